What follows belongs to an exercise in optimizing a design on an open flow for small area; a production flow would make more cautious choices.
At most, simulation tests tie the RTL to the original design; equivalence was not proved.
Order is by start time. A run may have started before the one above it ended, and the first run may already hold edits.
Not every run is shown, and edits may drop behaviour that the tests do not exercise.
For runs 2, 5 and 18, only the layout was checked, not whether the RTL still works.

### constraint.sdc
create_clock -name core_clock -period 12.0 [get_ports {i_clk}]
set_input_delay 2.4000 -clock core_clock [delete_from_list [all_inputs] [get_ports {i_clk}]]
set_output_delay 2.4000 -clock core_clock [all_outputs]
set_load 0.01 [all_outputs]
### design.v
module Top(
	input i_clk,
	input i_rst,
	input i_start,
	input [31:0] i_init,
	output [3:0] o_random_out,
	output o_idle
);
	parameter IDLE = 2'b00;
	parameter RUN_1 = 2'b01;
	parameter RUN_2 = 2'b10;
	parameter RUN_3 = 2'b11;
	logic [1:0]state, next_state;
	logic [29:0]count, next_count;
	logic [3:0] num;
	logic [3:0] show_num, n_show_num;
	logic [31:0] random, n_random;
	assign o_random_out = show_num;
	assign o_idle = (state == IDLE);
	always_comb begin
		case(state)
			IDLE: begin
				if(i_start == 0) next_state = IDLE;
				else next_state = RUN_1; 
				next_count = 30'b0;
				n_show_num = show_num;
			end
			RUN_1: begin
				if(count == 30'd10000)begin
					next_state = RUN_2;
					next_count = count + 1'b1;
				end
				else if(i_start == 1)begin
					next_state = RUN_1;
					next_count = 0;
				end
				else begin
					next_state = RUN_1;
					next_count = count + 1'b1;
				end
				if(count == 30'd500) n_show_num = num;
				else if(count == 30'd1000) n_show_num = num;
				else if(count == 30'd1500) n_show_num = num;
				else if(count == 30'd2000) n_show_num = num;
				else if(count == 30'd2500) n_show_num = num;
				else if(count == 30'd3000) n_show_num = num;
				else if(count == 30'd3500) n_show_num = num;
				else if(count == 30'd4000) n_show_num = num;
				else if(count == 30'd4500) n_show_num = num;
				else if(count == 30'd5000) n_show_num = num;
				else if(count == 30'd5500) n_show_num = num;
				else if(count == 30'd6000) n_show_num = num;
				else if(count == 30'd6500) n_show_num = num;
				else if(count == 30'd7000) n_show_num = num;
				else if(count == 30'd7500) n_show_num = num;
				else if(count == 30'd8000) n_show_num = num;
				else if(count == 30'd8500) n_show_num = num;
				else if(count == 30'd9000) n_show_num = num;
				else if(count == 30'd9500) n_show_num = num;
				else if(count == 30'd10000) n_show_num = num;
				else n_show_num = show_num;
			end
			RUN_2: begin
				if(count == 30'd20000)begin
					next_state = RUN_3;
					next_count = count + 1'b1;
				end
				else if(i_start == 1)begin
					next_state = RUN_1;
					next_count = 0;
				end
				else begin 
					next_state = RUN_2;
					next_count = count + 1'b1;
				end
				if(count == 30'd11000) n_show_num = num;
				else if(count == 30'd12000) n_show_num = num;
				else if(count == 30'd13000) n_show_num = num;
				else if(count == 30'd14000) n_show_num = num;
				else if(count == 30'd15000) n_show_num = num;
				else if(count == 30'd16000) n_show_num = num;
				else if(count == 30'd17000) n_show_num = num;
				else if(count == 30'd18000) n_show_num = num;
				else if(count == 30'd19000) n_show_num = num;
				else if(count == 30'd20000) n_show_num = num;
				else n_show_num = show_num;
			end
			RUN_3: begin
				if(count == 30'd30000)begin
					next_state = IDLE;
					next_count = count + 1'b1;
				end
				else if(i_start == 1)begin
					next_state = RUN_1;
					next_count = 0;
				end
				else begin 
					next_state = RUN_3;
					next_count = count + 1'b1;		
				end
				if(count == 30'd22500) n_show_num = num;	
				else if(count == 30'd25000) n_show_num = num;
				else if(count == 30'd27500) n_show_num = num;
				else if(count == 30'd30000) n_show_num = num;
				else n_show_num = show_num;	
			end
		endcase
	end
	assign n_random = random*16807 % 2147483647;
	assign num = random[27:24];
	always_ff@(posedge i_clk) begin
		if(~i_rst)begin
			state <= IDLE;
			count <= 30'd0;
			show_num <= 4'd0;
			random <= i_init;
		end
		else begin
			state <= next_state;
			count <= next_count;
			show_num <= n_show_num;
			random <= n_random;
		end
	end
endmodule
### run.sh
#!/bin/bash
# synth_recipe.tcl (not shown) runs the flow's synth.tcl, then flattens the netlist and writes it again
# the make line also repeats each setting of config.mk as NAME=value (left out here)
make -C /OpenROAD-flow-scripts/flow DESIGN_CONFIG=/design/flow/config.mk WORK_HOME=/design/flow/orfs CLKGATE_MAP_FILE= SYNTH_SCRIPT=/design/flow/synth_recipe.tcl finish
### config.mk
export PLATFORM = sky130hd
export DESIGN_NAME = Top
export DESIGN_NICKNAME = Top
export VERILOG_FILES = /design/flow/design.v
export SDC_FILE = /design/flow/constraint.sdc
export NUM_CORES = 4
export LEC_CHECK = 0
export CAP_MARGIN = 20
export CORE_MARGIN = 2
export CORE_UTILIZATION = 40
export SLEW_MARGIN = 20
==> impl_metrics.csv, run 1 <==
group,metric,value,unit
sta,fmax,104.6,MHz
placed_design,dpl.hpwl,23920,µm
synthesis,synth_area,11000,µm²
routing,wire_per_inst,17.48,µm
min_path,hp-class,"register to register",
floorplan,ios,40,
sta,period_minus_slack,9.558,ns
cts,cts_root_buf,"clkbuf_16",
floorplan,core,26950,µm²
global_routing,grt_pass1_vias,9035,
cts,clkLatencyLatePin,0.34,ns
sta,worstMarginPinSlew,1.031,ns
synthesis,ys_top_cells_by_area,"fa_1, ha_1, dfxtp_1, inv_1, xnor2_1",
synthesis,ys_ff_latch,68,
cts,cts_resized,0,
placed_design,io_buffers,39,
sta,skew,0.008926,ns
global_routing,grt_pass1_wl,48110,µm
synthesis,syn_area_per_cell,8.331,µm²
critical_path,reg2reg_setup_slack,2.44,ns
sta,rsz0062_at_grt,"false",
synthesis,synth_cell_types,92,
final_layout,synthToLayoutAreaGrowth,8.362,%
global_routing,grt_max_degree,36,
min_path,holdPathEnd,"count[0]",
critical_path,crit_top_cell,"inv_1",
routing,ant_nets,0,
routing,drtPass1Iterations,5,
critical_path,endpoint_kind,"register",
sta,setup_slack,2.442,ns
global_routing,grt_util_all_layers,21.19,%
global_routing,antenna_found_initial,0,
sta,finalSetupViolations,0,
placed_design,place_area,11620,µm²
floorplan,std_cell_rows,60,
sta,post-route-period-util,79.65,%
critical_path,reg2reg_from,"random[14]",
critical_path,crit_fanout,24,
sta,slew_violations,0,
sta,hold_viol_final,0,
synthesis,ys_seq_area_share,12.38,%
cts,post_cts.repair.setup_buffers,0,
final_layout,design_area,11920,µm²
global_routing,gr-total-overflow,0,
placed_design,preCtsSetupSlack,2.630,ns
critical_path,critical_path.max_stage_delay,0.82,ns
critical_path,worst_r2r_path_depth,31,
cts,clk_pin_slew,0.07,ns
routing,via_count,9173,
cts,clk_path_buf_depth,2,
synthesis,synth_top_area_share,20.57,%
final_layout,fin_util,44.22,%
synthesis,synth_ff_type,"dfxtp_1",
synthesis,yosysTopAreaCell,"fa_1",
critical_path,reg2reg_to,"random[10]",
final_layout,insertedDiodeCount,0,
floorplan,initial_utilization,40.80,%
final_layout,drive_above_1_share,3.910,%
cts,cts_inserted_buffers,9,
sta,slew_headroom,30.80,%
routing,drc,0,
final_layout,fin_nets,1613,
floorplan,dieArea,28830,µm²
critical_path,cp.arrival,9.79,ns
critical_path,start_kind,"register",
cts,cts_hold_buf,0,
routing,drtIter0Drc,584,
critical_path,worstSetupPathType,"register to register",
floorplan,fp.dieW,169.8,µm
synthesis,synth_edf_count,0,
synthesis,ys_async_sr_fraction,0,%
critical_path,worstPathRequired,12.23,ns
synthesis,ys_warn_count,1,
status,status,"finished clean",
routing,wl,29200,µm
cts,cts.sinks,68,
routing,viasPerCell,5.490,
min_path,hold_start,"count[0]",
floorplan,fp.dieH,169.8,µm
synthesis,synth_cells,1320,
critical_path,crit_path_top_delay_cell,"xnor2_1",
flow_run,drv_cap,0,
min_path,hold_path_depth,1,
placed_design,gp_congestion,0.9238,
cts,cts_tree,"done",
cts,htreeDepth,3,
sta,tns,0,ns
-- synthesized netlist by cell type, types with 13 or more instances --
| master | instances |
|---|---|
| nor2b_1 | 14 |
| nor4_1 | 16 |
| nor3_1 | 38 |
| nor2_1 | 102 |
| nand3_1 | 40 |
| o21ai_0 | 26 |
| dfxtp_1 | 68 |
| ha_1 | 140 |
| nand4_1 | 19 |
| xor2_1 | 31 |
| o21a_1 | 13 |
| nand2_1 | 87 |
| a21oi_1 | 47 |
| xnor2_1 | 49 |
| fa_1 | 113 |
| inv_1 | 241 |
| and3_1 | 16 |
| clkbuf_1 | 32 |
-- cells in the final DEF (no fill, tap or decap), types with 39 or more instances in the layout --
| cell type | count |
|---|---|
| xnor2_1 | 49 |
| fa_1 | 113 |
| nor2_1 | 102 |
| clkdlybuf4s50_1 | 39 |
| nand3_1 | 40 |
| nand2_1 | 87 |
| ha_1 | 140 |
| dfxtp_1 | 68 |
| inv_1 | 241 |
| a21oi_1 | 47 |
-- area by class of cell --
type | count | area [µm²]
Fill cell | 2685 | 15030
Multi-Input combinational cell | 961 | 8499
Sequential cell | 68 | 1361
Inverter | 242 | 908.4
Tap cell | 341 | 426.7
Timing Repair Buffer | 43 | 420.4
Clock buffer | 9 | 225.2
Clock inverter | 7 | 75.07
-- kinds of logic after synthesis --
group | after synthesis | synth area share (%)
flops | 68 | 12.38
simple gates | 415 | 20.49
buf+inv | 291 | 10.37
xor+xnor | 80 | 6.372
fa+ha+maj | 253 | 36.50
mux | 9 | 0.8761
compound gates | 204 | 13.02
-- per-stage QoR --
stage               hold WS [ns]  cells
detailed placement        0.4528   1655
global route              0.4933   1671
global placement          0.4447   1655
floorplan                 0.4297   1320
finish                    0.4647   1671
CTS                       0.4696   1671
-- routing by layer --
layer / GRT usage [%] / share of wire, % / vias up
met3: 1.702 / 3.7 / 29
met4: 4.719 / 1.4 / 0
met1: 29.98 / 48 / 4472
met5: 0 / 0 / -
li1: - / - / 4457
met2: 35.37 / 47 / 215
-- worst max-delay path, delay by kind of cell, from the launching register on --
| family | cells | cell delay, ns |
|---|---|---|
| fa+ha+maj | 8 | 3.55 |
| simple gates | 8 | 2.05 |
| compound gates | 8 | 1.99 |
| xor+xnor | 1 | 0.82 |
| flops | 1 | 0.55 |
| buf+inv | 6 | 0.45 |
-- state kept, by name (all words and copies together) (netlist names) --
name and count:
random 32, count 30, state 2, show_num 4
-- how the worst max path moves through the flow --
stage / startpoint / endpoint / slack (ns) / cells past startpoint
after floorplan: random[16] / random[19] / 4.12 / 32
after global placement: random[14] / random[10] / 2.61 / 31
after detailed placement: random[14] / random[10] / 2.63 / 31
after CTS: random[14] / random[10] / 2.54 / 31
after global routing: random[14] / random[10] / 1.81 / 31
final: random[14] / random[10] / 2.44 / 31
Power of run 1 is left out: the tool's default activity adds up to more than one toggle a clock period on the data nets, which glitch-free logic cannot reach.
==> run 2, diff against run 1 <==
==> design.v (replaced) <==
module Top(
	input i_clk,
	input i_rst,
	input i_start,
	input [31:0] i_init,
	output [3:0] o_random_out,
	output o_idle
);
  logic [31:0] P;
  logic        raw;
  logic        idle;
  logic [8:0]  r;
  logic [5:0]  q;
  logic [3:0]  show;
  assign o_random_out = show;
  assign o_idle = idle;
  wire [30:0] b = P[30:0];
  wire        a = P[31];
  wire [31:0] nb = {1'b1, ~b};
  wire        ones = &b[30:1];
  wire        corner = ones & (b[0] | a);
  wire        e1  = a & ~raw;
  wire        ne1 = ~e1;
  wire        t31 = raw & a;
  wire        ovr = corner & ~raw;
  wire [31:0] kprod = (a & b[0]) ? 32'd16807 : 32'd0;
  wire [31:0] pnext;
  assign pnext = ovr ? kprod : prod;
  wire [31:0] prod;
  wire ys1 = ~(nb[0] ^ e1);
  wire yc2 = nb[0] | e1;
  wire ys3 = nb[1] ^ e1 ^ yc2;
  wire yc4 = (nb[1] & e1) | (yc2 & (nb[1] ^ e1));
  wire ys5 = nb[2] ^ e1 ^ yc4;
  wire yc6 = (nb[2] & e1) | (yc4 & (nb[2] ^ e1));
  wire ys7 = b[0] ^ nb[3] ^ yc6;
  wire yc8 = (b[0] & nb[3]) | (yc6 & (b[0] ^ nb[3]));
  wire ys9 = b[1] ^ nb[4] ^ yc8;
  wire yc10 = (b[1] & nb[4]) | (yc8 & (b[1] ^ nb[4]));
  wire ys11 = b[2] ^ nb[5] ^ yc10;
  wire yc12 = (b[2] & nb[5]) | (yc10 & (b[2] ^ nb[5]));
  wire ys13 = b[3] ^ nb[6] ^ yc12;
  wire yc14 = (b[3] & nb[6]) | (yc12 & (b[3] ^ nb[6]));
  wire ys15 = b[4] ^ nb[7] ^ yc14;
  wire yc16 = (b[4] & nb[7]) | (yc14 & (b[4] ^ nb[7]));
  wire ys17 = b[5] ^ nb[8] ^ yc16;
  wire yc18 = (b[5] & nb[8]) | (yc16 & (b[5] ^ nb[8]));
  wire ys19 = b[6] ^ nb[9] ^ yc18;
  wire yc20 = (b[6] & nb[9]) | (yc18 & (b[6] ^ nb[9]));
  wire ys21 = b[7] ^ nb[10] ^ yc20;
  wire yc22 = (b[7] & nb[10]) | (yc20 & (b[7] ^ nb[10]));
  wire ys23 = b[8] ^ nb[11] ^ yc22;
  wire yc24 = (b[8] & nb[11]) | (yc22 & (b[8] ^ nb[11]));
  wire ys25 = b[9] ^ nb[12] ^ yc24;
  wire yc26 = (b[9] & nb[12]) | (yc24 & (b[9] ^ nb[12]));
  wire ys27 = b[10] ^ nb[13] ^ yc26;
  wire yc28 = (b[10] & nb[13]) | (yc26 & (b[10] ^ nb[13]));
  wire ys29 = b[11] ^ nb[14] ^ yc28;
  wire yc30 = (b[11] & nb[14]) | (yc28 & (b[11] ^ nb[14]));
  wire ys31 = b[12] ^ nb[15] ^ yc30;
  wire yc32 = (b[12] & nb[15]) | (yc30 & (b[12] ^ nb[15]));
  wire ys33 = b[13] ^ nb[16] ^ yc32;
  wire yc34 = (b[13] & nb[16]) | (yc32 & (b[13] ^ nb[16]));
  wire ys35 = b[14] ^ nb[17] ^ yc34;
  wire yc36 = (b[14] & nb[17]) | (yc34 & (b[14] ^ nb[17]));
  wire ys37 = b[15] ^ nb[18] ^ yc36;
  wire yc38 = (b[15] & nb[18]) | (yc36 & (b[15] ^ nb[18]));
  wire ys39 = b[16] ^ nb[19] ^ yc38;
  wire yc40 = (b[16] & nb[19]) | (yc38 & (b[16] ^ nb[19]));
  wire ys41 = b[17] ^ nb[20] ^ yc40;
  wire yc42 = (b[17] & nb[20]) | (yc40 & (b[17] ^ nb[20]));
  wire ys43 = b[18] ^ nb[21] ^ yc42;
  wire yc44 = (b[18] & nb[21]) | (yc42 & (b[18] ^ nb[21]));
  wire ys45 = b[19] ^ nb[22] ^ yc44;
  wire yc46 = (b[19] & nb[22]) | (yc44 & (b[19] ^ nb[22]));
  wire ys47 = b[20] ^ nb[23] ^ yc46;
  wire yc48 = (b[20] & nb[23]) | (yc46 & (b[20] ^ nb[23]));
  wire ys49 = b[21] ^ nb[24] ^ yc48;
  wire yc50 = (b[21] & nb[24]) | (yc48 & (b[21] ^ nb[24]));
  wire ys51 = b[22] ^ nb[25] ^ yc50;
  wire yc52 = (b[22] & nb[25]) | (yc50 & (b[22] ^ nb[25]));
  wire ys53 = b[23] ^ nb[26] ^ yc52;
  wire yc54 = (b[23] & nb[26]) | (yc52 & (b[23] ^ nb[26]));
  wire ys55 = b[24] ^ nb[27] ^ yc54;
  wire yc56 = (b[24] & nb[27]) | (yc54 & (b[24] ^ nb[27]));
  wire ys57 = b[25] ^ nb[28] ^ yc56;
  wire yc58 = (b[25] & nb[28]) | (yc56 & (b[25] ^ nb[28]));
  wire ys59 = b[26] ^ nb[29] ^ yc58;
  wire yc60 = (b[26] & nb[29]) | (yc58 & (b[26] ^ nb[29]));
  wire ys61 = b[27] ^ nb[30] ^ yc60;
  wire yc62 = (b[27] & nb[30]) | (yc60 & (b[27] ^ nb[30]));
  wire ys63 = ~(b[28] ^ yc62);
  wire yc64 = b[28] | yc62;
  wire y0_ = ys1;
  wire y1_ = ys3;
  wire y2_ = ys5;
  wire y3_ = ys7;
  wire y4_ = ys9;
  wire y5_ = ys11;
  wire y6_ = ys13;
  wire y7_ = ys15;
  wire y8_ = ys17;
  wire y9_ = ys19;
  wire y10_ = ys21;
  wire y11_ = ys23;
  wire y12_ = ys25;
  wire y13_ = ys27;
  wire y14_ = ys29;
  wire y15_ = ys31;
  wire y16_ = ys33;
  wire y17_ = ys35;
  wire y18_ = ys37;
  wire y19_ = ys39;
  wire y20_ = ys41;
  wire y21_ = ys43;
  wire y22_ = ys45;
  wire y23_ = ys47;
  wire y24_ = ys49;
  wire y25_ = ys51;
  wire y26_ = ys53;
  wire y27_ = ys55;
  wire y28_ = ys57;
  wire y29_ = ys59;
  wire y30_ = ys61;
  wire y31_ = ys63;
  wire ps65 = nb[0] ^ ne1 ^ y5_;
  wire pc66 = (nb[0] & ne1) | (y5_ & (nb[0] ^ ne1));
  wire ps67 = nb[1] ^ y0_ ^ y6_;
  wire pc68 = (nb[1] & y0_) | (y6_ & (nb[1] ^ y0_));
  wire ps69 = pc66 ^ ps67;
  wire pc70 = pc66 & ps67;
  wire ps71 = nb[2] ^ y1_ ^ y7_;
  wire pc72 = (nb[2] & y1_) | (y7_ & (nb[2] ^ y1_));
  wire ps73 = pc68 ^ pc70 ^ ps71;
  wire pc74 = (pc68 & pc70) | (ps71 & (pc68 ^ pc70));
  wire ps75 = nb[3] ^ y2_ ^ y8_;
  wire pc76 = (nb[3] & y2_) | (y8_ & (nb[3] ^ y2_));
  wire ps77 = pc72 ^ pc74 ^ ps75;
  wire pc78 = (pc72 & pc74) | (ps75 & (pc72 ^ pc74));
  wire ps79 = nb[4] ^ y3_ ^ y9_;
  wire pc80 = (nb[4] & y3_) | (y9_ & (nb[4] ^ y3_));
  wire ps81 = pc76 ^ pc78 ^ ps79;
  wire pc82 = (pc76 & pc78) | (ps79 & (pc76 ^ pc78));
  wire ps83 = nb[5] ^ y4_ ^ y10_;
  wire pc84 = (nb[5] & y4_) | (y10_ & (nb[5] ^ y4_));
  wire ps85 = pc80 ^ pc82 ^ ps83;
  wire pc86 = (pc80 & pc82) | (ps83 & (pc80 ^ pc82));
  wire ps87 = nb[6] ^ y5_ ^ y11_;
  wire pc88 = (nb[6] & y5_) | (y11_ & (nb[6] ^ y5_));
  wire ps89 = pc84 ^ pc86 ^ ps87;
  wire pc90 = (pc84 & pc86) | (ps87 & (pc84 ^ pc86));
  wire ps91 = nb[7] ^ y6_ ^ y12_;
  wire pc92 = (nb[7] & y6_) | (y12_ & (nb[7] ^ y6_));
  wire ps93 = pc88 ^ pc90 ^ ps91;
  wire pc94 = (pc88 & pc90) | (ps91 & (pc88 ^ pc90));
  wire ps95 = nb[8] ^ y7_ ^ y13_;
  wire pc96 = (nb[8] & y7_) | (y13_ & (nb[8] ^ y7_));
  wire ps97 = pc92 ^ pc94 ^ ps95;
  wire pc98 = (pc92 & pc94) | (ps95 & (pc92 ^ pc94));
  wire ps99 = b[0] ^ nb[9] ^ e1;
  wire pc100 = (b[0] & nb[9]) | (e1 & (b[0] ^ nb[9]));
  wire ps101 = ps99 ^ y8_ ^ y14_;
  wire pc102 = (ps99 & y8_) | (y14_ & (ps99 ^ y8_));
  wire ps103 = pc96 ^ pc98 ^ ps101;
  wire pc104 = (pc96 & pc98) | (ps101 & (pc96 ^ pc98));
  wire ps105 = b[1] ^ nb[10] ^ pc100;
  wire pc106 = (b[1] & nb[10]) | (pc100 & (b[1] ^ nb[10]));
  wire ps107 = ps105 ^ y9_ ^ y15_;
  wire pc108 = (ps105 & y9_) | (y15_ & (ps105 ^ y9_));
  wire ps109 = pc102 ^ pc104 ^ ps107;
  wire pc110 = (pc102 & pc104) | (ps107 & (pc102 ^ pc104));
  wire ps111 = b[2] ^ nb[11] ^ pc106;
  wire pc112 = (b[2] & nb[11]) | (pc106 & (b[2] ^ nb[11]));
  wire ps113 = ps111 ^ y10_ ^ y16_;
  wire pc114 = (ps111 & y10_) | (y16_ & (ps111 ^ y10_));
  wire ps115 = pc108 ^ pc110 ^ ps113;
  wire pc116 = (pc108 & pc110) | (ps113 & (pc108 ^ pc110));
  wire ps117 = b[3] ^ nb[12] ^ pc112;
  wire pc118 = (b[3] & nb[12]) | (pc112 & (b[3] ^ nb[12]));
  wire ps119 = ps117 ^ y11_ ^ y17_;
  wire pc120 = (ps117 & y11_) | (y17_ & (ps117 ^ y11_));
  wire ps121 = pc114 ^ pc116 ^ ps119;
  wire pc122 = (pc114 & pc116) | (ps119 & (pc114 ^ pc116));
  wire ps123 = b[4] ^ nb[13] ^ pc118;
  wire pc124 = (b[4] & nb[13]) | (pc118 & (b[4] ^ nb[13]));
  wire ps125 = ps123 ^ y12_ ^ y18_;
  wire pc126 = (ps123 & y12_) | (y18_ & (ps123 ^ y12_));
  wire ps127 = pc120 ^ pc122 ^ ps125;
  wire pc128 = (pc120 & pc122) | (ps125 & (pc120 ^ pc122));
  wire ps129 = b[5] ^ nb[14] ^ pc124;
  wire pc130 = (b[5] & nb[14]) | (pc124 & (b[5] ^ nb[14]));
  wire ps131 = ps129 ^ y13_ ^ y19_;
  wire pc132 = (ps129 & y13_) | (y19_ & (ps129 ^ y13_));
  wire ps133 = pc126 ^ pc128 ^ ps131;
  wire pc134 = (pc126 & pc128) | (ps131 & (pc126 ^ pc128));
  wire ps135 = b[6] ^ nb[15] ^ pc130;
  wire pc136 = (b[6] & nb[15]) | (pc130 & (b[6] ^ nb[15]));
  wire ps137 = ps135 ^ y14_ ^ y20_;
  wire pc138 = (ps135 & y14_) | (y20_ & (ps135 ^ y14_));
  wire ps139 = pc132 ^ pc134 ^ ps137;
  wire pc140 = (pc132 & pc134) | (ps137 & (pc132 ^ pc134));
  wire ps141 = b[7] ^ nb[16] ^ pc136;
  wire pc142 = (b[7] & nb[16]) | (pc136 & (b[7] ^ nb[16]));
  wire ps143 = ps141 ^ y15_ ^ y21_;
  wire pc144 = (ps141 & y15_) | (y21_ & (ps141 ^ y15_));
  wire ps145 = pc138 ^ pc140 ^ ps143;
  wire pc146 = (pc138 & pc140) | (ps143 & (pc138 ^ pc140));
  wire ps147 = b[8] ^ nb[17] ^ pc142;
  wire pc148 = (b[8] & nb[17]) | (pc142 & (b[8] ^ nb[17]));
  wire ps149 = ps147 ^ y16_ ^ y22_;
  wire pc150 = (ps147 & y16_) | (y22_ & (ps147 ^ y16_));
  wire ps151 = pc144 ^ pc146 ^ ps149;
  wire pc152 = (pc144 & pc146) | (ps149 & (pc144 ^ pc146));
  wire ps153 = b[9] ^ nb[18] ^ pc148;
  wire pc154 = (b[9] & nb[18]) | (pc148 & (b[9] ^ nb[18]));
  wire ps155 = ps153 ^ y17_ ^ y23_;
  wire pc156 = (ps153 & y17_) | (y23_ & (ps153 ^ y17_));
  wire ps157 = pc150 ^ pc152 ^ ps155;
  wire pc158 = (pc150 & pc152) | (ps155 & (pc150 ^ pc152));
  wire ps159 = b[10] ^ nb[19] ^ pc154;
  wire pc160 = (b[10] & nb[19]) | (pc154 & (b[10] ^ nb[19]));
  wire ps161 = ps159 ^ y18_ ^ y24_;
  wire pc162 = (ps159 & y18_) | (y24_ & (ps159 ^ y18_));
  wire ps163 = pc156 ^ pc158 ^ ps161;
  wire pc164 = (pc156 & pc158) | (ps161 & (pc156 ^ pc158));
  wire ps165 = b[11] ^ nb[20] ^ pc160;
  wire pc166 = (b[11] & nb[20]) | (pc160 & (b[11] ^ nb[20]));
  wire ps167 = ps165 ^ y19_ ^ y25_;
  wire pc168 = (ps165 & y19_) | (y25_ & (ps165 ^ y19_));
  wire ps169 = pc162 ^ pc164 ^ ps167;
  wire pc170 = (pc162 & pc164) | (ps167 & (pc162 ^ pc164));
  wire ps171 = b[12] ^ nb[21] ^ pc166;
  wire pc172 = (b[12] & nb[21]) | (pc166 & (b[12] ^ nb[21]));
  wire ps173 = ps171 ^ y20_ ^ y26_;
  wire pc174 = (ps171 & y20_) | (y26_ & (ps171 ^ y20_));
  wire ps175 = pc168 ^ pc170 ^ ps173;
  wire pc176 = (pc168 & pc170) | (ps173 & (pc168 ^ pc170));
  wire ps177 = b[13] ^ nb[22] ^ pc172;
  wire pc178 = (b[13] & nb[22]) | (pc172 & (b[13] ^ nb[22]));
  wire ps179 = ps177 ^ y21_ ^ y27_;
  wire pc180 = (ps177 & y21_) | (y27_ & (ps177 ^ y21_));
  wire ps181 = pc174 ^ pc176 ^ ps179;
  wire pc182 = (pc174 & pc176) | (ps179 & (pc174 ^ pc176));
  wire ps183 = b[14] ^ nb[23] ^ pc178;
  wire pc184 = (b[14] & nb[23]) | (pc178 & (b[14] ^ nb[23]));
  wire ps185 = ps183 ^ y22_ ^ y28_;
  wire pc186 = (ps183 & y22_) | (y28_ & (ps183 ^ y22_));
  wire ps187 = pc180 ^ pc182 ^ ps185;
  wire pc188 = (pc180 & pc182) | (ps185 & (pc180 ^ pc182));
  wire ps189 = b[15] ^ nb[24] ^ pc184;
  wire pc190 = (b[15] & nb[24]) | (pc184 & (b[15] ^ nb[24]));
  wire ps191 = ps189 ^ y23_ ^ y29_;
  wire pc192 = (ps189 & y23_) | (y29_ & (ps189 ^ y23_));
  wire ps193 = pc186 ^ pc188 ^ ps191;
  wire pc194 = (pc186 & pc188) | (ps191 & (pc186 ^ pc188));
  wire ps195 = b[16] ^ nb[25] ^ pc190;
  wire pc196 = (b[16] & nb[25]) | (pc190 & (b[16] ^ nb[25]));
  wire ps197 = ps195 ^ y24_ ^ y30_;
  wire pc198 = (ps195 & y24_) | (y30_ & (ps195 ^ y24_));
  wire ps199 = pc192 ^ pc194 ^ ps197;
  wire pc200 = (pc192 & pc194) | (ps197 & (pc192 ^ pc194));
  wire ps201 = b[17] ^ nb[26] ^ t31;
  wire ps203 = ps201 ^ pc196 ^ y25_;
  wire ps205 = ps203 ^ y31_ ^ pc198;
  wire ps207 = pc200 ^ ps205;
  assign prod = {ps207, ps199, ps193, ps187, ps181, ps175, ps169, ps163, ps157, ps151, ps145, ps139, ps133, ps127, ps121, ps115, ps109, ps103, ps97, ps93, ps89, ps85, ps81, ps77, ps73, ps69, ps65, y4_, y3_, y2_, y1_, y0_};
  wire        cy24 = a & (&b[23:0]);
  wire [3:0]  num = corner ? 4'd0 : (b[27:24] + {3'd0, cy24});
  wire r0 = (r == 9'd0);
  wire rlast = (r == 9'd499);
  logic hq;
  always_comb begin
    hq = 1'b0;
    if (q >= 6'd1 && q <= 6'd20) hq = 1'b1;
    if (q >= 6'd22 && q <= 6'd40 && !q[0]) hq = 1'b1;
    if (q == 6'd45 || q == 6'd50 || q == 6'd55 || q == 6'd60) hq = 1'b1;
  end
  wire endpt = r0 & (q == 6'd20 || q == 6'd40 || q == 6'd60);
  wire fin   = r0 & (q == 6'd60);
  wire sample = ~idle & r0 & hq;
  wire clr = idle | (i_start & ~endpt);
  always_ff @(posedge i_clk) begin
    if (~i_rst) begin
      P <= i_init;
      raw <= 1'b1;
      idle <= 1'b1;
      show <= 4'd0;
    end else begin
      P <= pnext;
      raw <= 1'b0;
      idle <= idle ? ~i_start : fin;
      if (sample) show <= num;
    end
  end
  always_ff @(posedge i_clk) begin
    if (clr) begin
      r <= 9'd0;
      q <= 6'd0;
    end else if (rlast) begin
      r <= 9'd0;
      q <= q + 6'd1;
    end else begin
      r <= r + 9'd1;
    end
  end
endmodule
==> run 2 against run 1 <==
The layout now fails its checks (setup timing). Non-clock buffer count rose by 30. Clock skew decreased by 0.0029 ns. Critical path depth rose by 13. Worst setup slack got worse by 3.6 ns. Critical path type unchanged. Critical endpoint is now P[31]. Largest cell class unchanged. Highest routed layer unchanged.
==> impl_metrics.csv, run 2 <==
group,metric,value,unit
cts,clkLatencyLatePin,0.29,ns
sta,tns,-2.199,ns
sta,worstMarginPinSlew,0.8221,ns
final_layout,stdcell_count,610,
synthesis,synth_most_common_cell,"fa_1",
sta,fmax,75.80,MHz
synthesis,yosysTopAreaCell,"fa_1",
cts,cts.sinks,53,
status,check.faults,"setup timing",
routing,via_count,3065,
cts,cts_tree,"done",
cts,cts_inserted_buffers,5,
routing,wl,10360,µm
sta,period_minus_slack,13.19,ns
routing,route.met3.wl,427,µm
synthesis,ys_warn_count,1,
final_layout,final_cell_mix,"inv_1, fa_1, dfxtp_1, fa_2, clkdlybuf4s50_1",
routing,wl_met1,4865,µm
critical_path,crit_path_top_delay_cell,"fa_1",
sta,setup_slack,-1.193,ns
routing,dr_wl_met2,4985,µm
sta,slew_headroom,44.74,%
critical_path,worstSetupPathType,"register to register",
routing,ant_nets,0,
critical_path,critical_path.max_stage_delay,0.58,ns
floorplan,initial_utilization,41.41,%
sta,rsz0062_at_grt,"true",
sta,post-route-period-util,109.9,%
critical_path,endpoint_kind,"register",
routing,highest_layer,"met4",
global_routing,grt_util_all_layers,19.10,%
final_layout,fin_nets,613,
cts,post_cts.repair.setup_buffers,0,
min_path,hp-class,"register to register",
placed_design,dpl.cell_count,601,
floorplan,ios,40,
global_routing,gr-total-overflow,0,
synthesis,synth_edf_count,0,
critical_path,worstPathRequired,12.21,ns
global_routing,grt_pass1_wl,17430,µm
routing,drc,0,
global_routing,grt_pass1_vias,3396,
routing,drtPass1Iterations,4,
critical_path,cp.arrival,13.40,ns
floorplan,std_cell_rows,38,
final_layout,fin_util,50.95,%
synthesis,ys_async_sr_fraction,0,%
critical_path,reg2reg_setup_slack,-1.19,ns
critical_path,crit_fanout,3,
sta,finalSetupViolations,3,
critical_path,start_kind,"register",
synthesis,synth_cells,401,
floorplan,dieArea,12190,µm²
sta,skew,0.005982,ns
floorplan,fp.dieW,110.4,µm
final_layout,largest-register,"P",
routing,drtIter0Drc,163,
placed_design,preCtsSetupSlack,-1.215,ns
placed_design,io_buffers,39,
routing,viasPerCell,5.025,
cts,cts_root_buf,"clkbuf_16",
final_layout,final_common_cell,"inv_1",
placed_design,dpl.hpwl,8589,µm
synthesis,synth_top_area_share,42.88,%
synthesis,ys_seq_area_share,23.43,%
sta,hold_viol_final,0,
synthesis,synth_cell_types,37,
placed_design,gp_congestion,0.9286,
final_layout,largest_reg_flops,32,
critical_path,crit_top_cell,"fa_2",
synthesis,ys_top_cells_by_area,"fa_1, dfxtp_1, inv_1, a22o_1, ha_1",
cts,clk_pin_slew,0.08,ns
final_layout,synthToLayoutAreaGrowth,23.04,%
floorplan,core,10940,µm²
final_layout,drive_above_1_share,20.21,%
global_routing,antenna_found_initial,0,
synthesis,ys_top_cells_by_count,"fa_1, inv_1, dfxtp_1",
final_layout,insertedDiodeCount,0,
final_layout,top_regs,"P x32, r x9, q x6",
sta,slew_violations,0,
global_routing,grt_max_degree,36,
flow_run,drv_cap,0,
routing,wire_per_inst,16.99,µm
synthesis,ys_ff_latch,53,
synthesis,syn_area_per_cell,11.29,µm²
floorplan,fp.dieH,110.4,µm
synthesis,synth_ff_type,"dfxtp_1",
status,status,"complete, but fails checks",
cts,htreeDepth,2,
synthesis,synth_area,4528,µm²
cts,clk_path_buf_depth,2,
cts,cts_hold_buf,0,
==> run 2: changes by cell type in the layout (fill, tap and decap cells not counted), moves of 39 or more <==
cell	change
a21oi_1	-45
fa_1	-55
fa_2	+39
ha_1	-129
inv_1	-168
nand2_1	-78
nor2_1	-80
==> run 2: routing by layer <==
layer / global-route usage [%] / up-vias
met5: 0 / -
met4: 3.036 / 0
met3: 2.939 / 8
met2: 31.73 / 58
met1: 27.12 / 1580
li1: - / 1419
==> run 2: final cells by class <==
type / count / area [µm²]
Fill cell: 997 / 5364
Multi-Input combinational cell: 256 / 3228
Sequential cell: 53 / 1064
Timing Repair Buffer: 73 / 653.1
Inverter: 80 / 300.3
Tap cell: 140 / 175.2
Clock buffer: 5 / 125.1
Clock inverter: 3 / 26.28
==> run 2: cells by family (layout without fill, tap and decap cells) <==
| logic type | count (synthesis) | after routing | synth area share, % |
|---|---|---|---|
| buffers and inverters | 92 | 161 | 8.041 |
| muxes | 5 | 5 | 1.105 |
| xor gates and xnor gates | 23 | 23 | 4.449 |
| AOI/OAI and AO/OA | 43 | 43 | 8.014 |
| adders and majority gates | 109 | 109 | 46.20 |
| DFF | 53 | 53 | 23.43 |
| and+or+nand+nor | 76 | 76 | 8.759 |
==> run 2: critical path: cells and delay by family (launching register included) <==
family | cells | cell delay, ns
flops | 1 | 0.33
simple gates | 1 | 0.13
compound gates | 1 | 0.19
fa+ha+maj | 33 | 11.64
buf+inv | 5 | 0.22
xor+xnor | 4 | 0.59
==> run 2: stage by stage <==
stage          hold WS, ns  instance area, µm²
5_1_grt             0.4875                5572
3_5_place_dp        0.4539                5395
2_1_floorplan       0.4415                4646
6_report            0.4604                5572
4_1_cts             0.4651                5547
3_3_place_gp        0.4458                5395
==> run 2: worst paths after layout <==
check / endpoint / from / cells past startpoint
setup / recovery: P[31] / raw / 44
hold / removal: show[3] / show[3] / 2
setup reg to reg: P[31] / raw / 44
hold reg to reg: show[3] / show[3] / 2
==> run 2: timing repair <==
| action | 4_1_cts | 5_1_grt |
|---|---|---|
| pin swaps | 3 | 6 |
| resized for setup | 2 | 1 |
| setup endpoints to repair | 4 | 4 |
| gates cloned | 0 | 0 |
Power of run 2 is left out for the same reason.
==> run 3, diff against run 2 <==
==> design.v (replaced) <==
module Top(
	input i_clk,
	input i_rst,
	input i_start,
	input [31:0] i_init,
	output [3:0] o_random_out,
	output o_idle
);
  localparam M = 23;
  logic [31:0] s;
  logic        c;
  logic        raw;
  logic        idle;
  logic [8:0]  r;
  logic [5:0]  q;
  logic [3:0]  show;
  assign o_random_out = show;
  assign o_idle = idle;
  wire [31:0] ns = ~s;
  wire        nc = ~c;
  wire        hi_ones = &s[30:M];
  wire        a = s[31] ^ (c & hi_ones);
  wire        ones = (&s[M-1:1]) & (&s[30:M+1]) & (s[M] ^ c);
  wire        corner = ones & (s[0] | a);
  wire        e1  = a & ~raw;
  wire        ne1 = ~e1;
  wire        t31 = raw ? s[31] : (c & hi_ones);
  wire [31:0] prod;
  wire        prod_c;
  wire ys1 = ~(ns[0] ^ e1);
  wire yc2 = ns[0] | e1;
  wire ys3 = ns[1] ^ e1 ^ yc2;
  wire yc4 = (ns[1] & e1) | (yc2 & (ns[1] ^ e1));
  wire ys5 = ns[2] ^ e1 ^ yc4;
  wire yc6 = (ns[2] & e1) | (yc4 & (ns[2] ^ e1));
  wire ys7 = s[0] ^ ns[3] ^ yc6;
  wire yc8 = (s[0] & ns[3]) | (yc6 & (s[0] ^ ns[3]));
  wire ys9 = s[1] ^ ns[4] ^ yc8;
  wire yc10 = (s[1] & ns[4]) | (yc8 & (s[1] ^ ns[4]));
  wire ys11 = s[2] ^ ns[5] ^ yc10;
  wire yc12 = (s[2] & ns[5]) | (yc10 & (s[2] ^ ns[5]));
  wire ys13 = s[3] ^ ns[6] ^ yc12;
  wire yc14 = (s[3] & ns[6]) | (yc12 & (s[3] ^ ns[6]));
  wire ys15 = s[4] ^ ns[7] ^ yc14;
  wire yc16 = (s[4] & ns[7]) | (yc14 & (s[4] ^ ns[7]));
  wire ys17 = s[5] ^ ns[8] ^ yc16;
  wire yc18 = (s[5] & ns[8]) | (yc16 & (s[5] ^ ns[8]));
  wire ys19 = s[6] ^ ns[9] ^ yc18;
  wire yc20 = (s[6] & ns[9]) | (yc18 & (s[6] ^ ns[9]));
  wire ys21 = s[7] ^ ns[10] ^ yc20;
  wire yc22 = (s[7] & ns[10]) | (yc20 & (s[7] ^ ns[10]));
  wire ys23 = s[8] ^ ns[11] ^ yc22;
  wire yc24 = (s[8] & ns[11]) | (yc22 & (s[8] ^ ns[11]));
  wire ys25 = s[9] ^ ns[12] ^ yc24;
  wire yc26 = (s[9] & ns[12]) | (yc24 & (s[9] ^ ns[12]));
  wire ys27 = s[10] ^ ns[13] ^ yc26;
  wire yc28 = (s[10] & ns[13]) | (yc26 & (s[10] ^ ns[13]));
  wire ys29 = s[11] ^ ns[14] ^ yc28;
  wire yc30 = (s[11] & ns[14]) | (yc28 & (s[11] ^ ns[14]));
  wire ys31 = s[12] ^ ns[15] ^ yc30;
  wire yc32 = (s[12] & ns[15]) | (yc30 & (s[12] ^ ns[15]));
  wire ys33 = s[13] ^ ns[16];
  wire yc34 = s[13] & ns[16];
  wire ys35 = s[14] ^ ns[17] ^ yc34;
  wire yc36 = (s[14] & ns[17]) | (yc34 & (s[14] ^ ns[17]));
  wire ys37 = s[15] ^ ns[18] ^ yc36;
  wire yc38 = (s[15] & ns[18]) | (yc36 & (s[15] ^ ns[18]));
  wire ys39 = s[16] ^ ns[19] ^ yc38;
  wire yc40 = (s[16] & ns[19]) | (yc38 & (s[16] ^ ns[19]));
  wire ys41 = s[17] ^ ns[20] ^ yc40;
  wire yc42 = (s[17] & ns[20]) | (yc40 & (s[17] ^ ns[20]));
  wire ys43 = s[18] ^ ns[21] ^ yc42;
  wire yc44 = (s[18] & ns[21]) | (yc42 & (s[18] ^ ns[21]));
  wire ys45 = s[19] ^ ns[22] ^ yc44;
  wire yc46 = (s[19] & ns[22]) | (yc44 & (s[19] ^ ns[22]));
  wire ys47 = s[20] ^ ns[23] ^ yc46;
  wire yc48 = (s[20] & ns[23]) | (yc46 & (s[20] ^ ns[23]));
  wire ys49 = s[21] ^ ns[24] ^ yc48;
  wire yc50 = (s[21] & ns[24]) | (yc48 & (s[21] ^ ns[24]));
  wire ys51 = s[22] ^ ns[25] ^ yc50;
  wire yc52 = (s[22] & ns[25]) | (yc50 & (s[22] ^ ns[25]));
  wire ys53 = s[23] ^ ns[26] ^ yc52;
  wire yc54 = (s[23] & ns[26]) | (yc52 & (s[23] ^ ns[26]));
  wire ys55 = s[24] ^ ns[27] ^ yc54;
  wire yc56 = (s[24] & ns[27]) | (yc54 & (s[24] ^ ns[27]));
  wire ys57 = s[25] ^ ns[28] ^ yc56;
  wire yc58 = (s[25] & ns[28]) | (yc56 & (s[25] ^ ns[28]));
  wire ys59 = s[26] ^ ns[29] ^ yc58;
  wire yc60 = (s[26] & ns[29]) | (yc58 & (s[26] ^ ns[29]));
  wire ys61 = s[27] ^ ns[30] ^ yc60;
  wire yc62 = (s[27] & ns[30]) | (yc60 & (s[27] ^ ns[30]));
  wire ys63 = ~(s[28] ^ yc62);
  wire y0_ = ys1;
  wire y1_ = ys3;
  wire y2_ = ys5;
  wire y3_ = ys7;
  wire y4_ = ys9;
  wire y5_ = ys11;
  wire y6_ = ys13;
  wire y7_ = ys15;
  wire y8_ = ys17;
  wire y9_ = ys19;
  wire y10_ = ys21;
  wire y11_ = ys23;
  wire y12_ = ys25;
  wire y13_ = ys27;
  wire y14_ = ys29;
  wire y15_ = ys31;
  wire y16_ = ys33;
  wire y17_ = ys35;
  wire y18_ = ys37;
  wire y19_ = ys39;
  wire y20_ = ys41;
  wire y21_ = ys43;
  wire y22_ = ys45;
  wire y23_ = ys47;
  wire y24_ = ys49;
  wire y25_ = ys51;
  wire y26_ = ys53;
  wire y27_ = ys55;
  wire y28_ = ys57;
  wire y29_ = ys59;
  wire y30_ = ys61;
  wire y31_ = ys63;
  wire yk16_ = yc32;
  wire ps65 = ns[0] ^ ne1 ^ y5_;
  wire pc66 = (ns[0] & ne1) | (y5_ & (ns[0] ^ ne1));
  wire ps67 = ns[1] ^ y0_ ^ y6_;
  wire pc68 = (ns[1] & y0_) | (y6_ & (ns[1] ^ y0_));
  wire ps69 = ns[2] ^ y1_ ^ y7_;
  wire pc70 = (ns[2] & y1_) | (y7_ & (ns[2] ^ y1_));
  wire ps71 = ns[3] ^ y2_ ^ y8_;
  wire pc72 = (ns[3] & y2_) | (y8_ & (ns[3] ^ y2_));
  wire ps73 = ns[4] ^ y3_ ^ y9_;
  wire pc74 = (ns[4] & y3_) | (y9_ & (ns[4] ^ y3_));
  wire ps75 = ns[5] ^ y4_ ^ y10_;
  wire pc76 = (ns[5] & y4_) | (y10_ & (ns[5] ^ y4_));
  wire ps77 = ns[6] ^ y5_ ^ y11_;
  wire pc78 = (ns[6] & y5_) | (y11_ & (ns[6] ^ y5_));
  wire ps79 = ns[7] ^ y6_ ^ y12_;
  wire pc80 = (ns[7] & y6_) | (y12_ & (ns[7] ^ y6_));
  wire ps81 = ns[8] ^ y7_ ^ y13_;
  wire pc82 = (ns[8] & y7_) | (y13_ & (ns[8] ^ y7_));
  wire ps83 = s[0] ^ ns[9] ^ e1;
  wire pc84 = (s[0] & ns[9]) | (e1 & (s[0] ^ ns[9]));
  wire ps85 = ps83 ^ y8_ ^ y14_;
  wire pc86 = (ps83 & y8_) | (y14_ & (ps83 ^ y8_));
  wire ps87 = s[1] ^ ns[10] ^ pc84;
  wire pc88 = (s[1] & ns[10]) | (pc84 & (s[1] ^ ns[10]));
  wire ps89 = ps87 ^ y9_ ^ y15_;
  wire pc90 = (ps87 & y9_) | (y15_ & (ps87 ^ y9_));
  wire ps91 = s[2] ^ ns[11] ^ y16_;
  wire pc92 = (s[2] & ns[11]) | (y16_ & (s[2] ^ ns[11]));
  wire ps93 = ps91 ^ pc88 ^ y10_;
  wire pc94 = (ps91 & pc88) | (y10_ & (ps91 ^ pc88));
  wire ps95 = ps93 ^ yk16_ ^ pc90;
  wire pc96 = (ps93 & yk16_) | (pc90 & (ps93 ^ yk16_));
  wire ps97 = s[3] ^ ns[12] ^ pc92;
  wire pc98 = (s[3] & ns[12]) | (pc92 & (s[3] ^ ns[12]));
  wire ps99 = y17_ ^ ps97 ^ y11_;
  wire pc100 = (y17_ & ps97) | (y11_ & (y17_ ^ ps97));
  wire ps101 = pc94 ^ ps99 ^ pc96;
  wire pc102 = (pc94 & ps99) | (pc96 & (pc94 ^ ps99));
  wire ps103 = s[4] ^ ns[13] ^ pc98;
  wire pc104 = (s[4] & ns[13]) | (pc98 & (s[4] ^ ns[13]));
  wire ps105 = y18_ ^ ps103 ^ y12_;
  wire pc106 = (y18_ & ps103) | (y12_ & (y18_ ^ ps103));
  wire ps107 = pc100 ^ ps105 ^ pc102;
  wire pc108 = (pc100 & ps105) | (pc102 & (pc100 ^ ps105));
  wire ps109 = s[5] ^ ns[14] ^ pc104;
  wire pc110 = (s[5] & ns[14]) | (pc104 & (s[5] ^ ns[14]));
  wire ps111 = y19_ ^ ps109 ^ y13_;
  wire pc112 = (y19_ & ps109) | (y13_ & (y19_ ^ ps109));
  wire ps113 = pc106 ^ ps111 ^ pc108;
  wire pc114 = (pc106 & ps111) | (pc108 & (pc106 ^ ps111));
  wire ps115 = s[6] ^ ns[15] ^ pc110;
  wire pc116 = (s[6] & ns[15]) | (pc110 & (s[6] ^ ns[15]));
  wire ps117 = y20_ ^ ps115 ^ y14_;
  wire pc118 = (y20_ & ps115) | (y14_ & (y20_ ^ ps115));
  wire ps119 = pc112 ^ ps117 ^ pc114;
  wire pc120 = (pc112 & ps117) | (pc114 & (pc112 ^ ps117));
  wire ps121 = s[7] ^ ns[16] ^ pc116;
  wire pc122 = (s[7] & ns[16]) | (pc116 & (s[7] ^ ns[16]));
  wire ps123 = y21_ ^ ps121 ^ y15_;
  wire pc124 = (y21_ & ps121) | (y15_ & (y21_ ^ ps121));
  wire ps125 = pc118 ^ ps123 ^ pc120;
  wire pc126 = (pc118 & ps123) | (pc120 & (pc118 ^ ps123));
  wire ps127 = s[8] ^ ns[17] ^ y16_;
  wire pc128 = (s[8] & ns[17]) | (y16_ & (s[8] ^ ns[17]));
  wire ps129 = ps127 ^ pc122 ^ y22_;
  wire pc130 = (ps127 & pc122) | (y22_ & (ps127 ^ pc122));
  wire ps131 = ps129 ^ yk16_ ^ pc124;
  wire pc132 = (ps129 & yk16_) | (pc124 & (ps129 ^ yk16_));
  wire ps133 = s[9] ^ c ^ ns[18];
  wire pc134 = (s[9] & c) | (ns[18] & (s[9] ^ c));
  wire ps135 = ps133 ^ pc128 ^ y17_;
  wire pc136 = (ps133 & pc128) | (y17_ & (ps133 ^ pc128));
  wire ps137 = ps135 ^ y23_ ^ pc130;
  wire pc138 = (ps135 & y23_) | (pc130 & (ps135 ^ y23_));
  wire ps139 = s[10] ^ c ^ ns[19];
  wire pc140 = (s[10] & c) | (ns[19] & (s[10] ^ c));
  wire ps141 = pc134 ^ ps139 ^ y18_;
  wire pc142 = (pc134 & ps139) | (y18_ & (pc134 ^ ps139));
  wire ps143 = pc136 ^ ps141 ^ y24_;
  wire pc144 = (pc136 & ps141) | (y24_ & (pc136 ^ ps141));
  wire ps145 = s[11] ^ c ^ ns[20];
  wire pc146 = (s[11] & c) | (ns[20] & (s[11] ^ c));
  wire ps147 = pc140 ^ ps145 ^ y19_;
  wire pc148 = (pc140 & ps145) | (y19_ & (pc140 ^ ps145));
  wire ps149 = pc142 ^ ps147 ^ y25_;
  wire pc150 = (pc142 & ps147) | (y25_ & (pc142 ^ ps147));
  wire ps151 = s[12] ^ ns[21] ^ pc146;
  wire pc152 = (s[12] & ns[21]) | (pc146 & (s[12] ^ ns[21]));
  wire ps153 = ps151 ^ y20_ ^ pc148;
  wire pc154 = (ps151 & y20_) | (pc148 & (ps151 ^ y20_));
  wire ps155 = ps153 ^ y26_ ^ pc150;
  wire pc156 = (ps153 & y26_) | (pc150 & (ps153 ^ y26_));
  wire ps157 = s[13] ^ ns[22] ^ pc152;
  wire pc158 = (s[13] & ns[22]) | (pc152 & (s[13] ^ ns[22]));
  wire ps159 = ps157 ^ y21_ ^ pc154;
  wire pc160 = (ps157 & y21_) | (pc154 & (ps157 ^ y21_));
  wire ps161 = ps159 ^ y27_ ^ pc156;
  wire pc162 = (ps159 & y27_) | (pc156 & (ps159 ^ y27_));
  wire ps163 = s[14] ^ c ^ ns[23];
  wire pc164 = (s[14] & c) | (ns[23] & (s[14] ^ c));
  wire ps165 = ps163 ^ pc158 ^ y22_;
  wire pc166 = (ps163 & pc158) | (y22_ & (ps163 ^ pc158));
  wire ps167 = pc160 ^ ps165 ^ y28_;
  wire pc168 = (pc160 & ps165) | (y28_ & (pc160 ^ ps165));
  wire ps169 = s[15] ^ ns[24] ^ pc164;
  wire pc170 = (s[15] & ns[24]) | (pc164 & (s[15] ^ ns[24]));
  wire ps171 = ps169 ^ y23_ ^ pc166;
  wire pc172 = (ps169 & y23_) | (pc166 & (ps169 ^ y23_));
  wire ps173 = ps171 ^ y29_ ^ pc168;
  wire pc174 = (ps171 & y29_) | (pc168 & (ps171 ^ y29_));
  wire ps175 = s[16] ^ c ^ ns[25];
  wire pc176 = (s[16] & c) | (ns[25] & (s[16] ^ c));
  wire ps177 = ps175 ^ pc170 ^ y24_;
  wire pc178 = (ps175 & pc170) | (y24_ & (ps175 ^ pc170));
  wire ps179 = pc172 ^ ps177 ^ y30_;
  wire pc180 = (pc172 & ps177) | (y30_ & (pc172 ^ ps177));
  wire ps181 = s[17] ^ c ^ ns[26];
  wire ps183 = pc176 ^ ps181 ^ t31;
  wire ps185 = ps183 ^ y25_ ^ pc178;
  wire ps187 = ps185 ^ y31_ ^ pc180;
  wire ps189 = pc66 ^ ps67;
  wire pc190 = pc66 & ps67;
  wire ps191 = pc68 ^ pc190 ^ ps69;
  wire pc192 = (pc68 & pc190) | (ps69 & (pc68 ^ pc190));
  wire ps193 = pc70 ^ ps71 ^ pc192;
  wire pc194 = (pc70 & ps71) | (pc192 & (pc70 ^ ps71));
  wire ps195 = pc72 ^ ps73 ^ pc194;
  wire pc196 = (pc72 & ps73) | (pc194 & (pc72 ^ ps73));
  wire ps197 = pc74 ^ ps75 ^ pc196;
  wire pc198 = (pc74 & ps75) | (pc196 & (pc74 ^ ps75));
  wire ps199 = pc76 ^ ps77 ^ pc198;
  wire pc200 = (pc76 & ps77) | (pc198 & (pc76 ^ ps77));
  wire ps201 = pc78 ^ ps79 ^ pc200;
  wire pc202 = (pc78 & ps79) | (pc200 & (pc78 ^ ps79));
  wire ps203 = pc80 ^ ps81 ^ pc202;
  wire pc204 = (pc80 & ps81) | (pc202 & (pc80 ^ ps81));
  wire ps205 = pc82 ^ ps85 ^ pc204;
  wire pc206 = (pc82 & ps85) | (pc204 & (pc82 ^ ps85));
  wire ps207 = pc86 ^ ps89 ^ pc206;
  wire pc208 = (pc86 & ps89) | (pc206 & (pc86 ^ ps89));
  wire ps209 = ps95 ^ pc208;
  wire pc210 = ps95 & pc208;
  wire ps211 = pc210 ^ ps101;
  wire pc212 = pc210 & ps101;
  wire ps213 = pc212 ^ ps107;
  wire pc214 = pc212 & ps107;
  wire ps215 = pc214 ^ ps113;
  wire pc216 = pc214 & ps113;
  wire ps217 = pc216 ^ ps119;
  wire pc218 = pc216 & ps119;
  wire ps219 = pc218 ^ ps125;
  wire pc220 = pc218 & ps125;
  wire ps221 = ps131 ^ pc126 ^ pc220;
  wire pc222 = (ps131 & pc126) | (pc220 & (ps131 ^ pc126));
  wire ps223 = ps137 ^ pc132;
  wire pc224 = ps137 & pc132;
  wire ps225 = pc138 ^ ps143 ^ pc224;
  wire pc226 = (pc138 & ps143) | (pc224 & (pc138 ^ ps143));
  wire ps227 = pc144 ^ ps149 ^ pc226;
  wire pc228 = (pc144 & ps149) | (pc226 & (pc144 ^ ps149));
  wire ps229 = ps155 ^ pc228;
  wire pc230 = ps155 & pc228;
  wire ps231 = ps161 ^ pc230;
  wire pc232 = ps161 & pc230;
  wire ps233 = pc162 ^ ps167 ^ pc232;
  wire pc234 = (pc162 & ps167) | (pc232 & (pc162 ^ ps167));
  wire ps235 = ps173 ^ pc234;
  wire pc236 = ps173 & pc234;
  wire ps237 = pc174 ^ ps179 ^ pc236;
  wire pc238 = (pc174 & ps179) | (pc236 & (pc174 ^ ps179));
  wire ps239 = ps187 ^ pc238;
  assign prod = {ps239, ps237, ps235, ps233, ps231, ps229, ps227, ps225, ps223, ps221, ps219, ps217, ps215, ps213, ps211, ps209, ps207, ps205, ps203, ps201, ps199, ps197, ps195, ps193, ps191, ps189, ps65, y4_, y3_, y2_, y1_, y0_};
  assign prod_c = pc222;
  wire        ovr = corner & ~raw;
  wire [31:0] s_next = ovr ? ((a & s[0]) ? 32'd16807 : 32'd0) : prod;
  wire        c_next = prod_c & ~ovr;
  localparam [23:0] HM = {24{1'b1}} << M;
  localparam [23:0] MK = ~(24'd1 << M);
  wire        inc24 = c & (&(s[23:0] | ~HM));
  wire        low_ones = (&(s[23:0] | ~MK)) & (s[M] ^ c);
  wire        cy24 = inc24 | (a & low_ones);
  wire [3:0]  num = corner ? 4'd0 : (s[27:24] + {3'd0, cy24});
  wire r0 = (r == 9'd0);
  wire rlast = (r == 9'd499);
  logic hq;
  always_comb begin
    hq = 1'b0;
    if (q >= 6'd1 && q <= 6'd20) hq = 1'b1;
    if (q >= 6'd22 && q <= 6'd40 && !q[0]) hq = 1'b1;
    if (q == 6'd45 || q == 6'd50 || q == 6'd55 || q == 6'd60) hq = 1'b1;
  end
  wire endpt = r0 & (q == 6'd20 || q == 6'd40 || q == 6'd60);
  wire fin   = r0 & (q == 6'd60);
  wire sample = ~idle & r0 & hq;
  wire clr = idle | (i_start & ~endpt);
  always_ff @(posedge i_clk) begin
    if (~i_rst) begin
      s <= i_init;
      c <= 1'b0;
      raw <= 1'b1;
      idle <= 1'b1;
      show <= 4'd0;
    end else begin
      s <= s_next;
      c <= c_next;
      raw <= 1'b0;
      idle <= idle ? ~i_start : fin;
      if (sample) show <= num;
    end
  end
  always_ff @(posedge i_clk) begin
    if (clr) begin
      r <= 9'd0;
      q <= 6'd0;
    end else if (rlast) begin
      r <= 9'd0;
      q <= q + 6'd1;
    end else begin
      r <= r + 9'd1;
    end
  end
endmodule
==> flow/run.sh (new file) <==
#!/bin/bash
# Layout flow: the standard synthesis, then a netlist pass that removes
# inverters around full adders (flow/fixinv.py, function unchanged, registers
# untouched), then the standard ORFS flow with minimum-size port buffers.
set -euo pipefail
R=orfs/results/${FLOW_PLATFORM}/Top/base
bash standard.sh synth > synth_make.log 2>&1
python3 flow/fixinv.py "$R/1_2_yosys.v" "$R/1_2_yosys.fixinv.v" > fixinv.log 2>&1
cp "$R/1_2_yosys.v" "$R/1_2_yosys.orig.v"
cp "$R/1_2_yosys.fixinv.v" "$R/1_2_yosys.v"
rm -f "$R/1_synth.odb" "$R/1_synth.sdc"
export BUFFER_PORTS_ARGS="-buffer_cell sky130_fd_sc_hd__buf_1"
bash standard.sh finish > layout_make.log 2>&1
==> flow/fixinv.py (new file) <==
#!/usr/bin/env python3
"""Removes inverters around full adders in a Yosys netlist.

A full adder is self-dual: FA(~a, ~b, ~c) = (~sum, ~cout). Yosys's extract_fa
often builds adders whose inputs and outputs pass through inverters. This
script treats every inverter as a literal (net, phase), chooses for every
full adder whether to flip it (feed it complemented inputs, which
complements both outputs), and then re-inserts one inverter per net whose
complement is still needed. The netlist's function is unchanged; registers
and all other cells are kept as they are.

usage: fixinv.py in.v out.v
"""
import re, sys, random

OUTPINS = {"X", "Y", "Q", "Q_N", "SUM", "COUT", "HI", "LO"}
src = open(sys.argv[1]).read()
inst_re = re.compile(r"^(\s*)(sky130_fd_sc_hd__\w+)\s+(\S+)\s*\((.*?)\);\n", re.S | re.M)
pin_re = re.compile(r"\.(\w+)\(\s*(.*?)\s*\)(?=\s*[,)]|\s*$)", re.S)

insts = []
for m in inst_re.finditer(src):
    body = m.group(4)
    pins = [(p, n.strip()) for p, n in re.findall(r"\.(\w+)\(([^()]*)\)", body)]
    insts.append({"span": m.span(), "type": m.group(2), "name": m.group(3), "pins": pins})

def is_inv(t): return re.match(r"sky130_fd_sc_hd__(inv|clkinv)_\d+$", t) is not None
def is_fa(t): return re.match(r"sky130_fd_sc_hd__fa_\d+$", t) is not None

# literal of a net: follow inverter chains to a non-inverter driver
inv_of = {}            # inverter output net -> input net
for it in insts:
    if is_inv(it["type"]):
        d = dict(it["pins"]); inv_of[d["Y"]] = d["A"]
def lit(n):
    ph = 0
    seen = 0
    while n in inv_of:
        n = inv_of[n]; ph ^= 1; seen += 1
        if seen > 1000: raise SystemExit("inverter loop")
    return (n, ph)

fas = [it for it in insts if is_fa(it["type"])]
others = [it for it in insts if not is_inv(it["type"])]
fa_out = {}            # base net -> fa index (nets driven by FA outputs)
for i, it in enumerate(fas):
    for p, n in it["pins"]:
        if p in OUTPINS: fa_out[n] = i

# consumers: list of (inst, pin, literal); FA inputs depend on flip
# ports: output port nets must be driven with their literal
port_outs = []
hdr = src[:src.index(");") + 2]
m = re.search(r"module\s+\w+\s*\((.*?)\);", src, re.S)
outs_decl = re.findall(r"^\s*output\s+(\[\d+:\d+\])?\s*(\w+);", src, re.M)
out_nets = set()
for rng, name in outs_decl:
    if rng:
        a, b = map(int, rng[1:-1].split(":"))
        for k in range(min(a, b), max(a, b) + 1): out_nets.add(f"{name}[{k}]")
    else:
        out_nets.add(name)
# a net that is an output port and driven by an inverter: keep it as is
cons = []   # (kind, idx, pin, literal)
for i, it in enumerate(insts):
    if is_inv(it["type"]):
        d = dict(it["pins"])
        if d["Y"] in out_nets:
            cons.append(("port", i, "Y", lit(d["Y"])))
        continue
    for p, n in it["pins"]:
        if p in OUTPINS: continue
        cons.append(("fa" if is_fa(it["type"]) else "cell", i, p, lit(n)))

fa_index = {id(it): k for k, it in enumerate(fas)}
def phys_phase(base, flip):
    k = fa_out.get(base)
    return flip[k] if k is not None else 0

def needed(flip):
    need = set()
    for kind, i, p, (base, ph) in cons:
        req = ph
        if kind == "fa":
            req ^= flip[fa_index[id(insts[i])]]
        if req != phys_phase(base, flip):
            need.add(base)
    return need

flip = [0] * len(fas)
best = len(needed(flip))
start = best
random.seed(1)
improved = True
while improved:
    improved = False
    for k in range(len(fas)):
        flip[k] ^= 1
        c = len(needed(flip))
        if c < best:
            best = c; improved = True
        else:
            flip[k] ^= 1
# a few rounds of pair moves
for _ in range(3):
    improved = False
    for k in range(len(fas)):
        for l in range(k + 1, len(fas)):
            flip[k] ^= 1; flip[l] ^= 1
            c = len(needed(flip))
            if c < best:
                best = c; improved = True
            else:
                flip[k] ^= 1; flip[l] ^= 1
    if not improved: break

need = needed(flip)
def esc(n): return n + " " if n.startswith("\\") else n
invnet = {}
newwires = []
newinsts = []
for k, base in enumerate(sorted(need)):
    nn = f"fixinv_n{k}"
    invnet[base] = nn
    newwires.append(f"  wire {nn};\n")
    newinsts.append(f"  sky130_fd_sc_hd__inv_1 fixinv_i{k} (\n    .A({esc(base)}),\n    .Y({nn})\n  );\n")

def net_for(base, req, flip):
    if req == phys_phase(base, flip): return base
    return invnet[base]

# rewrite instances
out = []
pos = 0
ci = 0
cons_by = {}
for kind, i, p, l in cons:
    cons_by[(i, p)] = (kind, l)
for i, it in enumerate(insts):
    a, b = it["span"]
    out.append(src[pos:a]); pos = b
    if is_inv(it["type"]):
        d = dict(it["pins"])
        if d["Y"] in out_nets:
            base, ph = lit(d["Y"])
            n = net_for(base, ph, flip)
            # drive the port with a buffer-free inverter pair is avoided: use inverter of the literal's complement
            if n == base:
                # need: port = literal(base, ph) and base carries ph physically -> port must equal base
                out.append(f"  sky130_fd_sc_hd__buf_1 {it['name']} (\n    .A({esc(base)}),\n    .X({esc(d['Y'])})\n  );\n")
            else:
                out.append(f"  sky130_fd_sc_hd__inv_1 {it['name']} (\n    .A({esc(base)}),\n    .Y({esc(d['Y'])})\n  );\n")
        continue
    pins = []
    fl = flip[fa_index[id(it)]] if is_fa(it["type"]) else 0
    for p, n in it["pins"]:
        if p in OUTPINS:
            pins.append((p, n)); continue
        kind, (base, ph) = cons_by[(i, p)]
        pins.append((p, net_for(base, ph ^ fl, flip)))
    body = ",\n".join(f"    .{p}({esc(n)})" for p, n in pins)
    out.append(f"  {it['type']} {it['name']} (\n{body}\n  );\n")
out.append(src[pos:])
res = "".join(out)
# declare new wires after the last wire declaration, new cells before endmodule
idx = res.rfind("endmodule")
res = res[:idx] + "".join(newinsts) + res[idx:]
m = list(re.finditer(r"^\s*wire .*;\n", res, re.M))[-1]
res = res[:m.end()] + "".join(newwires) + res[m.end():]
open(sys.argv[2], "w").write(res)
ninv0 = sum(1 for it in insts if is_inv(it["type"]))
sys.stderr.write(f"fixinv: {len(fas)} full adders, {sum(flip)} flipped; inverters {ninv0} -> {len(need)}\n")
==> standard.sh (new file) <==
#!/bin/bash
# synth_recipe.tcl (not shown) runs the flow's synth.tcl, then flattens the netlist and writes it again
# the make line also repeats each setting of config.mk as NAME=value (left out here)
make -C /OpenROAD-flow-scripts/flow DESIGN_CONFIG=/design/flow/config.mk WORK_HOME=/design/flow/orfs CLKGATE_MAP_FILE= SYNTH_SCRIPT=/design/flow/synth_recipe.tcl "${@:-finish}"
--- a/config.mk
+++ b/config.mk
@@ -9,3 +9,5 @@
 export CORE_MARGIN = 2
 export CORE_UTILIZATION = 40
+export CTS_BUF_LIST = sky130_fd_sc_hd__clkbuf_8
+export GPL_TIMING_DRIVEN = 0
 export SLEW_MARGIN = 20
removed: run.sh
==> run 3 against run 2 <==
Now clean on timing, DRC and antenna. Die area is 6.3% higher. Hold slack better by 0.012 ns. Flip-flop and latch count is 1 higher. Fmax is 14% higher. Core utilization is 6.1 points lower. Synthesized cell count is 0.50% higher. Global-route usage is 0.14 points lower. Worst setup slack better by 1.6 ns. Critical path type unchanged.
==> impl_metrics.csv, run 3 <==
group,metric,value,unit
final_layout,stdcell_count,603,
floorplan,ios,40,
final_layout,synthToLayoutAreaGrowth,10.69,%
routing,via_count,3119,
sta,slew_violations,0,
placed_design,dpl.hpwl,9168,µm
final_layout,fill_cells,1133,
routing,drtPass1Iterations,4,
cts,cts_hold_buf,0,
final_layout,final_common_cell,"fa_1",
synthesis,synth_area,4823,µm²
global_routing,gr-total-overflow,0,
min_path,hp-class,"register to register",
critical_path,worstSetupPathType,"register to register",
critical_path,worstPathRequired,12.23,ns
final_layout,top_regs,"s x32, r x9, q x6",
synthesis,ys_warn_count,1,
cts,cts.sinks,54,
critical_path,crit_fanout,6,
floorplan,fp.dieH,113.8,µm
global_routing,grt_max_degree,16,
routing,drc,0,
global_routing,antenna_found_initial,0,
critical_path,endpoint_kind,"register",
final_layout,final_cell_mix,"fa_1, inv_1, dfxtp_1, buf_1, ha_1",
sta,slew_headroom,50.05,%
floorplan,std_cell_rows,40,
sta,skew,0.01189,ns
cts,clkLatencyLatePin,0.33,ns
final_layout,largest-register,"s",
placed_design,io_buffers,38,
final_layout,largest_reg_flops,32,
sta,worstMarginPinSlew,0.7431,ns
cts,clk_pin_slew,0.10,ns
floorplan,fp.dieW,113.8,µm
final_layout,fin_nets,615,
flow_run,drv_cap,0,
final_layout,insertedDiodeCount,0,
cts,cts_inserted_buffers,5,
critical_path,crit_start,"s[26]",
critical_path,reg2reg_from,"s[26]",
cts,cts_root_buf,"clkbuf_8",
sta,finalSetupViolations,0,
critical_path,reg2reg_setup_slack,0.42,ns
placed_design,dpl.cell_count,588,
cts,clk_path_buf_depth,2,
synthesis,synth_cells,403,
status,status,"finished clean",
final_layout,drive_above_1_share,8.991,%
sta,fmax,86.32,MHz
critical_path,worst_r2r_path_depth,37,
final_layout,ff_latch_area,1092,µm²
critical_path,critical_path.max_stage_delay,0.48,ns
critical_path,cp.arrival,11.81,ns
critical_path,reg2reg_to,"s[31]",
critical_path,cp-endpoint,"s[31]",
routing,drtIter0Drc,162,
final_layout,multiInputGateArea,3522,µm²
global_routing,grt_pass1_wl,18340,µm
sta,period_minus_slack,11.58,ns
cts,cts_tree,"done",
routing,wl,11050,µm
floorplan,dieArea,12950,µm²
global_routing,grt_util_all_layers,18.96,%
sta,rsz0062_at_grt,"false",
global_routing,grt_pass1_vias,3468,
routing,wire_per_inst,18.32,µm
critical_path,start_kind,"register",
placed_design,gp_congestion,0.8780,
synthesis,syn_area_per_cell,11.97,µm²
critical_path,crit_path_top_delay_cell,"fa_2",
sta,post-route-period-util,96.54,%
floorplan,initial_utilization,40.49,%
critical_path,crit_top_cell,"fa_1",
routing,ant_nets,0,
routing,viasPerCell,5.172,
sta,hold_viol_final,0,
floorplan,core,11910,µm²
cts,htreeDepth,2,
-- run 3: what timing repair did --
action	4_1_cts	5_1_grt
endpoints found under the setup margin	2	1
pin swaps	0	5
resized for setup	6	9
buffers inserted	0	7
gates cloned	0	0
-- run 3: cell type report --
class                      instances  share of cell area, %
clock buffer                       6                  1.547
clock inverter                     2                 0.1640
tap                              147                  3.445
multi-input combinational        286                  65.97
inverter                          49                  3.445
timing repair buffer              45                  3.656
sequential                        54                  20.46
buffer                            14                  1.312
-- run 3: critical path: cells and delay by family, from the launching register on --
| kind | cells | cell delay (ns) |
|---|---|---|
| XOR/XNOR | 4 | 0.73 |
| AO/OA/AOI/OAI | 4 | 0.88 |
| flip-flops | 1 | 0.37 |
| buffers and inverters | 2 | 0.20 |
| adder cells (fa/ha/maj) | 26 | 9.19 |
| AND/OR/NAND/NOR | 1 | 0.10 |
-- run 3: worst min path at each step --
stage              end  depth (start not counted)     from  slack [ns]
6_report       show[0]                          2  show[0]        0.47
5_1_grt        show[0]                          2  show[0]        0.51
4_1_cts        show[0]                          2  show[0]        0.49
3_5_place_dp   show[0]                          2  show[0]        0.47
3_3_place_gp      r[0]                          1     r[0]        0.46
2_1_floorplan     r[0]                          1     r[0]        0.44
-- run 3: metal layers --
layer	part of all wire (%)	track usage (%)
met1	44	25.35
met2	49	31.06
met3	4.5	4.091
met4	2.0	6.016
met5	0	0
-- run 3: through the flow --
stage | utilization, % | area [µm²] | setup TNS [ns] | setup WS (ns) | hold slack [ns]
after floorplan | - | 4823 | 0 | 0.3117 | 0.4412
after global placement | 43.24 | 5150 | -0.4988 | -0.4988 | 0.4590
after detailed placement | 43.24 | 5150 | -0.6903 | -0.6519 | 0.4730
after CTS | 44.15 | 5259 | 0 | 0.006339 | 0.4876
after global routing | 44.82 | 5339 | 0 | 0.003576 | 0.5122
final | 44.82 | 5339 | 0 | 0.4153 | 0.4729
Power of run 3 is left out for the same reason.
==> run 4, diff against run 3 <==
==> flow/run.sh (replaced) <==
#!/bin/bash
# Layout flow: the standard synthesis, then a netlist pass (flow/fixinv.py)
# that sets cells to their smallest drive strength and removes inverters
# around full adders (function unchanged, registers untouched), then the
# standard ORFS flow with minimum-size port buffers and power recovery
# (downsizing of non-critical cells) after global routing.
set -euo pipefail
R=orfs/results/${FLOW_PLATFORM}/Top/base
LIB=${FLOW_HOME}/platforms/${FLOW_PLATFORM}/lib/sky130_fd_sc_hd__tt_025C_1v80.lib
bash standard.sh synth > synth_make.log 2>&1
python3 flow/fixinv.py "$R/1_2_yosys.v" "$R/1_2_yosys.fixinv.v" --downsize "$LIB" > fixinv.log 2>&1
cp "$R/1_2_yosys.v" "$R/1_2_yosys.orig.v"
cp "$R/1_2_yosys.fixinv.v" "$R/1_2_yosys.v"
rm -f "$R/1_synth.odb" "$R/1_synth.sdc"
export BUFFER_PORTS_ARGS="-buffer_cell sky130_fd_sc_hd__buf_1"
export RECOVER_POWER=100
bash standard.sh finish > layout_make.log 2>&1
--- a/flow/fixinv.py
+++ b/flow/fixinv.py
@@ -10,5 +10,9 @@
 and all other cells are kept as they are.
 
-usage: fixinv.py in.v out.v
+With --downsize LIB, every cell is first set to the smallest drive strength
+of its family in the liberty file (the layout's repair steps size cells up
+where timing or slew needs it).
+
+usage: fixinv.py in.v out.v [--downsize LIB]
 """
 import re, sys, random
@@ -16,4 +20,23 @@
 OUTPINS = {"X", "Y", "Q", "Q_N", "SUM", "COUT", "HI", "LO"}
 src = open(sys.argv[1]).read()
+if "--downsize" in sys.argv:
+    lib = open(sys.argv[sys.argv.index("--downsize") + 1]).read()
+    area = {m.group(1): float(m.group(2)) for m in re.finditer(
+        r'cell\s*\(\s*"?(sky130_fd_sc_hd__\w+)"?\s*\)\s*\{.*?area\s*:\s*([\d.]+)', lib, re.S)}
+    fam = {}
+    for c, a in area.items():
+        mm = re.match(r"(.*)_(\d+)$", c)
+        if mm: fam.setdefault(mm.group(1), []).append((a, 0 if mm.group(2) == "1" else 1, c))
+    def small(c):
+        mm = re.match(r"(.*)_(\d+)$", c)
+        if not mm or mm.group(1) not in fam: return c
+        return min(fam[mm.group(1)])[2]
+    nd = [0]
+    def rep(m):
+        c = small(m.group(1))
+        if c != m.group(1): nd[0] += 1
+        return m.group(0).replace(m.group(1), c, 1)
+    src = re.sub(r"^\s*(sky130_fd_sc_hd__\w+)\s", rep, src, flags=re.M)
+    sys.stderr.write(f"fixinv: downsized {nd[0]} cells\n")
 inst_re = re.compile(r"^(\s*)(sky130_fd_sc_hd__\w+)\s+(\S+)\s*\((.*?)\);\n", re.S | re.M)
 pin_re = re.compile(r"\.(\w+)\(\s*(.*?)\s*\)(?=\s*[,)]|\s*$)", re.S)
==> run 4 against run 3 <==
Critical endpoint unchanged. Largest cell class unchanged. Synthesized area decreased by 1.7%. Synthesized cell count unchanged. Clock skew shrank 0.0025 ns. Clock-buffer cell count decreased by 1. Hold slack worse by 0.011 ns. Worst setup slack improved by 0.032 ns. First-iteration DRC count down 12%. Flip-flop and latch count stayed put.
==> impl_metrics.csv, run 4 <==
group,metric,value,unit
global_routing,grt_pass1_wl,18210,µm
sta,hold_viol_final,0,
critical_path,worst_r2r_path_depth,36,
sta,slew_headroom,16.60,%
final_layout,largest_reg_flops,32,
final_layout,fin_nets,616,
synthesis,synth_area,4741,µm²
cts,clk_pin_slew,0.10,ns
cts,cts_root_buf,"clkbuf_8",
final_layout,final_cell_mix,"fa_1, inv_1, dfxtp_1, buf_1, ha_1",
final_layout,largest-register,"s",
critical_path,reg2reg_from,"s[26]",
sta,fmax,86.56,MHz
routing,drc,0,
sta,period_minus_slack,11.55,ns
placed_design,io_buffers,38,
sta,rsz0062_at_grt,"false",
critical_path,critical_path.max_stage_delay,0.47,ns
min_path,hold_path_depth,2,
critical_path,reg2reg_setup_slack,0.45,ns
floorplan,std_cell_rows,39,
floorplan,fp.dieH,112.9,µm
final_layout,final_common_cell,"fa_1",
floorplan,dieArea,12740,µm²
floorplan,fp.dieW,112.9,µm
synthesis,synth_cells,403,
routing,wire_per_inst,18.35,µm
sta,worstMarginPinSlew,1.240,ns
flow_run,drv_cap,0,
global_routing,gr-total-overflow,0,
critical_path,crit_path_top_delay_cell,"fa_2",
routing,via_count,3102,
critical_path,crit_top_cell,"fa_1",
final_layout,fin_util,45.95,%
cts,cts_inserted_buffers,5,
cts,cts_hold_buf,0,
status,status,"finished clean",
routing,viasPerCell,5.170,
critical_path,cp.arrival,11.79,ns
final_layout,synthToLayoutAreaGrowth,11.61,%
placed_design,dpl.hpwl,9095,µm
min_path,hold_start,"show[3]",
global_routing,grt_pass1_vias,3502,
synthesis,ys_warn_count,1,
critical_path,crit_fanout,7,
floorplan,core,11520,µm²
cts,cts.sinks,54,
cts,clkLatencyLatePin,0.34,ns
critical_path,reg2reg_to,"s[31]",
routing,wl,11010,µm
critical_path,endpoint_kind,"register",
global_routing,grt_util_all_layers,18.92,%
synthesis,syn_area_per_cell,11.76,µm²
cts,cts_tree,"done",
final_layout,top_regs,"s x32, r x9, q x6",
final_layout,drive_above_1_share,6.565,%
cts,clk_path_buf_depth,2,
critical_path,start_kind,"register",
floorplan,initial_utilization,41.17,%
routing,drtPass1Iterations,15,
min_path,hp-class,"register to register",
sta,skew,0.009367,ns
routing,drtIter0Drc,142,
critical_path,worstSetupPathType,"register to register",
sta,post-route-period-util,96.28,%
floorplan,ios,40,
critical_path,worstPathRequired,12.24,ns
placed_design,gp_congestion,0.9014,
global_routing,antenna_found_initial,0,
final_layout,insertedDiodeCount,0,
sta,slew_violations,0,
global_routing,grt_max_degree,17,
min_path,holdPathEnd,"show[3]",
sta,finalSetupViolations,0,
cts,htreeDepth,2,
routing,ant_nets,0,
[run 4: cell count changes in the layout (fill, tap and decap cells not counted), sizes merged]
cell / before / now
clkbuf: 12 / 14
bufinv: 0 / 1
clkinv: 1 / 2
inv: 50 / 49
buf: 53 / 51
[run 4: per-layer routing]
metal / global-route usage [%] / vias up / wire, µm
met5: 0 / - / 0
met4: 4.309 / 0 / 137
met3: 5.356 / 10 / 641
met2: 30.24 / 79 / 5129
met1: 25.92 / 1564 / 5102
li1: - / 1449 / -
[run 4: how the worst max path moves through the flow]
stage | from | end | cells after the start
detailed placement | c | s[31] | 36
global route | s[26] | s[31] | 36
floorplan | c | s[31] | 36
global placement | c | s[31] | 36
CTS | c | s[31] | 36
finish | s[26] | s[31] | 36
[run 4: critical path, delay by kind of cell, from the launching register on]
family,cells,cell delay [ns]
fa+ha+maj,26,9.13
flops,1,0.41
xor+xnor,4,0.80
compound gates,4,0.92
buf+inv,1,0.05
simple gates,1,0.12
[run 4: what timing repair did]
| action | in CTS | in global routing |
|---|---|---|
| resized for setup | 3 | 16 |
| pin swaps | 0 | 2 |
| setup buffers | 0 | 9 |
| setup endpoints to repair | 2 | 1 |
[run 4: area by class of cell]
class	instances	area [µm²]
Buffer	13	48.80
Clock buffer	5	68.82
Clock inverter	3	40.04
Fill cell	1081	6225
Inverter	49	183.9
Multi-Input combinational cell	286	3456
Sequential cell	54	1105
Tap cell	143	178.9
Timing Repair Buffer	47	210.2
[run 4: metrics by stage]
stage,std cells,area (µm²),setup TNS [ns],hold WS [ns],setup slack (ns)
detailed placement,584,5062,-0.5124,0.4523,-0.4936
finish,600,5291,0,0.4620,0.4470
CTS,591,5180,0,0.4671,0.03103
global route,600,5291,0,0.4961,0.01081
global placement,584,5062,-0.3626,0.4508,-0.3626
floorplan,403,4741,0,0.4412,0.4283
Power of run 4 is left out for the same reason.
==> run 5, diff against run 4 <==
==> design.v (replaced) <==
module Top(
	input i_clk,
	input i_rst,
	input i_start,
	input [31:0] i_init,
	output [3:0] o_random_out,
	output o_idle
);
  localparam M = 23;
  logic [31:0] s;
  logic        c;
  logic        raw;
  logic        idle;
  logic [8:0]  r;
  logic [5:0]  q;
  logic [3:0]  show;
  assign o_random_out = show;
  assign o_idle = idle;
  wire [31:0] ns = ~s;
  wire        nc = ~c;
  wire        hi_ones = &s[30:M];
  wire        a = s[31] ^ (c & hi_ones);
  wire        ones = (&s[M-1:1]) & (&s[30:M+1]) & (s[M] ^ c);
  wire        corner = ones & (s[0] | a);
  wire        e1  = a & ~raw;
  wire        ne1 = ~e1;
  wire        t31 = raw ? s[31] : (c & hi_ones);
  wire [31:0] prod;
  wire        prod_c;
  wire ys1 = ~(ns[0] ^ e1);
  wire yc2 = ns[0] | e1;
  wire ys3 = ns[1] ^ e1 ^ yc2;
  wire yc4 = (ns[1] & e1) | (yc2 & (ns[1] ^ e1));
  wire ys5 = ns[2] ^ e1 ^ yc4;
  wire yc6 = (ns[2] & e1) | (yc4 & (ns[2] ^ e1));
  wire ys7 = s[0] ^ ns[3] ^ yc6;
  wire yc8 = (s[0] & ns[3]) | (yc6 & (s[0] ^ ns[3]));
  wire ys9 = s[1] ^ ns[4] ^ yc8;
  wire yc10 = (s[1] & ns[4]) | (yc8 & (s[1] ^ ns[4]));
  wire ys11 = s[2] ^ ns[5] ^ yc10;
  wire yc12 = (s[2] & ns[5]) | (yc10 & (s[2] ^ ns[5]));
  wire ys13 = s[3] ^ ns[6];
  wire yc14 = s[3] & ns[6];
  wire ys15 = s[4] ^ ns[7] ^ yc14;
  wire yc16 = (s[4] & ns[7]) | (yc14 & (s[4] ^ ns[7]));
  wire ys17 = s[5] ^ ns[8] ^ yc16;
  wire yc18 = (s[5] & ns[8]) | (yc16 & (s[5] ^ ns[8]));
  wire ys19 = s[6] ^ ns[9] ^ yc18;
  wire yc20 = (s[6] & ns[9]) | (yc18 & (s[6] ^ ns[9]));
  wire ys21 = s[7] ^ ns[10] ^ yc20;
  wire yc22 = (s[7] & ns[10]) | (yc20 & (s[7] ^ ns[10]));
  wire ys23 = s[8] ^ ns[11] ^ yc22;
  wire yc24 = (s[8] & ns[11]) | (yc22 & (s[8] ^ ns[11]));
  wire ys25 = s[9] ^ ns[12] ^ yc24;
  wire yc26 = (s[9] & ns[12]) | (yc24 & (s[9] ^ ns[12]));
  wire ys27 = s[10] ^ ns[13];
  wire yc28 = s[10] & ns[13];
  wire ys29 = s[11] ^ ns[14] ^ yc28;
  wire yc30 = (s[11] & ns[14]) | (yc28 & (s[11] ^ ns[14]));
  wire ys31 = s[12] ^ ns[15] ^ yc30;
  wire yc32 = (s[12] & ns[15]) | (yc30 & (s[12] ^ ns[15]));
  wire ys33 = s[13] ^ ns[16] ^ yc32;
  wire yc34 = (s[13] & ns[16]) | (yc32 & (s[13] ^ ns[16]));
  wire ys35 = s[14] ^ ns[17] ^ yc34;
  wire yc36 = (s[14] & ns[17]) | (yc34 & (s[14] ^ ns[17]));
  wire ys37 = s[15] ^ ns[18] ^ yc36;
  wire yc38 = (s[15] & ns[18]) | (yc36 & (s[15] ^ ns[18]));
  wire ys39 = s[16] ^ ns[19] ^ yc38;
  wire yc40 = (s[16] & ns[19]) | (yc38 & (s[16] ^ ns[19]));
  wire ys41 = s[17] ^ ns[20] ^ yc40;
  wire yc42 = (s[17] & ns[20]) | (yc40 & (s[17] ^ ns[20]));
  wire ys43 = s[18] ^ ns[21] ^ yc42;
  wire yc44 = (s[18] & ns[21]) | (yc42 & (s[18] ^ ns[21]));
  wire ys45 = s[19] ^ ns[22] ^ yc44;
  wire yc46 = (s[19] & ns[22]) | (yc44 & (s[19] ^ ns[22]));
  wire ys47 = s[20] ^ ns[23] ^ yc46;
  wire yc48 = (s[20] & ns[23]) | (yc46 & (s[20] ^ ns[23]));
  wire ys49 = s[21] ^ ns[24] ^ yc48;
  wire yc50 = (s[21] & ns[24]) | (yc48 & (s[21] ^ ns[24]));
  wire ys51 = s[22] ^ ns[25] ^ yc50;
  wire yc52 = (s[22] & ns[25]) | (yc50 & (s[22] ^ ns[25]));
  wire ys53 = s[23] ^ ns[26] ^ yc52;
  wire yc54 = (s[23] & ns[26]) | (yc52 & (s[23] ^ ns[26]));
  wire ys55 = s[24] ^ ns[27] ^ yc54;
  wire yc56 = (s[24] & ns[27]) | (yc54 & (s[24] ^ ns[27]));
  wire ys57 = s[25] ^ ns[28] ^ yc56;
  wire yc58 = (s[25] & ns[28]) | (yc56 & (s[25] ^ ns[28]));
  wire ys59 = s[26] ^ ns[29] ^ yc58;
  wire yc60 = (s[26] & ns[29]) | (yc58 & (s[26] ^ ns[29]));
  wire ys61 = s[27] ^ ns[30] ^ yc60;
  wire yc62 = (s[27] & ns[30]) | (yc60 & (s[27] ^ ns[30]));
  wire ys63 = ~(s[28] ^ yc62);
  wire y0_ = ys1;
  wire y1_ = ys3;
  wire y2_ = ys5;
  wire y3_ = ys7;
  wire y4_ = ys9;
  wire y5_ = ys11;
  wire y6_ = ys13;
  wire y7_ = ys15;
  wire y8_ = ys17;
  wire y9_ = ys19;
  wire y10_ = ys21;
  wire y11_ = ys23;
  wire y12_ = ys25;
  wire y13_ = ys27;
  wire y14_ = ys29;
  wire y15_ = ys31;
  wire y16_ = ys33;
  wire y17_ = ys35;
  wire y18_ = ys37;
  wire y19_ = ys39;
  wire y20_ = ys41;
  wire y21_ = ys43;
  wire y22_ = ys45;
  wire y23_ = ys47;
  wire y24_ = ys49;
  wire y25_ = ys51;
  wire y26_ = ys53;
  wire y27_ = ys55;
  wire y28_ = ys57;
  wire y29_ = ys59;
  wire y30_ = ys61;
  wire y31_ = ys63;
  wire yk6_ = yc12;
  wire yk13_ = yc26;
  wire ps65 = ns[0] ^ ne1 ^ y5_;
  wire pc66 = (ns[0] & ne1) | (y5_ & (ns[0] ^ ne1));
  wire ps67 = ns[1] ^ y6_ ^ y0_;
  wire pc68 = (ns[1] & y6_) | (y0_ & (ns[1] ^ y6_));
  wire ps69 = ps67 ^ yk6_ ^ pc66;
  wire pc70 = (ps67 & yk6_) | (pc66 & (ps67 ^ yk6_));
  wire ps71 = ns[2] ^ y7_ ^ pc68;
  wire pc72 = (ns[2] & y7_) | (pc68 & (ns[2] ^ y7_));
  wire ps73 = y1_ ^ ps71 ^ pc70;
  wire pc74 = (y1_ & ps71) | (pc70 & (y1_ ^ ps71));
  wire ps75 = ns[3] ^ y8_ ^ pc72;
  wire pc76 = (ns[3] & y8_) | (pc72 & (ns[3] ^ y8_));
  wire ps77 = y2_ ^ ps75 ^ pc74;
  wire pc78 = (y2_ & ps75) | (pc74 & (y2_ ^ ps75));
  wire ps79 = ns[4] ^ y9_ ^ pc76;
  wire pc80 = (ns[4] & y9_) | (pc76 & (ns[4] ^ y9_));
  wire ps81 = y3_ ^ ps79 ^ pc78;
  wire pc82 = (y3_ & ps79) | (pc78 & (y3_ ^ ps79));
  wire ps83 = ns[5] ^ y10_ ^ pc80;
  wire pc84 = (ns[5] & y10_) | (pc80 & (ns[5] ^ y10_));
  wire ps85 = y4_ ^ ps83 ^ pc82;
  wire pc86 = (y4_ & ps83) | (pc82 & (y4_ ^ ps83));
  wire ps87 = ns[6] ^ y11_ ^ pc84;
  wire pc88 = (ns[6] & y11_) | (pc84 & (ns[6] ^ y11_));
  wire ps89 = y5_ ^ ps87 ^ pc86;
  wire pc90 = (y5_ & ps87) | (pc86 & (y5_ ^ ps87));
  wire ps91 = ns[7] ^ y6_ ^ y12_;
  wire pc92 = (ns[7] & y6_) | (y12_ & (ns[7] ^ y6_));
  wire ps93 = ps91 ^ yk6_ ^ pc88;
  wire pc94 = (ps91 & yk6_) | (pc88 & (ps91 ^ yk6_));
  wire ps95 = ns[8] ^ y13_ ^ y7_;
  wire pc96 = (ns[8] & y13_) | (y7_ & (ns[8] ^ y13_));
  wire ps97 = ps95 ^ yk13_ ^ pc92;
  wire pc98 = (ps95 & yk13_) | (pc92 & (ps95 ^ yk13_));
  wire ps99 = s[0] ^ ns[9] ^ y14_;
  wire pc100 = (s[0] & ns[9]) | (y14_ & (s[0] ^ ns[9]));
  wire ps101 = y8_ ^ pc96 ^ ps99;
  wire pc102 = (y8_ & pc96) | (ps99 & (y8_ ^ pc96));
  wire ps103 = e1 ^ ps101 ^ pc98;
  wire pc104 = (e1 & ps101) | (pc98 & (e1 ^ ps101));
  wire ps105 = s[1] ^ ns[10] ^ y15_;
  wire pc106 = (s[1] & ns[10]) | (y15_ & (s[1] ^ ns[10]));
  wire ps107 = pc100 ^ y9_ ^ pc102;
  wire pc108 = (pc100 & y9_) | (pc102 & (pc100 ^ y9_));
  wire ps109 = ps105 ^ ps107 ^ pc104;
  wire pc110 = (ps105 & ps107) | (pc104 & (ps105 ^ ps107));
  wire ps111 = s[2] ^ ns[11] ^ y16_;
  wire pc112 = (s[2] & ns[11]) | (y16_ & (s[2] ^ ns[11]));
  wire ps113 = pc106 ^ y10_ ^ pc108;
  wire pc114 = (pc106 & y10_) | (pc108 & (pc106 ^ y10_));
  wire ps115 = ps111 ^ ps113 ^ pc110;
  wire pc116 = (ps111 & ps113) | (pc110 & (ps111 ^ ps113));
  wire ps117 = s[3] ^ ns[12] ^ y17_;
  wire pc118 = (s[3] & ns[12]) | (y17_ & (s[3] ^ ns[12]));
  wire ps119 = pc112 ^ y11_ ^ pc114;
  wire pc120 = (pc112 & y11_) | (pc114 & (pc112 ^ y11_));
  wire ps121 = ps117 ^ ps119 ^ pc116;
  wire pc122 = (ps117 & ps119) | (pc116 & (ps117 ^ ps119));
  wire ps123 = s[4] ^ ns[13] ^ y18_;
  wire pc124 = (s[4] & ns[13]) | (y18_ & (s[4] ^ ns[13]));
  wire ps125 = pc118 ^ y12_ ^ pc120;
  wire pc126 = (pc118 & y12_) | (pc120 & (pc118 ^ y12_));
  wire ps127 = ps123 ^ ps125 ^ pc122;
  wire pc128 = (ps123 & ps125) | (pc122 & (ps123 ^ ps125));
  wire ps129 = s[5] ^ ns[14] ^ y13_;
  wire pc130 = (s[5] & ns[14]) | (y13_ & (s[5] ^ ns[14]));
  wire ps131 = ps129 ^ yk13_ ^ y19_;
  wire pc132 = (ps129 & yk13_) | (y19_ & (ps129 ^ yk13_));
  wire ps133 = pc124 ^ pc126 ^ ps131;
  wire pc134 = (pc124 & pc126) | (ps131 & (pc124 ^ pc126));
  wire ps135 = s[6] ^ ns[15] ^ y14_;
  wire pc136 = (s[6] & ns[15]) | (y14_ & (s[6] ^ ns[15]));
  wire ps137 = pc130 ^ ps135 ^ y20_;
  wire pc138 = (pc130 & ps135) | (y20_ & (pc130 ^ ps135));
  wire ps139 = pc132 ^ pc134 ^ ps137;
  wire pc140 = (pc132 & pc134) | (ps137 & (pc132 ^ pc134));
  wire ps141 = s[7] ^ ns[16] ^ y15_;
  wire pc142 = (s[7] & ns[16]) | (y15_ & (s[7] ^ ns[16]));
  wire ps143 = pc136 ^ ps141 ^ y21_;
  wire pc144 = (pc136 & ps141) | (y21_ & (pc136 ^ ps141));
  wire ps145 = pc138 ^ pc140 ^ ps143;
  wire pc146 = (pc138 & pc140) | (ps143 & (pc138 ^ pc140));
  wire ps147 = s[8] ^ ns[17] ^ y16_;
  wire pc148 = (s[8] & ns[17]) | (y16_ & (s[8] ^ ns[17]));
  wire ps149 = pc142 ^ ps147 ^ y22_;
  wire pc150 = (pc142 & ps147) | (y22_ & (pc142 ^ ps147));
  wire ps151 = pc144 ^ pc146 ^ ps149;
  wire pc152 = (pc144 & pc146) | (ps149 & (pc144 ^ pc146));
  wire ps153 = s[9] ^ c ^ ns[18];
  wire pc154 = (s[9] & c) | (ns[18] & (s[9] ^ c));
  wire ps155 = ps153 ^ y17_ ^ pc148;
  wire pc156 = (ps153 & y17_) | (pc148 & (ps153 ^ y17_));
  wire ps157 = ps155 ^ y23_ ^ pc150;
  wire pc158 = (ps155 & y23_) | (pc150 & (ps155 ^ y23_));
  wire ps159 = s[10] ^ c ^ ns[19];
  wire pc160 = (s[10] & c) | (ns[19] & (s[10] ^ c));
  wire ps161 = pc154 ^ ps159 ^ y18_;
  wire pc162 = (pc154 & ps159) | (y18_ & (pc154 ^ ps159));
  wire ps163 = pc156 ^ ps161 ^ y24_;
  wire pc164 = (pc156 & ps161) | (y24_ & (pc156 ^ ps161));
  wire ps165 = s[11] ^ c ^ ns[20];
  wire pc166 = (s[11] & c) | (ns[20] & (s[11] ^ c));
  wire ps167 = pc160 ^ ps165 ^ y19_;
  wire pc168 = (pc160 & ps165) | (y19_ & (pc160 ^ ps165));
  wire ps169 = pc162 ^ ps167 ^ y25_;
  wire pc170 = (pc162 & ps167) | (y25_ & (pc162 ^ ps167));
  wire ps171 = s[12] ^ ns[21] ^ pc166;
  wire pc172 = (s[12] & ns[21]) | (pc166 & (s[12] ^ ns[21]));
  wire ps173 = ps171 ^ y20_ ^ pc168;
  wire pc174 = (ps171 & y20_) | (pc168 & (ps171 ^ y20_));
  wire ps175 = ps173 ^ y26_ ^ pc170;
  wire pc176 = (ps173 & y26_) | (pc170 & (ps173 ^ y26_));
  wire ps177 = s[13] ^ ns[22] ^ pc172;
  wire pc178 = (s[13] & ns[22]) | (pc172 & (s[13] ^ ns[22]));
  wire ps179 = ps177 ^ y21_ ^ pc174;
  wire pc180 = (ps177 & y21_) | (pc174 & (ps177 ^ y21_));
  wire ps181 = ps179 ^ y27_ ^ pc176;
  wire pc182 = (ps179 & y27_) | (pc176 & (ps179 ^ y27_));
  wire ps183 = s[14] ^ c ^ ns[23];
  wire pc184 = (s[14] & c) | (ns[23] & (s[14] ^ c));
  wire ps185 = ps183 ^ pc178 ^ y22_;
  wire pc186 = (ps183 & pc178) | (y22_ & (ps183 ^ pc178));
  wire ps187 = pc180 ^ ps185 ^ y28_;
  wire pc188 = (pc180 & ps185) | (y28_ & (pc180 ^ ps185));
  wire ps189 = s[15] ^ ns[24] ^ pc184;
  wire pc190 = (s[15] & ns[24]) | (pc184 & (s[15] ^ ns[24]));
  wire ps191 = ps189 ^ y23_ ^ pc186;
  wire pc192 = (ps189 & y23_) | (pc186 & (ps189 ^ y23_));
  wire ps193 = ps191 ^ y29_ ^ pc188;
  wire pc194 = (ps191 & y29_) | (pc188 & (ps191 ^ y29_));
  wire ps195 = s[16] ^ c ^ ns[25];
  wire pc196 = (s[16] & c) | (ns[25] & (s[16] ^ c));
  wire ps197 = ps195 ^ pc190 ^ y24_;
  wire pc198 = (ps195 & pc190) | (y24_ & (ps195 ^ pc190));
  wire ps199 = pc192 ^ ps197 ^ y30_;
  wire pc200 = (pc192 & ps197) | (y30_ & (pc192 ^ ps197));
  wire ps201 = s[17] ^ c ^ ns[26];
  wire ps203 = pc196 ^ ps201 ^ t31;
  wire ps205 = ps203 ^ y25_ ^ pc198;
  wire ps207 = ps205 ^ y31_ ^ pc200;
  wire ps209 = ps93 ^ pc90;
  wire pc210 = ps93 & pc90;
  wire ps211 = ps97 ^ pc94 ^ pc210;
  wire pc212 = (ps97 & pc94) | (pc210 & (ps97 ^ pc94));
  wire ps213 = ps103 ^ pc212;
  wire pc214 = ps103 & pc212;
  wire ps215 = ps109 ^ pc214;
  wire pc216 = ps109 & pc214;
  wire ps217 = ps115 ^ pc216;
  wire pc218 = ps115 & pc216;
  wire ps219 = ps121 ^ pc218;
  wire pc220 = ps121 & pc218;
  wire ps221 = ps127 ^ pc220;
  wire pc222 = ps127 & pc220;
  wire ps223 = ps133 ^ pc128 ^ pc222;
  wire pc224 = (ps133 & pc128) | (pc222 & (ps133 ^ pc128));
  wire ps225 = ps139 ^ pc224;
  wire pc226 = ps139 & pc224;
  wire ps227 = ps145 ^ pc226;
  wire pc228 = ps145 & pc226;
  wire ps229 = ps151 ^ pc228;
  wire pc230 = ps151 & pc228;
  wire ps231 = ps157 ^ pc152;
  wire pc232 = ps157 & pc152;
  wire ps233 = pc158 ^ pc232 ^ ps163;
  wire pc234 = (pc158 & pc232) | (ps163 & (pc158 ^ pc232));
  wire ps235 = pc164 ^ ps169 ^ pc234;
  wire pc236 = (pc164 & ps169) | (pc234 & (pc164 ^ ps169));
  wire ps237 = ps175 ^ pc236;
  wire pc238 = ps175 & pc236;
  wire ps239 = pc238 ^ ps181;
  wire pc240 = pc238 & ps181;
  wire ps241 = pc182 ^ pc240 ^ ps187;
  wire pc242 = (pc182 & pc240) | (ps187 & (pc182 ^ pc240));
  wire ps243 = ps193 ^ pc242;
  wire pc244 = ps193 & pc242;
  wire ps245 = pc194 ^ pc244 ^ ps199;
  wire pc246 = (pc194 & pc244) | (ps199 & (pc194 ^ pc244));
  wire ps247 = ps207 ^ pc246;
  assign prod = {ps247, ps245, ps243, ps241, ps239, ps237, ps235, ps233, ps231, ps229, ps227, ps225, ps223, ps221, ps219, ps217, ps215, ps213, ps211, ps209, ps89, ps85, ps81, ps77, ps73, ps69, ps65, y4_, y3_, y2_, y1_, y0_};
  assign prod_c = pc230;
  wire        ovr = corner & ~raw;
  wire [31:0] s_next = ovr ? ((a & s[0]) ? 32'd16807 : 32'd0) : prod;
  wire        c_next = prod_c & ~ovr;
  localparam [23:0] HM = {24{1'b1}} << M;
  localparam [23:0] MK = ~(24'd1 << M);
  wire        inc24 = c & (&(s[23:0] | ~HM));
  wire        low_ones = (&(s[23:0] | ~MK)) & (s[M] ^ c);
  wire        cy24 = inc24 | (a & low_ones);
  wire [3:0]  num = corner ? 4'd0 : (s[27:24] + {3'd0, cy24});
  wire r0 = (r == 9'd0);
  wire rlast = (r == 9'd33);
  wire [8:0] r_step = {r[7:0], ~(r[8] ^ r[4])};
  logic hq;
  always_comb begin
    hq = 1'b0;
    if (q >= 6'd1 && q <= 6'd20) hq = 1'b1;
    if (q >= 6'd22 && q <= 6'd40 && !q[0]) hq = 1'b1;
    if (q == 6'd45 || q == 6'd50 || q == 6'd55 || q == 6'd60) hq = 1'b1;
  end
  wire endpt = r0 & (q == 6'd20 || q == 6'd40 || q == 6'd60);
  wire fin   = r0 & (q == 6'd60);
  wire sample = ~idle & r0 & hq;
  wire clr = idle | (i_start & ~endpt);
  always_ff @(posedge i_clk) begin
    if (~i_rst) begin
      s <= i_init;
      c <= 1'b0;
      raw <= 1'b1;
      idle <= 1'b1;
      show <= 4'd0;
    end else begin
      s <= s_next;
      c <= c_next;
      raw <= 1'b0;
      idle <= idle ? ~i_start : fin;
      if (sample) show <= num;
    end
  end
  always_ff @(posedge i_clk) begin
    if (clr) begin
      r <= 9'd0;
      q <= 6'd0;
    end else if (rlast) begin
      r <= 9'd0;
      q <= q + 6'd1;
    end else begin
      r <= r_step;
    end
  end
endmodule
==> run 5 against run 4 <==
Critical path depth down 7. First-iteration DRC count down 11%. Die area down 0.43%. Highest routed layer unchanged. Sequential share of layout area up 0.15 points. Critical path type unchanged. Via count down 2.3%. Final area down 2.8%. Clock skew down 0.00079 ns. Non-clock buffer count down 9. Still clean on timing, DRC and antenna.
==> impl_metrics.csv, run 5 <==
group,metric,value,unit
status,status,"finished clean",
routing,ant_nets,0,
synthesis,syn_area_per_cell,11.89,µm²
final_layout,insertedDiodeCount,0,
final_layout,largest_reg_flops,32,
floorplan,dieArea,12680,µm²
routing,drtIter0Drc,127,
cts,cts_hold_buf,0,
cts,cts_root_buf,"clkbuf_8",
flow_run,drv_cap,0,
global_routing,gr-total-overflow,0,
global_routing,grt_pass1_wl,17930,µm
final_layout,fill_cells,1049,
cts,htreeDepth,2,
cts,post_cts.repair.setup_buffers,0,
min_path,hp-class,"register to register",
sta,post-route-period-util,81.11,%
floorplan,core,11470,µm²
final_layout,fin_nets,604,
synthesis,synth_area,4720,µm²
cts,cts_inserted_buffers,5,
floorplan,fp.dieW,112.6,µm
routing,viasPerCell,5.172,
final_layout,ff_latch_area,1081,µm²
floorplan,fp.dieH,112.6,µm
min_path,hold_start,"show[1]",
critical_path,worstSetupPathType,"register to register",
cts,cts_tree,"done",
sta,slew_violations,0,
routing,wl,10670,µm
critical_path,start_kind,"register",
cts,clk_path_buf_depth,2,
cts,cts_resized,0,
final_layout,drive_above_1_share,1.806,%
final_layout,multiInputGateArea,3349,µm²
routing,wire_per_inst,18.20,µm
cts,cts.sinks,54,
critical_path,crit_start,"c",
floorplan,ios,40,
placed_design,gp_congestion,0.9194,
critical_path,crit_path_top_delay_cell,"dfxtp_1",
final_layout,largest-register,"s",
critical_path,crit_fanout,7,
routing,via_count,3031,
cts,clk_pin_slew,0.11,ns
floorplan,initial_utilization,41.16,%
synthesis,ys_warn_count,1,
sta,period_minus_slack,9.734,ns
global_routing,grt_util_all_layers,18.32,%
synthesis,synth_cells,397,
critical_path,crit_top_cell,"fa_1",
critical_path,endpoint_kind,"register",
routing,drc,0,
critical_path,worstPathRequired,12.23,ns
sta,tns,0,ns
final_layout,synthToLayoutAreaGrowth,8.934,%
global_routing,grt_pass1_vias,3392,
final_layout,final_common_cell,"fa_1",
critical_path,reg2reg_from,"c",
final_layout,final_cell_mix,"fa_1, inv_1, dfxtp_1, buf_1, ha_1",
sta,slew_headroom,8.028,%
critical_path,critical_path.max_stage_delay,0.56,ns
sta,finalSetupViolations,0,
routing,drtPass1Iterations,4,
final_layout,top_regs,"s x32, r x9, q x6",
global_routing,antenna_found_initial,0,
sta,skew,0.008582,ns
sta,worstMarginPinSlew,1.367,ns
sta,rsz0062_at_grt,"false",
sta,hold_viol_final,0,
sta,fmax,102.7,MHz
floorplan,std_cell_rows,39,
cts,clkLatencyLatePin,0.32,ns
global_routing,grt_max_degree,18,
placed_design,io_buffers,38,
critical_path,cp.arrival,9.96,ns
placed_design,dpl.hpwl,9017,µm
[run 5: critical path, delay by kind of cell, from the launching register on]
kind | cells | cell delay [ns]
fa+ha+maj | 23 | 7.43
simple gates | 2 | 0.79
flops | 1 | 0.56
buf+inv | 2 | 0.42
xor+xnor | 1 | 0.23
compound gates | 1 | 0.20
[run 5: metal layers]
metal / track usage (%) / routed length [µm] / vias to the layer above
met5: 0 / 0 / -
met4: 5.041 / 191 / 0
met3: 3.348 / 556 / 14
met2: 29.82 / 4968 / 91
met1: 25.35 / 4951 / 1534
li1: - / - / 1392
[run 5: area by class of cell]
| type | count | area share, % |
|---|---|---|
| multi-input cells | 266 | 65.15 |
| flip-flops and latches | 54 | 21.03 |
| inverters | 64 | 4.673 |
| well taps | 143 | 3.480 |
| repair buffers | 38 | 2.774 |
| clock buffers | 6 | 1.606 |
| plain buffers | 13 | 0.9491 |
| clock inverters | 2 | 0.3407 |
[run 5: path summary, 6_finish.rpt]
check,end,slack [ns],depth (start not counted)
worst max-delay path,s[22],2.27,29
worst max register to register,s[22],2.27,29
worst min-delay path,show[1],0.47,2
worst min register to register,show[1],0.47,2
[run 5: through the flow]
step	setup WS, ns	instances	cell area (µm²)	hold WS (ns)	utilization [%]
after global routing	1.700	586	5141	0.4788	44.83
after CTS	2.266	586	5147	0.4714	44.89
after global placement	2.405	578	5041	0.4488	43.96
after floorplan	3.017	397	4720	0.4385	-
after detailed placement	2.264	578	5047	0.4558	44.02
final	2.266	586	5141	0.4662	44.83
Power of run 5 is left out for the same reason.
==> run 6, diff against run 5 <==
--- a/design.v
+++ b/design.v
@@ -7,5 +7,5 @@
 	output o_idle
 );
-  localparam M = 23;
+  localparam M = 20;
   logic [31:0] s;
   logic        c;
@@ -195,38 +195,38 @@
   wire ps133 = pc124 ^ pc126 ^ ps131;
   wire pc134 = (pc124 & pc126) | (ps131 & (pc124 ^ pc126));
-  wire ps135 = s[6] ^ ns[15] ^ y14_;
-  wire pc136 = (s[6] & ns[15]) | (y14_ & (s[6] ^ ns[15]));
-  wire ps137 = pc130 ^ ps135 ^ y20_;
-  wire pc138 = (pc130 & ps135) | (y20_ & (pc130 ^ ps135));
-  wire ps139 = pc132 ^ pc134 ^ ps137;
-  wire pc140 = (pc132 & pc134) | (ps137 & (pc132 ^ pc134));
-  wire ps141 = s[7] ^ ns[16] ^ y15_;
-  wire pc142 = (s[7] & ns[16]) | (y15_ & (s[7] ^ ns[16]));
-  wire ps143 = pc136 ^ ps141 ^ y21_;
-  wire pc144 = (pc136 & ps141) | (y21_ & (pc136 ^ ps141));
-  wire ps145 = pc138 ^ pc140 ^ ps143;
-  wire pc146 = (pc138 & pc140) | (ps143 & (pc138 ^ pc140));
-  wire ps147 = s[8] ^ ns[17] ^ y16_;
-  wire pc148 = (s[8] & ns[17]) | (y16_ & (s[8] ^ ns[17]));
-  wire ps149 = pc142 ^ ps147 ^ y22_;
-  wire pc150 = (pc142 & ps147) | (y22_ & (pc142 ^ ps147));
-  wire ps151 = pc144 ^ pc146 ^ ps149;
-  wire pc152 = (pc144 & pc146) | (ps149 & (pc144 ^ pc146));
-  wire ps153 = s[9] ^ c ^ ns[18];
-  wire pc154 = (s[9] & c) | (ns[18] & (s[9] ^ c));
-  wire ps155 = ps153 ^ y17_ ^ pc148;
-  wire pc156 = (ps153 & y17_) | (pc148 & (ps153 ^ y17_));
-  wire ps157 = ps155 ^ y23_ ^ pc150;
-  wire pc158 = (ps155 & y23_) | (pc150 & (ps155 ^ y23_));
-  wire ps159 = s[10] ^ c ^ ns[19];
-  wire pc160 = (s[10] & c) | (ns[19] & (s[10] ^ c));
-  wire ps161 = pc154 ^ ps159 ^ y18_;
-  wire pc162 = (pc154 & ps159) | (y18_ & (pc154 ^ ps159));
-  wire ps163 = pc156 ^ ps161 ^ y24_;
-  wire pc164 = (pc156 & ps161) | (y24_ & (pc156 ^ ps161));
+  wire ps135 = s[6] ^ c ^ ns[15];
+  wire pc136 = (s[6] & c) | (ns[15] & (s[6] ^ c));
+  wire ps137 = ps135 ^ y14_ ^ pc130;
+  wire pc138 = (ps135 & y14_) | (pc130 & (ps135 ^ y14_));
+  wire ps139 = ps137 ^ y20_ ^ pc132;
+  wire pc140 = (ps137 & y20_) | (pc132 & (ps137 ^ y20_));
+  wire ps141 = s[7] ^ c ^ ns[16];
+  wire pc142 = (s[7] & c) | (ns[16] & (s[7] ^ c));
+  wire ps143 = pc136 ^ ps141 ^ y15_;
+  wire pc144 = (pc136 & ps141) | (y15_ & (pc136 ^ ps141));
+  wire ps145 = pc138 ^ ps143 ^ y21_;
+  wire pc146 = (pc138 & ps143) | (y21_ & (pc138 ^ ps143));
+  wire ps147 = s[8] ^ c ^ ns[17];
+  wire pc148 = (s[8] & c) | (ns[17] & (s[8] ^ c));
+  wire ps149 = pc142 ^ ps147 ^ y16_;
+  wire pc150 = (pc142 & ps147) | (y16_ & (pc142 ^ ps147));
+  wire ps151 = pc144 ^ ps149 ^ y22_;
+  wire pc152 = (pc144 & ps149) | (y22_ & (pc144 ^ ps149));
+  wire ps153 = s[9] ^ ns[18] ^ pc148;
+  wire pc154 = (s[9] & ns[18]) | (pc148 & (s[9] ^ ns[18]));
+  wire ps155 = ps153 ^ y17_ ^ pc150;
+  wire pc156 = (ps153 & y17_) | (pc150 & (ps153 ^ y17_));
+  wire ps157 = ps155 ^ y23_ ^ pc152;
+  wire pc158 = (ps155 & y23_) | (pc152 & (ps155 ^ y23_));
+  wire ps159 = s[10] ^ ns[19] ^ pc154;
+  wire pc160 = (s[10] & ns[19]) | (pc154 & (s[10] ^ ns[19]));
+  wire ps161 = ps159 ^ y18_ ^ pc156;
+  wire pc162 = (ps159 & y18_) | (pc156 & (ps159 ^ y18_));
+  wire ps163 = ps161 ^ y24_ ^ pc158;
+  wire pc164 = (ps161 & y24_) | (pc158 & (ps161 ^ y24_));
   wire ps165 = s[11] ^ c ^ ns[20];
   wire pc166 = (s[11] & c) | (ns[20] & (s[11] ^ c));
-  wire ps167 = pc160 ^ ps165 ^ y19_;
-  wire pc168 = (pc160 & ps165) | (y19_ & (pc160 ^ ps165));
+  wire ps167 = ps165 ^ pc160 ^ y19_;
+  wire pc168 = (ps165 & pc160) | (y19_ & (ps165 ^ pc160));
   wire ps169 = pc162 ^ ps167 ^ y25_;
   wire pc170 = (pc162 & ps167) | (y25_ & (pc162 ^ ps167));
@@ -237,14 +237,14 @@
   wire ps175 = ps173 ^ y26_ ^ pc170;
   wire pc176 = (ps173 & y26_) | (pc170 & (ps173 ^ y26_));
-  wire ps177 = s[13] ^ ns[22] ^ pc172;
-  wire pc178 = (s[13] & ns[22]) | (pc172 & (s[13] ^ ns[22]));
-  wire ps179 = ps177 ^ y21_ ^ pc174;
-  wire pc180 = (ps177 & y21_) | (pc174 & (ps177 ^ y21_));
-  wire ps181 = ps179 ^ y27_ ^ pc176;
-  wire pc182 = (ps179 & y27_) | (pc176 & (ps179 ^ y27_));
+  wire ps177 = s[13] ^ c ^ ns[22];
+  wire pc178 = (s[13] & c) | (ns[22] & (s[13] ^ c));
+  wire ps179 = ps177 ^ pc172 ^ y21_;
+  wire pc180 = (ps177 & pc172) | (y21_ & (ps177 ^ pc172));
+  wire ps181 = pc174 ^ ps179 ^ y27_;
+  wire pc182 = (pc174 & ps179) | (y27_ & (pc174 ^ ps179));
   wire ps183 = s[14] ^ c ^ ns[23];
   wire pc184 = (s[14] & c) | (ns[23] & (s[14] ^ c));
-  wire ps185 = ps183 ^ pc178 ^ y22_;
-  wire pc186 = (ps183 & pc178) | (y22_ & (ps183 ^ pc178));
+  wire ps185 = pc178 ^ ps183 ^ y22_;
+  wire pc186 = (pc178 & ps183) | (y22_ & (pc178 ^ ps183));
   wire ps187 = pc180 ^ ps185 ^ y28_;
   wire pc188 = (pc180 & ps185) | (y28_ & (pc180 ^ ps185));
@@ -255,55 +255,54 @@
   wire ps193 = ps191 ^ y29_ ^ pc188;
   wire pc194 = (ps191 & y29_) | (pc188 & (ps191 ^ y29_));
-  wire ps195 = s[16] ^ c ^ ns[25];
-  wire pc196 = (s[16] & c) | (ns[25] & (s[16] ^ c));
-  wire ps197 = ps195 ^ pc190 ^ y24_;
-  wire pc198 = (ps195 & pc190) | (y24_ & (ps195 ^ pc190));
-  wire ps199 = pc192 ^ ps197 ^ y30_;
-  wire pc200 = (pc192 & ps197) | (y30_ & (pc192 ^ ps197));
-  wire ps201 = s[17] ^ c ^ ns[26];
-  wire ps203 = pc196 ^ ps201 ^ t31;
-  wire ps205 = ps203 ^ y25_ ^ pc198;
-  wire ps207 = ps205 ^ y31_ ^ pc200;
-  wire ps209 = ps93 ^ pc90;
-  wire pc210 = ps93 & pc90;
-  wire ps211 = ps97 ^ pc94 ^ pc210;
-  wire pc212 = (ps97 & pc94) | (pc210 & (ps97 ^ pc94));
-  wire ps213 = ps103 ^ pc212;
-  wire pc214 = ps103 & pc212;
-  wire ps215 = ps109 ^ pc214;
-  wire pc216 = ps109 & pc214;
-  wire ps217 = ps115 ^ pc216;
-  wire pc218 = ps115 & pc216;
-  wire ps219 = ps121 ^ pc218;
-  wire pc220 = ps121 & pc218;
-  wire ps221 = ps127 ^ pc220;
-  wire pc222 = ps127 & pc220;
-  wire ps223 = ps133 ^ pc128 ^ pc222;
-  wire pc224 = (ps133 & pc128) | (pc222 & (ps133 ^ pc128));
-  wire ps225 = ps139 ^ pc224;
-  wire pc226 = ps139 & pc224;
-  wire ps227 = ps145 ^ pc226;
-  wire pc228 = ps145 & pc226;
-  wire ps229 = ps151 ^ pc228;
-  wire pc230 = ps151 & pc228;
-  wire ps231 = ps157 ^ pc152;
-  wire pc232 = ps157 & pc152;
-  wire ps233 = pc158 ^ pc232 ^ ps163;
-  wire pc234 = (pc158 & pc232) | (ps163 & (pc158 ^ pc232));
-  wire ps235 = pc164 ^ ps169 ^ pc234;
-  wire pc236 = (pc164 & ps169) | (pc234 & (pc164 ^ ps169));
-  wire ps237 = ps175 ^ pc236;
-  wire pc238 = ps175 & pc236;
-  wire ps239 = pc238 ^ ps181;
-  wire pc240 = pc238 & ps181;
-  wire ps241 = pc182 ^ pc240 ^ ps187;
-  wire pc242 = (pc182 & pc240) | (ps187 & (pc182 ^ pc240));
-  wire ps243 = ps193 ^ pc242;
-  wire pc244 = ps193 & pc242;
-  wire ps245 = pc194 ^ pc244 ^ ps199;
-  wire pc246 = (pc194 & pc244) | (ps199 & (pc194 ^ pc244));
-  wire ps247 = ps207 ^ pc246;
-  assign prod = {ps247, ps245, ps243, ps241, ps239, ps237, ps235, ps233, ps231, ps229, ps227, ps225, ps223, ps221, ps219, ps217, ps215, ps213, ps211, ps209, ps89, ps85, ps81, ps77, ps73, ps69, ps65, y4_, y3_, y2_, y1_, y0_};
-  assign prod_c = pc230;
+  wire ps195 = s[16] ^ ns[25] ^ pc190;
+  wire pc196 = (s[16] & ns[25]) | (pc190 & (s[16] ^ ns[25]));
+  wire ps197 = ps195 ^ y24_ ^ pc192;
+  wire pc198 = (ps195 & y24_) | (pc192 & (ps195 ^ y24_));
+  wire ps199 = ps197 ^ y30_ ^ pc194;
+  wire pc200 = (ps197 & y30_) | (pc194 & (ps197 ^ y30_));
+  wire ps201 = s[17] ^ ns[26] ^ pc196;
+  wire ps203 = t31 ^ ps201 ^ y25_;
+  wire ps205 = pc198 ^ ps203 ^ y31_;
+  wire ps207 = ps93 ^ pc90;
+  wire pc208 = ps93 & pc90;
+  wire ps209 = ps97 ^ pc94 ^ pc208;
+  wire pc210 = (ps97 & pc94) | (pc208 & (ps97 ^ pc94));
+  wire ps211 = ps103 ^ pc210;
+  wire pc212 = ps103 & pc210;
+  wire ps213 = ps109 ^ pc212;
+  wire pc214 = ps109 & pc212;
+  wire ps215 = ps115 ^ pc214;
+  wire pc216 = ps115 & pc214;
+  wire ps217 = ps121 ^ pc216;
+  wire pc218 = ps121 & pc216;
+  wire ps219 = ps127 ^ pc218;
+  wire pc220 = ps127 & pc218;
+  wire ps221 = ps133 ^ pc128 ^ pc220;
+  wire pc222 = (ps133 & pc128) | (pc220 & (ps133 ^ pc128));
+  wire ps223 = pc134 ^ ps139;
+  wire pc224 = pc134 & ps139;
+  wire ps225 = pc140 ^ pc224 ^ ps145;
+  wire pc226 = (pc140 & pc224) | (ps145 & (pc140 ^ pc224));
+  wire ps227 = pc146 ^ ps151 ^ pc226;
+  wire pc228 = (pc146 & ps151) | (pc226 & (pc146 ^ ps151));
+  wire ps229 = ps157 ^ pc228;
+  wire pc230 = ps157 & pc228;
+  wire ps231 = pc230 ^ ps163;
+  wire pc232 = pc230 & ps163;
+  wire ps233 = pc164 ^ pc232 ^ ps169;
+  wire pc234 = (pc164 & pc232) | (ps169 & (pc164 ^ pc232));
+  wire ps235 = ps175 ^ pc234;
+  wire pc236 = ps175 & pc234;
+  wire ps237 = pc176 ^ pc236 ^ ps181;
+  wire pc238 = (pc176 & pc236) | (ps181 & (pc176 ^ pc236));
+  wire ps239 = pc182 ^ ps187 ^ pc238;
+  wire pc240 = (pc182 & ps187) | (pc238 & (pc182 ^ ps187));
+  wire ps241 = ps193 ^ pc240;
+  wire pc242 = ps193 & pc240;
+  wire ps243 = pc242 ^ ps199;
+  wire pc244 = pc242 & ps199;
+  wire ps245 = pc200 ^ ps205 ^ pc244;
+  assign prod = {ps245, ps243, ps241, ps239, ps237, ps235, ps233, ps231, ps229, ps227, ps225, ps223, ps221, ps219, ps217, ps215, ps213, ps211, ps209, ps207, ps89, ps85, ps81, ps77, ps73, ps69, ps65, y4_, y3_, y2_, y1_, y0_};
+  assign prod_c = pc222;
   wire        ovr = corner & ~raw;
   wire [31:0] s_next = ovr ? ((a & s[0]) ? 32'd16807 : 32'd0) : prod;
==> run 6 against run 5 <==
Still clean. Synthesized cell count fell by 1.8%. Hold slack improved by 0.0094 ns. Critical path depth fell by 1. Wire length rose by 0.25%. Fmax rose by 4.1%. Non-clock buffer count fell by 1. Via count fell by 2.8%. Largest cell class unchanged. Highest routed layer unchanged.
==> impl_metrics.csv, run 6 <==
group,metric,value,unit
cts,cts_root_buf,"clkbuf_8",
floorplan,fp.dieH,112.0,µm
routing,wire_per_inst,18.44,µm
floorplan,dieArea,12550,µm²
critical_path,start_kind,"register",
critical_path,crit_top_cell,"fa_1",
routing,viasPerCell,5.078,
cts,cts_tree,"done",
routing,drtPass1Iterations,4,
synthesis,synth_cells,390,
critical_path,endpoint_kind,"register",
floorplan,initial_utilization,40.89,%
global_routing,antenna_found_initial,0,
sta,post-route-period-util,77.93,%
sta,hold_ws,0.4755,ns
min_path,hold_start,"r[3]",
sta,worstMarginPinSlew,1.223,ns
routing,via_count,2945,
cts,clk_pin_slew,0.11,ns
synthesis,ys_warn_count,1,
synthesis,syn_area_per_cell,11.97,µm²
sta,slew_violations,0,
final_layout,stdcell_count,580,
synthesis,synth_area,4669,µm²
cts,post_cts.repair.setup_buffers,0,
final_layout,fin_nets,597,
placed_design,dpl.hpwl,8916,µm
critical_path,critical_path.max_stage_delay,0.54,ns
sta,skew,0.009145,ns
final_layout,insertedDiodeCount,0,
cts,htreeDepth,2,
final_layout,largest_reg_flops,32,
sta,slew_headroom,17.75,%
critical_path,worstSetupPathType,"register to register",
final_layout,top_regs,"s x32, r x9, q x6",
sta,rsz0062_at_grt,"false",
sta,fmax,106.9,MHz
status,status,"finished clean",
final_layout,final_common_cell,"fa_1",
routing,drc,0,
final_layout,largest-register,"s",
critical_path,worstPathRequired,12.26,ns
cts,cts_inserted_buffers,5,
global_routing,grt_pass1_wl,17680,µm
sta,period_minus_slack,9.351,ns
floorplan,std_cell_rows,39,
final_layout,drive_above_1_share,1.831,%
flow_run,drv_cap,0,
global_routing,grt_max_degree,20,
global_routing,grt_util_all_layers,18.53,%
floorplan,ios,40,
min_path,hp-class,"register to register",
cts,cts_resized,0,
critical_path,crit_fanout,5,
placed_design,dpl.cell_count,572,
cts,clk_path_buf_depth,2,
routing,drtIter0Drc,126,
cts,cts.sinks,54,
final_layout,synthToLayoutAreaGrowth,9.003,%
critical_path,crit_start,"s[26]",
sta,hold_viol_final,0,
floorplan,fp.dieW,112.0,µm
global_routing,gr-total-overflow,0,
final_layout,final_cell_mix,"fa_1, inv_1, dfxtp_1, buf_1",
placed_design,io_buffers,39,
critical_path,crit_path_top_delay_cell,"fa_1",
placed_design,place_area,5001,µm²
cts,cts_hold_buf,0,
final_layout,design_area,5090,µm²
critical_path,cp.arrival,9.62,ns
global_routing,grt_pass1_vias,3293,
placed_design,gp_congestion,0.9005,
critical_path,reg2reg_from,"s[26]",
sta,tns,0,ns
sta,finalSetupViolations,0,
floorplan,core,11420,µm²
cts,clkLatencyLatePin,0.33,ns
routing,ant_nets,0,
routing,wl,10690,µm
## run 6: worst paths after layout
path / end / slack, ns / depth (start not counted)
worst max-delay path: s[19] / 2.65 / 28
worst min-delay path: r[4] / 0.48 / 1
worst max register to register: s[19] / 2.65 / 28
worst min register to register: r[4] / 0.48 / 1
## run 6: critical path: cells and delay by family (launching register included)
kind                       cells  cell delay, ns
DFF                            1            0.49
buffers and inverters          2            0.26
and+or+nand+nor                4            1.07
adders and majority gates     20            7.04
AOI/OAI and AO/OA              2            0.42
## run 6: metrics by stage
stage / worst slack [ns] / util [%]
finish: 2.649 / 44.58
floorplan: 3.647 / -
detailed placement: 2.916 / 43.80
CTS: 2.857 / 44.63
global route: 2.192 / 44.58
global placement: 3.050 / 43.74
## run 6: routing by layer
metal | global-route usage [%] | share of wire [%] | vias up
li1 | - | - | 1366
met1 | 25.86 | 46 | 1503
met3 | 3.834 | 4.3 | 13
met4 | 5.203 | 1.8 | 0
met2 | 29.78 | 48 | 63
met5 | 0 | 0 | -
## run 6: layout make-up
cell class              count  area (µm²)
multi-input cells         265        3322
repair buffers             39       146.4
clock buffers               5       68.82
well taps                 143       178.9
plain buffers              11       41.29
clock inverters             3       26.28
fillers                  1105        6329
inverters                  60       225.2
flip-flops and latches     54        1081
Power of run 6 is left out for the same reason.
==> run 7, diff against run 6 <==
--- a/flow/fixinv.py
+++ b/flow/fixinv.py
@@ -111,31 +111,41 @@
     return need
 
-flip = [0] * len(fas)
-best = len(needed(flip))
-start = best
-random.seed(1)
-improved = True
-while improved:
-    improved = False
-    for k in range(len(fas)):
-        flip[k] ^= 1
-        c = len(needed(flip))
-        if c < best:
-            best = c; improved = True
-        else:
+def descend(flip):
+    best = len(needed(flip))
+    improved = True
+    while improved:
+        improved = False
+        for k in range(len(fas)):
             flip[k] ^= 1
-# a few rounds of pair moves
-for _ in range(3):
-    improved = False
-    for k in range(len(fas)):
-        for l in range(k + 1, len(fas)):
-            flip[k] ^= 1; flip[l] ^= 1
             c = len(needed(flip))
             if c < best:
                 best = c; improved = True
             else:
-                flip[k] ^= 1; flip[l] ^= 1
-    if not improved: break
-
+                flip[k] ^= 1
+        if not improved:
+            for k in range(len(fas)):
+                for l in range(k + 1, len(fas)):
+                    flip[k] ^= 1; flip[l] ^= 1
+                    c = len(needed(flip))
+                    if c < best:
+                        best = c; improved = True
+                        break
+                    flip[k] ^= 1; flip[l] ^= 1
+                if improved: break
+    return best
+
+random.seed(1)
+flip = [0] * len(fas)
+start = len(needed(flip))
+best = descend(flip)
+bestflip = list(flip)
+for it in range(40):
+    f2 = list(bestflip)
+    for k in random.sample(range(len(fas)), max(1, len(fas) // 8)):
+        f2[k] ^= 1
+    c = descend(f2)
+    if c < best:
+        best, bestflip = c, f2
+flip = bestflip
 need = needed(flip)
 def esc(n): return n + " " if n.startswith("\\") else n
==> run 7 against run 6 <==
Now fails the layout checks on capacitance limit, slew limit. Core utilization about the same. Final cell count decreased by 2.1%. Die area shrank 0.94%. Critical endpoint is now s[31].
==> impl_metrics.csv, run 7 <==
group,metric,value,unit
floorplan,fp.dieW,111.5,µm
placed_design,io_buffers,39,
sta,period_minus_slack,9.471,ns
cts,cts.sinks,54,
routing,ant_nets,0,
critical_path,worst_r2r_path_depth,27,
synthesis,syn_area_per_cell,12.23,µm²
sta,skew,0.01087,ns
routing,viasPerCell,5.218,
sta,rsz0062_at_grt,"false",
critical_path,crit_fanout,4,
global_routing,gr-total-overflow,0,
cts,post_cts.repair.setup_buffers,0,
final_layout,final_cell_mix,"fa_1, dfxtp_1, inv_1, buf_1",
sta,fmax,105.6,MHz
routing,wl,10860,µm
sta,slew_headroom,-1.542,%
cts,clk_path_buf_depth,2,
final_layout,largest-register,"s",
final_layout,largest_reg_flops,32,
cts,cts_inserted_buffers,5,
cts,cts_resized,0,
final_layout,synthToLayoutAreaGrowth,9.551,%
floorplan,fp.dieH,111.5,µm
critical_path,cp.arrival,9.70,ns
sta,post-route-period-util,78.93,%
global_routing,antenna_found_initial,0,
final_layout,insertedDiodeCount,0,
global_routing,grt_pass1_vias,3338,
floorplan,ios,40,
sta,finalSetupViolations,0,
sta,tns,0,ns
sta,worstMarginPinSlew,1.509,ns
floorplan,initial_utilization,40.67,%
min_path,hold_path_depth,1,
sta,slew_violations,8,
cts,clkLatencyLatePin,0.33,ns
sta,hold_viol_final,0,
floorplan,dieArea,12440,µm²
critical_path,start_kind,"register",
final_layout,fin_nets,585,
critical_path,worstPathRequired,12.23,ns
status,check.faults,"capacitance limit, slew limit",
cts,cts_tree,"done",
placed_design,gp_congestion,0.9022,
floorplan,std_cell_rows,39,
min_path,hp-class,"register to register",
placed_design,dpl.hpwl,8983,µm
routing,drtPass1Iterations,4,
final_layout,top_regs,"s x32, r x9, q x6",
synthesis,synth_cells,378,
cts,htreeDepth,2,
floorplan,core,11370,µm²
final_layout,fill_cells,1083,
cts,cts_hold_buf,0,
synthesis,synth_area,4624,µm²
critical_path,worstSetupPathType,"register to register",
routing,drtIter0Drc,183,
routing,via_count,2964,
final_layout,final_common_cell,"fa_1",
global_routing,grt_util_all_layers,18.77,%
synthesis,ys_warn_count,1,
routing,wire_per_inst,19.11,µm
routing,drc,0,
flow_run,drv_cap,1,
global_routing,grt_max_degree,19,
critical_path,endpoint_kind,"register",
cts,cts_root_buf,"clkbuf_8",
global_routing,grt_pass1_wl,17880,µm
status,status,"complete, but fails checks",
cts,clk_pin_slew,0.11,ns
final_layout,drive_above_1_share,1.882,%
-- run 7: area by class of cell --
type	count	area [µm²]	area share, %
plain buffers	11	41.29	0.8150
flip-flops and latches	54	1081	21.34
inverters	48	180.2	3.556
clock buffers	5	68.82	1.358
clock inverters	3	47.55	0.9385
well taps	143	178.9	3.532
multi-input cells	265	3322	65.57
repair buffers	39	146.4	2.890
-- run 7: final timing paths --
| check | start | slack [ns] | to |
|---|---|---|---|
| setup / recovery | s[13] | 2.53 | s[31] |
| hold / removal | r[7] | 0.47 | r[8] |
| setup reg to reg | s[13] | 2.53 | s[31] |
| hold reg to reg | r[7] | 0.47 | r[8] |
-- run 7: metal layers --
| metal | track usage [%] | vias up | share of wire, % |
|---|---|---|---|
| li1 | - | 1349 | - |
| met1 | 26.83 | 1534 | 46 |
| met2 | 30.41 | 69 | 49 |
| met3 | 2.940 | 12 | 4.0 |
| met4 | 4.527 | 0 | 1.6 |
| met5 | 0 | - | 0 |
-- run 7: through the flow --
step	utilization [%]	area (µm²)	setup slack, ns	instances	hold WS, ns
6_report	44.56	5066	2.529	568	0.4697
5_1_grt	44.56	5066	2.227	568	0.4875
4_1_cts	44.61	5072	2.534	568	0.4729
3_5_place_dp	43.59	4956	2.588	560	0.4563
3_3_place_gp	43.53	4950	2.695	560	0.4485
2_1_floorplan	-	4624	3.161	378	0.4385
-- run 7: critical path, stage by stage, from the launching register on --
cell and delay, ns:
dfxtp_1 0.53, inv_1 0.13, ha_1 0.21, fa_1 0.39
fa_1 0.39, fa_1 0.39, fa_1 0.40, fa_1 0.41
fa_1 0.42, fa_1 0.40, fa_1 0.39, fa_1 0.40
fa_1 0.40, fa_1 0.41, fa_1 0.41, fa_1 0.40
fa_1 0.39, fa_1 0.39, fa_1 0.39, fa_1 0.52
fa_1 0.43, ha_1 0.22, xnor2_1 0.14, xnor2_1 0.21
xnor2_1 0.16, xnor2_1 0.16, xnor2_1 0.09, a22o_1 0.21
Power of run 7 is left out for the same reason.
==> run 8, diff against run 7 <==
--- a/flow/run.sh
+++ b/flow/run.sh
@@ -3,6 +3,5 @@
 # that sets cells to their smallest drive strength and removes inverters
 # around full adders (function unchanged, registers untouched), then the
-# standard ORFS flow with minimum-size port buffers and power recovery
-# (downsizing of non-critical cells) after global routing.
+# standard ORFS flow with minimum-size port buffers.
 set -euo pipefail
 R=orfs/results/${FLOW_PLATFORM}/Top/base
@@ -14,4 +13,3 @@
 rm -f "$R/1_synth.odb" "$R/1_synth.sdc"
 export BUFFER_PORTS_ARGS="-buffer_cell sky130_fd_sc_hd__buf_1"
-export RECOVER_POWER=100
 bash standard.sh finish > layout_make.log 2>&1
--- a/config.mk
+++ b/config.mk
@@ -9,5 +9,5 @@
 export CORE_MARGIN = 2
 export CORE_UTILIZATION = 40
-export CTS_BUF_LIST = sky130_fd_sc_hd__clkbuf_8
+export CTS_BUF_LIST = sky130_fd_sc_hd__clkbuf_4 sky130_fd_sc_hd__clkbuf_8
 export GPL_TIMING_DRIVEN = 0
 export SLEW_MARGIN = 20
==> run 8 against run 7 <==
The run now finishes clean. Critical endpoint unchanged. Synthesized cell count unchanged. Clock-buffer cell count unchanged. Critical path depth unchanged. Core utilization rose by 0.055 points. Fmax about the same. Global-route usage unchanged. Hold slack hardly changed. Sequential share of layout area barely moved.
==> impl_metrics.csv, run 8 <==
group,metric,value,unit
status,status,"finished clean",
placed_design,gp_congestion,0.9022,
critical_path,reg2reg_from,"s[13]",
cts,post_cts.repair.setup_buffers,0,
global_routing,use_met1,26.83,%
floorplan,core,11370,µm²
critical_path,reg2reg_setup_slack,2.52,ns
routing,wire_per_inst,19.02,µm
final_layout,top_regs,"s x32, r x9, q x6",
placed_design,io_buffers,39,
final_layout,fin_nets,585,
min_path,hp-class,"register to register",
critical_path,critical_path.max_stage_delay,0.53,ns
routing,via_count,2939,
placed_design,preCtsSetupSlack,2.588,ns
cts,clk_pin_slew,0.11,ns
cts,cts_inserted_buffers,5,
cts,htreeDepth,2,
critical_path,start_kind,"register",
routing,drc,0,
synthesis,synth_cells,378,
floorplan,fp.dieW,111.5,µm
min_path,hold_start,"r[7]",
min_path,holdPathEnd,"r[8]",
sta,skew,0.01105,ns
cts,cts_tree,"done",
floorplan,fp.dieH,111.5,µm
synthesis,ys_warn_count,1,
synthesis,syn_area_per_cell,12.23,µm²
routing,viasPerCell,5.174,
routing,wl,10800,µm
final_layout,synthToLayoutAreaGrowth,9.686,%
final_layout,stdcell_count,568,
critical_path,cp.arrival,9.70,ns
final_layout,drive_above_1_share,2.118,%
sta,hold_ws,0.4695,ns
critical_path,worstSetupPathType,"register to register",
sta,rsz0062_at_grt,"false",
min_path,hold_path_depth,1,
final_layout,fill_cells,1081,
final_layout,final_cell_mix,"fa_1, dfxtp_1, inv_1, buf_1",
critical_path,worst_r2r_path_depth,27,
sta,hold_viol_final,0,
critical_path,critPathTopFamily,"adder cells",
sta,period_minus_slack,9.475,ns
placed_design,dpl.cell_count,560,
global_routing,grt_util_all_layers,18.77,%
critical_path,crit_path_top_delay_cell,"dfxtp_1",
global_routing,grt-busiest-layer,"met2",
critical_path,crit_top_cell,"fa_1",
final_layout,multiInputGateArea,3328,µm²
global_routing,grt_max_degree,19,
global_routing,grt_pass1_wl,17880,µm
sta,worstMarginPinSlew,0.9233,ns
critical_path,crit_fanout,4,
routing,drtPass1Iterations,4,
cts,clkLatencyLatePin,0.33,ns
sta,slew_violations,0,
floorplan,std_cell_rows,39,
sta,finalSetupViolations,0,
sta,setup_slack,2.525,ns
global_routing,grt_pass1_vias,3338,
critical_path,reg2reg_to,"s[31]",
floorplan,dieArea,12440,µm²
final_layout,ff_latch_area,1081,µm²
routing,ant_nets,0,
final_layout,largest_reg_flops,32,
sta,fmax,105.5,MHz
final_layout,final_common_cell,"fa_1",
flow_run,drv_cap,0,
critical_path,worstPathRequired,12.23,ns
cts,cts_root_buf,"clkbuf_8",
global_routing,use_met3,2.940,%
sta,tns,0,ns
final_layout,insertedDiodeCount,0,
sta,slew_headroom,37.93,%
global_routing,gr-usage-met2,30.41,%
global_routing,antenna_found_initial,0,
cts,cts.sinks,54,
routing,drtIter0Drc,183,
final_layout,largest-register,"s",
synthesis,synth_area,4624,µm²
cts,clk_path_buf_depth,2,
sta,post-route-period-util,78.96,%
floorplan,initial_utilization,40.67,%
critical_path,endpoint_kind,"register",
placed_design,dpl.hpwl,8983,µm
cts,cts_hold_buf,0,
cts,cts_resized,0,
floorplan,ios,40,
global_routing,gr-total-overflow,0,
critical_path,cp_num_buf_inv,1,
-- run 8: metal layers --
| metal | share of wire, % | vias to the layer above |
|---|---|---|
| met3 | 4.1 | 12 |
| met1 | 46 | 1516 |
| met4 | 1.6 | 0 |
| li1 | - | 1349 |
| met5 | 0 | - |
| met2 | 49 | 62 |
-- run 8: layout make-up --
class                   instances  share of cell area [%]
multi-input cells             265                   65.61
well taps                     143                   3.527
flip-flops and latches         54                   21.31
plain buffers                  11                  0.8140
repair buffers                 39                   2.886
clock inverters                 3                  0.9373
inverters                      48                   3.552
clock buffers                   5                   1.357
-- run 8: metrics by stage --
| stage | utilization, % | cell area, µm² |
|---|---|---|
| 3_5_place_dp | 43.59 | 4956 |
| 5_1_grt | 44.61 | 5072 |
| 4_1_cts | 44.61 | 5072 |
| 3_3_place_gp | 43.53 | 4950 |
| 2_1_floorplan | - | 4624 |
| 6_report | 44.61 | 5072 |
-- run 8: how the worst max path moves through the flow --
stage | endpoint | slack (ns) | from | cells past startpoint
after floorplan | s[31] | 3.16 | s[13] | 27
after global placement | s[31] | 2.70 | s[13] | 27
after detailed placement | s[31] | 2.59 | s[13] | 27
after CTS | s[31] | 2.53 | s[13] | 27
after global routing | s[31] | 2.23 | s[13] | 27
final | s[31] | 2.52 | s[13] | 27
Power of run 8 is left out for the same reason.
==> run 9, diff against run 8 <==
--- a/config.mk
+++ b/config.mk
@@ -9,5 +9,5 @@
 export CORE_MARGIN = 2
 export CORE_UTILIZATION = 40
-export CTS_BUF_LIST = sky130_fd_sc_hd__clkbuf_4 sky130_fd_sc_hd__clkbuf_8
+export CTS_BUF_LIST = sky130_fd_sc_hd__clkbuf_8
 export GPL_TIMING_DRIVEN = 0
 export SLEW_MARGIN = 20
==> run 9 against run 8 <==
Clock-buffer cell count unchanged. Synthesized area unchanged. Non-clock buffer count unchanged. Worst setup slack unchanged. Final area unchanged. Final cell count unchanged. Critical endpoint unchanged.
==> impl_metrics.csv, run 9 <==
group,metric,value,unit
final_layout,synthToLayoutAreaGrowth,9.686,%
critical_path,crit_fanout,4,
synthesis,syn_area_per_cell,12.23,µm²
flow_run,drv_cap,0,
sta,fmax,105.5,MHz
final_layout,largest-register,"s",
placed_design,io_buffers,39,
cts,cts.sinks,54,
routing,via_count,2939,
routing,viasPerCell,5.174,
final_layout,fill_cells,1081,
cts,clkLatencyLatePin,0.33,ns
synthesis,ys_warn_count,1,
routing,drc,0,
critical_path,worstSetupPathType,"register to register",
final_layout,largest_reg_flops,32,
cts,cts_root_buf,"clkbuf_8",
sta,rsz0062_at_grt,"false",
synthesis,synth_area,4624,µm²
sta,period_minus_slack,9.475,ns
global_routing,antenna_found_initial,0,
critical_path,endpoint_kind,"register",
final_layout,drive_above_1_share,2.118,%
routing,wire_per_inst,19.02,µm
sta,tns,0,ns
floorplan,initial_utilization,40.67,%
sta,finalSetupViolations,0,
cts,cts_tree,"done",
routing,drtIter0Drc,183,
final_layout,insertedDiodeCount,0,
placed_design,dpl.hpwl,8983,µm
floorplan,fp.dieW,111.5,µm
floorplan,fp.dieH,111.5,µm
routing,wl,10800,µm
critical_path,worstPathRequired,12.23,ns
sta,slew_violations,0,
final_layout,final_common_cell,"fa_1",
floorplan,ios,40,
min_path,hp-class,"register to register",
global_routing,grt_max_degree,19,
critical_path,cp.arrival,9.70,ns
floorplan,dieArea,12440,µm²
global_routing,grt_pass1_vias,3338,
sta,worstMarginPinSlew,0.9233,ns
critical_path,start_kind,"register",
status,status,"finished clean",
sta,post-route-period-util,78.96,%
placed_design,gp_congestion,0.9022,
global_routing,grt_util_all_layers,18.77,%
cts,htreeDepth,2,
cts,clk_pin_slew,0.11,ns
global_routing,gr-total-overflow,0,
routing,drtPass1Iterations,4,
cts,cts_hold_buf,0,
sta,hold_viol_final,0,
sta,slew_headroom,37.93,%
routing,ant_nets,0,
floorplan,std_cell_rows,39,
final_layout,final_cell_mix,"fa_1, dfxtp_1, inv_1, buf_1",
floorplan,core,11370,µm²
global_routing,grt_pass1_wl,17880,µm
final_layout,top_regs,"s x32, r x9, q x6",
final_layout,fin_nets,585,
cts,cts_inserted_buffers,5,
cts,cts_resized,0,
cts,post_cts.repair.setup_buffers,0,
synthesis,synth_cells,378,
cts,clk_path_buf_depth,2,
sta,skew,0.01105,ns
==> run 9: area by class of cell <==
type	count	area, µm²	area share (%)
multi-input combinational	265	3328	65.61
sequential	54	1081	21.31
inverter	48	180.2	3.552
tap	143	178.9	3.527
timing repair buffer	39	146.4	2.886
clock buffer	5	68.82	1.357
clock inverter	3	47.55	0.9373
buffer	11	41.29	0.8140
==> run 9: stage by stage <==
step	std cells	hold WS (ns)	cell area, µm²	utilization [%]	worst slack [ns]
after floorplan	378	0.4385	4624	-	3.161
after global placement	560	0.4485	4950	43.53	2.695
after detailed placement	560	0.4563	4956	43.59	2.588
after CTS	568	0.4729	5072	44.61	2.534
after global routing	568	0.4875	5072	44.61	2.231
final	568	0.4695	5072	44.61	2.525
==> run 9: per-layer routing <==
| metal | up-vias | GRT usage [%] | share of wire, % |
|---|---|---|---|
| met5 | - | 0 | 0 |
| met4 | 0 | 4.527 | 1.6 |
| met3 | 12 | 2.940 | 4.1 |
| met2 | 62 | 30.41 | 49 |
| met1 | 1516 | 26.83 | 46 |
| li1 | 1349 | - | - |
==> run 9: critical path: stages, from the launching register on <==
cell and delay [ns]:
dfxtp_1 0.53, inv_1 0.13, ha_1 0.21, fa_1 0.39
fa_1 0.39, fa_1 0.39, fa_1 0.40, fa_1 0.41
fa_1 0.42, fa_1 0.40, fa_1 0.39, fa_1 0.40
fa_1 0.40, fa_1 0.41, fa_1 0.41, fa_1 0.40
fa_1 0.39, fa_1 0.39, fa_1 0.39, fa_1 0.52
fa_1 0.43, ha_1 0.22, xnor2_1 0.14, xnor2_1 0.21
xnor2_1 0.16, xnor2_1 0.16, xnor2_1 0.09, a22o_1 0.21
==> run 9: path summary, 6_finish.rpt <==
| path | start | endpoint | slack (ns) | cells past startpoint |
|---|---|---|---|---|
| setup / recovery | s[13] | s[31] | 2.52 | 27 |
| hold / removal | r[7] | r[8] | 0.47 | 1 |
| setup reg to reg | s[13] | s[31] | 2.52 | 27 |
| hold reg to reg | r[7] | r[8] | 0.47 | 1 |
Power of run 9 is left out for the same reason.
==> run 10, diff against run 9 <==
--- a/flow/run.sh
+++ b/flow/run.sh
@@ -3,5 +3,6 @@
 # that sets cells to their smallest drive strength and removes inverters
 # around full adders (function unchanged, registers untouched), then the
-# standard ORFS flow with minimum-size port buffers.
+# standard ORFS flow with minimum-size port buffers and a clock tree
+# without dummy balancing loads.
 set -euo pipefail
 R=orfs/results/${FLOW_PLATFORM}/Top/base
@@ -13,3 +14,4 @@
 rm -f "$R/1_synth.odb" "$R/1_synth.sdc"
 export BUFFER_PORTS_ARGS="-buffer_cell sky130_fd_sc_hd__buf_1"
+export CTS_ARGS="-repair_clock_nets -dont_use_dummy_load -buf_list sky130_fd_sc_hd__clkbuf_16"
 bash standard.sh finish > layout_make.log 2>&1
--- a/config.mk
+++ b/config.mk
@@ -9,5 +9,4 @@
 export CORE_MARGIN = 2
 export CORE_UTILIZATION = 40
-export CTS_BUF_LIST = sky130_fd_sc_hd__clkbuf_8
 export GPL_TIMING_DRIVEN = 0
 export SLEW_MARGIN = 20
==> run 10 against run 9 <==
First-iteration DRC count shrank 22%. Via count down 0.14%. Sequential share of layout area is essentially flat. Hold slack lost 0.0047 ns. Worst setup slack gained 0.022 ns. Die area unchanged. Synthesized area stayed put. Largest cell class unchanged.
==> impl_metrics.csv, run 10 <==
group,metric,value,unit
placed_design,dpl.hpwl,8983,µm
critical_path,worstSetupPathType,"register to register",
synthesis,syn_area_per_cell,12.23,µm²
sta,period_minus_slack,9.454,ns
routing,wl,10860,µm
routing,drtPass1Iterations,4,
critical_path,worst_r2r_path_depth,27,
global_routing,gr-total-overflow,0,
sta,finalSetupViolations,0,
flow_run,drv_cap,0,
cts,clk_path_buf_depth,2,
final_layout,drive_above_1_share,1.422,%
sta,skew,0.01801,ns
critical_path,reg2reg_to,"s[31]",
cts,cts_resized,0,
cts,cts_tree,"done",
cts,post_cts.repair.setup_buffers,0,
final_layout,insertedDiodeCount,0,
sta,slew_violations,0,
routing,route.met3.wl,476,µm
final_layout,largest_reg_flops,32,
routing,ant_nets,0,
placed_design,gp_congestion,0.9022,
critical_path,reg2reg_from,"s[13]",
sta,tns,0,ns
global_routing,antenna_found_initial,0,
critical_path,cp.arrival,9.64,ns
floorplan,std_cell_rows,39,
placed_design,dpl.cell_count,560,
sta,hold_viol_final,0,
cts,cts.sinks,54,
routing,dr_wl_met2,5205,µm
cts,cts_hold_buf,0,
floorplan,initial_utilization,40.67,%
placed_design,place_area,4956,µm²
synthesis,synth_area,4624,µm²
final_layout,design_area,5081,µm²
status,status,"finished clean",
routing,highest_layer,"met4",
final_layout,stdcell_count,565,
sta,slew_headroom,38.83,%
critical_path,start_kind,"register",
min_path,hold_start,"r[7]",
final_layout,final_cell_mix,"fa_1, dfxtp_1, inv_1, buf_1",
cts,cts_root_buf,"clkbuf_16",
global_routing,grt_util_all_layers,18.98,%
floorplan,ios,40,
floorplan,fp.dieW,111.5,µm
routing,viasPerCell,5.195,
routing,drtIter0Drc,142,
routing,via_count,2935,
floorplan,dieArea,12440,µm²
min_path,hp-class,"register to register",
sta,rsz0062_at_grt,"false",
final_layout,synthToLayoutAreaGrowth,9.875,%
synthesis,synth_cells,378,
global_routing,grt_pass1_wl,17950,µm
sta,post-route-period-util,78.78,%
sta,fmax,105.8,MHz
routing,wire_per_inst,19.23,µm
critical_path,reg2reg_setup_slack,2.55,ns
critical_path,crit_fanout,4,
cts,htreeDepth,2,
placed_design,io_buffers,39,
global_routing,grt_pass1_vias,3347,
cts,clk_pin_slew,0.08,ns
min_path,holdPathEnd,"r[8]",
final_layout,final_common_cell,"fa_1",
global_routing,grt_max_degree,19,
critical_path,endpoint_kind,"register",
final_layout,largest-register,"s",
critical_path,worstPathRequired,12.19,ns
cts,cts_inserted_buffers,5,
final_layout,top_regs,"s x32, r x9, q x6",
cts,clkLatencyLatePin,0.30,ns
synthesis,ys_warn_count,1,
routing,wl_met1,4930,µm
floorplan,core,11370,µm²
min_path,hold_path_depth,1,
floorplan,fp.dieH,111.5,µm
routing,drc,0,
final_layout,fin_nets,585,
sta,worstMarginPinSlew,0.9099,ns
==> run 10: worst max path at each step <==
stage	startpoint	to	slack (ns)
floorplan	s[13]	s[31]	3.16
global placement	s[13]	s[31]	2.70
detailed placement	s[13]	s[31]	2.59
CTS	s[13]	s[31]	2.53
global route	s[13]	s[31]	2.23
finish	s[13]	s[31]	2.55
==> run 10: critical path, stage by stage, from the launching register on <==
cell and delay, ns:
dfxtp_1 0.51, inv_1 0.13, ha_1 0.21, fa_1 0.38, fa_1 0.39, fa_1 0.39
fa_1 0.40, fa_1 0.40, fa_1 0.42, fa_1 0.40, fa_1 0.39, fa_1 0.40
fa_1 0.40, fa_1 0.41, fa_1 0.41, fa_1 0.40, fa_1 0.39, fa_1 0.39
fa_1 0.39, fa_1 0.52, fa_1 0.43, ha_1 0.22, xnor2_1 0.14, xnor2_1 0.21
xnor2_1 0.16, xnor2_1 0.16, xnor2_1 0.09, a22o_1 0.21
==> run 10: routing by layer <==
layer  vias up  track usage (%)
met3        15            3.702
met4         0            6.420
met1      1501            26.61
met2        77            29.88
li1       1342                -
met5         -                0
==> run 10: cell type report <==
class | count | area, µm²
fill | 1073 | 6289
multi-input combinational | 265 | 3328
sequential | 54 | 1081
inverter | 48 | 180.2
tap | 143 | 178.9
timing repair buffer | 39 | 146.4
clock buffer | 5 | 125.1
buffer | 11 | 41.29
==> run 10: stage by stage <==
step                      setup WS, ns  hold slack (ns)  util [%]
after CTS                        2.532           0.4675     44.69
final                            2.546           0.4649     44.69
after detailed placement         2.588           0.4563     43.59
after floorplan                  3.161           0.4385         -
after global placement           2.695           0.4485     43.53
after global routing             2.226           0.4819     44.69
Power of run 10 is left out for the same reason.
==> run 11, diff against run 10 <==
--- a/flow/run.sh
+++ b/flow/run.sh
@@ -14,4 +14,4 @@
 rm -f "$R/1_synth.odb" "$R/1_synth.sdc"
 export BUFFER_PORTS_ARGS="-buffer_cell sky130_fd_sc_hd__buf_1"
-export CTS_ARGS="-repair_clock_nets -dont_use_dummy_load -buf_list sky130_fd_sc_hd__clkbuf_16"
+export CTS_ARGS="-sink_clustering_enable -repair_clock_nets -dont_use_dummy_load -buf_list sky130_fd_sc_hd__clkbuf_8"
 bash standard.sh finish > layout_make.log 2>&1
==> run 11 against run 10 <==
Still clean on timing, DRC and antenna. Global-route usage decreased by 0.22 points. Clock skew increased by 0.0077 ns. Worst setup slack improved by 0.00067 ns. Register-to-register slack about the same. Critical path depth unchanged. Die area unchanged. First-iteration DRC count increased by 7.0%. Critical path type unchanged. Largest cell class unchanged. Highest routed layer unchanged.
==> impl_metrics.csv, run 11 <==
group,metric,value,unit
critical_path,cp-endpoint,"s[31]",
final_layout,top_regs,"s x32, r x9, q x6",
placed_design,io_buffers,39,
critical_path,critPathTopFamily,"adder cells",
placed_design,place_area,4956,µm²
placed_design,preCtsSetupSlack,2.588,ns
global_routing,grt_pass1_wl,17860,µm
sta,skew,0.02571,ns
final_layout,synthToLayoutAreaGrowth,8.658,%
final_layout,final_common_cell,"fa_1",
critical_path,crit_fanout,4,
synthesis,ys_warn_count,1,
final_layout,insertedDiodeCount,0,
critical_path,worst_r2r_path_depth,27,
synthesis,synth_cells,378,
final_layout,design_area,5025,µm²
floorplan,fp.dieW,111.5,µm
sta,period_minus_slack,9.453,ns
floorplan,std_cell_rows,39,
global_routing,gr-total-overflow,0,
synthesis,syn_area_per_cell,12.23,µm²
floorplan,initial_utilization,40.67,%
critical_path,cp.depth,27,
critical_path,worstPathRequired,12.22,ns
critical_path,cp.arrival,9.67,ns
final_layout,largest-register,"s",
critical_path,reg2reg_from,"s[13]",
cts,cts_hold_buf,0,
final_layout,final_cell_mix,"fa_1, dfxtp_1, inv_1, buf_1",
cts,clk_pin_slew,0.11,ns
cts,cts_root_buf,"clkbuf_8",
sta,slew_violations,0,
floorplan,core,11370,µm²
sta,rsz0062_at_grt,"false",
sta,post-route-period-util,78.77,%
sta,worstMarginPinSlew,0.9066,ns
cts,cts_inserted_buffers,5,
sta,slew_headroom,39.05,%
final_layout,ff_latch_area,1081,µm²
critical_path,endpoint_kind,"register",
floorplan,fp.dieH,111.5,µm
global_routing,grt_pass1_vias,3329,
flow_run,drv_cap,0,
routing,wl,10830,µm
synthesis,synth_area,4624,µm²
final_layout,fill_cells,1087,
sta,finalSetupViolations,0,
critical_path,critical_path.max_stage_delay,0.52,ns
cts,post_cts.repair.setup_buffers,0,
routing,wire_per_inst,19.17,µm
placed_design,dpl.hpwl,8983,µm
final_layout,fin_nets,585,
cts,clk_path_buf_depth,2,
critical_path,cp_num_buf_inv,1,
routing,drc,0,
routing,via_count,2942,
final_layout,multiInputGateArea,3328,µm²
min_path,hp-class,"register to register",
global_routing,antenna_found_initial,0,
routing,viasPerCell,5.207,
critical_path,start_kind,"register",
placed_design,gp_congestion,0.9022,
critical_path,reg2reg_to,"s[31]",
floorplan,ios,40,
critical_path,worstSetupPathType,"register to register",
critical_path,crit_start,"s[13]",
cts,cts.sinks,54,
status,status,"finished clean",
sta,setup_slack,2.547,ns
critical_path,crit_path_top_delay_cell,"fa_1",
critical_path,crit_top_cell,"fa_1",
floorplan,dieArea,12440,µm²
sta,tns,0,ns
routing,drtPass1Iterations,4,
cts,clkLatencyLatePin,0.32,ns
cts,htreeDepth,2,
cts,cts_resized,0,
global_routing,grt_util_all_layers,18.76,%
critical_path,reg2reg_setup_slack,2.55,ns
routing,ant_nets,0,
cts,cts_tree,"done",
sta,hold_viol_final,0,
routing,drtIter0Drc,152,
sta,fmax,105.8,MHz
global_routing,grt_max_degree,19,
final_layout,drive_above_1_share,1.422,%
final_layout,largest_reg_flops,32,
## run 11: final cells by class
class                           count  share of cell area, %
Timing Repair Buffer               39                  2.913
Tap cell                          143                  3.561
Buffer                             11                 0.8217
Sequential cell                    54                  21.51
Inverter                           48                  3.586
Clock buffer                        5                  1.370
Multi-Input combinational cell    265                  66.24
## run 11: worst min path at each step
stage	startpoint	end	slack, ns	cells past startpoint
after floorplan	r[2]	r[3]	0.44	1
after global placement	r[7]	r[8]	0.45	1
after detailed placement	r[7]	r[8]	0.46	1
after CTS	r[7]	r[8]	0.47	1
after global routing	r[7]	r[8]	0.49	1
final	r[7]	r[8]	0.47	1
## run 11: worst register-to-register path: stages, from the launching register on
cell,delay (ns)
dfxtp_1,0.51
inv_1,0.13
ha_1,0.21
fa_1,0.38
fa_1,0.39
fa_1,0.39
fa_1,0.40
fa_1,0.41
fa_1,0.42
fa_1,0.40
fa_1,0.39
fa_1,0.40
fa_1,0.40
fa_1,0.41
fa_1,0.41
fa_1,0.40
fa_1,0.39
fa_1,0.39
fa_1,0.39
fa_1,0.52
fa_1,0.43
ha_1,0.22
xnor2_1,0.14
xnor2_1,0.21
xnor2_1,0.16
xnor2_1,0.16
xnor2_1,0.09
a22o_1,0.21
## run 11: layer usage
layer / up-vias / track usage, % / wire length, µm
met5: - / 0 / 0
met4: 0 / 4.609 / 187
met3: 14 / 3.266 / 408
met2: 60 / 30.16 / 5237
met1: 1526 / 26.76 / 4995
li1: 1342 / - / -
## run 11: through the flow
step | hold WS, ns | cells | util [%]
after global placement | 0.4485 | 560 | 43.53
after floorplan | 0.4385 | 378 | -
after CTS | 0.4729 | 565 | 44.20
after detailed placement | 0.4563 | 560 | 43.59
after global routing | 0.4875 | 565 | 44.20
final | 0.4693 | 565 | 44.20
Power of run 11 is left out for the same reason.
==> run 12, diff against run 11 <==
--- a/design.v
+++ b/design.v
@@ -343,14 +343,13 @@
     end
   end
+  wire [5:0] qt;
+  assign qt[0] = rlast;
+  genvar gi;
+  generate for (gi = 1; gi < 6; gi = gi + 1) begin : g_qt
+    assign qt[gi] = qt[gi-1] & q[gi-1];
+  end endgenerate
   always_ff @(posedge i_clk) begin
-    if (clr) begin
-      r <= 9'd0;
-      q <= 6'd0;
-    end else if (rlast) begin
-      r <= 9'd0;
-      q <= q + 6'd1;
-    end else begin
-      r <= r_step;
-    end
+    r <= (clr | rlast) ? 9'd0 : r_step;
+    q <= clr ? 6'd0 : (q ^ qt);
   end
 endmodule
==> run 12 against run 11 <==
Still clean. Synthesized area decreased by 2.1%. Core utilization is 0.89 points higher. Flip-flop and latch count unchanged. Critical path depth rose by 1. Final cell count decreased by 4.2%. Worst setup slack got worse by 0.097 ns. Non-clock buffer count shrank 2. Final area shrank 1.9%.
==> impl_metrics.csv, run 12 <==
group,metric,value,unit
cts,cts_resized,0,
cts,cts_tree,"done",
synthesis,ys_warn_count,1,
placed_design,preCtsSetupSlack,2.486,ns
global_routing,grt_pass1_wl,17190,µm
final_layout,largest_reg_flops,32,
sta,slew_violations,0,
global_routing,grt-busiest-layer,"met2",
flow_run,drv_cap,0,
synthesis,syn_area_per_cell,12.68,µm²
floorplan,fp.dieH,110.4,µm
routing,drc,0,
status,status,"finished clean",
routing,via_count,2839,
sta,hold_ws,0.4730,ns
cts,cts_root_buf,"clkbuf_8",
routing,viasPerCell,5.248,
sta,fmax,104.7,MHz
cts,cts_inserted_buffers,5,
placed_design,dpl.cell_count,536,
final_layout,drive_above_1_share,1.746,%
routing,wl,10600,µm
min_path,hold_path_depth,1,
final_layout,final_common_cell,"fa_1",
sta,tns,0,ns
critical_path,crit_path_top_delay_cell,"dfxtp_1",
final_layout,stdcell_count,541,
cts,htreeDepth,2,
routing,drtPass1Iterations,4,
critical_path,start_kind,"register",
sta,skew,0.02329,ns
sta,slew_headroom,41.76,%
critical_path,crit_fanout,8,
synthesis,synth_cells,357,
critical_path,critical_path.max_stage_delay,0.70,ns
global_routing,antenna_found_initial,0,
final_layout,final_cell_mix,"fa_1, dfxtp_1, inv_1, buf_1",
global_routing,gr-total-overflow,0,
final_layout,synthToLayoutAreaGrowth,8.870,%
critical_path,endpoint_kind,"register",
placed_design,gp_congestion,0.9205,
floorplan,initial_utilization,41.41,%
floorplan,dieArea,12190,µm²
global_routing,grt_max_degree,20,
sta,worstMarginPinSlew,0.8684,ns
routing,ant_nets,0,
cts,clk_pin_slew,0.11,ns
synthesis,synth_area,4528,µm²
placed_design,io_buffers,39,
sta,setup_slack,2.450,ns
floorplan,std_cell_rows,38,
global_routing,use_met1,28.70,%
sta,period_minus_slack,9.550,ns
min_path,hp-class,"register to register",
floorplan,fp.dieW,110.4,µm
final_layout,largest-register,"s",
placed_design,dpl.hpwl,8719,µm
critical_path,worstPathRequired,12.24,ns
cts,cts.sinks,54,
global_routing,grt_pass1_vias,3246,
critical_path,cp.arrival,9.79,ns
sta,hold_viol_final,0,
floorplan,core,10940,µm²
sta,finalSetupViolations,0,
cts,cts_hold_buf,0,
cts,post_cts.repair.setup_buffers,0,
global_routing,grt_util_all_layers,19.61,%
critical_path,worst_r2r_path_depth,28,
routing,wire_per_inst,19.59,µm
critical_path,worstSetupPathType,"register to register",
final_layout,fin_nets,564,
critical_path,crit_top_cell,"fa_1",
sta,post-route-period-util,79.58,%
final_layout,insertedDiodeCount,0,
sta,rsz0062_at_grt,"false",
global_routing,gr-usage-met2,30.89,%
cts,clkLatencyLatePin,0.32,ns
final_layout,top_regs,"s x32, r x9, q x6",
global_routing,use_met3,3.116,%
cts,clk_path_buf_depth,2,
floorplan,ios,40,
routing,drtIter0Drc,104,
[run 12: final cells by class]
class                      instances  area, µm²
buffer                             9      33.78
clock buffer                       5      68.82
timing repair buffer              39      146.4
multi-input combinational        250       3259
sequential                        54       1081
fill                            1039       6006
inverter                          44      165.2
tap                              140      175.2
[run 12: final timing paths]
path,startpoint,to,slack [ns]
max,c,s[19],2.45
min,r[7],r[8],0.47
max reg2reg,c,s[19],2.45
min reg2reg,r[7],r[8],0.47
[run 12: routing by layer]
| metal | vias up | routed length [µm] |
|---|---|---|
| met5 | - | 0 |
| met4 | 0 | 127 |
| met3 | 11 | 451 |
| met2 | 70 | 5019 |
| met1 | 1469 | 5001 |
| li1 | 1289 | - |
[run 12: through the flow]
stage,cell area [µm²],util (%)
finish,4930,45.08
CTS,4923,45.02
floorplan,4528,-
global placement,4850,44.35
global route,4930,45.08
detailed placement,4855,44.39
[run 12: critical path: cells and delay by family, from the launching register on]
family	cells	cell delay, ns
AO/OA/AOI/OAI	1	0.11
adder cells (fa/ha/maj)	21	7.62
flip-flops	1	0.70
AND/OR/NAND/NOR	3	0.75
XOR/XNOR	1	0.21
buffers and inverters	2	0.09
Power of run 12 is left out for the same reason.
==> run 13, diff against run 12 <==
--- a/design.v
+++ b/design.v
@@ -313,5 +313,6 @@
   wire        low_ones = (&(s[23:0] | ~MK)) & (s[M] ^ c);
   wire        cy24 = inc24 | (a & low_ones);
-  wire [3:0]  num = corner ? 4'd0 : (s[27:24] + {3'd0, cy24});
+  wire [3:0]  ninc = {cy24 & s[24] & s[25] & s[26], cy24 & s[24] & s[25], cy24 & s[24], cy24};
+  wire [3:0]  num = corner ? 4'd0 : (s[27:24] ^ ninc);
   wire r0 = (r == 9'd0);
   wire rlast = (r == 9'd33);
==> run 13 against run 12 <==
Final cell count decreased by 0.55%. Core utilization is 0.23 points lower. Via count grew 0.35%. Synthesized cell count shrank 0.84%. Synthesized area down 0.30%. Hold slack worse by 0.020 ns. Clock skew grew 0.0061 ns. Critical path depth grew 1.
==> impl_metrics.csv, run 13 <==
group,metric,value,unit
status,status,"finished clean",
final_layout,fin_util,44.85,%
synthesis,syn_area_per_cell,12.75,µm²
cts,htreeDepth,2,
critical_path,worstSetupPathType,"register to register",
final_layout,largest-register,"s",
sta,slew_headroom,47.61,%
critical_path,cp-endpoint,"s[19]",
sta,hold_viol_final,0,
min_path,hp-class,"register to register",
final_layout,top_regs,"s x32, r x9, q x6",
critical_path,reg2reg_from,"c",
critical_path,start_kind,"register",
flow_run,drv_cap,0,
critical_path,endpoint_kind,"register",
final_layout,fin_nets,562,
final_layout,synthToLayoutAreaGrowth,8.647,%
placed_design,io_buffers,39,
cts,clk_pin_slew,0.12,ns
cts,cts_root_buf,"clkbuf_8",
sta,worstMarginPinSlew,0.7859,ns
final_layout,final_common_cell,"fa_1",
global_routing,grt_util_all_layers,19.57,%
cts,cts.sinks,54,
critical_path,crit_top_cell,"fa_1",
placed_design,dpl.hpwl,8652,µm
final_layout,drive_above_1_share,1.256,%
global_routing,grt_pass1_wl,17280,µm
critical_path,reg2reg_setup_slack,2.24,ns
critical_path,worstPathRequired,12.23,ns
routing,drtPass1Iterations,5,
cts,cts_resized,0,
floorplan,fp.dieH,110.2,µm
cts,cts_hold_buf,0,
sta,period_minus_slack,9.760,ns
cts,clkLatencyLatePin,0.32,ns
sta,tns,0,ns
floorplan,std_cell_rows,38,
sta,post-route-period-util,81.33,%
cts,cts_inserted_buffers,5,
critical_path,crit_start,"c",
floorplan,core,10940,µm²
sta,rsz0062_at_grt,"false",
critical_path,critical_path.max_stage_delay,0.71,ns
floorplan,fp.dieW,110.2,µm
critical_path,crit_fanout,8,
min_path,hold_start,"r[7]",
critical_path,worst_r2r_path_depth,29,
critical_path,cp.arrival,9.99,ns
synthesis,ys_warn_count,1,
critical_path,reg2reg_to,"s[19]",
critical_path,crit_path_top_delay_cell,"dfxtp_1",
routing,drc,0,
routing,viasPerCell,5.296,
final_layout,final_cell_mix,"fa_1, dfxtp_1, inv_1, buf_1, ha_1",
routing,wl,10380,µm
floorplan,initial_utilization,41.28,%
synthesis,synth_cells,354,
global_routing,antenna_found_initial,0,
routing,ant_nets,0,
cts,clk_path_buf_depth,2,
sta,fmax,102.5,MHz
global_routing,grt_pass1_vias,3191,
routing,drtIter0Drc,114,
floorplan,ios,40,
routing,via_count,2849,
cts,post_cts.repair.setup_buffers,0,
sta,slew_violations,0,
placed_design,gp_congestion,0.8960,
sta,skew,0.02939,ns
synthesis,synth_area,4514,µm²
final_layout,fill_cells,1045,
sta,hold_ws,0.4527,ns
final_layout,largest_reg_flops,32,
global_routing,grt_max_degree,20,
routing,wire_per_inst,19.29,µm
final_layout,insertedDiodeCount,0,
global_routing,gr-total-overflow,0,
cts,cts_tree,"done",
sta,finalSetupViolations,0,
floorplan,dieArea,12150,µm²
==> run 13: metal layers <==
layer / part of all wire [%] / up-vias / GRT usage, %
li1: - / 1274 / -
met1: 45 / 1470 / 28.91
met2: 48 / 91 / 30.54
met3: 6.1 / 14 / 3.998
met4: 0.92 / 0 / 3.125
met5: 0 / - / 0
==> run 13: worst min-delay path by stage <==
| stage | endpoint | slack, ns | cells after the start |
|---|---|---|---|
| 4_1_cts | r[8] | 0.46 | 1 |
| 2_1_floorplan | r[2] | 0.43 | 1 |
| 3_3_place_gp | r[4] | 0.44 | 1 |
| 6_report | r[8] | 0.45 | 1 |
| 3_5_place_dp | r[4] | 0.46 | 1 |
| 5_1_grt | r[8] | 0.46 | 1 |
==> run 13: final cells by class <==
cell class | instances | area (µm²) | area share, %
inverter | 45 | 168.9 | 3.444
sequential | 54 | 1081 | 22.04
clock buffer | 5 | 68.82 | 1.403
tap | 140 | 175.2 | 3.571
timing repair buffer | 39 | 146.4 | 2.985
buffer | 10 | 37.54 | 0.7653
multi-input combinational | 245 | 3227 | 65.79
==> run 13: through the flow <==
step	area, µm²	setup WS (ns)	std cells
2_1_floorplan	4514	3.027	354
3_5_place_dp	4836	2.267	533
6_report	4905	2.240	538
4_1_cts	4905	2.209	538
3_3_place_gp	4836	2.373	533
5_1_grt	4905	1.832	538
==> run 13: critical path, delay by kind of cell (launching register included) <==
kind,cells,cell delay [ns]
buffers and inverters,3,0.26
adders and majority gates,21,7.60
xor gates and xnor gates,1,0.17
DFF,1,0.71
and+or+nand+nor,3,0.85
AOI/OAI and AO/OA,1,0.11
Power of run 13 is left out for the same reason.
==> run 14, diff against run 13 <==
--- a/flow/run.sh
+++ b/flow/run.sh
@@ -14,4 +14,4 @@
 rm -f "$R/1_synth.odb" "$R/1_synth.sdc"
 export BUFFER_PORTS_ARGS="-buffer_cell sky130_fd_sc_hd__buf_1"
-export CTS_ARGS="-sink_clustering_enable -repair_clock_nets -dont_use_dummy_load -buf_list sky130_fd_sc_hd__clkbuf_8"
+export CTS_ARGS="-sink_clustering_enable -sink_clustering_size 20 -sink_clustering_max_diameter 100 -repair_clock_nets -dont_use_dummy_load -buf_list sky130_fd_sc_hd__clkbuf_8"
 bash standard.sh finish > layout_make.log 2>&1
==> run 14 against run 13 <==
Non-clock buffer count stayed put. Flip-flop and latch count stayed put. Final cell count did not move. Synthesized cell count stayed put. Die area unchanged. Worst setup slack unchanged. Global-route usage is the same. First-iteration DRC count unchanged. Critical path type unchanged.
==> impl_metrics.csv, run 14 <==
group,metric,value,unit
cts,cts_tree,"done",
floorplan,dieArea,12150,µm²
sta,fmax,102.5,MHz
routing,wl,10380,µm
final_layout,final_cell_mix,"fa_1, dfxtp_1, inv_1, buf_1, ha_1",
synthesis,synth_cells,354,
synthesis,syn_area_per_cell,12.75,µm²
sta,slew_headroom,47.61,%
cts,cts.sinks,54,
global_routing,grt_max_degree,20,
critical_path,worst_r2r_path_depth,29,
placed_design,dpl.hpwl,8652,µm
sta,tns,0,ns
status,status,"finished clean",
global_routing,gr-total-overflow,0,
placed_design,io_buffers,39,
cts,cts_inserted_buffers,5,
sta,worstMarginPinSlew,0.7859,ns
sta,slew_violations,0,
sta,post-route-period-util,81.33,%
final_layout,largest_reg_flops,32,
final_layout,largest-register,"s",
sta,hold_viol_final,0,
routing,wl_met1,4686,µm
sta,rsz0062_at_grt,"false",
final_layout,final_common_cell,"fa_1",
critical_path,worstSetupPathType,"register to register",
sta,finalSetupViolations,0,
critical_path,start_kind,"register",
sta,period_minus_slack,9.760,ns
min_path,holdPathEnd,"r[8]",
final_layout,drive_above_1_share,1.256,%
global_routing,grt_util_all_layers,19.57,%
floorplan,fp.dieW,110.2,µm
cts,cts_hold_buf,0,
critical_path,crit_path_top_delay_cell,"dfxtp_1",
routing,drc,0,
routing,drtIter0Drc,114,
routing,viasPerCell,5.296,
critical_path,crit_top_cell,"fa_1",
cts,post_cts.repair.setup_buffers,0,
global_routing,antenna_found_initial,0,
global_routing,grt_pass1_wl,17280,µm
routing,route.met3.wl,637,µm
floorplan,std_cell_rows,38,
cts,clkLatencyLatePin,0.32,ns
floorplan,initial_utilization,41.28,%
floorplan,fp.dieH,110.2,µm
critical_path,crit_fanout,8,
routing,wire_per_inst,19.29,µm
synthesis,synth_area,4514,µm²
critical_path,critical_path.max_stage_delay,0.71,ns
cts,clk_pin_slew,0.12,ns
final_layout,fin_nets,562,
flow_run,drv_cap,0,
sta,skew,0.02939,ns
critical_path,cp.arrival,9.99,ns
final_layout,insertedDiodeCount,0,
routing,drtPass1Iterations,5,
global_routing,grt_pass1_vias,3191,
min_path,hold_path_depth,1,
final_layout,synthToLayoutAreaGrowth,8.647,%
synthesis,ys_warn_count,1,
min_path,hp-class,"register to register",
cts,cts_resized,0,
routing,highest_layer,"met4",
placed_design,gp_congestion,0.8960,
cts,htreeDepth,2,
critical_path,reg2reg_setup_slack,2.24,ns
routing,ant_nets,0,
floorplan,core,10940,µm²
critical_path,reg2reg_from,"c",
critical_path,endpoint_kind,"register",
min_path,hold_start,"r[7]",
routing,dr_wl_met2,4959,µm
routing,via_count,2849,
final_layout,top_regs,"s x32, r x9, q x6",
critical_path,reg2reg_to,"s[19]",
cts,clk_path_buf_depth,2,
floorplan,ios,40,
critical_path,worstPathRequired,12.23,ns
cts,cts_root_buf,"clkbuf_8",
## run 14: layout make-up
class	instances	area (µm²)
Buffer	10	37.54
Clock buffer	5	68.82
Fill cell	1045	6031
Inverter	45	168.9
Multi-Input combinational cell	245	3227
Sequential cell	54	1081
Tap cell	140	175.2
Timing Repair Buffer	39	146.4
## run 14: worst max-delay path, delay by kind of cell (launching register included)
family	cells	cell delay, ns
XOR/XNOR	1	0.17
adder cells (fa/ha/maj)	21	7.60
AND/OR/NAND/NOR	3	0.85
buffers and inverters	3	0.26
flip-flops	1	0.71
AO/OA/AOI/OAI	1	0.11
## run 14: worst max path at each step
stage	from	to	slack, ns
after detailed placement	c	s[19]	2.27
after CTS	c	s[19]	2.21
after global placement	c	s[19]	2.37
final	c	s[19]	2.24
after global routing	c	s[19]	1.83
after floorplan	c	s[19]	3.03
## run 14: per-stage QoR
stage          setup WS, ns  utilization (%)  instances  instance area, µm²  hold WS (ns)
6_report              2.240            44.85        538                4905        0.4527
3_3_place_gp          2.373            44.22        533                4836        0.4391
2_1_floorplan         3.027                -        354                4514        0.4302
4_1_cts               2.209            44.85        538                4905        0.4583
3_5_place_dp          2.267            44.22        533                4836        0.4563
5_1_grt               1.832            44.85        538                4905        0.4625
## run 14: layer usage
| metal | vias up | track usage, % |
|---|---|---|
| li1 | 1274 | - |
| met5 | - | 0 |
| met1 | 1470 | 28.91 |
| met3 | 14 | 3.998 |
| met2 | 91 | 30.54 |
| met4 | 0 | 3.125 |
Power of run 14 is left out for the same reason.
==> run 15, diff against run 14 <==
--- a/flow/run.sh
+++ b/flow/run.sh
@@ -4,5 +4,6 @@
 # around full adders (function unchanged, registers untouched), then the
 # standard ORFS flow with minimum-size port buffers and a clock tree
-# without dummy balancing loads.
+# without dummy balancing loads; the buffers ABC inserted are removed at
+# floorplan (the repair steps add buffers where needed).
 set -euo pipefail
 R=orfs/results/${FLOW_PLATFORM}/Top/base
@@ -14,4 +15,5 @@
 rm -f "$R/1_synth.odb" "$R/1_synth.sdc"
 export BUFFER_PORTS_ARGS="-buffer_cell sky130_fd_sc_hd__buf_1"
-export CTS_ARGS="-sink_clustering_enable -sink_clustering_size 20 -sink_clustering_max_diameter 100 -repair_clock_nets -dont_use_dummy_load -buf_list sky130_fd_sc_hd__clkbuf_8"
+export REMOVE_ABC_BUFFERS=1
+export CTS_ARGS="-sink_clustering_enable -repair_clock_nets -dont_use_dummy_load -buf_list sky130_fd_sc_hd__clkbuf_8"
 bash standard.sh finish > layout_make.log 2>&1
==> run 15 against run 14 <==
Still clean on timing, DRC and antenna. Via count shrank 2.9%. Final cell count down 1.7%. Synthesized area is the same. Die area unchanged. Register-to-register slack better by 0.04 ns. Flip-flop and latch count did not move. Critical endpoint unchanged. Largest cell class unchanged. Highest routed layer unchanged.
==> impl_metrics.csv, run 15 <==
group,metric,value,unit
status,status,"finished clean",
final_layout,drive_above_1_share,1.799,%
critical_path,worstPathRequired,12.23,ns
critical_path,crit_start,"c",
sta,hold_viol_final,0,
critical_path,reg2reg_from,"c",
sta,skew,0.01822,ns
critical_path,start_kind,"register",
cts,clk_pin_slew,0.11,ns
critical_path,worstSetupPathType,"register to register",
critical_path,crit_path_top_delay_cell,"dfxtp_1",
cts,cts_resized,0,
critical_path,endpoint_kind,"register",
critical_path,cp-endpoint,"s[19]",
sta,fmax,102.9,MHz
floorplan,fp.dieW,110.2,µm
min_path,hp-class,"register to register",
cts,cts_root_buf,"clkbuf_8",
floorplan,core,10940,µm²
global_routing,grt_max_degree,27,
routing,wl,9499,µm
placed_design,io_buffers,39,
global_routing,grt_util_all_layers,18.02,%
cts,cts_inserted_buffers,5,
cts,clk_path_buf_depth,2,
sta,finalSetupViolations,0,
cts,cts_hold_buf,0,
placed_design,dpl.hpwl,7998,µm
sta,worstMarginPinSlew,0.8510,ns
global_routing,gr-total-overflow,0,
final_layout,largest_reg_flops,32,
sta,rsz0062_at_grt,"false",
sta,post-route-period-util,81.01,%
floorplan,std_cell_rows,38,
global_routing,grt_pass1_wl,16100,µm
synthesis,syn_area_per_cell,12.75,µm²
floorplan,initial_utilization,41.28,%
synthesis,ys_warn_count,1,
floorplan,ios,40,
placed_design,gp_congestion,0.8618,
sta,slew_headroom,43.27,%
global_routing,antenna_found_initial,0,
routing,ant_nets,0,
cts,cts_tree,"done",
critical_path,reg2reg_to,"s[19]",
sta,tns,0,ns
sta,slew_violations,0,
floorplan,fp.dieH,110.2,µm
final_layout,top_regs,"s x32, r x9, q x6",
global_routing,grt_pass1_vias,3128,
final_layout,fill_cells,1050,
critical_path,cp.arrival,9.96,ns
routing,drc,0,
final_layout,final_common_cell,"fa_1",
routing,via_count,2766,
critical_path,crit_top_cell,"fa_1",
critical_path,critical_path.max_stage_delay,0.68,ns
critical_path,reg2reg_setup_slack,2.28,ns
routing,viasPerCell,5.229,
final_layout,insertedDiodeCount,0,
final_layout,synthToLayoutAreaGrowth,8.454,%
critical_path,worst_r2r_path_depth,29,
final_layout,multiInputGateArea,3228,µm²
routing,drtIter0Drc,78,
final_layout,fin_nets,553,
synthesis,synth_cells,354,
final_layout,final_cell_mix,"fa_1, dfxtp_1, inv_1, buf_1, ha_1",
routing,drtPass1Iterations,4,
flow_run,drv_cap,0,
cts,htreeDepth,2,
sta,period_minus_slack,9.722,ns
cts,post_cts.repair.setup_buffers,0,
final_layout,largest-register,"s",
final_layout,ff_latch_area,1081,µm²
floorplan,dieArea,12150,µm²
cts,cts.sinks,54,
synthesis,synth_area,4514,µm²
cts,clkLatencyLatePin,0.32,ns
critical_path,crit_fanout,8,
routing,wire_per_inst,17.96,µm
## run 15: metal layers
layer	vias up	routed length [µm]	global-route usage, %	part of all wire [%]
met5	-	0	0	0
met1	1451	4476	25.71	47
met3	6	353	3.645	3.7
met2	50	4591	28.83	48
met4	0	77	3.571	0.81
li1	1259	-	-	-
## run 15: how the worst min path moves through the flow
stage / slack, ns / cells after the start / end / startpoint
final: 0.46 / 1 / r[2] / r[1]
after global routing: 0.46 / 1 / r[2] / r[1]
after CTS: 0.46 / 1 / r[2] / r[1]
after detailed placement: 0.45 / 1 / r[4] / r[3]
after global placement: 0.45 / 1 / r[4] / r[3]
after floorplan: 0.43 / 1 / r[2] / r[1]
## run 15: layout make-up
cell class | instances | share of cell area (%)
sequential | 54 | 22.08
multi-input combinational | 245 | 65.93
inverter | 45 | 3.450
timing repair buffer | 40 | 3.552
clock buffer | 5 | 1.406
tap | 140 | 3.578
## run 15: metrics by stage
stage / utilization (%) / area (µm²) / hold slack (ns) / instances / setup WS, ns
6_report: 44.77 / 4896 / 0.4599 / 529 / 2.278
5_1_grt: 44.77 / 4896 / 0.4609 / 529 / 1.715
4_1_cts: 44.76 / 4895 / 0.4564 / 529 / 2.223
3_5_place_dp: 44.13 / 4826 / 0.4494 / 524 / 2.246
3_3_place_gp: 43.88 / 4798 / 0.4458 / 523 / 2.333
2_1_floorplan: - / 4477 / 0.4302 / 344 / 3.027
## run 15: critical path: cells and delay by family, from the launching register on
family,cells,cell delay [ns]
DFF,1,0.68
and+or+nand+nor,3,0.80
adders and majority gates,21,7.66
AOI/OAI and AO/OA,1,0.10
xor gates and xnor gates,1,0.16
buffers and inverters,3,0.26
Power of run 15 is left out for the same reason.
==> run 16, diff against run 15 <==
--- a/flow/run.sh
+++ b/flow/run.sh
@@ -16,4 +16,4 @@
 export BUFFER_PORTS_ARGS="-buffer_cell sky130_fd_sc_hd__buf_1"
 export REMOVE_ABC_BUFFERS=1
-export CTS_ARGS="-sink_clustering_enable -repair_clock_nets -dont_use_dummy_load -buf_list sky130_fd_sc_hd__clkbuf_8"
+export CTS_ARGS="-sink_clustering_enable -sink_clustering_size 30 -sink_clustering_max_diameter 300 -repair_clock_nets -dont_use_dummy_load -buf_list sky130_fd_sc_hd__clkbuf_8"
 bash standard.sh finish > layout_make.log 2>&1
==> run 16 against run 15 <==
Still clean. Final cell count is the same. Fmax unchanged. Clock skew did not move. Synthesized area is the same. Largest cell class unchanged.
==> impl_metrics.csv, run 16 <==
group,metric,value,unit
placed_design,io_buffers,39,
cts,cts_tree,"done",
sta,post-route-period-util,81.01,%
global_routing,gr-total-overflow,0,
critical_path,crit_fanout,8,
floorplan,dieArea,12150,µm²
cts,cts_resized,0,
status,status,"finished clean",
critical_path,worstPathRequired,12.23,ns
sta,hold_viol_final,0,
cts,clk_pin_slew,0.11,ns
cts,clkLatencyLatePin,0.32,ns
final_layout,drive_above_1_share,1.799,%
floorplan,ios,40,
sta,worstMarginPinSlew,0.8510,ns
final_layout,largest-register,"s",
global_routing,grt_pass1_vias,3128,
synthesis,syn_area_per_cell,12.75,µm²
final_layout,final_common_cell,"fa_1",
routing,drtPass1Iterations,4,
global_routing,grt_pass1_wl,16100,µm
global_routing,grt_max_degree,27,
cts,clk_path_buf_depth,2,
final_layout,insertedDiodeCount,0,
cts,cts.sinks,54,
placed_design,dpl.hpwl,7998,µm
critical_path,critical_path.max_stage_delay,0.68,ns
placed_design,preCtsSetupSlack,2.246,ns
sta,rsz0062_at_grt,"false",
sta,slew_violations,0,
floorplan,core,10940,µm²
critical_path,start_kind,"register",
routing,ant_nets,0,
critical_path,endpoint_kind,"register",
sta,setup_slack,2.278,ns
global_routing,antenna_found_initial,0,
min_path,hp-class,"register to register",
floorplan,fp.dieH,110.2,µm
routing,wl,9499,µm
cts,cts_inserted_buffers,5,
routing,viasPerCell,5.229,
cts,cts_root_buf,"clkbuf_8",
final_layout,top_regs,"s x32, r x9, q x6",
sta,finalSetupViolations,0,
final_layout,fin_util,44.77,%
final_layout,final_cell_mix,"fa_1, dfxtp_1, inv_1, buf_1, ha_1",
global_routing,grt_util_all_layers,18.02,%
critical_path,crit_path_top_delay_cell,"dfxtp_1",
final_layout,fin_nets,553,
routing,via_count,2766,
sta,slew_headroom,43.27,%
cts,post_cts.repair.setup_buffers,0,
critical_path,worstSetupPathType,"register to register",
final_layout,synthToLayoutAreaGrowth,8.454,%
final_layout,fill_cells,1050,
synthesis,synth_area,4514,µm²
cts,htreeDepth,2,
floorplan,fp.dieW,110.2,µm
sta,fmax,102.9,MHz
routing,drc,0,
cts,cts_hold_buf,0,
critical_path,cp.arrival,9.96,ns
sta,hold_ws,0.4599,ns
sta,tns,0,ns
flow_run,drv_cap,0,
routing,wire_per_inst,17.96,µm
sta,period_minus_slack,9.722,ns
placed_design,gp_congestion,0.8618,
synthesis,ys_warn_count,1,
critical_path,crit_top_cell,"fa_1",
routing,drtIter0Drc,78,
sta,skew,0.01822,ns
floorplan,initial_utilization,41.28,%
synthesis,synth_cells,354,
floorplan,std_cell_rows,38,
final_layout,largest_reg_flops,32,
==> run 16: metal layers <==
layer / vias to the layer above / GRT usage, % / part of all wire, %
met5: - / 0 / 0
li1: 1259 / - / -
met2: 50 / 28.83 / 48
met1: 1451 / 25.71 / 47
met4: 0 / 3.571 / 0.81
met3: 6 / 3.645 / 3.7
==> run 16: through the flow <==
step	area [µm²]	instances
CTS	4895	529
floorplan	4477	344
finish	4896	529
global route	4896	529
global placement	4798	523
detailed placement	4826	524
==> run 16: critical path, delay by kind of cell, from the launching register on <==
kind	cells	cell delay, ns
AO/OA/AOI/OAI	1	0.10
XOR/XNOR	1	0.16
adder cells (fa/ha/maj)	21	7.66
buffers and inverters	3	0.26
flip-flops	1	0.68
AND/OR/NAND/NOR	3	0.80
==> run 16: final cells by class <==
cell class	count	area, µm²	share of cell area [%]
Multi-Input combinational cell	245	3228	65.93
Sequential cell	54	1081	22.08
Tap cell	140	175.2	3.578
Timing Repair Buffer	40	173.9	3.552
Inverter	45	168.9	3.450
Clock buffer	5	68.82	1.406
==> run 16: final timing paths <==
kind / start / end / slack (ns) / depth (start not counted)
worst max-delay path: c / s[19] / 2.28 / 29
worst min-delay path: r[1] / r[2] / 0.46 / 1
worst max register to register: c / s[19] / 2.28 / 29
worst min register to register: r[1] / r[2] / 0.46 / 1
Power of run 16 is left out for the same reason.
==> run 17, diff against run 16 <==
--- a/flow/run.sh
+++ b/flow/run.sh
@@ -16,4 +16,4 @@
 export BUFFER_PORTS_ARGS="-buffer_cell sky130_fd_sc_hd__buf_1"
 export REMOVE_ABC_BUFFERS=1
-export CTS_ARGS="-sink_clustering_enable -sink_clustering_size 30 -sink_clustering_max_diameter 300 -repair_clock_nets -dont_use_dummy_load -buf_list sky130_fd_sc_hd__clkbuf_8"
+export CTS_ARGS="-sink_clustering_enable -sink_clustering_size 60 -sink_clustering_max_diameter 500 -repair_clock_nets -dont_use_dummy_load -buf_list sky130_fd_sc_hd__clkbuf_16"
 bash standard.sh finish > layout_make.log 2>&1
==> run 17 against run 16 <==
Still clean. Wire length is 0.31% higher. Worst setup slack better by 0.0059 ns. Hold slack worse by 0.0057 ns. Non-clock buffer count stayed put. Flip-flop and latch count stayed put. Via count is 0.25% higher. Final cell count stayed put. Critical endpoint unchanged. Highest routed layer unchanged.
==> impl_metrics.csv, run 17 <==
group,metric,value,unit
status,status,"finished clean",
cts,cts_hold_buf,0,
routing,wire_per_inst,18.01,µm
placed_design,io_buffers,39,
final_layout,insertedDiodeCount,0,
final_layout,final_common_cell,"fa_1",
critical_path,crit_top_cell,"fa_1",
critical_path,worst_r2r_path_depth,29,
global_routing,grt_max_degree,27,
cts,clk_path_buf_depth,2,
global_routing,grt_util_all_layers,18.19,%
sta,hold_ws,0.4542,ns
floorplan,initial_utilization,41.28,%
sta,post-route-period-util,80.96,%
routing,drtIter0Drc,87,
floorplan,std_cell_rows,38,
floorplan,fp.dieH,110.2,µm
critical_path,crit_start,"c",
cts,post_cts.repair.setup_buffers,0,
sta,fmax,102.9,MHz
cts,clkLatencyLatePin,0.30,ns
final_layout,fill_cells,1039,
sta,period_minus_slack,9.716,ns
sta,slew_headroom,43.66,%
floorplan,ios,40,
cts,cts_resized,0,
placed_design,dpl.hpwl,7998,µm
global_routing,gr-total-overflow,0,
final_layout,synthToLayoutAreaGrowth,9.701,%
final_layout,drive_above_1_share,1.799,%
critical_path,reg2reg_to,"s[19]",
final_layout,top_regs,"s x32, r x9, q x6",
final_layout,final_cell_mix,"fa_1, dfxtp_1, inv_1, buf_1, ha_1",
synthesis,ys_warn_count,1,
placed_design,gp_congestion,0.8618,
critical_path,start_kind,"register",
critical_path,worstSetupPathType,"register to register",
synthesis,synth_cells,354,
routing,viasPerCell,5.242,
critical_path,reg2reg_setup_slack,2.28,ns
synthesis,syn_area_per_cell,12.75,µm²
critical_path,critical_path.max_stage_delay,0.67,ns
routing,via_count,2773,
synthesis,synth_area,4514,µm²
final_layout,largest-register,"s",
min_path,holdPathEnd,"r[2]",
cts,cts.sinks,54,
critical_path,crit_fanout,8,
critical_path,reg2reg_from,"c",
floorplan,fp.dieW,110.2,µm
cts,cts_inserted_buffers,5,
min_path,hold_start,"r[1]",
global_routing,use_met1,25.55,%
final_layout,largest_reg_flops,32,
min_path,hp-class,"register to register",
critical_path,worstPathRequired,12.21,ns
global_routing,grt-busiest-layer,"met2",
final_layout,fin_nets,553,
critical_path,cp.arrival,9.93,ns
cts,htreeDepth,2,
global_routing,grt_pass1_vias,3139,
placed_design,place_area,4826,µm²
global_routing,grt_pass1_wl,16220,µm
global_routing,antenna_found_initial,0,
sta,slew_violations,0,
cts,cts_root_buf,"clkbuf_16",
routing,ant_nets,0,
critical_path,crit_path_top_delay_cell,"dfxtp_1",
cts,cts_tree,"done",
global_routing,gr-usage-met2,29.18,%
final_layout,design_area,4952,µm²
critical_path,endpoint_kind,"register",
cts,clk_pin_slew,0.08,ns
final_layout,fin_util,45.29,%
floorplan,core,10940,µm²
sta,hold_viol_final,0,
sta,worstMarginPinSlew,0.8450,ns
flow_run,drv_cap,0,
routing,wl,9528,µm
sta,tns,0,ns
floorplan,dieArea,12150,µm²
sta,finalSetupViolations,0,
min_path,hold_path_depth,1,
routing,drc,0,
routing,drtPass1Iterations,4,
global_routing,use_met3,3.880,%
sta,skew,0.01661,ns
sta,rsz0062_at_grt,"false",
[run 17: how the worst max path moves through the flow]
stage,to,slack (ns),cells after the start
after floorplan,s[19],3.03,29
after global placement,s[19],2.33,29
after detailed placement,s[19],2.25,29
after CTS,s[19],2.23,29
after global routing,s[19],1.71,29
final,s[19],2.28,29
[run 17: through the flow]
stage / setup slack [ns] / std cells
final: 2.284 / 529
after global routing: 1.710 / 529
after CTS: 2.226 / 529
after detailed placement: 2.246 / 524
after global placement: 2.333 / 523
after floorplan: 3.027 / 344
[run 17: critical path, delay by kind of cell (launching register included)]
kind	cells	cell delay (ns)
AND/OR/NAND/NOR	3	0.81
adder cells (fa/ha/maj)	21	7.65
buffers and inverters	3	0.24
XOR/XNOR	1	0.16
flip-flops	1	0.67
AO/OA/AOI/OAI	1	0.10
[run 17: per-layer routing]
| metal | vias to the layer above | share of wire (%) |
|---|---|---|
| li1 | 1265 | - |
| met1 | 1440 | 46 |
| met2 | 61 | 48 |
| met3 | 7 | 4.2 |
| met4 | 0 | 1.1 |
| met5 | - | 0 |
[run 17: cell type report]
type | count | area [µm²] | area share [%]
Multi-Input combinational cell | 245 | 3228 | 65.18
Sequential cell | 54 | 1081 | 21.83
Tap cell | 140 | 175.2 | 3.537
Timing Repair Buffer | 40 | 173.9 | 3.512
Inverter | 45 | 168.9 | 3.411
Clock buffer | 5 | 125.1 | 2.527
Power of run 17 is left out for the same reason.
==> run 18, diff against run 17 <==
--- a/design.v
+++ b/design.v
@@ -7,5 +7,5 @@
 	output o_idle
 );
-  localparam M = 20;
+  localparam M = 23;
   logic [31:0] s;
   logic        c;
@@ -195,38 +195,38 @@
   wire ps133 = pc124 ^ pc126 ^ ps131;
   wire pc134 = (pc124 & pc126) | (ps131 & (pc124 ^ pc126));
-  wire ps135 = s[6] ^ c ^ ns[15];
-  wire pc136 = (s[6] & c) | (ns[15] & (s[6] ^ c));
-  wire ps137 = ps135 ^ y14_ ^ pc130;
-  wire pc138 = (ps135 & y14_) | (pc130 & (ps135 ^ y14_));
-  wire ps139 = ps137 ^ y20_ ^ pc132;
-  wire pc140 = (ps137 & y20_) | (pc132 & (ps137 ^ y20_));
-  wire ps141 = s[7] ^ c ^ ns[16];
-  wire pc142 = (s[7] & c) | (ns[16] & (s[7] ^ c));
-  wire ps143 = pc136 ^ ps141 ^ y15_;
-  wire pc144 = (pc136 & ps141) | (y15_ & (pc136 ^ ps141));
-  wire ps145 = pc138 ^ ps143 ^ y21_;
-  wire pc146 = (pc138 & ps143) | (y21_ & (pc138 ^ ps143));
-  wire ps147 = s[8] ^ c ^ ns[17];
-  wire pc148 = (s[8] & c) | (ns[17] & (s[8] ^ c));
-  wire ps149 = pc142 ^ ps147 ^ y16_;
-  wire pc150 = (pc142 & ps147) | (y16_ & (pc142 ^ ps147));
-  wire ps151 = pc144 ^ ps149 ^ y22_;
-  wire pc152 = (pc144 & ps149) | (y22_ & (pc144 ^ ps149));
-  wire ps153 = s[9] ^ ns[18] ^ pc148;
-  wire pc154 = (s[9] & ns[18]) | (pc148 & (s[9] ^ ns[18]));
-  wire ps155 = ps153 ^ y17_ ^ pc150;
-  wire pc156 = (ps153 & y17_) | (pc150 & (ps153 ^ y17_));
-  wire ps157 = ps155 ^ y23_ ^ pc152;
-  wire pc158 = (ps155 & y23_) | (pc152 & (ps155 ^ y23_));
-  wire ps159 = s[10] ^ ns[19] ^ pc154;
-  wire pc160 = (s[10] & ns[19]) | (pc154 & (s[10] ^ ns[19]));
-  wire ps161 = ps159 ^ y18_ ^ pc156;
-  wire pc162 = (ps159 & y18_) | (pc156 & (ps159 ^ y18_));
-  wire ps163 = ps161 ^ y24_ ^ pc158;
-  wire pc164 = (ps161 & y24_) | (pc158 & (ps161 ^ y24_));
+  wire ps135 = s[6] ^ ns[15] ^ y14_;
+  wire pc136 = (s[6] & ns[15]) | (y14_ & (s[6] ^ ns[15]));
+  wire ps137 = pc130 ^ ps135 ^ y20_;
+  wire pc138 = (pc130 & ps135) | (y20_ & (pc130 ^ ps135));
+  wire ps139 = pc132 ^ pc134 ^ ps137;
+  wire pc140 = (pc132 & pc134) | (ps137 & (pc132 ^ pc134));
+  wire ps141 = s[7] ^ ns[16] ^ y15_;
+  wire pc142 = (s[7] & ns[16]) | (y15_ & (s[7] ^ ns[16]));
+  wire ps143 = pc136 ^ ps141 ^ y21_;
+  wire pc144 = (pc136 & ps141) | (y21_ & (pc136 ^ ps141));
+  wire ps145 = pc138 ^ pc140 ^ ps143;
+  wire pc146 = (pc138 & pc140) | (ps143 & (pc138 ^ pc140));
+  wire ps147 = s[8] ^ ns[17] ^ y16_;
+  wire pc148 = (s[8] & ns[17]) | (y16_ & (s[8] ^ ns[17]));
+  wire ps149 = pc142 ^ ps147 ^ y22_;
+  wire pc150 = (pc142 & ps147) | (y22_ & (pc142 ^ ps147));
+  wire ps151 = pc144 ^ pc146 ^ ps149;
+  wire pc152 = (pc144 & pc146) | (ps149 & (pc144 ^ pc146));
+  wire ps153 = s[9] ^ c ^ ns[18];
+  wire pc154 = (s[9] & c) | (ns[18] & (s[9] ^ c));
+  wire ps155 = ps153 ^ y17_ ^ pc148;
+  wire pc156 = (ps153 & y17_) | (pc148 & (ps153 ^ y17_));
+  wire ps157 = ps155 ^ y23_ ^ pc150;
+  wire pc158 = (ps155 & y23_) | (pc150 & (ps155 ^ y23_));
+  wire ps159 = s[10] ^ c ^ ns[19];
+  wire pc160 = (s[10] & c) | (ns[19] & (s[10] ^ c));
+  wire ps161 = pc154 ^ ps159 ^ y18_;
+  wire pc162 = (pc154 & ps159) | (y18_ & (pc154 ^ ps159));
+  wire ps163 = pc156 ^ ps161 ^ y24_;
+  wire pc164 = (pc156 & ps161) | (y24_ & (pc156 ^ ps161));
   wire ps165 = s[11] ^ c ^ ns[20];
   wire pc166 = (s[11] & c) | (ns[20] & (s[11] ^ c));
-  wire ps167 = ps165 ^ pc160 ^ y19_;
-  wire pc168 = (ps165 & pc160) | (y19_ & (ps165 ^ pc160));
+  wire ps167 = pc160 ^ ps165 ^ y19_;
+  wire pc168 = (pc160 & ps165) | (y19_ & (pc160 ^ ps165));
   wire ps169 = pc162 ^ ps167 ^ y25_;
   wire pc170 = (pc162 & ps167) | (y25_ & (pc162 ^ ps167));
@@ -237,14 +237,14 @@
   wire ps175 = ps173 ^ y26_ ^ pc170;
   wire pc176 = (ps173 & y26_) | (pc170 & (ps173 ^ y26_));
-  wire ps177 = s[13] ^ c ^ ns[22];
-  wire pc178 = (s[13] & c) | (ns[22] & (s[13] ^ c));
-  wire ps179 = ps177 ^ pc172 ^ y21_;
-  wire pc180 = (ps177 & pc172) | (y21_ & (ps177 ^ pc172));
-  wire ps181 = pc174 ^ ps179 ^ y27_;
-  wire pc182 = (pc174 & ps179) | (y27_ & (pc174 ^ ps179));
+  wire ps177 = s[13] ^ ns[22] ^ pc172;
+  wire pc178 = (s[13] & ns[22]) | (pc172 & (s[13] ^ ns[22]));
+  wire ps179 = ps177 ^ y21_ ^ pc174;
+  wire pc180 = (ps177 & y21_) | (pc174 & (ps177 ^ y21_));
+  wire ps181 = ps179 ^ y27_ ^ pc176;
+  wire pc182 = (ps179 & y27_) | (pc176 & (ps179 ^ y27_));
   wire ps183 = s[14] ^ c ^ ns[23];
   wire pc184 = (s[14] & c) | (ns[23] & (s[14] ^ c));
-  wire ps185 = pc178 ^ ps183 ^ y22_;
-  wire pc186 = (pc178 & ps183) | (y22_ & (pc178 ^ ps183));
+  wire ps185 = ps183 ^ pc178 ^ y22_;
+  wire pc186 = (ps183 & pc178) | (y22_ & (ps183 ^ pc178));
   wire ps187 = pc180 ^ ps185 ^ y28_;
   wire pc188 = (pc180 & ps185) | (y28_ & (pc180 ^ ps185));
@@ -255,54 +255,55 @@
   wire ps193 = ps191 ^ y29_ ^ pc188;
   wire pc194 = (ps191 & y29_) | (pc188 & (ps191 ^ y29_));
-  wire ps195 = s[16] ^ ns[25] ^ pc190;
-  wire pc196 = (s[16] & ns[25]) | (pc190 & (s[16] ^ ns[25]));
-  wire ps197 = ps195 ^ y24_ ^ pc192;
-  wire pc198 = (ps195 & y24_) | (pc192 & (ps195 ^ y24_));
-  wire ps199 = ps197 ^ y30_ ^ pc194;
-  wire pc200 = (ps197 & y30_) | (pc194 & (ps197 ^ y30_));
-  wire ps201 = s[17] ^ ns[26] ^ pc196;
-  wire ps203 = t31 ^ ps201 ^ y25_;
-  wire ps205 = pc198 ^ ps203 ^ y31_;
-  wire ps207 = ps93 ^ pc90;
-  wire pc208 = ps93 & pc90;
-  wire ps209 = ps97 ^ pc94 ^ pc208;
-  wire pc210 = (ps97 & pc94) | (pc208 & (ps97 ^ pc94));
-  wire ps211 = ps103 ^ pc210;
-  wire pc212 = ps103 & pc210;
-  wire ps213 = ps109 ^ pc212;
-  wire pc214 = ps109 & pc212;
-  wire ps215 = ps115 ^ pc214;
-  wire pc216 = ps115 & pc214;
-  wire ps217 = ps121 ^ pc216;
-  wire pc218 = ps121 & pc216;
-  wire ps219 = ps127 ^ pc218;
-  wire pc220 = ps127 & pc218;
-  wire ps221 = ps133 ^ pc128 ^ pc220;
-  wire pc222 = (ps133 & pc128) | (pc220 & (ps133 ^ pc128));
-  wire ps223 = pc134 ^ ps139;
-  wire pc224 = pc134 & ps139;
-  wire ps225 = pc140 ^ pc224 ^ ps145;
-  wire pc226 = (pc140 & pc224) | (ps145 & (pc140 ^ pc224));
-  wire ps227 = pc146 ^ ps151 ^ pc226;
-  wire pc228 = (pc146 & ps151) | (pc226 & (pc146 ^ ps151));
-  wire ps229 = ps157 ^ pc228;
-  wire pc230 = ps157 & pc228;
-  wire ps231 = pc230 ^ ps163;
-  wire pc232 = pc230 & ps163;
-  wire ps233 = pc164 ^ pc232 ^ ps169;
-  wire pc234 = (pc164 & pc232) | (ps169 & (pc164 ^ pc232));
-  wire ps235 = ps175 ^ pc234;
-  wire pc236 = ps175 & pc234;
-  wire ps237 = pc176 ^ pc236 ^ ps181;
-  wire pc238 = (pc176 & pc236) | (ps181 & (pc176 ^ pc236));
-  wire ps239 = pc182 ^ ps187 ^ pc238;
-  wire pc240 = (pc182 & ps187) | (pc238 & (pc182 ^ ps187));
-  wire ps241 = ps193 ^ pc240;
-  wire pc242 = ps193 & pc240;
-  wire ps243 = pc242 ^ ps199;
-  wire pc244 = pc242 & ps199;
-  wire ps245 = pc200 ^ ps205 ^ pc244;
-  assign prod = {ps245, ps243, ps241, ps239, ps237, ps235, ps233, ps231, ps229, ps227, ps225, ps223, ps221, ps219, ps217, ps215, ps213, ps211, ps209, ps207, ps89, ps85, ps81, ps77, ps73, ps69, ps65, y4_, y3_, y2_, y1_, y0_};
-  assign prod_c = pc222;
+  wire ps195 = s[16] ^ c ^ ns[25];
+  wire pc196 = (s[16] & c) | (ns[25] & (s[16] ^ c));
+  wire ps197 = ps195 ^ pc190 ^ y24_;
+  wire pc198 = (ps195 & pc190) | (y24_ & (ps195 ^ pc190));
+  wire ps199 = pc192 ^ ps197 ^ y30_;
+  wire pc200 = (pc192 & ps197) | (y30_ & (pc192 ^ ps197));
+  wire ps201 = s[17] ^ c ^ ns[26];
+  wire ps203 = pc196 ^ ps201 ^ t31;
+  wire ps205 = ps203 ^ y25_ ^ pc198;
+  wire ps207 = ps205 ^ y31_ ^ pc200;
+  wire ps209 = ps93 ^ pc90;
+  wire pc210 = ps93 & pc90;
+  wire ps211 = ps97 ^ pc94 ^ pc210;
+  wire pc212 = (ps97 & pc94) | (pc210 & (ps97 ^ pc94));
+  wire ps213 = ps103 ^ pc212;
+  wire pc214 = ps103 & pc212;
+  wire ps215 = ps109 ^ pc214;
+  wire pc216 = ps109 & pc214;
+  wire ps217 = ps115 ^ pc216;
+  wire pc218 = ps115 & pc216;
+  wire ps219 = ps121 ^ pc218;
+  wire pc220 = ps121 & pc218;
+  wire ps221 = ps127 ^ pc220;
+  wire pc222 = ps127 & pc220;
+  wire ps223 = ps133 ^ pc128 ^ pc222;
+  wire pc224 = (ps133 & pc128) | (pc222 & (ps133 ^ pc128));
+  wire ps225 = ps139 ^ pc224;
+  wire pc226 = ps139 & pc224;
+  wire ps227 = ps145 ^ pc226;
+  wire pc228 = ps145 & pc226;
+  wire ps229 = ps151 ^ pc228;
+  wire pc230 = ps151 & pc228;
+  wire ps231 = ps157 ^ pc152;
+  wire pc232 = ps157 & pc152;
+  wire ps233 = pc158 ^ pc232 ^ ps163;
+  wire pc234 = (pc158 & pc232) | (ps163 & (pc158 ^ pc232));
+  wire ps235 = pc164 ^ ps169 ^ pc234;
+  wire pc236 = (pc164 & ps169) | (pc234 & (pc164 ^ ps169));
+  wire ps237 = ps175 ^ pc236;
+  wire pc238 = ps175 & pc236;
+  wire ps239 = pc238 ^ ps181;
+  wire pc240 = pc238 & ps181;
+  wire ps241 = pc182 ^ pc240 ^ ps187;
+  wire pc242 = (pc182 & pc240) | (ps187 & (pc182 ^ pc240));
+  wire ps243 = ps193 ^ pc242;
+  wire pc244 = ps193 & pc242;
+  wire ps245 = pc194 ^ pc244 ^ ps199;
+  wire pc246 = (pc194 & pc244) | (ps199 & (pc194 ^ pc244));
+  wire ps247 = ps207 ^ pc246;
+  assign prod = {ps247, ps245, ps243, ps241, ps239, ps237, ps235, ps233, ps231, ps229, ps227, ps225, ps223, ps221, ps219, ps217, ps215, ps213, ps211, ps209, ps89, ps85, ps81, ps77, ps73, ps69, ps65, y4_, y3_, y2_, y1_, y0_};
+  assign prod_c = pc230;
   wire        ovr = corner & ~raw;
   wire [31:0] s_next = ovr ? ((a & s[0]) ? 32'd16807 : 32'd0) : prod;
--- a/flow/run.sh
+++ b/flow/run.sh
@@ -16,4 +16,4 @@
 export BUFFER_PORTS_ARGS="-buffer_cell sky130_fd_sc_hd__buf_1"
 export REMOVE_ABC_BUFFERS=1
-export CTS_ARGS="-sink_clustering_enable -sink_clustering_size 60 -sink_clustering_max_diameter 500 -repair_clock_nets -dont_use_dummy_load -buf_list sky130_fd_sc_hd__clkbuf_16"
+export CTS_ARGS="-sink_clustering_enable -repair_clock_nets -dont_use_dummy_load -buf_list sky130_fd_sc_hd__clkbuf_8"
 bash standard.sh finish > layout_make.log 2>&1
==> run 18 against run 17 <==
Still clean. Register-to-register slack got worse by 0.46 ns. Core utilization fell by 1.5 points. Non-clock buffer count fell by 1. Fmax fell by 4.5%. Wire length rose by 5.8%. First-iteration DRC count rose by 130%. Critical endpoint is now s[22]. Largest cell class unchanged. Highest routed layer unchanged.
==> impl_metrics.csv, run 18 <==
group,metric,value,unit
status,status,"finished clean",
final_layout,synthToLayoutAreaGrowth,7.867,%
min_path,hp-class,"register to register",
global_routing,grt_max_degree,35,
cts,clkLatencyLatePin,0.33,ns
routing,wire_per_inst,18.57,µm
critical_path,crit_path_top_delay_cell,"dfxtp_1",
sta,tns,0,ns
final_layout,fin_util,43.83,%
sta,hold_viol_final,0,
cts,clk_path_buf_depth,2,
critical_path,crit_top_cell,"fa_1",
flow_run,drv_cap,0,
global_routing,grt_pass1_vias,3368,
sta,slew_headroom,50.57,%
sta,period_minus_slack,10.18,ns
synthesis,ys_warn_count,1,
placed_design,dpl.hpwl,8319,µm
critical_path,cp_num_buf_inv,1,
floorplan,ios,40,
cts,cts_root_buf,"clkbuf_8",
cts,cts.sinks,54,
final_layout,final_cell_mix,"fa_1, dfxtp_1, inv_1, buf_1, ha_1",
synthesis,syn_area_per_cell,12.48,µm²
synthesis,synth_area,4581,µm²
final_layout,largest-register,"s",
floorplan,initial_utilization,40.64,%
cts,cts_inserted_buffers,5,
cts,htreeDepth,2,
floorplan,fp.dieH,111.0,µm
placed_design,dpl.cell_count,538,
final_layout,drive_above_1_share,2.000,%
final_layout,insertedDiodeCount,0,
routing,drc,0,
critical_path,crit_fanout,10,
cts,cts_resized,0,
floorplan,core,11270,µm²
critical_path,cp.arrival,10.37,ns
global_routing,gr-total-overflow,0,
synthesis,synth_cells,367,
sta,slew_violations,0,
global_routing,grt_util_all_layers,18.10,%
min_path,hold_start,"show[1]",
critical_path,reg2reg_from,"c",
routing,via_count,2843,
routing,viasPerCell,5.236,
floorplan,dieArea,12320,µm²
floorplan,fp.dieW,111.0,µm
sta,finalSetupViolations,0,
critical_path,worstSetupPathType,"register to register",
final_layout,largest_reg_flops,32,
sta,fmax,98.28,MHz
critical_path,start_kind,"register",
routing,wl,10080,µm
final_layout,top_regs,"s x32, r x9, q x6",
cts,clk_pin_slew,0.08,ns
placed_design,io_buffers,39,
routing,ant_nets,0,
critical_path,critical_path.max_stage_delay,0.69,ns
critical_path,endpoint_kind,"register",
final_layout,final_common_cell,"fa_1",
sta,rsz0062_at_grt,"false",
sta,worstMarginPinSlew,0.7353,ns
routing,drtPass1Iterations,4,
cts,post_cts.repair.setup_buffers,0,
cts,cts_hold_buf,0,
critical_path,critPathTopFamily,"adder cells",
final_layout,fin_nets,565,
cts,cts_tree,"done",
routing,drtIter0Drc,204,
global_routing,grt_pass1_wl,17260,µm
floorplan,std_cell_rows,39,
final_layout,stdcell_count,543,
placed_design,gp_congestion,0.8981,
critical_path,crit_start,"c",
global_routing,antenna_found_initial,0,
sta,skew,0.03051,ns
sta,post-route-period-util,84.79,%
critical_path,worstPathRequired,12.20,ns
run 18: cell count changes in the layout (fill, tap and decap cells not counted), moves of 4 or more:
cell,delta
clkbuf_8,+5
a22o_1,-4
nor2_1,+4
o21ai_1,+5
and2_1,-4
clkbuf_16,-5
nor2b_1,+10
nand2_1,+4
and3_1,-7
o2111ai_1,+4
run 18: final cells by class:
cell class,count,area (µm²)
fill,1066,6331
multi-input combinational,258,3301
sequential,54,1081
tap,143,178.9
inverter,44,165.2
timing repair buffer,39,146.4
clock buffer,5,68.82
run 18: worst min-delay path: cells and delay by family, from the launching register on:
family / cells / cell delay [ns]
compound gates: 1 / 0.05
flops: 1 / 0.32
simple gates: 1 / 0.05
run 18: final timing paths:
kind                                end  slack, ns  cells past startpoint
worst max-delay path              s[22]       1.82                     30
worst min-delay path            show[1]       0.46                      2
worst min register to register  show[1]       0.46                      2
worst max register to register    s[22]       1.82                     30
run 18: stage by stage:
stage	worst slack [ns]	instance area [µm²]	hold slack, ns
final	1.825	4941	0.4630
after global routing	1.314	4941	0.4934
after CTS	1.736	4933	0.4681
after detailed placement	1.769	4865	0.4510
after global placement	1.881	4865	0.4458
after floorplan	2.466	4539	0.4302
run 18: routing by layer:
layer | up-vias | wire length (µm) | GRT usage (%)
met5 | - | 0 | 0
met4 | 0 | 125 | 3.457
met3 | 11 | 728 | 4.155
met2 | 83 | 4860 | 30.35
met1 | 1447 | 4370 | 24.54
li1 | 1302 | - | -
Power of run 18 is left out for the same reason.

afterwards: timing with drivers on the ports:
How much do the figures lean on ideal ports? The routed layouts below were timed once more, with nothing changed but the port constraints. Step 1 sets driving cells, clkbuf_16 on the clock port and buf_2 on the other inputs (assumed; they add their load-dependent delay and slew). Step 2 times the ports against the registers' clock, not the clock port: input delays grow and output delays shrink by t, the midpoint of the rising clock arrivals with the driver on. Slacks: ideal / step 1 / step 2; pairs: ideal / step 1.
| run | t, ns | setup WS [ns] | worst setup path at the end | worst register clock-pin slew, ns | worst slew at a driven data input, ns |
|---|---|---|---|---|---|
| run 1 | 0.380 | 2.442 / 2.442 / 2.442 | register to register | 0.07 / 0.07 | 0.06 |
| run 2 | 0.328 | -1.193 / -1.193 / -1.193 | register to register | 0.08 / 0.08 | 0.04 |
| run 3 | 0.362 | 0.415 / 0.415 / 0.415 | register to register | 0.11 / 0.11 | 0.04 |
| run 4 | 0.372 | 0.447 / 0.447 / 0.447 | register to register | 0.11 / 0.11 | 0.05 |
| run 5 | 0.349 | 2.266 / 2.266 / 2.266 | register to register | 0.11 / 0.11 | 0.03 |
| run 6 | 0.361 | 2.649 / 2.649 / 2.649 | register to register | 0.11 / 0.11 | 0.03 |
| run 7 | 0.352 | 2.529 / 2.529 / 2.529 | register to register | 0.11 / 0.11 | 0.03 |
| run 8 | 0.352 | 2.525 / 2.525 / 2.525 | register to register | 0.11 / 0.11 | 0.03 |
| run 9 | 0.352 | 2.525 / 2.525 / 2.525 | register to register | 0.11 / 0.11 | 0.03 |
| run 10 | 0.331 | 2.546 / 2.546 / 2.546 | register to register | 0.08 / 0.08 | 0.03 |
| run 11 | 0.340 | 2.547 / 2.547 / 2.547 | register to register | 0.11 / 0.11 | 0.04 |
| run 12 | 0.343 | 2.450 / 2.450 / 2.450 | register to register | 0.11 / 0.11 | 0.04 |
| run 13 | 0.342 | 2.240 / 2.240 / 2.240 | register to register | 0.12 / 0.12 | 0.04 |
| run 14 | 0.342 | 2.240 / 2.240 / 2.240 | register to register | 0.12 / 0.12 | 0.04 |
| run 15 | 0.337 | 2.278 / 2.278 / 2.278 | register to register | 0.11 / 0.11 | 0.04 |
| run 16 | 0.337 | 2.278 / 2.278 / 2.278 | register to register | 0.11 / 0.11 | 0.04 |
| run 17 | 0.328 | 2.284 / 2.284 / 2.284 | register to register | 0.08 / 0.08 | 0.04 |
| run 18 | 0.343 | 1.825 / 1.825 / 1.825 | register to register | 0.12 / 0.12 | 0.05 |
